Source: an optimization exercise on an open RTL-to-GDS flow (aim: small area and a short achievable clock period). Production flows keep margins and buffers that such runs may drop. RTL that was checked went through simulation tests only; none was proved equivalent to the original. The runs stand in the order in which they began. Some may have run side by side, so a run need not build on the results above it, and the first need not be the original design. Not every run is shown, and edits may drop behaviour that the tests do not exercise. Only the layout flow was run in runs 2, 4 to 7, 9, 10, 18 and 23; the RTL was not checked for function there.

==> config.mk <==
export PLATFORM = sky130hd
export DESIGN_NAME = ULA_LCD
export DESIGN_NICKNAME = ULA_LCD
export VERILOG_FILES = /design/flow/design.v
export SDC_FILE = /design/flow/constraint.sdc
export NUM_CORES = 4
export LEC_CHECK = 0
export CAP_MARGIN = 20
export CORE_MARGIN = 2
export CORE_UTILIZATION = 40
export SLEW_MARGIN = 20
==> constraint.sdc <==
create_clock -name core_clock -period 120.0 [get_ports {clk}]
set_input_delay 24.0000 -clock core_clock [delete_from_list [all_inputs] [get_ports {clk}]]
set_output_delay 24.0000 -clock core_clock [all_outputs]
set_load 0.01 [all_outputs]
==> design.v <==
module ULA_LCD(clk, rst, rs, rw, en, dados, SOMA, SUBT, MULT, IGUAL, A, B, sinalA, sinalB);
	input [7:0] A;
	input [7:0] B;
	input sinalA;
	input sinalB;
	input SOMA;
	input SUBT;
	input MULT;
	input IGUAL;
	output en;
	output rw;
	output rs;
	output [7:0] dados;
	input clk;
	input rst;
	reg rs;
	reg rw;
	reg en;
	reg [7:0] dados;
	reg [21:0] c45;
	reg [21:0] c5;
	reg [21:0] c25;
	integer c1;
	reg flag45;
	reg flag5;
	reg flag2meio;
	reg [9:0] est2;
	reg flagbt1;
	reg flagbt2;
	reg flagbt3;
	reg flagbt4;
	reg flag_rst;
	reg [31:0] estado;
	reg subest;
	reg [5:0] charPos;
	reg [1:0] operacao;
	reg menos;
	reg [7:0] Alinha;
	reg [7:0] Blinha;
	reg menosA;
	reg menosB;
	reg menosR;
	parameter T45 = 2250, T5 = 250, T25 = 125;
	parameter clear = 1, opSOMA=1, opSUBT=2, opMULT=3, opIGUAL=4, skipLn=192, WAIT=10, WRITE=11, DEFAULT=6;
	reg [21:0] n45, n5, n25;
	reg nf45, nf5, nf25;
	always @(posedge clk) begin
		n45 = c45; n5 = c5; n25 = c25;
		nf45 = flag45; nf5 = flag5; nf25 = flag2meio;
    	if(flag_rst) begin
        	n45 = 0;
        	n25 = 0;
        	n5 = 0;
        	nf5 = 0;
        	nf45 = 0;
        	nf25 = 0;
    	end
    	if(n45 == T45) begin
            	n45 = 0;
            	nf45 = 1;
    	end
    	else if (n45 < T45) begin
        	n45 = n45+1;
    	end
    	if(n5 == T5) begin
        	n5 = 0;
        	nf5 = 1;
    	end
    	else if (n5 < T5) begin
        	n5 = n5 + 1;
    	end
    	if(n25 == T25) begin
			n25 = 0;
			nf25 = 1;
		end
		else if(n25 < T25) begin
			n25 = n25 + 1;
		end
		if(rst) begin
			c45 <= 0; c5 <= 0; c25 <= 0;
			flag45 <= 0; flag5 <= 0; flag2meio <= 0;
		end
		else begin
			c45 <= n45; c5 <= n5; c25 <= n25;
			flag45 <= nf45; flag5 <= nf5; flag2meio <= nf25;
		end
	end
	always @(posedge clk) begin
	if(rst) begin
		rs <= 0;
		rw <= 0;
		en <= 0;
		dados <= 0;
		c1 = 0;
		est2 <= 0;
		flagbt1 = 0;
		flagbt2 = 0;
		flagbt3 = 0;
		flagbt4 = 0;
		flag_rst <= 0;
		estado <= 0;
		subest = 0;
		charPos <= 0;
		operacao = 0;
		menos = 0;
		Alinha = 0;
		Blinha = 0;
		menosA <= 0;
		menosB <= 0;
	end
	else begin
    	case(estado)
			0: begin
				if(flag45) begin
					estado <= 1;
					subest <= 0;
				end
				else begin
					rs <= 0;
					rw <= 0;
					en <= 0;
				end
			end
        	1: begin
   			 if(subest == 0) begin
   				 en <= 0;
   				 subest <= 1;
   				 flag_rst <= 1;
   			 end
   			 else if(subest == 1) begin
   				 if(flag5) begin
   					 c1 = c1+1;
   					 rs <= 0;
   					 rw <= 0;
   					 en <= 1;
   					 dados <= 8'b00111000;
   					 flag_rst <= 1;
   					 subest = 0;
   					 estado <= 20;
   					 est2 <= 1;
   				 end
   				 else begin
   					 en <= 0;
   					 flag_rst <= 0;
   				 end
   				 if(c1 == 4) begin
   					 flag_rst <= 1;
   					 estado <= 20;
   					 subest <= 0;
   					 est2 <= 2;
   				 end
   			 end
        	end
        	20: begin
				en <= 1;
				if(subest == 0) begin
					subest <= 1;
					flag_rst <= 1;
				end
				else if(subest == 1) begin
					if(flag2meio) begin
						estado <= est2;
						subest <= 0;
					end
					else begin
						flag_rst <= 0;
					end
				end
			end
        	2: begin
   			 if(subest == 0) begin
   				 en <= 0;
   				 subest <= 1;
   				 flag_rst <= 1;
   			 end
   			 else if(subest == 1) begin  	
				if(flag5) begin
					 rs <= 0;
					 rw <= 0;
					 en <= 1;
					 dados <= 8'b00001100;
					 flag_rst <= 1;
					 subest <= 0;
					 estado <= 20;
					 est2 <= 3;	
				end
				else flag_rst <= 0; 
   			 end
        	end
        	3: begin
   			 if(subest == 0) begin
   				 en <= 0;
   				 subest <= 1;
   				 flag_rst <= 1;
   			 end
   			 if(subest == 1) begin
   				 if(flag5) begin
   					 dados <= 1;
   					 flag_rst <= 1;
   					 subest <= 0;
   					 estado <= 20;
   					 est2 <= 4;
   				 end
   				 else begin
   					 en <= 0;
   					 flag_rst <= 0;
   				 end
   			 end
        	end
        	4: begin
				 if(subest == 0) begin
					 en <= 0;
					 subest <= 1;
					 flag_rst <= 1;
				 end
				 if(subest == 1) begin
					 if(flag5) begin
						 rs <= 1'b0;
						 rw <= 1'b0;
						 en <= 1'b1;
						 dados <= 8'b0000110;
						 flag_rst <= 1;
						 subest <= 0;
						 estado <= 20;
						 est2 <= 5;
					 end
					 else begin
						 en <= 0;
						 flag_rst <= 0;
					 end
				 end
        	end
        	5: begin
				if(subest == 0) begin
					dados <= 0;
					 en <= 0;
					 subest <= 1;
					 flag_rst <= 1;
				 end
				 if(subest == 1) begin
					 if(flag5) begin
						 subest <= 0;
						 estado <= 6; 
					 end
					 else begin
						 en <= 0;
						 flag_rst <= 0;
					 end
				 end
			end
			6: begin
				en <= 0;
				if(!SOMA & !flagbt1) begin
					flagbt1 = 1;
				end
				else if(SOMA & flagbt1) begin
					subest <= 0;
					estado <= 9;
					charPos <= 20;
					flagbt1 <= 0;
					flag_rst <= 1;
					menosA <= 1;
					menosB <= 1;
					operacao = opSOMA;
				end
				if(!SUBT & !flagbt2) begin
					flagbt2 = 1;
				end
				else if(SUBT & flagbt2) begin
					subest <= 0;
					estado <= 17;
					charPos <= 20;
					flag_rst <= 1;
					flagbt2 <= 0;
					menosA <= 1;
					menosB <= 1;
					operacao = opSUBT;
				end
				if(!MULT & !flagbt3) begin
					flagbt3 = 1;
				end
				else if(MULT & flagbt3) begin
					subest <= 0;
					estado <= 25;
					flagbt3 = 0;
					flag_rst <= 1;
					operacao = opMULT;
					menosA <= 1;
					menosB <= 1;
					charPos <= 20;
				end
				if(!IGUAL & !flagbt4) begin
					flagbt4 = 1;
				end
				else if(IGUAL & flagbt4) begin
					charPos <= 0;
					subest <= 0;
					estado <= 15;
					flagbt4 = 0;
				end
			end
			9: begin
				if(subest == 0) begin
					subest <= 1;
					flag_rst <= 1;
				end
				else if(subest == 1) begin
					if(flag5) begin
						rs <= 0;
						rw <= 0;
						en <= 1;
						dados <= 1;
						subest <= 0;
						flag_rst <= 1;
						estado <= 20;
						est2 <= 10;
					end
					else begin
						flag_rst <= 0;
						en <= 0;
					end
				end
			end
        	10: begin
				en <= 0;
				if(subest == 0) begin
					subest <= 1;
					flag_rst <= 1;
				end
				else if(subest == 1) begin
					if(flag5) begin
						subest <= 0;
						flag_rst <= 1;
						estado <= 11;
					end
					else begin
						flag_rst <= 0;
					end
				end
   			end
   			11: begin
				if (charPos == 20) begin
					rs <= 0;
					rw <= 0;
					en <= 1;
					dados <= 1;
					charPos <= 0;
					estado <= 20;
					est2 <= 10;
					subest <= 0;
				end	
				else if(charPos == 0) begin
					if(sinalA & menosA) begin
						rs <= 1;
						rw <= 0;
						en <= 1;
						dados <= 45;
						estado <= 20;
						est2 <= 10;
						subest <= 0;
						menosA <= 0;
					end
					else begin 
						rs <= 1;
						rw <= 0;
						en <= 1;
						dados <= ((A/100) + 48);
						charPos <= 1;
						estado <= 20;
						est2 <= 10;
						subest <= 0;
					end
				end
				else if(charPos == 1) begin
					rs <= 1;
					rw <= 0;
					en <= 1;
					dados <= (((A/10)%10) + 48);
					charPos <= 2;
					estado <= 20;
					est2 <= 10;
					subest <= 0;
				end
				else if(charPos == 2) begin
					rs <= 1;
					rw <= 0;
					en <= 1;
					dados <= ((A%10) + 48);
					charPos <= 3;
					estado <= 20;
					est2 <= 10;
					subest <= 0;
				end
				else if(charPos == 3) begin
					rs <= 1;
					rw <= 0;
					en <= 1;
					dados <= 32;
					charPos <= 4;
					estado <= 20;
					est2 <= 10;
					subest <= 0;
				end
				else if(charPos == 4) begin
					rs <= 1;
					rw <= 0;
					en <= 1;
					dados <= 43;
					charPos <= 5;
					estado <= 20;
					est2 <= 10;
					subest <= 0;
				end
				else if(charPos == 5) begin
					rs <= 1;
					rw <= 0;
					en <= 1;
					dados <= 32;
					charPos <= 6;
					estado <= 20;
					est2 <= 10;
					subest <= 0;
				end
				else if(charPos == 6) begin
					if(sinalB & menosB) begin
						rs <= 1;
						rw <= 0;
						en <= 1;
						dados <= 45;
						estado <= 20;
						est2 <= 10;
						subest <= 0;
						menosB <= 0;
					end
					else begin
						rs <= 1;
						rw <= 0;
						en <= 1;
						dados <= ((B/100) + 48);
						charPos <= 7;
						estado <= 20;
						est2 <= 10;
						subest <= 0;
					end
				end
				else if(charPos == 7) begin
					rs <= 1;
					rw <= 0;
					en <= 1;
					dados <= ((B/10)%10 + 48);
					charPos <= 8;
					estado <= 20;
					est2 <= 10;
					subest <= 0;
				end
				else if(charPos == 8) begin
					rs <= 1;
					rw <= 0;
					en <= 1;
					dados <= ((B%10) + 48);
					charPos <= 9;
					estado <= 20;
					est2 <= 10;
					subest <= 0;
				end
				else if(charPos == 9) begin
					rs <= 1;
					rw <= 0;
					en <= 1;
					dados <= 32;
					charPos <= 10;
					estado <= 20;
					est2 <= 10;
					subest <= 0;
				end
				else if(charPos == 10) begin
					rs <= 1;
					rw <= 0;
					en <= 1;
					dados <= 32;
					charPos <= 11;
					estado <= 20;
					est2 <= 10;
					subest <= 0;
				end
				else if(charPos == 11) begin
					rs <= 1;
					rw <= 0;
					en <= 1;
					dados <= 32;
					charPos <= 12;
					estado <= 20;
					est2 <= 10;
					subest <= 0;
				end
				else if(charPos == 12) begin
					rs <= 1;
					rw <= 0;
					en <= 1;
					dados <= 32;
					charPos <= 13;
					estado <= 20;
					est2 <= 10;
					subest <= 0;
				end
				else if(charPos == 13) begin
					rs <= 1;
					rw <= 0;
					en <= 1;
					dados <= 32;
					charPos <= 14;
					estado <= 20;
					est2 <= 10;
					subest <= 0;
				end
				else if(charPos == 14) begin
					rs <= 1;
					rw <= 0;
					en <= 1;
					dados <= 32;
					charPos <= 15;
					estado <= 20;
					est2 <= 10;
					subest <= 0;
				end
				else if(charPos == 15) begin
					rs <= 1;
					rw <= 0;
					en <= 1;
					dados <= 32;
					charPos <= 17;
					estado <= 20;
					est2 <= 10;
					subest <= 0;
				end
				else if(charPos == 17) begin
					en <= 0;
					estado <= 20;
					est2 <= 10;
					charPos <= 18;
					subest <= 0;
				end
				else if(charPos == 18) begin
					estado <= 6;
					subest <= 0;
				end
			end
   			15: begin
				Alinha = A;
				Blinha = B;
				if(operacao == opSOMA) begin
					if(sinalA & !sinalB) begin
						operacao = opSUBT;
						if(A > B) begin
							menos = 1;
						end
						else begin
							menos = 0;
							Alinha = B;
							Blinha = A;
						end
					end
					else if(!sinalA & sinalB) begin
						operacao = opSUBT;
						if(B > A) begin
							menos = 1;
							Alinha = B;
							Blinha = A;
						end
						else menos = 0;
					end
					else if(sinalA & sinalB) begin
						if(A>0 & B>0) menos = 1;
						else menos = 0;
					end
					else menos = 0;
				end
				else if(operacao == opSUBT) begin
					if(sinalA & !sinalB) begin
						operacao = opSOMA;
						if(A>0 & B>0) menos = 1;
						else menos = 0;
					end
					else if(!sinalA & sinalB) begin
						operacao = opSOMA;
						menos = 0;
					end
					else if(sinalA & sinalB) begin
						if(A > B) begin
							menos = 1;
						end
						else begin
							menos = 0;
							Alinha = B;
							Blinha = A;
						end
					end
					else begin
						if(B > A) begin
							menos = 1;
							Alinha = B;
							Blinha = A;
						end
						else menos = 0;
					end
				end
				case(operacao) 
					opSOMA: begin
						if(subest == 0) begin
							en <= 0;
							subest <= 1;
							flag_rst <= 1;
						end
						else if(subest == 1) begin
							if(flag5) begin
								rs <= 0;
								rw <= 0;
								en <= 1;
								subest <= 0;
								estado <= 20;
								est2 <= 13;
								dados <= 8'b11000000;
							end
							else begin
								flag_rst <= 0;
								en <= 0;
							end
						end
					end
					opSUBT: begin
						if(subest == 0) begin
							en <= 0;
							subest <= 1;
							flag_rst <= 1;
						end
						else if(subest == 1) begin
							if(flag5) begin
								rs <= 0;
								rw <= 0;
								en <= 1;
								subest <= 0;
								estado <= 20;
								est2 <= 18;
								dados <= 8'b11000000;
							end
							else begin
								flag_rst <= 0;
								en <= 0;
							end
						end
					end
					opMULT: begin
						if(subest == 0) begin
							en <= 0;
							subest <= 1;
							flag_rst <= 1;
						end
						else if(subest == 1) begin
							if(flag5) begin
								rs <= 0;
								rw <= 0;
								en <= 1;
								subest <= 0;
								estado <= 20;
								est2 <= 21;
								dados <= 8'b11000000;
								if(sinalA & !sinalB || !sinalA & sinalB) begin
									if(A>0 & B>0) menos = 1;
									else menos = 0;
								end
								else begin
									menos = 0;
								end
							end
							else begin
								flag_rst <= 0;
								en <= 0;
							end
						end
					end
				endcase		
			end
			13: begin
				if(subest == 0) begin
					en <= 0;
					subest <= 1;
					flag_rst <= 1;
				end
				else if(subest == 1) begin
					if(flag5) begin
						subest <= 0;
						estado <= 14;
					end
					else begin
						flag_rst <= 0;
						en <= 0;
					end
				end
			end
			14: begin
				if(subest == 0) begin
					en <= 0;
					subest <= 1;
					flag_rst <= 1;
				end
				else if(subest == 1) begin
					if(flag5) begin
						if(charPos == 0) begin
							subest <= 0;
							estado <= 20;
							est2 <= 13;
							charPos <= 1;
						end
						else if(charPos == 1) begin
							if(menos) begin
								menos = 0;
								rs <= 1;
								rw <= 0;
								en <= 1;
								dados <= 45;
								estado <= 20;
								est2 <= 13;
								subest <= 0;
							end
							else begin
								rs <= 1;
								rw <= 0;
								en <= 1;
								dados <= ((A+B)/100 + 48);
								subest <= 0;
								charPos <= 2;
								estado <= 20;
								est2 <= 13;
							end
						end
						else if(charPos == 2) begin
							rs <= 1;
							rw <= 0;
							en <= 1;
							dados <= ((((A+B)/10)%10) + 48);
							subest <= 0;
							charPos <= 3;
							estado <= 20;
							est2 <= 13;
						end
						else if(charPos == 3) begin
							rs <= 1;
							rw <= 0;
							en <= 1;
							dados <= (((A+B)%10) + 48);
							subest <= 0;
							charPos <= 4;
							estado <= 20;
							est2 <= 13;
						end
						else if(charPos == 4) begin
							rs <= 1;
							rw <= 0;
							en <= 1;
							dados <= 32;
							subest <= 0;
							charPos <= 5;
							estado <= 20;
							est2 <= 13;
						end
						else if(charPos == 5) begin
							subest <= 0;
							estado <= 20;
							est2 <= 6;
						end
					end
					else begin
						flag_rst <= 0;
						en <= 0;
					end
				end
			end
			16: begin
				en <= 0;
				if(subest == 0) begin
					subest <= 1;
					flag_rst <= 1;
				end
				else if(subest == 1) begin
					if(flag5) begin
						subest <= 0;
						flag_rst <= 1;
						estado <= 17;
					end
					else begin
						flag_rst <= 0;
					end
				end
			end
			17: begin
				if (charPos == 20) begin
					rs <= 0;
					rw <= 0;
					en <= 1;
					dados <= 1;
					charPos <= 0;
					estado <= 20;
					est2 <= 16;
					subest <= 0;
				end	
				else if(charPos == 0) begin
					if(sinalA & menosA) begin
						rs <= 1;
						rw <= 0;
						en <= 1;
						dados <= 45;
						estado <= 20;
						est2 <= 16;
						subest <= 0;
						menosA <= 0;
					end
					else begin 
						rs <= 1;
						rw <= 0;
						en <= 1;
						dados <= ((A/100) + 48);
						charPos <= 1;
						estado <= 20;
						est2 <= 16;
						subest <= 0;
					end
				end
				else if(charPos == 1) begin
					rs <= 1;
					rw <= 0;
					en <= 1;
					dados <= (((A/10)%10) + 48);
					charPos <= 2;
					estado <= 20;
					est2 <= 16;
					subest <= 0;
				end
				else if(charPos == 2) begin
					rs <= 1;
					rw <= 0;
					en <= 1;
					dados <= ((A%10) + 48);
					charPos <= 3;
					estado <= 20;
					est2 <= 16;
					subest <= 0;
				end
				else if(charPos == 3) begin
					rs <= 1;
					rw <= 0;
					en <= 1;
					dados <= 32;
					charPos <= 4;
					estado <= 20;
					est2 <= 16;
					subest <= 0;
				end
				else if(charPos == 4) begin
					rs <= 1;
					rw <= 0;
					en <= 1;
					dados <= 45;
					charPos <= 5;
					estado <= 20;
					est2 <= 16;
					subest <= 0;
				end
				else if(charPos == 5) begin
					rs <= 1;
					rw <= 0;
					en <= 1;
					dados <= 32;
					charPos <= 6;
					estado <= 20;
					est2 <= 16;
					subest <= 0;
				end
				else if(charPos == 6) begin
					if(sinalB & menosB) begin
						rs <= 1;
						rw <= 0;
						en <= 1;
						dados <= 45;
						estado <= 20;
						est2 <= 16;
						subest <= 0;
						menosB <= 0;
					end
					else begin 
						rs <= 1;
						rw <= 0;
						en <= 1;
						dados <= ((B/100) + 48);
						charPos <= 7;
						estado <= 20;
						est2 <= 16;
						subest <= 0;
					end
				end
				else if(charPos == 7) begin
					rs <= 1;
					rw <= 0;
					en <= 1;
					dados <= ((B/10)%10 + 48);
					charPos <= 8;
					estado <= 20;
					est2 <= 16;
					subest <= 0;
				end
				else if(charPos == 8) begin
					rs <= 1;
					rw <= 0;
					en <= 1;
					dados <= ((B%10) + 48);
					charPos <= 9;
					estado <= 20;
					est2 <= 16;
					subest <= 0;
				end
				else if(charPos == 9) begin
					rs <= 1;
					rw <= 0;
					en <= 1;
					dados <= 32;
					charPos <= 10;
					estado <= 20;
					est2 <= 16;
					subest <= 0;
				end
				else if(charPos == 10) begin
					rs <= 1;
					rw <= 0;
					en <= 1;
					dados <= 32;
					charPos <= 11;
					estado <= 20;
					est2 <= 16;
					subest <= 0;
				end
				else if(charPos == 11) begin
					rs <= 1;
					rw <= 0;
					en <= 1;
					dados <= 32;
					charPos <= 12;
					estado <= 20;
					est2 <= 16;
					subest <= 0;
				end
				else if(charPos == 12) begin
					rs <= 1;
					rw <= 0;
					en <= 1;
					dados <= 32;
					charPos <= 13;
					estado <= 20;
					est2 <= 16;
					subest <= 0;
				end
				else if(charPos == 13) begin
					rs <= 1;
					rw <= 0;
					en <= 1;
					dados <= 32;
					charPos <= 14;
					estado <= 20;
					est2 <= 16;
					subest <= 0;
				end
				else if(charPos == 14) begin
					rs <= 1;
					rw <= 0;
					en <= 1;
					dados <= 32;
					charPos <= 15;
					estado <= 20;
					est2 <= 16;
					subest <= 0;
				end
				else if(charPos == 15) begin
					rs <= 1;
					rw <= 0;
					en <= 1;
					dados <= 32;
					charPos <= 16;
					estado <= 20;
					est2 <= 16;
					subest <= 0;
				end
				else if(charPos == 16) begin
					en <= 0;
					estado <= 20;
					est2 <= 16;
					charPos <= 17;
					subest <= 0;
				end
				else if(charPos == 17) begin
					estado <= 6;
					subest <= 0;
				end
			end
			18: begin
				if(subest == 0) begin
					en <= 0;
					subest <= 1;
					flag_rst <= 1;
				end
				else if(subest == 1) begin
					if(flag5) begin
						subest <= 0;
						estado <= 19;
					end
					else begin
						flag_rst <= 0;
						en <= 0;
					end
				end
			end
			19: begin
				if(subest == 0) begin
					en <= 0;
					subest <= 1;
					flag_rst <= 1;
				end
				else if(subest == 1) begin
					if(flag5) begin
						if(charPos == 0) begin
							subest <= 0;
							estado <= 20;
							est2 <= 18;
							charPos <= 1;
						end
						else if(charPos == 1) begin
							if(menos) begin
								menos = 0;
								rs <= 1;
								rw <= 0;
								en <= 1;
								dados <= 45;
								estado <= 20;
								est2 <= 18;
								subest <= 0;
							end
							else begin
								rs <= 1;
								rw <= 0;
								en <= 1;
								dados <= ((Alinha-Blinha)/100 + 48);
								subest <= 0;
								charPos <= 2;
								estado <= 20;
								est2 <= 18;
							end
						end
						else if(charPos == 2) begin
							rs <= 1;
							rw <= 0;
							en <= 1;
							dados <= ((((Alinha-Blinha)/10)%10) + 48);
							subest <= 0;
							charPos <= 3;
							estado <= 20;
							est2 <= 18;
						end
						else if(charPos == 3) begin
							rs <= 1;
							rw <= 0;
							en <= 1;
							dados <= (((Alinha-Blinha)%10) + 48);
							subest <= 0;
							charPos <= 4;
							estado <= 20;
							est2 <= 18;
						end
						else if(charPos == 4) begin
							rs <= 1;
							rw <= 0;
							en <= 1;
							dados <= 32;
							subest <= 0;
							charPos <= 5;
							estado <= 20;
							est2 <= 18;
						end
						else if(charPos == 5) begin
							subest <= 0;
							estado <= 20;
							est2 <= 6;
						end
					end
					else begin
						flag_rst <= 0;
						en <= 0;
					end
				end
			end
			21: begin
				if(subest == 0) begin
					en <= 0;
					subest <= 1;
					flag_rst <= 1;
				end
				else if(subest == 1) begin
					if(flag5) begin
						subest <= 0;
						estado <= 22;
					end
					else begin
						flag_rst <= 0;
						en <= 0;
					end
				end
			end
			22: begin
				if(subest == 0) begin
					en <= 0;
					subest <= 1;
					flag_rst <= 1;
				end
				else if(subest == 1) begin
					if(flag5) begin
						if(charPos == 0) begin
							subest <= 0;
							estado <= 20;
							est2 <= 21;
							charPos <= 1;
						end
						else if(charPos == 1) begin
							if(menos) begin
								menos = 0;
								rs <= 1;
								rw <= 0;
								en <= 1;
								dados <= 45;
								estado <= 20;
								est2 <= 21;
								subest <= 0;
							end
							else begin
								rs <= 1;
								rw <= 0;
								en <= 1;
								dados <= ((A*B)/10000 + 48);
								subest <= 0;
								charPos <= 2;
								estado <= 20;
								est2 <= 21;
							end
						end
						else if(charPos == 2) begin
							rs <= 1;
							rw <= 0;
							en <= 1;
							dados <= ((((A*B)/1000)%10) + 48);
							subest <= 0;
							charPos <= 3;
							estado <= 20;
							est2 <= 21;
						end
						else if(charPos == 3) begin
							rs <= 1;
							rw <= 0;
							en <= 1;
							dados <= (((A*B/100)%10) + 48);
							subest <= 0;
							charPos <= 4;
							estado <= 20;
							est2 <= 21;
						end
						else if(charPos == 4) begin
							rs <= 1;
							rw <= 0;
							en <= 1;
							dados <= (((A*B/10)%10) + 48);
							subest <= 0;
							charPos <= 5;
							estado <= 20;
							est2 <= 21;
						end
						else if(charPos == 5) begin
							rs <= 1;
							rw <= 0;
							en <= 1;
							dados <= ((A*B)%10) + 48;
							subest <= 0;
							charPos <= 6;
							estado <= 20;
							est2 <= 21;
						end
						else if(charPos == 6) begin
							rs <= 1;
							rw <= 0;
							en <= 1;
							dados <= 32;
							subest <= 0;
							charPos <= 7;
							estado <= 20;
							est2 <= 21;
						end
						else if(charPos == 7) begin
							subest <= 0;
							estado <= 20;
							est2 <= 6;
						end
					end
					else begin
						flag_rst <= 0;
						en <= 0;
					end
				end
			end
			24: begin
				en <= 0;
				if(subest == 0) begin
					subest <= 1;
					flag_rst <= 1;
				end
				else if(subest == 1) begin
					if(flag5) begin
						subest <= 0;
						flag_rst <= 1;
						estado <= 25;
					end
					else begin
						flag_rst <= 0;
					end
				end
			end
			25: begin
				if (charPos == 20) begin
					rs <= 0;
					rw <= 0;
					en <= 1;
					dados <= 1;
					charPos <= 0;
					estado <= 20;
					est2 <= 24;
					subest <= 0;
				end	
				else if(charPos == 0) begin
					if(sinalA & menosA) begin
						rs <= 1;
						rw <= 0;
						en <= 1;
						dados <= 45;
						estado <= 20;
						est2 <= 24;
						subest <= 0;
						menosA <= 0;
					end
					else begin 
						rs <= 1;
						rw <= 0;
						en <= 1;
						dados <= ((A/100) + 48);
						charPos <= 1;
						estado <= 20;
						est2 <= 24;
						subest <= 0;
					end
				end
				else if(charPos == 1) begin
					rs <= 1;
					rw <= 0;
					en <= 1;
					dados <= (((A/10)%10) + 48);
					charPos <= 2;
					estado <= 20;
					est2 <= 24;
					subest <= 0;
				end
				else if(charPos == 2) begin
					rs <= 1;
					rw <= 0;
					en <= 1;
					dados <= ((A%10) + 48);
					charPos <= 3;
					estado <= 20;
					est2 <=24;
					subest <= 0;
				end
				else if(charPos == 3) begin
					rs <= 1;
					rw <= 0;
					en <= 1;
					dados <= 32;
					charPos <= 4;
					estado <= 20;
					est2 <= 24;
					subest <= 0;
				end
				else if(charPos == 4) begin
					rs <= 1;
					rw <= 0;
					en <= 1;
					dados <= 42;
					charPos <= 5;
					estado <= 20;
					est2 <= 24;
					subest <= 0;
				end
				else if(charPos == 5) begin
					rs <= 1;
					rw <= 0;
					en <= 1;
					dados <= 32;
					charPos <= 6;
					estado <= 20;
					est2 <= 24;
					subest <= 0;
				end
				else if(charPos == 6) begin
					if(sinalB & menosB) begin
						rs <= 1;
						rw <= 0;
						en <= 1;
						dados <= 45;
						estado <= 20;
						est2 <= 24;
						subest <= 0;
						menosB <= 0;
					end
					else begin 
						rs <= 1;
						rw <= 0;
						en <= 1;
						dados <= ((B/100) + 48);
						charPos <= 7;
						estado <= 20;
						est2 <= 24;
						subest <= 0;
					end
				end
				else if(charPos == 7) begin
					rs <= 1;
					rw <= 0;
					en <= 1;
					dados <= ((B/10)%10 + 48);
					charPos <= 8;
					estado <= 20;
					est2 <= 24;
					subest <= 0;
				end
				else if(charPos == 8) begin
					rs <= 1;
					rw <= 0;
					en <= 1;
					dados <= ((B%10) + 48);
					charPos <= 9;
					estado <= 20;
					est2 <= 24;
					subest <= 0;
				end
				else if(charPos == 9) begin
					rs <= 1;
					rw <= 0;
					en <= 1;
					dados <= 32;
					charPos <= 10;
					estado <= 20;
					est2 <= 24;
					subest <= 0;
				end
				else if(charPos == 10) begin
					rs <= 1;
					rw <= 0;
					en <= 1;
					dados <= 32;
					charPos <= 11;
					estado <= 20;
					est2 <= 24;
					subest <= 0;
				end
				else if(charPos == 11) begin
					rs <= 1;
					rw <= 0;
					en <= 1;
					dados <= 32;
					charPos <= 12;
					estado <= 20;
					est2 <= 24;
					subest <= 0;
				end
				else if(charPos == 12) begin
					rs <= 1;
					rw <= 0;
					en <= 1;
					dados <= 32;
					charPos <= 13;
					estado <= 20;
					est2 <= 24;
					subest <= 0;
				end
				else if(charPos == 13) begin
					rs <= 1;
					rw <= 0;
					en <= 1;
					dados <= 32;
					charPos <= 14;
					estado <= 20;
					est2 <= 24;
					subest <= 0;
				end
				else if(charPos == 14) begin
					rs <= 1;
					rw <= 0;
					en <= 1;
					dados <= 32;
					charPos <= 15;
					estado <= 20;
					est2 <= 24;
					subest <= 0;
				end
				else if(charPos == 15) begin
					rs <= 1;
					rw <= 0;
					en <= 1;
					dados <= 32;
					charPos <= 16;
					estado <= 20;
					est2 <= 24;
					subest <= 0;
				end
				else if(charPos == 16) begin
					en <= 0;
					estado <= 20;
					est2 <= 24;
					charPos <= 17;
					subest <= 0;
				end
				else if(charPos == 17) begin
					estado <= 6;
					subest <= 0;
				end
			end
    	endcase
	end
	end
endmodule
==> run.sh <==
#!/bin/bash
# synth_recipe.tcl (not shown) runs the flow's synth.tcl, then flattens the netlist and writes it again
# the make line also repeats each setting of config.mk as NAME=value (left out here)
make -C /OpenROAD-flow-scripts/flow DESIGN_CONFIG=/design/flow/config.mk WORK_HOME=/design/flow/orfs CLKGATE_MAP_FILE= SYNTH_SCRIPT=/design/flow/synth_recipe.tcl finish
==> impl_metrics.ini, run 1 <==
[status]
status = complete, no violations

[clock_network]
clkTransAtPathRegs_ps = 80
cts_hold_buf = 0
cts_buffer_depth = 2
cts-root-buf = clkbuf_16
cts_setup_buffers = 0
post_cts_resized = 0
cts_sinks = 186
cts_tree = yes
htree_levels = 4
clock_latency_ps = 460
numCtsBuffers = 17

[timing]
post-route-period-util_pct = 34.7
fmax_mhz = 24.0
fin_ws_ps = 78380
rsz0062_at_grt = no
timing.final.crit_period_ps = 41620
max_slew_margin_pct = 22.3
tns_ps = 0
slew_violations = 0
finClkSkew_ps = 14.8
worst_slew_pin_slew_ps = 1160
hold_viol = 0
setup_viol = 0

[placed_design]
gp_congestion = 0.986
dpl.hpwl_um = 72900
dp_slack_ps = 78260
port_buffers = 33

[floorplan]
num_rows = 98
pin_count = 35
fp.dieW_um = 272
die_area_sq_um = 74000
initial_core_util_pct = 40.3
die-height_um = 272
coreArea_sq_um = 71400

[synth]
synth_edf_count = 0
synth-async-reset-ratio_pct = 0
yosys-top-cells-area = dfxtp_1 13%, nor2_1 6.2%, ha_1 6.1%
avgSynthCellArea_sq_um = 6.80
ys_warn_count = 1
yosysTopAreaCell = dfxtp_1
ys_types = 125
synthCells = 4225
synth_flop_cell = dfxtp_1
yosysSeqAreaShare_pct = 13.0
ys_seq_elements = 186
synth_area_sq_um = 28700
post-synth-top-area-fraction_pct = 13.0

[drt]
dr.pass1.iters = 7
top_layer = met4
dr_wl_met3_um = 6360
wl_per_cell_um = 18.9
vias = 31500
ant_nets = 0
drc = 0
wl_met2_um = 43500
dr.first_iter.drc_count = 3260
drt-met1-wl_um = 43200
vias_per_cell = 6.22
wirelength_um = 95500

[grt]
antenna_found_initial = 0
grtUsageTotal_pct = 24.9
grt_max_degree = 91
grt_overflow = 0
first_global_vias = 28400
grt_pass1_wl_um = 154000

[cells_and_area]
drive_above_1_share_pct = 5.32
n_fill_cell = 7573
layout.nets = 4303
syn_to_final_growth_pct = 5.74
finalCoreUtilization_pct = 42.6

[worst_setup_path]
arrival_ps = 42020
path_max_fanout = 20
cp_slowest_cell = clkdlybuf4s50_1
cp_top_family = compound AO/OA/AOI/OAI gates
worst-endpoint-required_ps = 120400
worst_setup_path_start_kind = input port
endpoint_kind = flop
slowest_delay_ps = 1020
cpMostUsedCell = ha_1
critical_path_class = input port to flop
crit_buf_inv = 4

[run]
max_cap_viol_count = 0

[worst_hold_path]
hp-class = flop to flop
-- layer usage --
| layer | GRT usage (%) | up-vias |
|---|---|---|
| li1 | - | 15300 |
| met5 | 0 | - |
| met2 | 40.9 | 1231 |
| met3 | 2.35 | 178 |
| met1 | 34.7 | 14800 |
| met4 | 6.77 | 0 |
-- worst reg2reg max path, stage by stage (launching register included) --
cell and delay, ps:
dfxtp_1 600, nand2_1 140, nor2_1 170, and3_1 300, nand2_1 80, nor2_1 200, and3_1 310, inv_1 60
nor2_1 240, and3_1 290, and2_1 220, nor2b_1 320, and3_1 260, xor2_1 80, nor3_1 150, nor4b_1 490
a31oi_1 330, nand2_1 220, o21a_1 200, nor3b_1 740, a21oi_1 280, and2_1 240
-- worst paths after layout --
| path | start | end | slack, ps | cells after the start |
|---|---|---|---|---|
| max reg2reg | flag5 | est2[5] | 113990 | 21 |
| min reg2reg | c5[13] | c5[13] | 460 | 1 |
| max | A[4] | dados[5] | 78380 | 53 |
| min | c5[13] | c5[13] | 460 | 1 |
-- cell usage after synthesis, types with 20 or more instances --
library cell  count
maj3_1           29
a211oi_1         81
xnor2_1         169
o2111ai_1        29
nor4_1           57
inv_1           173
nand4_1          59
nor2b_1          60
nor3_1          144
dfxtp_1         186
a21oi_1         314
mux2i_1          52
ha_1            141
fa_1             38
o211ai_1         61
a31oi_1          88
clkbuf_1        181
nand2_1         439
or3_1            51
nor2_1          472
o22ai_1          46
a21o_1           44
o21ai_0         274
o21bai_1         20
o21a_1           28
and2_1           94
buf_2            21
a22oi_1          30
xor2_1           89
and3_1           58
or2_2            28
nand2b_1         37
a211o_1          22
nand3_1         147
a221oi_1         29
o31ai_1          26
-- final cells by class --
cell class,count,area (sq um),area share [%]
multi-input combinational,3621,23400,77.1
clock buffer,18,429,1.41
inverter,185,697,2.29
tap,950,1190,3.91
sequential,186,3720,12.2
clock inverter,14,184,0.605
timing repair buffer,89,748,2.46
antenna,1,2.50,0.00823
-- cells by family after synthesis --
kind of cell | Yosys count | synth area share (%)
AO/OA/AOI/OAI | 1335 | 31.1
XOR/XNOR | 262 | 8.09
adder cells (fa/ha/maj) | 210 | 9.87
buffers and inverters | 421 | 5.94
flip-flops | 186 | 13.0
multiplexers | 68 | 2.44
other | 2 | 0.0261
AND/OR/NAND/NOR | 1741 | 29.5
-- cell usage in the layout (no fill, tap or decap), types with 37 or more instances in the layout --
| cell type | instances |
|---|---|
| buf_4 | 57 |
| o211ai_1 | 61 |
| xnor2_1 | 164 |
| nor2_1 | 471 |
| nand3_1 | 147 |
| nor2b_1 | 60 |
| dfxtp_1 | 186 |
| nand2_1 | 439 |
| nor4_1 | 56 |
| and3_1 | 57 |
| xor2_1 | 85 |
| o22ai_1 | 46 |
| a31oi_1 | 87 |
| ha_1 | 141 |
| fa_1 | 38 |
| and2_1 | 94 |
| inv_1 | 173 |
| nand4_1 | 59 |
| or3_1 | 51 |
| a211oi_1 | 81 |
| mux2i_1 | 52 |
| a21oi_1 | 314 |
| a21o_1 | 44 |
| nand2b_1 | 37 |
| o21ai_0 | 274 |
| nor3_1 | 144 |
-- through the flow --
stage,area [sq um],hold WS (ps),std cells
floorplan,28800,429,4228
global route,30400,475,5063
finish,30400,459,5064
detailed placement,29800,444,5031
global placement,29800,442,5031
CTS,30400,465,5063
-- state kept, by name, indices dropped and copies added (netlist names), 2 cells and up --
signal and flops:
c1 32, estado 32, c25 22, c45 22, c5 22, est2 10
Alinha 8, Blinha 8, dados 8, charPos 6, operacao 2
Power of run 1 is left out: the tool's default activity adds up to more than one toggle a clock period on the data nets, which glitch-free logic cannot reach.
==> run 2: changes to the inputs <==
==> design.v (replaced) <==
module ULA_LCD(clk, rst, rs, rw, en, dados, SOMA, SUBT, MULT, IGUAL, A, B, sinalA, sinalB);
	input [7:0] A;
	input [7:0] B;
	input sinalA;
	input sinalB;
	input SOMA;
	input SUBT;
	input MULT;
	input IGUAL;
	output en;
	output rw;
	output rs;
	output [7:0] dados;
	input clk;
	input rst;
	reg rs;
	reg en;
	reg [7:0] dados;
	parameter T45 = 2250, T5 = 250, T25 = 125;
	assign rw = 1'b0;
	reg [11:0] cnt;
	reg flag_rst;
	wire flag45    = (cnt == T45 + 1);
	wire flag5     = (cnt > T5);
	wire flag2meio = (cnt > T25);
	always @(posedge clk) begin
		if (rst)
			cnt <= 0;
		else if (flag_rst)
			cnt <= 1;
		else if (cnt != T45 + 1)
			cnt <= cnt + 1'b1;
	end
	localparam E0 = 4'd0,      
	           E1 = 4'd1,      
	           E2 = 4'd2,      
	           E3 = 4'd3,      
	           E4 = 4'd4,      
	           E5 = 4'd5,      
	           E6 = 4'd6,      
	           E9 = 4'd7,      
	           L1W = 4'd8,     
	           L1 = 4'd9,      
	           E15 = 4'd10,    
	           L2W = 4'd11,    
	           L2 = 4'd12;     
	reg [3:0] estado;    
	reg in20;            
	reg subest;
	reg [4:0] charPos;   
	reg [1:0] operacao;
	reg menos;
	reg menosA;
	reg menosB;
	reg flagbt1, flagbt2, flagbt3, flagbt4;
	reg [7:0] D;         
	wire sL2 = (estado == L2);
	wire opMul = (operacao == 2'd3);
	wire opSub = (operacao == 2'd2);
	wire selB = charPos[3] | (charPos[2] & charPos[1]);    
	wire mulsel = sL2 & opMul;
	wire xa = sL2 ? (operacao == 2'd1) : ~selB;
	wire [7:0] X = mulsel ? B : {7'd0, xa};
	wire [7:0] Y = (sL2 ? (opSub ? D : (operacao == 2'd1) ? B : 8'd0) : (selB ? B : 8'd0));
	reg [15:0] V;
	reg [7:0] s, c, ns, nc, pp;
	reg cy;
	integer r, k;
	always @(*) begin
		pp = A & {8{X[0]}};
		s = pp ^ Y;
		c = pp & Y;
		V[0] = s[0];
		for (r = 1; r < 8; r = r + 1) begin
			pp = A & {8{X[r]}};
			for (k = 0; k < 8; k = k + 1) begin
				ns[k] = pp[k] ^ (k < 7 ? s[k+1] : 1'b0) ^ c[k];
				nc[k] = pp[k] & (k < 7 ? s[k+1] : 1'b0) | c[k] & (pp[k] ^ (k < 7 ? s[k+1] : 1'b0));
			end
			s = ns;
			c = nc;
			V[r] = s[0];
		end
		cy = 1'b0;
		for (k = 0; k < 8; k = k + 1) begin
			V[8+k] = (k < 7 ? s[k+1] : 1'b0) ^ c[k] ^ cy;
			cy = (k < 7 ? s[k+1] : 1'b0) & c[k] | cy & ((k < 7 ? s[k+1] : 1'b0) ^ c[k]);
		end
	end
	function [3:0] add3(input [3:0] x);
		add3 = {x[3] | x[2]&x[0] | x[2]&x[1],
		        x[3]&x[0] | x[2]&~x[1]&~x[0],
		        x[3]&~x[0] | ~x[2]&x[1] | x[1]&x[0],
		        x[3]&~x[0] | ~x[3]&~x[2]&x[0] | x[2]&x[1]&~x[0]};
	endfunction
	reg [19:0] bcd;
	integer i;
	always @(*) begin
		bcd = 0;
		for (i = 15; i >= 0; i = i - 1) begin
			bcd[3:0] = add3(bcd[3:0]);
			bcd[7:4] = add3(bcd[7:4]);
			bcd[11:8] = add3(bcd[11:8]);
			bcd[15:12] = add3(bcd[15:12]);
			bcd = {bcd[18:0], V[i]};
		end
	end
	reg [3:0] dig;
	always @(*) begin
		if (sL2) begin
			case (charPos[2:0])
				3'd1: dig = opMul ? bcd[19:16] : bcd[11:8];
				3'd2: dig = opMul ? bcd[15:12] : bcd[7:4];
				3'd3: dig = opMul ? bcd[11:8] : bcd[3:0];
				3'd4: dig = bcd[7:4];
				default: dig = bcd[3:0];
			endcase
		end
		else begin
			case (charPos[3:0])
				4'd0, 4'd6: dig = bcd[11:8];
				4'd1, 4'd7: dig = bcd[7:4];
				default: dig = bcd[3:0];
			endcase
		end
	end
	wire [7:0] dch = {4'b0011, dig};
	wire [8:0] dif = {1'b0, A} - {1'b0, B};
	wire AgtB = ~dif[8] & (dif[7:0] != 0);
	wire BgtA = dif[8];
	wire [7:0] absd = dif[8] ? (~dif[7:0] + 1'b1) : dif[7:0];
	wire nz = (A != 0) & (B != 0);
	reg [1:0] opn;
	reg menosn;
	reg [2:0] c1n;
	task go20(input [3:0] st);
		begin
			in20 <= 1;
			estado <= st;
			subest <= 0;
		end
	endtask
	always @(posedge clk) begin
	if (rst) begin
		rs <= 0;
		en <= 0;
		dados <= 0;
		flagbt1 <= 0;
		flagbt2 <= 0;
		flagbt3 <= 0;
		flagbt4 <= 0;
		flag_rst <= 0;
		estado <= E0;
		in20 <= 0;
		subest <= 0;
		charPos <= 0;
		operacao <= 0;
		menos <= 0;
		D <= 0;
		menosA <= 0;
		menosB <= 0;
	end
	else if (in20) begin
		en <= 1;
		if (subest == 0) begin
			subest <= 1;
			flag_rst <= 1;
		end
		else if (flag2meio) begin
			in20 <= 0;
			subest <= 0;
		end
		else
			flag_rst <= 0;
	end
	else case (estado)
		E0: begin
			if (flag45) begin
				estado <= E1;
				subest <= 0;
			end
		end
		E6: begin
			en <= 0;
			opn = operacao;
			if (!SOMA & !flagbt1) flagbt1 <= 1;
			else if (SOMA & flagbt1) begin
				subest <= 0;
				estado <= E9;
				charPos <= 31;
				flagbt1 <= 0;
				flag_rst <= 1;
				menosA <= 1;
				menosB <= 1;
				opn = 1;
			end
			if (!SUBT & !flagbt2) flagbt2 <= 1;
			else if (SUBT & flagbt2) begin
				subest <= 0;
				estado <= L1;
				charPos <= 31;
				flag_rst <= 1;
				flagbt2 <= 0;
				menosA <= 1;
				menosB <= 1;
				opn = 2;
			end
			if (!MULT & !flagbt3) flagbt3 <= 1;
			else if (MULT & flagbt3) begin
				subest <= 0;
				estado <= L1;
				flagbt3 <= 0;
				flag_rst <= 1;
				opn = 3;
				menosA <= 1;
				menosB <= 1;
				charPos <= 31;
			end
			if (!IGUAL & !flagbt4) flagbt4 <= 1;
			else if (IGUAL & flagbt4) begin
				charPos <= 0;
				subest <= 0;
				estado <= E15;
				flagbt4 <= 0;
			end
			operacao <= opn;
		end
		L1: begin
			if (charPos == 17) begin
				estado <= E6;
				subest <= 0;
			end
			else if (charPos == 16) begin
				en <= 0;
				go20(L1W);
				charPos <= 17;
			end
			else if (charPos <= 15 || charPos == 31) begin
				rs <= 1;
				en <= 1;
				go20(L1W);
				charPos <= charPos + 1'b1;
				case (charPos)
				31: begin
					rs <= 0;
					dados <= 1;
				end
				0: begin
					if (sinalA & menosA) begin
						dados <= 45;
						menosA <= 0;
						charPos <= 0;
					end
					else dados <= dch;
				end
				1, 2, 7, 8: dados <= dch;
				4: dados <= (operacao == 2'd1) ? 8'd43 : (operacao == 2'd2) ? 8'd45 : 8'd42;
				6: begin
					if (sinalB & menosB) begin
						dados <= 45;
						menosB <= 0;
						charPos <= 6;
					end
					else dados <= dch;
				end
				default: dados <= 32;
				endcase
			end
		end
		default: begin
			opn = operacao;
			menosn = menos;
			if (estado == E15) begin
				if (operacao == 1) begin
					if (sinalA & !sinalB) begin
						opn = 2;
						menosn = AgtB;
					end
					else if (!sinalA & sinalB) begin
						opn = 2;
						menosn = BgtA;
					end
					else if (sinalA & sinalB) menosn = nz;
					else menosn = 0;
				end
				else if (operacao == 2) begin
					if (sinalA & !sinalB) begin
						opn = 1;
						menosn = nz;
					end
					else if (!sinalA & sinalB) begin
						opn = 1;
						menosn = 0;
					end
					else if (sinalA & sinalB) menosn = AgtB;
					else menosn = BgtA;
				end
				D <= absd;
				operacao <= opn;
			end
			if (estado != E15 || opn != 0) begin
				if (subest == 0) begin
					en <= 0;
					subest <= 1;
					flag_rst <= 1;
					if (estado == E5) dados <= 0;
				end
				else if (!flag5) begin
					en <= 0;
					flag_rst <= 0;
				end
				else case (estado)
					E1: begin
						c1n = charPos[2:0] + 1'b1;
						charPos <= c1n;
						rs <= 0;
						en <= 1;
						dados <= 8'h38;
						flag_rst <= 1;
						go20((c1n == 4) ? E2 : E1);
					end
					E2: begin
						rs <= 0;
						en <= 1;
						dados <= 8'h0C;
						flag_rst <= 1;
						go20(E3);
					end
					E3: begin
						dados <= 1;
						flag_rst <= 1;
						go20(E4);
					end
					E4: begin
						rs <= 0;
						en <= 1;
						dados <= 8'h06;
						flag_rst <= 1;
						go20(E5);
					end
					E5: begin
						subest <= 0;
						estado <= E6;
					end
					E9: begin
						rs <= 0;
						en <= 1;
						dados <= 1;
						flag_rst <= 1;
						go20(L1W);
					end
					L1W: begin
						en <= 0;
						subest <= 0;
						flag_rst <= 1;
						estado <= L1;
					end
					E15: begin
						rs <= 0;
						en <= 1;
						dados <= 8'hC0;
						go20(L2W);
						if (opn == 3) menosn = (sinalA ^ sinalB) & nz;
					end
					L2W: begin
						subest <= 0;
						estado <= L2;
					end
					L2: begin
						if (charPos == 0) begin
							go20(L2W);
							charPos <= 1;
						end
						else if (charPos == 1 && menos) begin
							menosn = 0;
							rs <= 1;
							en <= 1;
							dados <= 45;
							go20(L2W);
						end
						else if (opMul ? (charPos == 7) : (charPos == 5)) begin
							go20(E6);
						end
						else if (opMul ? (charPos <= 6) : (charPos <= 4)) begin
							rs <= 1;
							en <= 1;
							dados <= (opMul ? (charPos == 6) : (charPos == 4)) ? 8'd32 : dch;
							charPos <= charPos + 1'b1;
							go20(L2W);
						end
					end
					default: ;
				endcase
			end
			menos <= menosn;
		end
	endcase
	end
endmodule
--- a/config.mk
+++ b/config.mk
@@ -6,4 +6,5 @@
 export NUM_CORES = 4
 export LEC_CHECK = 0
+export ABC_AREA = 1
 export CAP_MARGIN = 20
 export CORE_MARGIN = 2
==> run 2 against run 1 <==
- area after synthesis decreased by 67%
- synthesized cell count decreased by 63%
- still clean on timing, DRC and antenna
- worst hold slack got worse by 19 ps
- global-route usage decreased by 3.7 points
- sequential share of layout area decreased by 2.6 points
- clock skew decreased by 7.8 ps
- count of clock-buffer cells in the layout decreased by 13
- critical path depth increased by 9
- sequential cell count decreased by 136
==> impl_metrics.ini, run 2 <==
[status]
status = complete, no violations

[floorplan]
die-height_um = 158
num_rows = 56
fp.dieW_um = 158
initial_core_util_pct = 40.5
pin_count = 35
die_area_sq_um = 25000
coreArea_sq_um = 23400

[synth]
ys_warn_count = 1
post-synth-top-area-fraction_pct = 14.3
avgSynthCellArea_sq_um = 6.00
synth-async-reset-ratio_pct = 0
synth_area_sq_um = 9490
synth_commonest_cells = 362 x nand2_1, 227 x nor2_1, 217 x inv_1
yosysTopAreaCell = nand2_1
yosysMostFrequentCell = nand2_1
synthCells = 1581
synth_flop_cell = dfxtp_1
yosys-top-cells-area = nand2_1 14%, fa_1 12%, dfxtp_1 11%
ys_types = 56
synth_edf_count = 0
ys_seq_elements = 50
yosysSeqAreaShare_pct = 10.6

[timing]
slew_violations = 0
post-route-period-util_pct = 29.7
tns_ps = 0
max_slew_margin_pct = 43.0
rsz0062_at_grt = no
timing.final.crit_period_ps = 35630
worst_slew_pin_slew_ps = 855
setup_viol = 0
fmax_mhz = 28.1
finClkSkew_ps = 6.92
hold_viol = 0

[worst_setup_path]
worst_setup_path_start_kind = input port
r2r_end = dados[0]
reg2reg_slack_ps = 106290
critical_path_class = input port to flop
path_max_fanout = 8
worst-endpoint-required_ps = 120200
arrival_ps = 35830
endpoint_kind = flop
reg2regPathDepth = 65
crit_path_end = dados[0]
slowest_delay_ps = 600
cpMostUsedCell = nand2_1
cp_slowest_cell = fa_1
startpoint = B[0]

[cells_and_area]
final_cell_mix = 362 x nand2_1, 227 x nor2_1, 217 x inv_1, 143 x nand3_1, 85 x a21oi_1
layout.nets = 1737
syn_to_final_growth_pct = 8.81
final_common_cell = nand2_1
drive_above_1_share_pct = 8.91
n_fill_cell = 2539
finalCoreUtilization_pct = 44.1
n_antenna_cell = 0
largest_register_ffs = 12
top_register = cnt

[grt]
grt_pass1_wl_um = 43900
grtUsageTotal_pct = 21.2
first_global_vias = 9154
grt_max_degree = 26
antenna_found_initial = 0
grt_overflow = 0

[drt]
drc = 0
dr.pass1.iters = 5
vias = 10000
wl_per_cell_um = 13.5
ant_nets = 0
vias_per_cell = 5.21
wirelength_um = 26000
dr.first_iter.drc_count = 737

[clock_network]
cts_buffer_depth = 2
htree_levels = 2
cts_tree = yes
cts_sinks = 50
post_cts_resized = 0
cts_hold_buf = 0
numCtsBuffers = 5
clock_latency_ps = 300
clkTransAtPathRegs_ps = 70
cts-root-buf = clkbuf_16
cts_setup_buffers = 0

[placed_design]
port_buffers = 33
gp_congestion = 0.960
dpl.hpwl_um = 21300

[worst_hold_path]
hp-class = flop to flop

[run]
max_cap_viol_count = 0
run 2: worst min path at each step:
stage | endpoint | cells after the start | startpoint
4_1_cts | cnt[10] | 1 | cnt[10]
3_5_place_dp | cnt[10] | 1 | cnt[10]
3_3_place_gp | cnt[10] | 1 | cnt[10]
5_1_grt | cnt[10] | 1 | cnt[10]
6_report | cnt[10] | 1 | cnt[10]
2_1_floorplan | cnt[10] | 1 | cnt[10]
run 2: cell type report:
type / instances / area (sq um) / share of cell area (%)
inverters: 240 / 901 / 8.73
clock inverters: 3 / 40.0 / 0.388
well taps: 319 / 399 / 3.87
clock buffers: 5 / 125 / 1.21
multi-input cells: 1270 / 7500 / 72.6
flip-flops and latches: 50 / 1000 / 9.70
repair buffers: 37 / 360 / 3.49
run 2: stage by stage:
step                      instance area [sq um]  hold slack [ps]  setup WS, ps  instances
after global placement                    10200              430         84190       1916
final                                     10300              439         84370       1924
after floorplan                            9490              412         85590       1581
after detailed placement                  10200              429         84010       1916
after global routing                      10300              475         83380       1924
after CTS                                 10300              443         84330       1924
run 2: cell families (layout without fill, tap and decap cells):
group                      after synthesis  after routing  synth area share, %
DFF                                     50             50                 10.6
AOI/OAI and AO/OA                      276            276                 17.8
other                                    1              1               0.0395
adders and majority gates              109            109                 18.8
buffers and inverters                  261            285                 10.4
and+or+nand+nor                        873            873                 41.4
xor gates and xnor gates                11             11                 1.02
run 2: critical path: cells and delay by family:
| family | cells | cell delay (ps) |
|---|---|---|
| adders and majority gates | 15 | 6110 |
| and+or+nand+nor | 39 | 4020 |
| AOI/OAI and AO/OA | 3 | 970 |
| buffers and inverters | 5 | 740 |
run 2: metal layers:
| metal | vias to the layer above | part of all wire (%) | track usage, % |
|---|---|---|---|
| met4 | 0 | 0.92 | 2.45 |
| met3 | 26 | 5.6 | 2.55 |
| met1 | 4552 | 51 | 32.3 |
| met2 | 244 | 43 | 32.9 |
| met5 | - | 0 | 0 |
| li1 | 5197 | - | - |
Power of run 2 is not shown: the default activity estimate is doubtful for this run.
==> run 3: changes to the inputs <==
==> design.v (replaced) <==
module ULA_LCD(clk, rst, rs, rw, en, dados, SOMA, SUBT, MULT, IGUAL, A, B, sinalA, sinalB);
	input [7:0] A;
	input [7:0] B;
	input sinalA;
	input sinalB;
	input SOMA;
	input SUBT;
	input MULT;
	input IGUAL;
	output en;
	output rw;
	output rs;
	output [7:0] dados;
	input clk;
	input rst;
	reg rs;
	reg en;
	reg [7:0] dados;
	parameter T45 = 2250, T5 = 250, T25 = 125;
	assign rw = 1'b0;
	localparam E0 = 4'd0,      
	           E1 = 4'd1,      
	           E2 = 4'd2,      
	           E3 = 4'd3,      
	           E4 = 4'd4,      
	           E5 = 4'd5,      
	           E6 = 4'd6,      
	           E9 = 4'd7,      
	           L1W = 4'd8,     
	           L1 = 4'd9,      
	           E15 = 4'd10,    
	           L2W = 4'd11,    
	           L2 = 4'd12;     
	reg [3:0] estado;    
	reg in20;            
	reg subest;
	reg [4:0] charPos;   
	reg flag_rst;
	reg [1:0] operacao;
	reg menos;
	reg menosA;
	reg menosB;
	reg flagbt1, flagbt2, flagbt3, flagbt4;
	reg [7:0] S;         
	reg sgn;             
	wire sE0 = (estado == E0);
	wire sE1 = (estado == E1);
	wire sE2 = (estado == E2);
	wire sE3 = (estado == E3);
	wire sE4 = (estado == E4);
	wire sE5 = (estado == E5);
	wire sE6 = (estado == E6);
	wire sE9 = (estado == E9);
	wire sL1W = (estado == L1W);
	wire sL1 = (estado == L1);
	wire sE15 = (estado == E15);
	wire sL2W = (estado == L2W);
	wire sL2 = (estado == L2);
	reg [7:0] cnt;
	wire flag45    = charPos[3] & (cnt == 8'd203);
	wire flag5     = (cnt > T5) | (sE1 & (charPos == 0));
	wire flag2meio = (cnt > T25);
	always @(posedge clk) begin
		if (rst)
			cnt <= 0;
		else if (flag_rst)
			cnt <= 1;
		else if (cnt != 8'd255 || sE0)
			cnt <= cnt + 1'b1;
	end
	wire opSom = (operacao == 2'd1);
	wire opSub = (operacao == 2'd2);
	wire opMul = (operacao == 2'd3);
	wire selB = charPos[3] | (charPos[2] & charPos[1]);    
	wire mulsel = sL2 & opMul;
	wire xa = sE15 | (sL2 ? opSom : ~selB);
	wire [7:0] X = mulsel ? B : {7'd0, xa};
	wire cin = sE15 | (sL2 & opSub & sgn);
	wire [7:0] Y = sE15 ? ~B :
	               sL2 ? (opSub ? (S ^ {8{sgn}}) : opSom ? B : 8'd0) :
	               (selB ? B : 8'd0);
	reg [15:0] V;
	reg [7:0] s, c, ns, nc, pp;
	reg cy;
	integer r, k;
	always @(*) begin
		pp = A & {8{X[0]}};
		s = pp ^ Y ^ {7'd0, cin};
		c = (pp & Y) | ({7'd0, cin} & (pp ^ Y));
		V[0] = s[0];
		for (r = 1; r < 8; r = r + 1) begin
			pp = A & {8{X[r]}};
			for (k = 0; k < 8; k = k + 1) begin
				ns[k] = pp[k] ^ (k < 7 ? s[k+1] : 1'b0) ^ c[k];
				nc[k] = pp[k] & (k < 7 ? s[k+1] : 1'b0) | c[k] & (pp[k] ^ (k < 7 ? s[k+1] : 1'b0));
			end
			s = ns;
			c = nc;
			V[r] = s[0];
		end
		cy = 1'b0;
		for (k = 0; k < 8; k = k + 1) begin
			V[8+k] = (k < 7 ? s[k+1] : 1'b0) ^ c[k] ^ cy;
			cy = (k < 7 ? s[k+1] : 1'b0) & c[k] | cy & ((k < 7 ? s[k+1] : 1'b0) ^ c[k]);
		end
	end
	function [3:0] add3(input [3:0] x);
		case (x)
			4'd5: add3 = 4'd8;
			4'd6: add3 = 4'd9;
			4'd7: add3 = 4'd10;
			4'd8: add3 = 4'd11;
			4'd9: add3 = 4'd12;
			default: add3 = x;
		endcase
	endfunction
	reg [19:0] bcd;
	integer i;
	always @(*) begin
		bcd = 0;
		for (i = 15; i >= 0; i = i - 1) begin
			bcd[3:0] = add3(bcd[3:0]);
			bcd[7:4] = add3(bcd[7:4]);
			bcd[11:8] = add3(bcd[11:8]);
			bcd[15:12] = add3(bcd[15:12]);
			bcd = {bcd[18:0], V[i]};
		end
	end
	reg [3:0] dig;
	always @(*) begin
		if (sL2) begin
			case (charPos[2:0])
				3'd1: dig = opMul ? bcd[19:16] : bcd[11:8];
				3'd2: dig = opMul ? bcd[15:12] : bcd[7:4];
				3'd3: dig = opMul ? bcd[11:8] : bcd[3:0];
				3'd4: dig = bcd[7:4];
				default: dig = bcd[3:0];
			endcase
		end
		else begin
			case (charPos[3:0])
				4'd0, 4'd6: dig = bcd[11:8];
				4'd1, 4'd7: dig = bcd[7:4];
				default: dig = bcd[3:0];
			endcase
		end
	end
	wire [7:0] dch = {4'b0011, dig};
	wire AgtB = V[8] & (V[7:0] != 0);
	wire BgtA = ~V[8];
	wire nz = (A != 0) & (B != 0);
	reg [1:0] opn;       
	reg menosn;
	always @(*) begin
		opn = operacao;
		menosn = menos;
		if (opSom) begin
			if (sinalA & !sinalB) begin
				opn = 2;
				menosn = AgtB;
			end
			else if (!sinalA & sinalB) begin
				opn = 2;
				menosn = BgtA;
			end
			else if (sinalA & sinalB) menosn = nz;
			else menosn = 0;
		end
		else if (opSub) begin
			if (sinalA & !sinalB) begin
				opn = 1;
				menosn = nz;
			end
			else if (!sinalA & sinalB) begin
				opn = 1;
				menosn = 0;
			end
			else if (sinalA & sinalB) menosn = AgtB;
			else menosn = BgtA;
		end
	end
	wire inW = sE1 | sE2 | sE3 | sE4 | sE5 | sE9 | sL1W | sL2W | sL2 | (sE15 & (operacao != 0));
	wire fire = !in20 & inW & subest & flag5;
	wire relS = sE6 & !in20 & SOMA & flagbt1;
	wire relU = sE6 & !in20 & SUBT & flagbt2;
	wire relM = sE6 & !in20 & MULT & flagbt3;
	wire relI = sE6 & !in20 & IGUAL & flagbt4;
	wire relOp = relS | relU | relM;
	wire l1 = !in20 & sL1;
	wire l1clr = charPos == 31;
	wire l1end = charPos == 17;
	wire l1off = charPos == 16;
	wire l1chr = !charPos[4];                
	wire l1signA = (charPos == 0) & sinalA & menosA;
	wire l1signB = (charPos == 6) & sinalB & menosB;
	wire l1dig = (charPos[3:0] == 0) | (charPos[3:0] == 1) | (charPos[3:0] == 2) |
	             (charPos[3:0] == 6) | (charPos[3:0] == 7) | (charPos[3:0] == 8);
	wire l1op = charPos[3:0] == 4;
	wire l2 = fire & sL2;
	wire l2last = opMul ? (charPos == 7) : (charPos == 5);
	wire l2sp = opMul ? (charPos == 6) : (charPos == 4);
	wire l2minus = (charPos == 1) & menos;
	wire l2skip = (charPos == 0);
	wire wr1 = l1 & (l1clr | l1chr);
	wire wr2 = l2 & !l2skip & !l2last;
	wire wrC = fire & (sE1 | sE2 | sE4 | sE9 | sE15);    
	wire wr = wr1 | wr2 | wrC;
	always @(posedge clk) begin
		if (rst) begin
			estado <= E0;
			in20 <= 0;
			subest <= 0;
			flag_rst <= 0;
			charPos <= 0;
			rs <= 0;
			en <= 0;
			dados <= 0;
			operacao <= 0;
			menos <= 0;
			menosA <= 0;
			menosB <= 0;
			flagbt1 <= 0;
			flagbt2 <= 0;
			flagbt3 <= 0;
			flagbt4 <= 0;
			S <= 0;
			sgn <= 0;
		end
		else begin
			if (in20) subest <= !(subest & flag2meio);
			else subest <= inW & !(subest & flag5);
			if (in20 | inW) begin
				if (!subest) flag_rst <= 1;
				else if (!(in20 ? flag2meio : flag5)) flag_rst <= 0;
				else if (!in20 & (sE1 | sE2 | sE3 | sE4 | sE9 | sL1W)) flag_rst <= 1;
			end
			else if (relOp) flag_rst <= 1;
			en <= in20 | wr;
			if (in20) begin
				if (subest & flag2meio) in20 <= 0;
			end
			else if (sE0) begin
				if (flag45) estado <= E1;
			end
			else if (sE6) begin
				if (relI) estado <= E15;
				else if (relM | relU) estado <= L1;
				else if (relS) estado <= E9;
			end
			else if (l1) begin
				if (l1end) estado <= E6;
				else if (l1off | l1clr | l1chr) in20 <= 1;
				if (l1off | l1clr | l1chr) estado <= L1W;
			end
			else if (fire) begin
				if (!sE5 & !sL1W & !sL2W) in20 <= 1;
				case (estado)
					E1: estado <= (charPos == 3) ? E2 : E1;
					E2: estado <= E3;
					E3: estado <= E4;
					E4: estado <= E5;
					E5: estado <= E6;
					E9: estado <= L1W;
					L1W: estado <= L1;
					E15: estado <= L2W;
					L2W: estado <= L2;
					L2: estado <= l2last ? E6 : L2W;
					default: ;
				endcase
			end
			if (sE0 & !in20) begin
				if (flag45) charPos <= 0;
				else if (cnt == 8'd255) charPos <= charPos + 1'b1;
			end
			else if (sE6 & !in20) begin
				if (relI) charPos <= 0;
				else if (relOp) charPos <= 31;
			end
			else if ((fire & sE1) | (l1 & (l1clr | l1off | (l1chr & !l1signA & !l1signB))) |
			         (l2 & !l2minus & !l2last))
				charPos <= charPos + 1'b1;
			if (wr) rs <= wr1 ? !l1clr : wr2;
			if (wr) begin
				if (wrC) begin
					dados <= sE1 ? 8'h38 : sE2 ? 8'h0C : sE4 ? 8'h06 : sE15 ? 8'hC0 : 8'h01;
				end
				else if (wr1) begin
					if (l1clr) dados <= 8'h01;
					else if (l1signA | l1signB) dados <= 45;
					else if (l1dig) dados <= dch;
					else if (l1op) dados <= opSom ? 8'd43 : opSub ? 8'd45 : 8'd42;
					else dados <= 32;
				end
				else begin
					if (l2minus) dados <= 45;
					else if (l2sp) dados <= 32;
					else dados <= dch;
				end
			end
			else if (fire & sE3) dados <= 8'h01;
			else if (!in20 & sE5 & !subest) dados <= 0;
			if (sE6 & !in20) begin
				if (relM) operacao <= 3;
				else if (relU) operacao <= 2;
				else if (relS) operacao <= 1;
			end
			else if (sE15 & !in20) operacao <= opn;
			if (sE15 & !in20) begin
				if (fire & (opn == 3)) menos <= (sinalA ^ sinalB) & nz;
				else menos <= menosn;
				S <= V[7:0];
				sgn <= ~V[8];
			end
			else if (l2 & l2minus) menos <= 0;
			if (relOp) begin
				menosA <= 1;
				menosB <= 1;
			end
			else if (l1 & l1signA) menosA <= 0;
			else if (l1 & l1signB) menosB <= 0;
			if (sE6 & !in20) begin
				if (!SOMA & !flagbt1) flagbt1 <= 1;
				else if (SOMA & flagbt1) flagbt1 <= 0;
				if (!SUBT & !flagbt2) flagbt2 <= 1;
				else if (SUBT & flagbt2) flagbt2 <= 0;
				if (!MULT & !flagbt3) flagbt3 <= 1;
				else if (MULT & flagbt3) flagbt3 <= 0;
				if (!IGUAL & !flagbt4) flagbt4 <= 1;
				else if (IGUAL & flagbt4) flagbt4 <= 0;
			end
		end
	end
endmodule
==> run 3 against run 2 <==
- cell area down 15%
- setup slack worse by 160 ps
- register-to-register slack better by 170 ps
- worst hold slack better by 30 ps
- sequential cell count down 3
- non-clock buffer count down 2
- highest routed layer unchanged
- count of clock-buffer cells in the layout up 1
- synthesized cell count down 17%
==> impl_metrics.ini, run 3 <==
[drt]
wl_per_cell_um = 12.9
wirelength_um = 20600
dr.first_iter.drc_count = 548
vias = 8300
ant_nets = 0
dr.pass1.iters = 5
vias_per_cell = 5.20
drc = 0

[run]
max_cap_viol_count = 0

[cells_and_area]
n_antenna_cell = 0
final_common_cell = nand2_1
layout.nets = 1449
n_fill_cell = 2082
multi_input_area_sq_um = 6130
fin_cells = 1596
drive_above_1_share_pct = 8.19
syn_to_final_growth_pct = 9.61
final_cell_mix = 316 x nand2_1, 208 x inv_1, 136 x nor2_1, 89 x nand3_1, 76 x a21oi_1
seq_area_sq_um = 941

[worst_setup_path]
cpMostUsedCell = fa_1
slowest_delay_ps = 580
critical_path_class = input port to flop
path_max_fanout = 8
worst-endpoint-required_ps = 120210
arrival_ps = 36010
endpoint_kind = flop
cp_slowest_cell = fa_1
worst_setup_path_start_kind = input port

[clock_network]
cts_setup_buffers = 0
post_cts_resized = 0
cts_sinks = 47
cts_buffer_depth = 2
clkTransAtPathRegs_ps = 70
cts_hold_buf = 0
cts-root-buf = clkbuf_16
htree_levels = 2
clock_latency_ps = 290
numCtsBuffers = 5
cts_tree = yes

[grt]
grt_overflow = 0
antenna_found_initial = 0
first_global_vias = 7601
grtUsageTotal_pct = 19.7
grt_pass1_wl_um = 35600
grt_max_degree = 22

[floorplan]
fp.dieW_um = 146
die-height_um = 146
coreArea_sq_um = 19600
die_area_sq_um = 21200
pin_count = 35
num_rows = 51
initial_core_util_pct = 41.0

[synth]
synth_edf_count = 0
ys_seq_elements = 47
post-synth-top-area-fraction_pct = 14.8
avgSynthCellArea_sq_um = 6.14
yosysSeqAreaShare_pct = 11.7
yosysMostFrequentCell = nand2_1
synth_flop_cell = dfxtp_1
yosys-top-cells-area = nand2_1 15%, fa_1 14%, dfxtp_1 12%
synth_commonest_cells = 316 x nand2_1, 208 x inv_1, 137 x nor2_1
synth-async-reset-ratio_pct = 0
yosysTopAreaCell = nand2_1
synth_area_sq_um = 8030
synthCells = 1309
ys_types = 55
ys_warn_count = 1

[worst_hold_path]
hp-class = flop to flop

[timing]
rsz0062_at_grt = no
finClkSkew_ps = 6.16
fmax_mhz = 27.9
post-route-period-util_pct = 29.8
worst_slew_pin_slew_ps = 850
hold_viol = 0
slew_violations = 0
tns_ps = 0
timing.final.crit_period_ps = 35790
max_slew_margin_pct = 43.2
setup_viol = 0

[placed_design]
port_buffers = 33
gp_congestion = 0.873
dpl.hpwl_um = 17000
post-place-cells = 1588

[status]
status = complete, no violations
## run 3: cell count changes after synthesis, sizes merged, moves of 5 or more
cell / delta
nor2: -91
nand4: +27
o211ai: -6
o31ai: +5
xnor2: +8
nor3: -13
nand3: -69
nand2: -72
a21oi: -9
ha: -14
a211oi: -12
a22oi: +7
o21ai: -19
xor2: -6
## run 3: layer usage
layer	track usage, %	part of all wire (%)	up-vias
li1	-	-	4307
met1	29.1	51	3755
met2	30.4	42	210
met3	2.79	4.9	28
met4	4.61	1.9	0
met5	0	0	-
## run 3: worst paths after layout
kind / start / endpoint / slack, ps / cells past startpoint
worst max-delay path: B[0] / dados[2] / 84210 / 57
worst min-delay path: dados[2] / dados[2] / 470 / 2
worst max register to register: estado[0] / dados[2] / 106460 / 62
worst min register to register: dados[2] / dados[2] / 470 / 2
## run 3: kinds of logic after synthesis
| family | share of synthesized area (%) |
|---|---|
| flops | 11.7 |
| compound gates | 18.8 |
| fa+ha+maj | 20.0 |
| buf+inv | 12.1 |
| xor+xnor | 1.42 |
| simple gates | 36.0 |
| other cells | 0.0467 |
## run 3: cell type report
type | count | area share [%]
Clock inverter | 2 | 0.398
Clock buffer | 6 | 1.58
Multi-Input combinational cell | 1006 | 69.6
Tap cell | 265 | 3.77
Sequential cell | 47 | 10.7
Timing Repair Buffer | 35 | 3.92
Inverter | 235 | 10.0
## run 3: worst max-delay path: cells and delay by family
kind / cells / cell delay [ps]
simple gates: 20 / 1920
buf+inv: 10 / 1070
compound gates: 12 / 2730
fa+ha+maj: 15 / 6270
## run 3: per-stage QoR
stage / utilization, % / setup WS (ps) / cell area, sq um / hold slack (ps)
final: 45.0 / 84210 / 8810 / 469
after floorplan: - / 85390 / 8030 / 455
after CTS: 44.9 / 84210 / 8800 / 466
after global placement: 44.1 / 84030 / 8630 / 453
after detailed placement: 44.1 / 83890 / 8630 / 457
after global routing: 45.0 / 83140 / 8810 / 502
Power of run 3 is not shown: the default activity estimate is doubtful for this run.
==> run 4: changes to the inputs <==
--- a/design.v
+++ b/design.v
@@ -16,5 +16,7 @@
 	reg rs;
 	reg en;
-	reg [7:0] dados;
+	reg [7:0] dados_r;   
+	reg [15:0] Vr;       
+	reg dsel;            
 	parameter T45 = 2250, T5 = 250, T25 = 125;
 	assign rw = 1'b0;
@@ -124,15 +126,16 @@
 			bcd[11:8] = add3(bcd[11:8]);
 			bcd[15:12] = add3(bcd[15:12]);
-			bcd = {bcd[18:0], V[i]};
+			bcd = {bcd[18:0], Vr[i]};
 		end
 	end
+	wire line2 = (estado == L2) | (estado == L2W);
 	reg [3:0] dig;
 	always @(*) begin
-		if (sL2) begin
+		if (line2) begin
 			case (charPos[2:0])
-				3'd1: dig = opMul ? bcd[19:16] : bcd[11:8];
-				3'd2: dig = opMul ? bcd[15:12] : bcd[7:4];
-				3'd3: dig = opMul ? bcd[11:8] : bcd[3:0];
-				3'd4: dig = bcd[7:4];
+				3'd2: dig = opMul ? bcd[19:16] : bcd[11:8];
+				3'd3: dig = opMul ? bcd[15:12] : bcd[7:4];
+				3'd4: dig = opMul ? bcd[11:8] : bcd[3:0];
+				3'd5: dig = bcd[7:4];
 				default: dig = bcd[3:0];
 			endcase
@@ -140,11 +143,11 @@
 		else begin
 			case (charPos[3:0])
-				4'd0, 4'd6: dig = bcd[11:8];
-				4'd1, 4'd7: dig = bcd[7:4];
+				4'd1, 4'd7: dig = bcd[11:8];
+				4'd2, 4'd8: dig = bcd[7:4];
 				default: dig = bcd[3:0];
 			endcase
 		end
 	end
-	wire [7:0] dch = {4'b0011, dig};
+	assign dados = {dados_r[7:4], dsel ? dig : dados_r[3:0]};
 	wire AgtB = V[8] & (V[7:0] != 0);
 	wire BgtA = ~V[8];
@@ -215,5 +218,7 @@
 			rs <= 0;
 			en <= 0;
-			dados <= 0;
+			dados_r <= 0;
+			Vr <= 0;
+			dsel <= 0;
 			operacao <= 0;
 			menos <= 0;
@@ -282,22 +287,36 @@
 			if (wr) rs <= wr1 ? !l1clr : wr2;
 			if (wr) begin
+				dsel <= 0;
 				if (wrC) begin
-					dados <= sE1 ? 8'h38 : sE2 ? 8'h0C : sE4 ? 8'h06 : sE15 ? 8'hC0 : 8'h01;
+					dados_r <= sE1 ? 8'h38 : sE2 ? 8'h0C : sE4 ? 8'h06 : sE15 ? 8'hC0 : 8'h01;
 				end
 				else if (wr1) begin
-					if (l1clr) dados <= 8'h01;
-					else if (l1signA | l1signB) dados <= 45;
-					else if (l1dig) dados <= dch;
-					else if (l1op) dados <= opSom ? 8'd43 : opSub ? 8'd45 : 8'd42;
-					else dados <= 32;
+					if (l1clr) dados_r <= 8'h01;
+					else if (l1signA | l1signB) dados_r <= 45;
+					else if (l1dig) begin
+						dados_r <= 8'h30;
+						dsel <= 1;
+					end
+					else if (l1op) dados_r <= opSom ? 8'd43 : opSub ? 8'd45 : 8'd42;
+					else dados_r <= 32;
 				end
 				else begin
-					if (l2minus) dados <= 45;
-					else if (l2sp) dados <= 32;
-					else dados <= dch;
+					if (l2minus) dados_r <= 45;
+					else if (l2sp) dados_r <= 32;
+					else begin
+						dados_r <= 8'h30;
+						dsel <= 1;
+					end
 				end
 			end
-			else if (fire & sE3) dados <= 8'h01;
-			else if (!in20 & sE5 & !subest) dados <= 0;
+			else if (fire & sE3) begin
+				dados_r <= 8'h01;
+				dsel <= 0;
+			end
+			else if (!in20 & sE5 & !subest) begin
+				dados_r <= 0;
+				dsel <= 0;
+			end
+			if (wr & ((wr1 & !l1clr & !l1signA & !l1signB & l1dig) | (wr2 & !l2minus & !l2sp))) Vr <= V;
 			if (sE6 & !in20) begin
 				if (relM) operacao <= 3;
==> run 4 against run 3 <==
- still clean
- setup slack better by 4500 ps
- critical path depth shrank 32
- clock skew rose by 1.9 ps
- via count rose by 5.5%
- critical endpoint is now Vr[15]
- highest routed layer unchanged
==> impl_metrics.ini, run 4 <==
[cells_and_area]
layout.nets = 1533
drive_above_1_share_pct = 7.05
n_antenna_cell = 0
finalCoreUtilization_pct = 44.8
final_common_cell = nand2_1
largest_register_ffs = 16
syn_to_final_growth_pct = 9.81
top_register = Vr
n_fill_cell = 2258
final_cell_mix = 353 x nand2_1, 215 x inv_1, 137 x nor2_1, 92 x nand3_1, 88 x a21oi_1

[clock_network]
clock_latency_ps = 340
cts_hold_buf = 0
post_cts_resized = 0
htree_levels = 3
cts_setup_buffers = 0
cts_tree = yes
clkTransAtPathRegs_ps = 60
cts-root-buf = clkbuf_16
cts_sinks = 64
cts_buffer_depth = 2
numCtsBuffers = 9

[timing]
tns_ps = 0
rsz0062_at_grt = no
worst_slew_pin_slew_ps = 1050
slew_violations = 0
post-route-period-util_pct = 26.1
fmax_mhz = 31.9
hold_viol = 0
setup_viol = 0
finClkSkew_ps = 8.02
max_slew_margin_pct = 30.2
timing.final.crit_period_ps = 31310

[synth]
ys_seq_elements = 64
yosysTopAreaCell = nand2_1
post-synth-top-area-fraction_pct = 15.5
synth-async-reset-ratio_pct = 0
synth_area_sq_um = 8570
synth_flop_cell = dfxtp_1
yosys-top-cells-area = nand2_1 15%, dfxtp_1 15%, fa_1 13%
synth_edf_count = 0
synthCells = 1394
yosysMostFrequentCell = nand2_1
ys_types = 48
avgSynthCellArea_sq_um = 6.15
ys_warn_count = 1
yosysSeqAreaShare_pct = 15.0
synth_commonest_cells = 353 x nand2_1, 215 x inv_1, 137 x nor2_1

[floorplan]
coreArea_sq_um = 21000
initial_core_util_pct = 40.8
pin_count = 35
die-height_um = 150
num_rows = 53
fp.dieW_um = 150
die_area_sq_um = 22600

[grt]
grt_pass1_wl_um = 37600
grt_max_degree = 36
grt_overflow = 0
first_global_vias = 8130
antenna_found_initial = 0
grtUsageTotal_pct = 20.1

[drt]
dr.pass1.iters = 5
wirelength_um = 21900
wl_per_cell_um = 12.9
vias = 8756
drc = 0
vias_per_cell = 5.17
dr.first_iter.drc_count = 641
ant_nets = 0

[worst_setup_path]
path_max_fanout = 8
worst_setup_path_start_kind = input port
reg2regPathDepth = 31
endpoint_kind = flop
arrival_ps = 31530
critical_path_class = input port to flop
worst-endpoint-required_ps = 120210

[placed_design]
port_buffers = 33
dpl.hpwl_um = 17700
gp_congestion = 0.900

[run]
max_cap_viol_count = 0

[worst_hold_path]
hp-class = flop to flop
hold_depth = 2

[status]
status = complete, no violations
## run 4: layout make-up
cell class,instances,area [sq um],area share (%)
clock buffers,9,225,2.39
clock inverters,7,47.5,0.505
inverters,240,901,9.57
multi-input cells,1063,6260,66.5
flip-flops and latches,64,1280,13.6
well taps,275,344,3.66
repair buffers,36,353,3.75
## run 4: per-stage QoR
stage | area [sq um] | setup WS, ps | std cells | hold WS, ps
2_1_floorplan | 8570 | 89170 | 1394 | 441
3_3_place_gp | 9140 | 88380 | 1678 | 452
3_5_place_dp | 9140 | 88250 | 1678 | 454
4_1_cts | 9410 | 88610 | 1694 | 464
5_1_grt | 9410 | 88280 | 1694 | 483
6_report | 9410 | 88690 | 1694 | 461
## run 4: final timing paths
kind         startpoint      to  slack (ps)
max                B[0]  Vr[15]       88690
min                  rs      rs         460
max reg2reg   estado[0]  Vr[15]      111190
min reg2reg          rs      rs         460
## run 4: critical path, stage by stage
cell and delay (ps):
clkdlybuf4s50_1 490, o21ai_1 520, nor2_1 90, ha_1 300
inv_1 50, fa_1 400, fa_1 510, fa_1 440
fa_1 540, fa_1 440, fa_1 510, inv_1 50
fa_1 460, ha_1 210, inv_1 60, fa_1 150
inv_1 40, fa_1 370, fa_1 380, fa_1 380
fa_1 380, fa_1 380, xor2_1 150, o21ai_0 150
a21oi_1 60
## run 4: kinds of logic (layout without fill, tap and decap cells)
kind of cell | after synthesis | in the layout | share of synthesized area, %
and+or+nand+nor | 689 | 689 | 34.8
AOI/OAI and AO/OA | 273 | 273 | 18.9
buffers and inverters | 267 | 292 | 12.0
adders and majority gates | 95 | 95 | 18.8
DFF | 64 | 64 | 15.0
xor gates and xnor gates | 5 | 5 | 0.511
other | 1 | 1 | 0.0438
## run 4: layer usage
layer / vias to the layer above / routed length [um] / GRT usage, %
li1: 4559 / - / -
met1: 4009 / 11200 / 28.5
met2: 170 / 9690 / 33.1
met3: 18 / 746 / 2.21
met4: 0 / 215 / 4.34
met5: - / 0 / 0
Power of run 4 is not shown: the default activity estimate is doubtful for this run.
==> run 5: changes to the inputs <==
==> flow/run.sh (new file) <==
#!/bin/bash
# Standard ORFS layout, except that after the standard synthesis the
# combinational logic is mapped again by ABC for area (flow/remap.abc);
# the flip-flops of the standard synthesis are kept as they are, with their
# names and cells.
set -euo pipefail
HERE=$(pwd)
R=$HERE/orfs/results/sky130hd/ULA_LCD/base
LIB=$FLOW_HOME/platforms/sky130hd/lib/sky130_fd_sc_hd__tt_025C_1v80.lib

bash standard.sh synth > $HERE/synth_std.log 2>&1

cp $R/1_2_yosys.v $HERE/netlist_std.v
cat > $HERE/remap.ys <<EOY
read_liberty -ignore_miss_func $LIB
read_verilog $HERE/netlist_std.v
hierarchy -top ULA_LCD
setattr -mod -set blackbox 1 sky130_fd_sc_hd__dfxtp_1
flatten
opt -full
techmap
opt -fast
abc -liberty $LIB $(cat $HERE/flow/dontuse.txt) -script $HERE/flow/remap.abc
opt_clean -purge
hilomap -singleton -hicell sky130_fd_sc_hd__conb_1 HI -locell sky130_fd_sc_hd__conb_1 LO
insbuf -buf sky130_fd_sc_hd__buf_4 A X
splitnets
opt_clean -purge
tee -o $HERE/remap_stat.log stat -liberty $LIB
write_verilog -noattr -nohex -nodec $HERE/netlist_remap.v
EOY
yosys -s $HERE/remap.ys > $HERE/remap.log 2>&1

cat > $HERE/remap_equiv.ys <<EOY
read_liberty -ignore_miss_func $LIB
read_verilog $HERE/netlist_std.v
rename ULA_LCD gold
read_verilog $HERE/netlist_remap.v
rename ULA_LCD gate
flatten gold gate
hierarchy -check
setattr -mod -set blackbox 1 sky130_fd_sc_hd__dfxtp_1
opt_clean
equiv_make gold gate eq
hierarchy -top eq
equiv_simple -seq 1
equiv_status -assert
EOY
yosys -s $HERE/remap_equiv.ys > $HERE/remap_equiv.log 2>&1

cp $HERE/netlist_remap.v $R/1_2_yosys.v
touch $R/1_2_yosys.v
bash standard.sh finish > $HERE/finish.log 2>&1
==> flow/dontuse.txt (new file) <==
-dont_use sky130_fd_sc_hd__lpflow_bleeder_1 -dont_use sky130_fd_sc_hd__lpflow_clkbufkapwr_1 -dont_use sky130_fd_sc_hd__lpflow_clkbufkapwr_16 -dont_use sky130_fd_sc_hd__lpflow_clkbufkapwr_2 -dont_use sky130_fd_sc_hd__lpflow_clkbufkapwr_4 -dont_use sky130_fd_sc_hd__lpflow_clkbufkapwr_8 -dont_use sky130_fd_sc_hd__lpflow_clkinvkapwr_1 -dont_use sky130_fd_sc_hd__lpflow_clkinvkapwr_16 -dont_use sky130_fd_sc_hd__lpflow_clkinvkapwr_2 -dont_use sky130_fd_sc_hd__lpflow_clkinvkapwr_4 -dont_use sky130_fd_sc_hd__lpflow_clkinvkapwr_8 -dont_use sky130_fd_sc_hd__lpflow_decapkapwr_12 -dont_use sky130_fd_sc_hd__lpflow_decapkapwr_3 -dont_use sky130_fd_sc_hd__lpflow_decapkapwr_4 -dont_use sky130_fd_sc_hd__lpflow_decapkapwr_6 -dont_use sky130_fd_sc_hd__lpflow_decapkapwr_8 -dont_use sky130_fd_sc_hd__lpflow_inputiso0n_1 -dont_use sky130_fd_sc_hd__lpflow_inputiso0p_1 -dont_use sky130_fd_sc_hd__lpflow_inputiso1n_1 -dont_use sky130_fd_sc_hd__lpflow_inputiso1p_1 -dont_use sky130_fd_sc_hd__lpflow_inputisolatch_1 -dont_use sky130_fd_sc_hd__lpflow_isobufsrc_1 -dont_use sky130_fd_sc_hd__lpflow_isobufsrc_16 -dont_use sky130_fd_sc_hd__lpflow_isobufsrc_2 -dont_use sky130_fd_sc_hd__lpflow_isobufsrc_4 -dont_use sky130_fd_sc_hd__lpflow_isobufsrc_8 -dont_use sky130_fd_sc_hd__lpflow_isobufsrckapwr_16 -dont_use sky130_fd_sc_hd__lpflow_lsbuf_lh_hl_isowell_tap_1 -dont_use sky130_fd_sc_hd__lpflow_lsbuf_lh_hl_isowell_tap_2 -dont_use sky130_fd_sc_hd__lpflow_lsbuf_lh_hl_isowell_tap_4 -dont_use sky130_fd_sc_hd__lpflow_lsbuf_lh_isowell_4 -dont_use sky130_fd_sc_hd__lpflow_lsbuf_lh_isowell_tap_1 -dont_use sky130_fd_sc_hd__lpflow_lsbuf_lh_isowell_tap_2 -dont_use sky130_fd_sc_hd__lpflow_lsbuf_lh_isowell_tap_4 -dont_use sky130_fd_sc_hd__probe_p_8 -dont_use sky130_fd_sc_hd__probec_p_8 
==> flow/remap.abc (new file) <==
strash
dch
amap
topo
==> standard.sh (new file) <==
#!/bin/bash
# synth_recipe.tcl (not shown) runs the flow's synth.tcl, then flattens the netlist and writes it again
# the make line also repeats each setting of config.mk as NAME=value (left out here)
make -C /OpenROAD-flow-scripts/flow DESIGN_CONFIG=/design/flow/config.mk WORK_HOME=/design/flow/orfs CLKGATE_MAP_FILE= SYNTH_SCRIPT=/design/flow/synth_recipe.tcl "${@:-finish}"
removed: run.sh
==> run 5 against run 4 <==
- via count grew 2.9%
- count of clock-buffer cells in the layout is the same
- critical endpoint is now dados[1]
- critical path type is now flop to output pin
- wire length is 1.2% higher
- area after synthesis down 14%
- sequential cell count did not move
- core utilization grew 1.2 points
==> impl_metrics.ini, run 5 <==
[clock_network]
clock_latency_ps = 340
post_cts_resized = 0
cts_hold_buf = 0
cts_tree = yes
cts_setup_buffers = 0
clkTransAtPathRegs_ps = 60
cts-root-buf = clkbuf_16
cts_sinks = 64
numCtsBuffers = 9
cts_buffer_depth = 2
htree_levels = 3

[cells_and_area]
final_cell_mix = 349 x nor2_1, 146 x clkinv_1, 136 x nand2_1, 130 x o21ai_0, 122 x a21oi_1
top_register = Vr
n_fill_cell = 1966
syn_to_final_growth_pct = 12.3
n_antenna_cell = 0
drive_above_1_share_pct = 1.70
layout.nets = 1375
final_common_cell = nor2_1
largest_register_ffs = 16

[status]
status = complete, no violations

[drt]
dr.first_iter.drc_count = 698
drc = 0
ant_nets = 0
dr.pass1.iters = 7
vias_per_cell = 5.68
vias = 9010
wl_per_cell_um = 14.0
wirelength_um = 22100

[floorplan]
die_area_sq_um = 19500
coreArea_sq_um = 18000
fp.dieW_um = 140
num_rows = 49
die-height_um = 140
initial_core_util_pct = 40.9
pin_count = 35

[timing]
timing.final.crit_period_ps = 33060
fmax_mhz = 30.2
post-route-period-util_pct = 27.6
finClkSkew_ps = 10.7
rsz0062_at_grt = no
slew_violations = 0
worst_slew_pin_slew_ps = 972
hold_viol = 0
tns_ps = 0
setup_viol = 0
max_slew_margin_pct = 34.4

[worst_setup_path]
crit_buf_inv = 7
reg2regPathDepth = 46
worst-endpoint-required_ps = 96000
cp_slowest_cell = clkdlybuf4s50_1
cpMostUsedCell = nor2_1
arrival_ps = 9060
cp_top_family = compound AO/OA/AOI/OAI gates
critical_path_class = flop to output pin
r2r_end = Vr[14]
worst_setup_path_start_kind = flop
endpoint_kind = output pin
reg2reg_slack_ps = 111860
slowest_delay_ps = 590
path_max_fanout = 6

[placed_design]
gp_congestion = 0.940
port_buffers = 33
dpl.hpwl_um = 17500

[run]
max_cap_viol_count = 0

[grt]
grt_max_degree = 41
grtUsageTotal_pct = 22.7
grt_overflow = 0
grt_pass1_wl_um = 37700
antenna_found_initial = 0
first_global_vias = 8108

[synth]
avgSynthCellArea_sq_um = 5.65
ys_warn_count = 1
synth_area_sq_um = 7380
synthCells = 1306

[worst_hold_path]
worstHoldEndpoint = cnt[3]
hold_depth = 2
hp-class = flop to flop
hold_start = cnt[3]
run 5: tightest hold or removal path: cells and delay by family, from the launching register on:
| family | cells | cell delay (ps) |
|---|---|---|
| DFF | 1 | 310 |
| AOI/OAI and AO/OA | 1 | 60 |
| buffers and inverters | 1 | 50 |
run 5: worst max path at each step:
stage,end,startpoint,cells after the start
2_1_floorplan,dados[1],Vr[13],41
6_report,dados[1],Vr[13],42
5_1_grt,dados[1],Vr[13],42
4_1_cts,dados[1],Vr[13],42
3_3_place_gp,dados[1],Vr[13],42
3_5_place_dp,dados[1],Vr[13],42
run 5: stage by stage:
step	util (%)	setup slack, ps	cells	hold WS, ps	cell area (sq um)
3_5_place_dp	44.4	87460	1569	461	8000
2_1_floorplan	-	88980	1306	435	7380
6_report	45.9	86940	1585	463	8280
3_3_place_gp	44.4	87820	1569	464	8000
5_1_grt	45.9	85690	1585	495	8280
4_1_cts	45.9	87080	1585	471	8270
run 5: routing by layer:
| metal | vias up | GRT usage [%] | wire length [um] |
|---|---|---|---|
| met3 | 26 | 2.44 | 908 |
| met2 | 230 | 36.9 | 9790 |
| li1 | 4765 | - | - |
| met4 | 0 | 6.53 | 334 |
| met5 | - | 0 | 0 |
| met1 | 3989 | 31.8 | 11100 |
run 5: layout make-up:
class / count / area (sq um) / share of cell area (%)
Multi-Input combinational cell: 1091 / 5520 / 66.6
Sequential cell: 64 / 1280 / 15.5
Inverter: 146 / 548 / 6.62
Timing Repair Buffer: 39 / 375 / 4.53
Tap cell: 229 / 287 / 3.46
Clock buffer: 9 / 225 / 2.72
Clock inverter: 7 / 47.5 / 0.574
Power of run 5 is not shown: the default activity estimate is doubtful for this run.
==> run 6: changes to the inputs <==
--- a/design.v
+++ b/design.v
@@ -16,5 +16,5 @@
 	reg rs;
 	reg en;
-	reg [7:0] dados_r;   
+	reg [6:0] dados_r;   
 	reg [15:0] Vr;       
 	reg dsel;            
@@ -149,5 +149,5 @@
 		end
 	end
-	assign dados = {dados_r[7:4], dsel ? dig : dados_r[3:0]};
+	assign dados = {dados_r[6], dados_r[6:4], dsel ? dig : dados_r[3:0]};
 	wire AgtB = V[8] & (V[7:0] != 0);
 	wire BgtA = ~V[8];
@@ -219,16 +219,10 @@
 			en <= 0;
 			dados_r <= 0;
-			Vr <= 0;
 			dsel <= 0;
 			operacao <= 0;
-			menos <= 0;
-			menosA <= 0;
-			menosB <= 0;
 			flagbt1 <= 0;
 			flagbt2 <= 0;
 			flagbt3 <= 0;
 			flagbt4 <= 0;
-			S <= 0;
-			sgn <= 0;
 		end
 		else begin
@@ -289,21 +283,21 @@
 				dsel <= 0;
 				if (wrC) begin
-					dados_r <= sE1 ? 8'h38 : sE2 ? 8'h0C : sE4 ? 8'h06 : sE15 ? 8'hC0 : 8'h01;
+					dados_r <= sE1 ? 7'h38 : sE2 ? 7'h0C : sE4 ? 7'h06 : sE15 ? 7'h40 : 7'h01;
 				end
 				else if (wr1) begin
-					if (l1clr) dados_r <= 8'h01;
-					else if (l1signA | l1signB) dados_r <= 45;
+					if (l1clr) dados_r <= 7'h01;
+					else if (l1signA | l1signB) dados_r <= 7'd45;
 					else if (l1dig) begin
-						dados_r <= 8'h30;
+						dados_r <= 7'h30;
 						dsel <= 1;
 					end
-					else if (l1op) dados_r <= opSom ? 8'd43 : opSub ? 8'd45 : 8'd42;
-					else dados_r <= 32;
+					else if (l1op) dados_r <= opSom ? 7'd43 : opSub ? 7'd45 : 7'd42;
+					else dados_r <= 7'd32;
 				end
 				else begin
-					if (l2minus) dados_r <= 45;
-					else if (l2sp) dados_r <= 32;
+					if (l2minus) dados_r <= 7'd45;
+					else if (l2sp) dados_r <= 7'd32;
 					else begin
-						dados_r <= 8'h30;
+						dados_r <= 7'h30;
 						dsel <= 1;
 					end
@@ -311,5 +305,5 @@
 			end
 			else if (fire & sE3) begin
-				dados_r <= 8'h01;
+				dados_r <= 7'h01;
 				dsel <= 0;
 			end
@@ -318,5 +312,4 @@
 				dsel <= 0;
 			end
-			if (wr & ((wr1 & !l1clr & !l1signA & !l1signB & l1dig) | (wr2 & !l2minus & !l2sp))) Vr <= V;
 			if (sE6 & !in20) begin
 				if (relM) operacao <= 3;
@@ -325,17 +318,4 @@
 			end
 			else if (sE15 & !in20) operacao <= opn;
-			if (sE15 & !in20) begin
-				if (fire & (opn == 3)) menos <= (sinalA ^ sinalB) & nz;
-				else menos <= menosn;
-				S <= V[7:0];
-				sgn <= ~V[8];
-			end
-			else if (l2 & l2minus) menos <= 0;
-			if (relOp) begin
-				menosA <= 1;
-				menosB <= 1;
-			end
-			else if (l1 & l1signA) menosA <= 0;
-			else if (l1 & l1signB) menosB <= 0;
 			if (sE6 & !in20) begin
 				if (!SOMA & !flagbt1) flagbt1 <= 1;
@@ -350,3 +330,19 @@
 		end
 	end
+	always @(posedge clk) begin
+		if (!dsel | wr) Vr <= V;
+		if (sE15 & !in20) begin
+			if (fire & (opn == 3)) menos <= (sinalA ^ sinalB) & nz;
+			else menos <= menosn;
+			S <= V[7:0];
+			sgn <= ~V[8];
+		end
+		else if (l2 & l2minus) menos <= 0;
+		if (relOp) begin
+			menosA <= 1;
+			menosB <= 1;
+		end
+		else if (l1 & l1signA) menosA <= 0;
+		else if (l1 & l1signB) menosB <= 0;
+	end
 endmodule
--- a/flow/run.sh
+++ b/flow/run.sh
@@ -16,5 +16,5 @@
 read_verilog $HERE/netlist_std.v
 hierarchy -top ULA_LCD
-setattr -mod -set blackbox 1 sky130_fd_sc_hd__dfxtp_1
+setattr -mod -set blackbox 1 sky130_fd_sc_hd__*df*
 flatten
 opt -full
@@ -40,5 +40,5 @@
 flatten gold gate
 hierarchy -check
-setattr -mod -set blackbox 1 sky130_fd_sc_hd__dfxtp_1
+setattr -mod -set blackbox 1 sky130_fd_sc_hd__*df*
 opt_clean
 equiv_make gold gate eq
@@ -51,3 +51,3 @@
 cp $HERE/netlist_remap.v $R/1_2_yosys.v
 touch $R/1_2_yosys.v
-bash standard.sh finish > $HERE/finish.log 2>&1
+bash standard.sh finish SETUP_SLACK_MARGIN=90 > $HERE/finish.log 2>&1
==> flow/remap.abc (replaced) <==
strash
&get -n
&deepsyn -T 30
&put
dch -f
amap
topo
==> run 6 against run 5 <==
- still clean
- cell count down 3.0%
- die area shrank 9.3%
- sequential cell count unchanged
- first-iteration DRC count is 1.4% lower
- via count down 3.4%
- wire length rose by 9.7%
- global-route usage rose by 1.5 points
- sequential share of layout area grew 0.29 points
- non-clock buffer count is 143 higher
- critical path depth rose by 16
- count of clock-buffer cells in the layout stayed put
==> impl_metrics.ini, run 6 <==
[synth]
synthCells = 1124
synth_area_sq_um = 6670
avgSynthCellArea_sq_um = 5.93
ys_warn_count = 1

[timing]
post-route-period-util_pct = 27.5
slew_violations = 0
max_slew_margin_pct = 36.8
fmax_mhz = 30.3
setup_viol = 0
worst_slew_pin_slew_ps = 938
timing.final.crit_period_ps = 33050
finClkSkew_ps = 13.9
tns_ps = 0
rsz0062_at_grt = yes
hold_viol = 0

[clock_network]
cts_hold_buf = 0
cts_buffer_depth = 2
clock_latency_ps = 330
cts_tree = yes
cts_sinks = 64
clkTransAtPathRegs_ps = 60
cts-root-buf = clkbuf_16
htree_levels = 3
numCtsBuffers = 9

[worst_setup_path]
arrival_ps = 9050
critical_path_class = flop to output pin
path_max_fanout = 3
endpoint_kind = output pin
cpMostUsedCell = nor2_4
reg2regPathDepth = 53
r2r-start = estado[2]
reg2reg_slack_ps = 112310
r2r_end = Vr[14]
worst-endpoint-required_ps = 96000
startpoint = Vr[15]
worst_setup_path_start_kind = flop
slowest_delay_ps = 610
cp_slowest_cell = a21oi_1

[floorplan]
pin_count = 35
coreArea_sq_um = 16500
die-height_um = 133
fp.dieW_um = 133
die_area_sq_um = 17700
initial_core_util_pct = 40.5
num_rows = 47

[placed_design]
port_buffers = 33
dpl.hpwl_um = 15300
gp_congestion = 0.935

[drt]
dr.pass1.iters = 5
vias_per_cell = 5.66
ant_nets = 0
vias = 8707
wirelength_um = 24300
drc = 0
wl_per_cell_um = 15.8
dr.first_iter.drc_count = 688

[grt]
grtUsageTotal_pct = 24.2
grt_max_degree = 23
grt_overflow = 0
first_global_vias = 7456
antenna_found_initial = 0
grt_pass1_wl_um = 35700

[status]
status = complete, no violations

[cells_and_area]
final_cell_mix = 228 x nor2_1, 141 x nand2_1, 136 x buf_4, 81 x clkinv_1, 70 x o21ai_0
layout.nets = 1336
n_antenna_cell = 0
final_common_cell = nor2_1
drive_above_1_share_pct = 29.2
syn_to_final_growth_pct = 46.7
top_register = Vr
largest_register_ffs = 16

[worst_hold_path]
hp-class = flop to flop
hold_start = menosA
hold_depth = 2
worstHoldEndpoint = menosA

[run]
max_cap_viol_count = 0
==> run 6: how the worst max path moves through the flow <==
stage	end	slack, ps
4_1_cts	dados[1]	87650
2_1_floorplan	dados[1]	87700
6_report	dados[1]	86950
3_5_place_dp	dados[1]	86080
3_3_place_gp	dados[1]	86330
5_1_grt	dados[1]	86520
==> run 6: repair_timing <==
item                       4_1_cts  5_1_grt
setup endpoints to repair        6        8
pin swaps                       54       94
buffers inserted                84       62
gates resized for setup        107      207
cloned                           0        0
==> run 6: routing by layer <==
| layer | global-route usage (%) | wire, um |
|---|---|---|
| met5 | 0 | 0 |
| met3 | 3.01 | 1370 |
| met4 | 7.33 | 881 |
| met1 | 34.0 | 11000 |
| met2 | 39.2 | 11000 |
==> run 6: critical path, delay by kind of cell (launching register included) <==
kind | cells | cell delay [ps]
buffers and inverters | 19 | 2180
DFF | 1 | 380
and+or+nand+nor | 17 | 1970
AOI/OAI and AO/OA | 22 | 4160
==> run 6: cell type report <==
cell class | instances | area (sq um)
multi-input combinational | 935 | 5680
inverter | 120 | 514
clock inverter | 7 | 45.0
clock buffer | 9 | 225
timing repair buffer | 182 | 1500
sequential | 64 | 1540
fill | 1526 | 6680
tap | 220 | 275
==> run 6: stage by stage <==
step | hold WS, ps | setup WS, ps | instance area [sq um] | utilization, % | std cells
floorplan | 428 | 87700 | 6920 | - | 1124
global placement | 439 | 86330 | 7510 | 45.6 | 1375
detailed placement | 446 | 86080 | 7510 | 45.6 | 1375
CTS | 455 | 87650 | 8720 | 53.0 | 1475
global route | 474 | 86520 | 9780 | 59.4 | 1537
finish | 460 | 86950 | 9780 | 59.4 | 1537
Power of run 6 is not shown: the default activity estimate is doubtful for this run.
==> run 7: changes to the inputs <==
--- a/flow/run.sh
+++ b/flow/run.sh
@@ -51,3 +51,3 @@
 cp $HERE/netlist_remap.v $R/1_2_yosys.v
 touch $R/1_2_yosys.v
-bash standard.sh finish SETUP_SLACK_MARGIN=90 > $HERE/finish.log 2>&1
+bash standard.sh finish SETUP_SLACK_MARGIN=88 > $HERE/finish.log 2>&1
==> run 7 against run 6 <==
- register-to-register slack worse by 340 ps
- cell area decreased by 2.7%
- maximum frequency increased by 0.98%
- wire length shrank 1.2%
- area after synthesis did not move
- setup slack better by 320 ps
- highest routed layer unchanged
- critical path type unchanged
- non-clock buffer count is 13 lower
- cell count fell by 0.85%
- still clean on timing, DRC and antenna
==> impl_metrics.ini, run 7 <==
[worst_setup_path]
path_max_fanout = 4
arrival_ps = 8730
endpoint_kind = output pin
critical_path_class = flop to output pin
slowest_delay_ps = 450
cp_slowest_cell = edfxtp_1
cpMostUsedCell = nor2_4
worst_setup_path_start_kind = flop
worst-endpoint-required_ps = 96000

[timing]
max_slew_margin_pct = 34.4
setup_viol = 0
tns_ps = 0
slew_violations = 0
finClkSkew_ps = 11.0
hold_ws_ps = 453
timing.final.crit_period_ps = 32730
post-route-period-util_pct = 27.3
rsz0062_at_grt = yes
fmax_mhz = 30.6
worst_slew_pin_slew_ps = 973
hold_viol = 0

[floorplan]
fp.dieW_um = 133
initial_core_util_pct = 40.5
die-height_um = 133
num_rows = 47
coreArea_sq_um = 16500
die_area_sq_um = 17700
pin_count = 35

[clock_network]
cts_sinks = 64
clkTransAtPathRegs_ps = 60
cts_buffer_depth = 2
cts_tree = yes
cts-root-buf = clkbuf_16
htree_levels = 3
clock_latency_ps = 340
numCtsBuffers = 9

[cells_and_area]
layout.nets = 1323
drive_above_1_share_pct = 24.2
fin_area_sq_um = 9520
n_fill_cell = 1554
seq_area_sq_um = 1540
final_cell_mix = 237 x nor2_1, 143 x nand2_1, 122 x buf_4, 105 x o21ai_0, 91 x clkinv_1
finalCoreUtilization_pct = 57.8
multi_input_area_sq_um = 5540
syn_to_final_growth_pct = 42.8
n_antenna_cell = 0
top_register = Vr
final_common_cell = nor2_1
largest_register_ffs = 16

[grt]
first_global_vias = 7612
grt_pass1_wl_um = 36100
antenna_found_initial = 0
grtUsageTotal_pct = 24.5
grt_max_degree = 23
grt_overflow = 0

[drt]
wirelength_um = 24000
ant_nets = 0
dr.pass1.iters = 6
drc = 0
wl_met2_um = 10900
dr_wl_met3_um = 1200
wl_per_cell_um = 15.7
dr.first_iter.drc_count = 673
vias_per_cell = 5.63
vias = 8586
top_layer = met4
drt-met1-wl_um = 10900

[synth]
avgSynthCellArea_sq_um = 5.93
ys_warn_count = 1
synth_area_sq_um = 6670
synthCells = 1124

[placed_design]
port_buffers = 33
place_area_sq_um = 7510
gp_congestion = 0.972
dpl.hpwl_um = 15400

[status]
status = complete, no violations

[run]
max_cap_viol_count = 0

[worst_hold_path]
hp-class = flop to flop
run 7: per-layer routing:
layer	vias up	track usage [%]
li1	4351	-
met1	3868	33.1
met2	279	40.8
met3	88	3.08
met4	0	7.74
met5	-	0
run 7: critical path: cells and delay by family (launching register included):
| family | cells | cell delay [ps] |
|---|---|---|
| buffers and inverters | 16 | 1590 |
| DFF | 1 | 450 |
| and+or+nand+nor | 23 | 2680 |
| AOI/OAI and AO/OA | 24 | 3640 |
run 7: worst paths after layout:
| path | start | to | slack [ps] | cells past startpoint |
|---|---|---|---|---|
| setup / recovery | Vr[13] | dados[2] | 87270 | 63 |
| hold / removal | menosA | menosA | 450 | 2 |
| setup reg to reg | estado[2] | Vr[14] | 111970 | 53 |
| hold reg to reg | menosA | menosA | 450 | 2 |
run 7: through the flow:
stage          std cells  setup WS [ps]
6_report            1524          87270
3_3_place_gp        1375          86240
4_1_cts             1488          87700
5_1_grt             1524          86870
2_1_floorplan       1124          87700
3_5_place_dp        1375          86010
run 7: cell type report:
cell class                 instances  share of cell area [%]
clock inverter                     6                   0.421
inverter                         120                    5.22
multi-input combinational        935                    58.2
tap                              220                    2.89
timing repair buffer             169                    14.5
sequential                        64                    16.2
clock buffer                      10                    2.51
run 7: repair_timing:
action,4_1_cts,5_1_grt
setup buffers,97,36
pin swaps,63,77
gates resized for setup,115,99
hold buffers,0,0
hold endpoints to repair,0,0
endpoints found under the setup margin,4,4
cloned,0,0
Power of run 7 is not shown: the default activity estimate is doubtful for this run.
==> run 8: changes to the inputs <==
--- a/design.v
+++ b/design.v
@@ -44,5 +44,4 @@
 	reg menosB;
 	reg flagbt1, flagbt2, flagbt3, flagbt4;
-	reg [7:0] S;         
 	reg sgn;             
 	wire sE0 = (estado == E0);
@@ -80,5 +79,5 @@
 	wire cin = sE15 | (sL2 & opSub & sgn);
 	wire [7:0] Y = sE15 ? ~B :
-	               sL2 ? (opSub ? (S ^ {8{sgn}}) : opSom ? B : 8'd0) :
+	               sL2 ? (opSub ? (Vr[7:0] ^ {8{sgn}}) : opSom ? B : 8'd0) :
 	               (selB ? B : 8'd0);
 	reg [15:0] V;
@@ -331,12 +330,12 @@
 	end
 	always @(posedge clk) begin
-		if (!dsel | wr) Vr <= V;
+		if (wr | (sE15 & !in20)) Vr <= V;
 		if (sE15 & !in20) begin
 			if (fire & (opn == 3)) menos <= (sinalA ^ sinalB) & nz;
 			else menos <= menosn;
-			S <= V[7:0];
 			sgn <= ~V[8];
 		end
-		else if (l2 & l2minus) menos <= 0;
+		else if (wr & sL2 & opSub) sgn <= 0;    
+		if (!(sE15 & !in20) & l2 & l2minus) menos <= 0;
 		if (relOp) begin
 			menosA <= 1;
--- a/flow/run.sh
+++ b/flow/run.sh
@@ -51,3 +51,3 @@
 cp $HERE/netlist_remap.v $R/1_2_yosys.v
 touch $R/1_2_yosys.v
-bash standard.sh finish SETUP_SLACK_MARGIN=88 > $HERE/finish.log 2>&1
+bash standard.sh finish > $HERE/finish.log 2>&1
==> run 8 against run 7 <==
- setup slack got worse by 3400 ps
- non-clock buffer count fell by 133
- global-route usage fell by 1.2 points
- clock skew rose by 0.52 ps
- critical endpoint is now dados[1]
- wire length fell by 21%
- critical path type unchanged
- worst hold slack improved by 7.0 ps
- cell count fell by 14%
- critical path depth fell by 16
- sequential cell count fell by 8
- register-to-register slack improved by 380 ps
==> impl_metrics.ini, run 8 <==
[floorplan]
num_rows = 45
die_area_sq_um = 16700
coreArea_sq_um = 15300
pin_count = 35
initial_core_util_pct = 41.2
fp.dieW_um = 129
die-height_um = 129

[clock_network]
cts_setup_buffers = 0
cts_tree = yes
post_cts_resized = 0
cts_buffer_depth = 2
cts_hold_buf = 0
cts_sinks = 56
htree_levels = 2
clkTransAtPathRegs_ps = 70
cts-root-buf = clkbuf_16
clock_latency_ps = 310
numCtsBuffers = 5

[timing]
timing.final.crit_period_ps = 36150
fmax_mhz = 27.7
post-route-period-util_pct = 30.1
hold_ws_ps = 460
rsz0062_at_grt = no
max_slew_margin_pct = 39.4
tns_ps = 0
worst_slew_pin_slew_ps = 902
setup_viol = 0
slew_violations = 0
finClkSkew_ps = 11.5
hold_viol = 0

[worst_hold_path]
hp-class = flop to flop

[worst_setup_path]
cp_slowest_cell = a311oi_1
critical_path_class = flop to output pin
endpoint_kind = output pin
worst-endpoint-required_ps = 96000
worst_setup_path_start_kind = flop
slowest_delay_ps = 780
arrival_ps = 12150
path_max_fanout = 10

[placed_design]
post-place-cells = 1304
port_buffers = 33
dpl.hpwl_um = 15300
gp_congestion = 0.994

[grt]
antenna_found_initial = 0
grt_use_met3_pct = 3.14
grt_overflow = 0
grtUsageTotal_pct = 23.3
busiest_layer = met1
grt_max_degree = 24
met1_usage_pct = 35.5
met2_usage_pct = 33.8
first_global_vias = 6476
grt_pass1_wl_um = 31800

[cells_and_area]
fin_cells = 1312
syn_to_final_growth_pct = 11.6
layout.nets = 1124
final_common_cell = nor2_1
final_cell_mix = 230 x nor2_1, 155 x o21ai_0, 129 x nand2_1, 120 x clkinv_1, 79 x a21oi_1
n_antenna_cell = 0
top_register = Vr
drive_above_1_share_pct = 0.999
largest_register_ffs = 16

[synth]
synthCells = 1062
ys_warn_count = 1
synth_area_sq_um = 6290
avgSynthCellArea_sq_um = 5.92

[drt]
wirelength_um = 19000
wl_per_cell_um = 14.4
vias = 7556
vias_per_cell = 5.76
dr.first_iter.drc_count = 772
dr.pass1.iters = 8
ant_nets = 0
drc = 0

[status]
status = complete, no violations

[run]
max_cap_viol_count = 0
run 8: cell types whose count changed in the layout (fill, tap and decap cells not counted), sizes merged, moves of 18 or more:
cell | previous run | this run
buf | 140 | 3
nor2 | 280 | 230
o21ai | 129 | 155
nand2 | 153 | 129
a21oi | 102 | 79
inv | 22 | 1
clkinv | 103 | 121
run 8: cell type report:
cell class,count,area (sq um)
repair buffers,36,353
flip-flops and latches,56,1290
well taps,211,264
clock inverters,2,13.8
fillers,1638,8240
multi-input cells,881,4510
clock buffers,6,129
inverters,120,450
run 8: worst paths after layout:
kind / from / to / slack [ps] / cells past startpoint
setup / recovery: Vr[15] / dados[1] / 83850 / 47
hold / removal: flagbt4 / flagbt4 / 460 / 2
setup reg to reg: estado[1] / Vr[14] / 112350 / 42
hold reg to reg: flagbt4 / flagbt4 / 460 / 2
run 8: per-layer routing:
metal | up-vias | part of all wire (%)
met5 | - | 0
met4 | 0 | 2.0
met3 | 30 | 7.6
met2 | 264 | 40
met1 | 3292 | 51
li1 | 3970 | -
run 8: critical path, delay by kind of cell, from the launching register on:
kind,cells,cell delay (ps)
and+or+nand+nor,14,2690
buffers and inverters,9,2020
DFF,1,460
AOI/OAI and AO/OA,24,6670
run 8: stage by stage:
stage / worst slack [ps] / util (%) / cell area, sq um
floorplan: 86770 / - / 6290
global placement: 84970 / 45.0 / 6870
detailed placement: 84480 / 45.0 / 6870
CTS: 84060 / 46.0 / 7010
global route: 82290 / 46.0 / 7010
finish: 83850 / 46.0 / 7010
Power of run 8 is left out: the tool's default activity adds up to more than one toggle a clock period on the data nets, which glitch-free logic cannot reach.
==> run 9: changes to the inputs <==
--- a/design.v
+++ b/design.v
@@ -17,5 +17,5 @@
 	reg en;
 	reg [6:0] dados_r;   
-	reg [15:0] Vr;       
+	reg [16:0] Vr;       
 	reg dsel;            
 	parameter T45 = 2250, T5 = 250, T25 = 125;
@@ -116,9 +116,18 @@
 		endcase
 	endfunction
-	reg [19:0] bcd;
+	reg [19:0] bcdh;
 	integer i;
 	always @(*) begin
-		bcd = 0;
-		for (i = 15; i >= 0; i = i - 1) begin
+		bcdh = 0;
+		for (i = 15; i >= 11; i = i - 1) begin
+			bcdh[3:0] = add3(bcdh[3:0]);
+			bcdh = {bcdh[18:0], V[i]};
+		end
+	end
+	wire [16:0] Vin = {bcdh[5:0], V[10:0]};
+	reg [19:0] bcd;
+	always @(*) begin
+		bcd = {14'd0, Vr[16:11]};
+		for (i = 10; i >= 0; i = i - 1) begin
 			bcd[3:0] = add3(bcd[3:0]);
 			bcd[7:4] = add3(bcd[7:4]);
@@ -330,5 +339,5 @@
 	end
 	always @(posedge clk) begin
-		if (wr | (sE15 & !in20)) Vr <= V;
+		if (wr | (sE15 & !in20)) Vr <= Vin;
 		if (sE15 & !in20) begin
 			if (fire & (opn == 3)) menos <= (sinalA ^ sinalB) & nz;
==> run 9 against run 8 <==
- critical path type unchanged
- sequential cell count is 1 higher
- global-route usage shrank 1.0 points
- synthesized cell count up 10%
- sequential share of layout area fell by 1.2 points
- critical path depth up 5
- setup slack better by 1800 ps
- worst hold slack barely moved
- core utilization grew 0.46 points
- cell count increased by 9.5%
- die area increased by 7.1%
- non-clock buffer count stayed put
- count of clock-buffer cells in the layout increased by 3
- still clean
==> impl_metrics.ini, run 9 <==
[worst_setup_path]
worst-endpoint-required_ps = 96000
worst_setup_path_start_kind = flop
reg2regPathDepth = 50
r2r_end = Vr[14]
path_max_fanout = 6
cp_slowest_cell = clkdlybuf4s50_1
cpMostUsedCell = nor2_1
endpoint_kind = output pin
reg2reg_slack_ps = 111210
r2r-start = estado[1]
arrival_ps = 10380
critical_path_class = flop to output pin
slowest_delay_ps = 570

[drt]
wirelength_um = 19700
vias = 8063
dr.pass1.iters = 7
drc = 0
dr.first_iter.drc_count = 662
top_layer = met4
drt-met1-wl_um = 9670
wl_met2_um = 8550
vias_per_cell = 5.61
wl_per_cell_um = 13.7
dr_wl_met3_um = 1100
ant_nets = 0

[synth]
ys_warn_count = 1
avgSynthCellArea_sq_um = 5.77
synthCells = 1169
synth_area_sq_um = 6750

[floorplan]
die-height_um = 134
fp.dieW_um = 134
die_area_sq_um = 17900
num_rows = 47
coreArea_sq_um = 16500
pin_count = 35
initial_core_util_pct = 40.8

[cells_and_area]
drive_above_1_share_pct = 1.73
largest_register_ffs = 17
n_antenna_cell = 0
syn_to_final_growth_pct = 13.7
layout.nets = 1235
final_cell_mix = 257 x nor2_1, 188 x o21ai_0, 147 x nand2_1, 134 x clkinv_1, 84 x a21oi_1
final_common_cell = nor2_1
top_register = Vr
n_fill_cell = 1744

[grt]
grt_max_degree = 30
antenna_found_initial = 0
grtUsageTotal_pct = 22.2
first_global_vias = 7060
grt_overflow = 0
grt_pass1_wl_um = 33300

[timing]
tns_ps = 0
rsz0062_at_grt = no
fmax_mhz = 29.1
finClkSkew_ps = 11.2
timing.final.crit_period_ps = 34380
slew_violations = 0
max_slew_margin_pct = 44.7
post-route-period-util_pct = 28.7
hold_viol = 0
setup_viol = 0
worst_slew_pin_slew_ps = 826

[clock_network]
clkTransAtPathRegs_ps = 60
post_cts_resized = 0
numCtsBuffers = 9
cts_hold_buf = 0
cts_setup_buffers = 0
clock_latency_ps = 340
cts_buffer_depth = 2
htree_levels = 3
cts_sinks = 57
cts_tree = yes
cts-root-buf = clkbuf_16

[worst_hold_path]
hp-class = flop to flop
hold_start = rs
worstHoldEndpoint = rs
hold_depth = 2

[placed_design]
port_buffers = 33
gp_congestion = 0.957
dpl.hpwl_um = 15800

[run]
max_cap_viol_count = 0

[status]
status = complete, no violations
run 9: how the worst max path moves through the flow:
stage	slack [ps]	to	cells past startpoint	from
after floorplan	87600	dados[3]	51	Vr[14]
after global placement	86410	dados[3]	52	Vr[14]
after detailed placement	86050	dados[3]	52	Vr[14]
after CTS	85650	dados[3]	52	Vr[14]
after global routing	84120	dados[1]	52	Vr[14]
final	85620	dados[3]	52	Vr[14]
run 9: area by class of cell:
cell class	count	area [sq um]	share of cell area [%]
clock buffers	9	225	2.94
flip-flops and latches	57	1320	17.2
repair buffers	36	353	4.60
inverters	134	503	6.56
clock inverters	7	101	1.32
well taps	220	275	3.59
multi-input cells	973	4890	63.8
run 9: worst max-delay path: cells and delay by family, from the launching register on:
family | cells | cell delay [ps]
AOI/OAI and AO/OA | 20 | 4540
DFF | 1 | 320
and+or+nand+nor | 23 | 3430
buffers and inverters | 9 | 1770
run 9: through the flow:
stage / instance area, sq um / utilization [%] / cells / setup slack (ps) / hold WS [ps]
after detailed placement: 7350 / 44.5 / 1420 / 86050 / 455
final: 7670 / 46.4 / 1436 / 85620 / 460
after floorplan: 6750 / - / 1169 / 87600 / 427
after global placement: 7350 / 44.5 / 1420 / 86410 / 445
after CTS: 7670 / 46.4 / 1436 / 85650 / 464
after global routing: 7670 / 46.4 / 1436 / 84120 / 476
run 9: routing by layer:
layer / global-route usage, % / vias up
li1: - / 4289
met1: 31.3 / 3510
met2: 35.8 / 225
met3: 2.87 / 39
met4: 5.91 / 0
met5: 0 / -
Power of run 9 is not shown: the default activity estimate is doubtful for this run.
==> run 10: changes to the inputs <==
==> flow/remap.abc (replaced) <==
strash
&get -n
&deepsyn -T 30
&put
dch -f
map -a
topo
==> run 10 against run 9 <==
- wire length up 2.5%
- cell count rose by 10%
- global-route usage shrank 1.4 points
- area after synthesis increased by 7.5%
- clock skew down 4.0 ps
- largest cell class unchanged
- highest routed layer unchanged
==> impl_metrics.ini, run 10 <==
[floorplan]
fp.dieW_um = 139
coreArea_sq_um = 17900
num_rows = 49
die_area_sq_um = 19200
die-height_um = 139
pin_count = 35
initial_core_util_pct = 40.5

[cells_and_area]
final_cell_mix = 276 x nand2_1, 236 x nor2_1, 211 x clkinv_1, 121 x o21ai_0, 113 x a21oi_1
drive_above_1_share_pct = 3.77
syn_to_final_growth_pct = 12.1
largest_register_ffs = 17
layout.nets = 1370
top_register = Vr
n_antenna_cell = 0
final_common_cell = nand2_1
n_fill_cell = 1951

[synth]
synthCells = 1305
avgSynthCellArea_sq_um = 5.56
synth_area_sq_um = 7250
ys_warn_count = 1

[clock_network]
cts_hold_buf = 0
post_cts_resized = 0
cts_tree = yes
htree_levels = 3
clock_latency_ps = 330
cts_setup_buffers = 0
clkTransAtPathRegs_ps = 50
cts-root-buf = clkbuf_16
cts_sinks = 57
numCtsBuffers = 9
cts_buffer_depth = 2

[worst_setup_path]
worst-endpoint-required_ps = 96000
arrival_ps = 9390
cp_slowest_cell = clkdlybuf4s50_1
endpoint_kind = output pin
cpMostUsedCell = nand2_1
worst_setup_path_start_kind = flop
r2r_end = Vr[12]
reg2reg_slack_ps = 111970
reg2regPathDepth = 45
slowest_delay_ps = 570
path_max_fanout = 4
critical_path_class = flop to output pin

[drt]
ant_nets = 0
wl_per_cell_um = 12.8
drc = 0
vias_per_cell = 5.25
dr.first_iter.drc_count = 460
dr.pass1.iters = 5
wirelength_um = 20200
vias = 8292

[run]
max_cap_viol_count = 0

[status]
status = complete, no violations

[placed_design]
dpl.hpwl_um = 16900
gp_congestion = 0.959
port_buffers = 33

[grt]
grt_overflow = 0
antenna_found_initial = 0
grt_max_degree = 18
first_global_vias = 7256
grt_pass1_wl_um = 34000
grtUsageTotal_pct = 20.8

[worst_hold_path]
hp-class = flop to flop
hold_start = flagbt2
worstHoldEndpoint = flagbt2
hold_depth = 2

[timing]
hold_viol = 0
worst_slew_pin_slew_ps = 804
tns_ps = 0
fmax_mhz = 29.9
post-route-period-util_pct = 27.8
finClkSkew_ps = 7.23
timing.final.crit_period_ps = 33390
rsz0062_at_grt = no
setup_viol = 0
slew_violations = 0
max_slew_margin_pct = 46.1
[run 10: layout make-up]
type	instances	area (sq um)	area share (%)
clock buffers	10	239	2.94
multi-input cells	1032	5100	62.8
inverters	211	792	9.74
well taps	229	287	3.52
repair buffers	35	345	4.25
clock inverters	6	41.3	0.508
flip-flops and latches	57	1320	16.3
[run 10: critical path: cells and delay by family, from the launching register on]
family | cells | cell delay (ps)
xor+xnor | 1 | 200
buf+inv | 13 | 1730
flops | 1 | 420
compound gates | 17 | 2820
simple gates | 34 | 3920
[run 10: worst max path at each step]
stage          startpoint  endpoint  slack, ps  cells past startpoint
3_5_place_dp       Vr[14]  dados[1]      87100                     65
2_1_floorplan      Vr[14]  dados[1]      88490                     64
5_1_grt            Vr[14]  dados[1]      85260                     65
3_3_place_gp       Vr[14]  dados[1]      87510                     65
6_report           Vr[14]  dados[1]      86610                     65
4_1_cts            Vr[14]  dados[1]      86710                     65
[run 10: per-stage QoR]
step           util [%]  std cells  setup WS (ps)  cell area, sq um  hold WS [ps]
6_report           45.4       1580          86610              8130           435
5_1_grt            45.4       1580          85260              8130           464
4_1_cts            45.4       1580          86710              8130           440
3_5_place_dp       43.8       1564          87100              7850           432
3_3_place_gp       43.8       1564          87510              7850           426
2_1_floorplan         -       1305          88490              7250           412
[run 10: routing by layer]
layer | vias up | part of all wire, % | track usage, %
li1 | 4446 | - | -
met1 | 3650 | 51 | 30.2
met2 | 182 | 44 | 33.2
met3 | 14 | 4.4 | 2.35
met4 | 0 | 1.1 | 4.73
met5 | - | 0 | 0
Power of run 10 is not shown: the default activity estimate is doubtful for this run.
==> run 11: changes to the inputs <==
--- a/design.v
+++ b/design.v
@@ -17,5 +17,5 @@
 	reg en;
 	reg [6:0] dados_r;   
-	reg [16:0] Vr;       
+	reg [15:0] Vr;       
 	reg dsel;            
 	parameter T45 = 2250, T5 = 250, T25 = 125;
@@ -116,18 +116,9 @@
 		endcase
 	endfunction
-	reg [19:0] bcdh;
-	integer i;
-	always @(*) begin
-		bcdh = 0;
-		for (i = 15; i >= 11; i = i - 1) begin
-			bcdh[3:0] = add3(bcdh[3:0]);
-			bcdh = {bcdh[18:0], V[i]};
-		end
-	end
-	wire [16:0] Vin = {bcdh[5:0], V[10:0]};
 	reg [19:0] bcd;
+	integer i;
 	always @(*) begin
-		bcd = {14'd0, Vr[16:11]};
-		for (i = 10; i >= 0; i = i - 1) begin
+		bcd = 0;
+		for (i = 15; i >= 0; i = i - 1) begin
 			bcd[3:0] = add3(bcd[3:0]);
 			bcd[7:4] = add3(bcd[7:4]);
@@ -339,5 +330,5 @@
 	end
 	always @(posedge clk) begin
-		if (wr | (sE15 & !in20)) Vr <= Vin;
+		if (wr | (sE15 & !in20)) Vr <= V;
 		if (sE15 & !in20) begin
 			if (fire & (opn == 3)) menos <= (sinalA ^ sinalB) & nz;
==> run 11 against run 10 <==
- still clean on timing, DRC and antenna
- synthesized cell count down 9.0%
- wire length down 3.5%
- setup slack worse by 37 ps
- first-iteration DRC count up 13%
- count of clock-buffer cells in the layout down 5
- sequential cell count down 1
- maximum frequency down 0.11%
- non-clock buffer count down 1
- clock skew up 7.2 ps
==> impl_metrics.ini, run 11 <==
[run]
max_cap_viol_count = 0

[clock_network]
post_cts_resized = 0
cts_tree = yes
cts_hold_buf = 0
clkTransAtPathRegs_ps = 80
cts_setup_buffers = 0
cts_sinks = 56
numCtsBuffers = 5
htree_levels = 2
cts_buffer_depth = 2
cts-root-buf = clkbuf_16
clock_latency_ps = 310

[timing]
max_slew_margin_pct = 43.4
hold_viol = 0
tns_ps = 0
rsz0062_at_grt = no
post-route-period-util_pct = 27.9
slew_violations = 0
setup_viol = 0
finClkSkew_ps = 14.4
worst_slew_pin_slew_ps = 828
timing.final.crit_period_ps = 33430
hold_ws_ps = 463
fmax_mhz = 29.9

[drt]
dr.pass1.iters = 5
dr.first_iter.drc_count = 518
ant_nets = 0
vias_per_cell = 5.30
vias = 7657
drc = 0
wl_per_cell_um = 13.5
wirelength_um = 19500

[synth]
ys_warn_count = 1
synth_area_sq_um = 6840
avgSynthCellArea_sq_um = 5.76
synthCells = 1187

[placed_design]
port_buffers = 33
gp_congestion = 0.944
dpl.hpwl_um = 16200

[floorplan]
num_rows = 47
fp.dieW_um = 135
die-height_um = 135
coreArea_sq_um = 16600
initial_core_util_pct = 41.1
pin_count = 35
die_area_sq_um = 18200

[worst_setup_path]
r2r_end = Vr[14]
reg2reg_slack_ps = 111670
cp_slowest_cell = edfxtp_1
path_max_fanout = 11
critical_path_class = flop to output pin
arrival_ps = 9430
slowest_delay_ps = 550
worst_setup_path_start_kind = flop
r2r-start = estado[3]
endpoint_kind = output pin
reg2regPathDepth = 42
worst-endpoint-required_ps = 96000
cpMostUsedCell = nor2_1

[grt]
grt_pass1_wl_um = 32300
first_global_vias = 6687
antenna_found_initial = 0
grtUsageTotal_pct = 21.6
grt_overflow = 0
grt_max_degree = 21

[cells_and_area]
top_register = Vr
drive_above_1_share_pct = 4.25
final_common_cell = nand2_1
largest_register_ffs = 16
syn_to_final_growth_pct = 10.7
final_cell_mix = 212 x nand2_1, 207 x nor2_1, 202 x clkinv_1, 106 x o21ai_0, 80 x a21oi_1
n_antenna_cell = 0
layout.nets = 1247

[worst_hold_path]
worstHoldEndpoint = flagbt3
hp-class = flop to flop
hold_depth = 2
hold_start = flagbt3

[status]
status = complete, no violations
[run 11: per-stage QoR]
step	setup slack (ps)	std cells	utilization [%]	cell area, sq um
final	86570	1444	45.5	7570
after global routing	85200	1444	45.5	7570
after CTS	86700	1444	45.5	7570
after detailed placement	87070	1436	44.6	7420
after global placement	87220	1436	44.6	7420
after floorplan	89070	1187	-	6840
[run 11: cell type report]
cell class	instances	area (sq um)
clock buffers	5	125
clock inverters	3	28.8
fillers	1853	9070
inverters	202	758
multi-input cells	924	4750
flip-flops and latches	56	1290
well taps	220	275
repair buffers	34	338
[run 11: how the worst max path moves through the flow]
stage | slack (ps) | endpoint | startpoint | cells past startpoint
after detailed placement | 87070 | dados[1] | Vr[15] | 53
after global placement | 87220 | dados[1] | Vr[15] | 51
after floorplan | 89070 | dados[1] | Vr[15] | 52
after CTS | 86700 | dados[1] | Vr[15] | 53
after global routing | 85200 | dados[1] | Vr[15] | 55
final | 86570 | dados[1] | Vr[15] | 53
[run 11: critical path, delay by kind of cell (launching register included)]
kind / cells / cell delay (ps)
buffers and inverters: 9 / 1600
AO/OA/AOI/OAI: 16 / 3220
flip-flops: 1 / 550
AND/OR/NAND/NOR: 27 / 3510
XOR/XNOR: 1 / 260
[run 11: layer usage]
layer	wire (um)	track usage, %
met4	331	5.38
met1	10000	32.5
met3	1010	2.10
met2	8170	33.1
met5	0	0
Power of run 11 is left out: the tool's default activity adds up to more than one toggle a clock period on the data nets, which glitch-free logic cannot reach.
==> run 12: changes to the inputs <==
--- a/flow/run.sh
+++ b/flow/run.sh
@@ -51,3 +51,3 @@
 cp $HERE/netlist_remap.v $R/1_2_yosys.v
 touch $R/1_2_yosys.v
-bash standard.sh finish > $HERE/finish.log 2>&1
+bash standard.sh finish "BUFFER_PORTS_ARGS=-buffer_cell sky130_fd_sc_hd__buf_2" > $HERE/finish.log 2>&1
==> run 12 against run 11 <==
- still clean
- worst hold slack got worse by 7.1 ps
- via count decreased by 0.46%
- die area unchanged
- synthesized cell count unchanged
- global-route usage increased by 0.17 points
- register-to-register slack got worse by 130 ps
- maximum frequency increased by 1.6%
- wire length increased by 0.52%
- cell count unchanged
- area after synthesis unchanged
- non-clock buffer count unchanged
- largest cell class unchanged
==> impl_metrics.ini, run 12 <==
[placed_design]
dpl.hpwl_um = 16400
port_buffers = 33
place_area_sq_um = 7250
dp_slack_ps = 87500
gp_congestion = 0.959

[worst_setup_path]
worst-endpoint-required_ps = 96000
startpoint = Vr[15]
r2r-start = estado[1]
arrival_ps = 8900
path_depth = 55
cp_top_family = simple AND/OR/NAND/NOR gates
slowest_delay_ps = 550
endpoint_kind = output pin
path_max_fanout = 11
reg2regPathDepth = 42
crit_buf_inv = 12
critical_path_class = flop to output pin
worst_setup_path_start_kind = flop
cp_slowest_cell = edfxtp_1
cpMostUsedCell = nor2_1
reg2reg_slack_ps = 111540

[cells_and_area]
final_cell_mix = 212 x nand2_1, 207 x nor2_1, 202 x clkinv_1, 106 x o21ai_0, 80 x a21oi_1
fin_area_sq_um = 7400
seq_area_sq_um = 1290
drive_above_1_share_pct = 6.94
n_fill_cell = 1839
layout.nets = 1247
largest_register_ffs = 16
top_register = Vr
syn_to_final_growth_pct = 8.25
multi_input_area_sq_um = 4750
final_common_cell = nand2_1
n_antenna_cell = 0

[drt]
wl_per_cell_um = 13.6
drc = 0
ant_nets = 0
vias = 7622
dr.pass1.iters = 4
wirelength_um = 19600
vias_per_cell = 5.28
dr.first_iter.drc_count = 526

[floorplan]
die_area_sq_um = 18200
coreArea_sq_um = 16600
fp.dieW_um = 135
initial_core_util_pct = 41.1
die-height_um = 135
num_rows = 47
pin_count = 35

[grt]
antenna_found_initial = 0
grt_max_degree = 21
grt_overflow = 0
grt_pass1_wl_um = 32800
grtUsageTotal_pct = 21.8
first_global_vias = 6817

[clock_network]
cts_tree = yes
cts_setup_buffers = 0
htree_levels = 2
clkTransAtPathRegs_ps = 80
clock_latency_ps = 300
cts_sinks = 56
cts_buffer_depth = 2
cts_hold_buf = 0
cts-root-buf = clkbuf_16
numCtsBuffers = 5
post_cts_resized = 0

[worst_hold_path]
hold_depth = 2
hold_start = dados_r[4]
hp-class = flop to flop

[timing]
tns_ps = 0
fmax_mhz = 30.4
worst_slew_pin_slew_ps = 794
fin_ws_ps = 87100
setup_viol = 0
slew_violations = 0
hold_viol = 0
post-route-period-util_pct = 27.4
rsz0062_at_grt = no
finClkSkew_ps = 10.5
max_slew_margin_pct = 45.7
timing.final.crit_period_ps = 32900

[synth]
synth_area_sq_um = 6840
avgSynthCellArea_sq_um = 5.76
ys_warn_count = 1
synthCells = 1187

[status]
status = complete, no violations

[run]
max_cap_viol_count = 0
==> run 12: changes by cell type in the layout (fill, tap and decap cells not counted) <==
cell / delta
buf_2: +33
clkdlybuf4s50_1: -33
==> run 12: layout make-up <==
type,count,area share (%)
clock buffer,5,1.69
clock inverter,3,0.389
inverter,202,10.2
multi-input combinational,924,64.2
sequential,56,17.4
tap,220,3.72
timing repair buffer,34,2.33
==> run 12: path summary, 6_finish.rpt <==
path	to
max	dados[1]
min	dados_r[4]
max reg2reg	Vr[14]
min reg2reg	dados_r[4]
==> run 12: layer usage <==
| metal | GRT usage [%] | part of all wire (%) | vias to the layer above |
|---|---|---|---|
| li1 | - | - | 4042 |
| met1 | 32.3 | 51 | 3403 |
| met2 | 34.1 | 43 | 154 |
| met3 | 1.65 | 4.1 | 23 |
| met4 | 5.79 | 1.9 | 0 |
| met5 | 0 | 0 | - |
==> run 12: worst min-delay path, delay by kind of cell (launching register included) <==
family | cells | cell delay, ps
flops | 1 | 330
simple gates | 2 | 100
==> run 12: metrics by stage <==
step | utilization, % | instances | hold slack (ps)
detailed placement | 43.6 | 1436 | 441
CTS | 44.5 | 1444 | 459
global placement | 43.6 | 1436 | 440
finish | 44.5 | 1444 | 456
global route | 44.5 | 1444 | 481
floorplan | - | 1187 | 428
Power of run 12 is left out for the same reason.
==> run 13: changes to the inputs <==
==> flow/remap.abc (replaced) <==
strash
&get -n
&deepsyn -T 30
&dch -f
&nf -p -R 1000
&put
topo
==> run 13 against run 12 <==
- core utilization up 0.15 points
- via count is 11% lower
- area after synthesis down 3.7%
- cell count decreased by 15%
- clock skew is 0.55 ps higher
==> impl_metrics.ini, run 13 <==
[timing]
fmax_mhz = 29.9
finClkSkew_ps = 11.1
rsz0062_at_grt = no
timing.final.crit_period_ps = 33440
setup_viol = 0
worst_slew_pin_slew_ps = 898
max_slew_margin_pct = 39.8
post-route-period-util_pct = 27.9
slew_violations = 0
tns_ps = 0
hold_viol = 0
fin_ws_ps = 86560

[clock_network]
clock_latency_ps = 310
cts_buffer_depth = 2
numCtsBuffers = 5
cts_tree = yes
clkTransAtPathRegs_ps = 80
cts_sinks = 56
cts-root-buf = clkbuf_16
htree_levels = 2
post_cts_resized = 0
cts_setup_buffers = 0
cts_hold_buf = 0

[synth]
avgSynthCellArea_sq_um = 6.75
synthCells = 975
ys_warn_count = 1
synth_area_sq_um = 6580

[floorplan]
pin_count = 35
num_rows = 46
die_area_sq_um = 17500
fp.dieW_um = 132
die-height_um = 132
initial_core_util_pct = 41.1
coreArea_sq_um = 16000

[drt]
wl_per_cell_um = 13.8
wirelength_um = 17000
dr.first_iter.drc_count = 433
dr.pass1.iters = 5
drc = 0
ant_nets = 0
vias = 6818
vias_per_cell = 5.55

[worst_setup_path]
cp_slowest_cell = edfxtp_1
arrival_ps = 9440
path_max_fanout = 15
cpMostUsedCell = o21ai_0
critical_path_class = flop to output pin
worst-endpoint-required_ps = 96000
worst_setup_path_start_kind = flop
crit_path_end = dados[1]
reg2reg_slack_ps = 112710
endpoint_kind = output pin
slowest_delay_ps = 640
r2r_end = Vr[14]
startpoint = Vr[15]
r2r-start = estado[1]
reg2regPathDepth = 33

[cells_and_area]
n_fill_cell = 1694
top_register = Vr
final_common_cell = nand2_1
layout.nets = 1035
drive_above_1_share_pct = 4.15
syn_to_final_growth_pct = 8.49
largest_register_ffs = 16
n_antenna_cell = 0
final_cell_mix = 173 x nand2_1, 100 x nor2_1, 92 x a21oi_1, 74 x xnor2_1, 69 x o21ai_0

[placed_design]
dp_slack_ps = 86930
gp_congestion = 0.907
port_buffers = 33
dpl.hpwl_um = 13600

[grt]
grt_overflow = 0
grt_max_degree = 25
first_global_vias = 5959
grtUsageTotal_pct = 19.3
antenna_found_initial = 0
grt_pass1_wl_um = 28700

[run]
max_cap_viol_count = 0

[worst_hold_path]
hp-class = flop to flop

[status]
status = complete, no violations
run 13: how the worst min path moves through the flow:
| stage | from | endpoint | slack [ps] | cells after the start |
|---|---|---|---|---|
| after floorplan | menosB | menosB | 420 | 2 |
| after global placement | flagbt4 | flagbt4 | 440 | 2 |
| after detailed placement | menosA | menosA | 440 | 2 |
| after CTS | menosA | menosA | 450 | 2 |
| after global routing | menosB | menosB | 480 | 2 |
| final | menosA | menosA | 450 | 2 |
run 13: routing by layer:
| layer | share of wire [%] | track usage, % |
|---|---|---|
| met5 | 0 | 0 |
| met4 | 0.79 | 3.29 |
| met3 | 4.3 | 2.15 |
| met2 | 43 | 30.2 |
| met1 | 52 | 28.9 |
run 13: final cells by class:
class                   count  area (sq um)  area share [%]
multi-input cells         888          5160            72.2
inverters                  26          97.6            1.37
clock buffers               5           125            1.75
repair buffers             34           173            2.42
clock inverters             3          28.8           0.403
flip-flops and latches     56          1290            18.1
well taps                 216           270            3.78
run 13: per-stage QoR:
stage          instance area, sq um  std cells  hold slack [ps]  util, %
2_1_floorplan                  6580        975              423        -
3_3_place_gp                   6990       1220              436     43.7
3_5_place_dp                   6990       1220              439     43.7
4_1_cts                        7140       1228              452     44.6
5_1_grt                        7140       1228              484     44.6
6_report                       7140       1228              446     44.6
run 13: critical path, delay by kind of cell (launching register included):
family                 cells  cell delay, ps
XOR/XNOR                   3             850
AND/OR/NAND/NOR           14            2470
AO/OA/AOI/OAI             20            4680
buffers and inverters      4             470
flip-flops                 1             640
Power of run 13 is not shown: the default activity estimate is doubtful for this run.
==> run 14: changes to the inputs <==
--- a/config.mk
+++ b/config.mk
@@ -9,4 +9,6 @@
 export CAP_MARGIN = 20
 export CORE_MARGIN = 2
-export CORE_UTILIZATION = 40
+export CORE_UTILIZATION = 60
+export CTS_BUF_LIST = sky130_fd_sc_hd__clkbuf_8
+export CTS_CLUSTER_SIZE = 30
 export SLEW_MARGIN = 20
==> run 14 against run 13 <==
- cell count shrank 6.2%
- area after synthesis stayed put
- maximum frequency is 0.30% higher
- largest cell class unchanged
- worst hold slack improved by 2.9 ps
- sequential cell count unchanged
- count of clock-buffer cells in the layout unchanged
- first-iteration DRC count up 49%
- still clean on timing, DRC and antenna
- sequential share of layout area is 0.36 points higher
- clock skew is 1.2 ps lower
- via count about the same
- synthesized cell count is the same
==> impl_metrics.ini, run 14 <==
[worst_setup_path]
cp_top_family = compound AO/OA/AOI/OAI gates
arrival_ps = 9340
worst-endpoint-required_ps = 96000
slowest_delay_ps = 650
r2r-start = estado[1]
cpMostUsedCell = o21ai_0
path_max_fanout = 15
worst_setup_path_start_kind = flop
reg2regPathDepth = 30
r2r_end = Vr[14]
critical_path_class = flop to output pin
crit_buf_inv = 4
endpoint_kind = output pin
cp_slowest_cell = edfxtp_1
reg2reg_slack_ps = 112580

[placed_design]
post-place-cells = 1144
dpl.hpwl_um = 13100
port_buffers = 33
gp_congestion = 0.941

[clock_network]
cts_hold_buf = 0
cts-root-buf = clkbuf_8
clock_latency_ps = 330
htree_levels = 2
cts_buffer_depth = 2
cts_sinks = 56
clkTransAtPathRegs_ps = 100
cts_setup_buffers = 0
cts_tree = yes
post_cts_resized = 0
numCtsBuffers = 5

[timing]
setup_viol = 0
timing.final.crit_period_ps = 33340
post-route-period-util_pct = 27.8
tns_ps = 0
slew_violations = 0
rsz0062_at_grt = no
fmax_mhz = 30.0
worst_slew_pin_slew_ps = 886
hold_viol = 0
finClkSkew_ps = 9.92
max_slew_margin_pct = 40.7

[grt]
antenna_found_initial = 0
grtUsageTotal_pct = 28.0
grt_overflow = 0
grt_max_degree = 25
grt_pass1_wl_um = 26900
first_global_vias = 5650

[drt]
dr.pass1.iters = 5
ant_nets = 0
vias = 6816
vias_per_cell = 5.92
dr.first_iter.drc_count = 644
wirelength_um = 16400
wl_per_cell_um = 14.3
drc = 0

[cells_and_area]
fin_cells = 1152
seq_area_sq_um = 1290
final_cell_mix = 173 x nand2_1, 100 x nor2_1, 92 x a21oi_1, 74 x xnor2_1, 69 x o21ai_0
multi_input_area_sq_um = 5160
syn_to_final_growth_pct = 6.40
finalCoreUtilization_pct = 64.9
n_antenna_cell = 0
final_common_cell = nand2_1
n_fill_cell = 1048
drive_above_1_share_pct = 4.05
top_register = Vr
layout.nets = 1035
largest_register_ffs = 16

[worst_hold_path]
hp-class = flop to flop
hold_start = menosB
worstHoldEndpoint = menosB
hold_depth = 2

[run]
max_cap_viol_count = 0

[floorplan]
coreArea_sq_um = 10800
fp.dieW_um = 109
pin_count = 35
die-height_um = 109
die_area_sq_um = 11800
num_rows = 38
initial_core_util_pct = 61.0

[synth]
synth_area_sq_um = 6580
ys_warn_count = 1
synthCells = 975
avgSynthCellArea_sq_um = 6.75

[status]
status = complete, no violations
## run 14: worst max-delay path by stage
stage	to	cells past startpoint	slack (ps)	startpoint
floorplan	dados[2]	39	88410	Vr[15]
CTS	dados[1]	41	86690	Vr[15]
global route	dados[1]	41	85370	Vr[15]
finish	dados[1]	41	86660	Vr[15]
global placement	dados[1]	39	87390	Vr[15]
detailed placement	dados[1]	40	87100	Vr[15]
## run 14: layer usage
metal | up-vias | wire length (um) | GRT usage [%]
met4 | 0 | 172 | 5.68
met3 | 17 | 1070 | 4.24
met1 | 3070 | 8270 | 42.3
li1 | 3537 | - | -
met5 | - | 0 | 0
met2 | 192 | 6930 | 42.1
## run 14: metrics by stage
step,worst slack [ps],area [sq um],hold WS (ps)
after global routing,85370,7010,487
after floorplan,88410,6580,423
final,86660,7010,449
after CTS,86690,7010,454
after detailed placement,87100,6890,438
after global placement,87390,6890,434
## run 14: layout make-up
class / count / share of cell area, %
multi-input combinational: 888 / 73.6
clock inverter: 3 / 0.607
tap: 140 / 2.50
inverter: 26 / 1.39
timing repair buffer: 34 / 2.46
sequential: 56 / 18.4
clock buffer: 5 / 0.982
## run 14: worst min-delay path: stages, from the launching register on
cell and delay, ps:
dfxtp_1 320, nand2_1 50, nand2_1 40
Power of run 14 is not shown: the default activity estimate is doubtful for this run.
==> run 15: changes to the inputs <==
--- a/flow/run.sh
+++ b/flow/run.sh
@@ -51,3 +51,3 @@
 cp $HERE/netlist_remap.v $R/1_2_yosys.v
 touch $R/1_2_yosys.v
-bash standard.sh finish "BUFFER_PORTS_ARGS=-buffer_cell sky130_fd_sc_hd__buf_2" > $HERE/finish.log 2>&1
+bash standard.sh finish SETUP_SLACK_MARGIN=87.7 "BUFFER_PORTS_ARGS=-buffer_cell sky130_fd_sc_hd__buf_2" > $HERE/finish.log 2>&1
==> run 15 against run 14 <==
- still clean on timing, DRC and antenna
- wire length increased by 4.2%
- global-route usage increased by 0.34 points
- register-to-register slack about the same
- critical path depth fell by 1
- cell count up 1.3%
- clock skew about the same
- sequential share of layout area down 0.83 points
- cell area is 4.7% higher
- count of clock-buffer cells in the layout did not move
- non-clock buffer count increased by 15
- setup slack improved by 1500 ps
- largest cell class unchanged
==> impl_metrics.ini, run 15 <==
[cells_and_area]
fin_cells = 1167
top_register = Vr
drive_above_1_share_pct = 9.64
n_antenna_cell = 0
largest_register_ffs = 16
syn_to_final_growth_pct = 11.4
final_cell_mix = 169 x nand2_1, 96 x nor2_1, 87 x a21oi_1, 70 x xnor2_1, 59 x o21ai_0
final_common_cell = nand2_1
layout.nets = 1050

[clock_network]
clkTransAtPathRegs_ps = 100
cts_buffer_depth = 2
numCtsBuffers = 5
htree_levels = 2
cts_sinks = 56
cts_tree = yes
cts-root-buf = clkbuf_8
clock_latency_ps = 330

[floorplan]
die_area_sq_um = 11800
num_rows = 38
initial_core_util_pct = 61.0
die-height_um = 109
coreArea_sq_um = 10800
fp.dieW_um = 109
pin_count = 35

[worst_setup_path]
endpoint_kind = output pin
r2r-start = estado[1]
arrival_ps = 7830
critical_path_class = flop to output pin
path_max_fanout = 14
slowest_delay_ps = 430
worst_setup_path_start_kind = flop
startpoint = Vr[15]
worst-endpoint-required_ps = 96000
cp_slowest_cell = or3_1

[timing]
hold_viol = 0
max_slew_margin_pct = 40.8
timing.final.crit_period_ps = 31830
fin_ws_ps = 88170
tns_ps = 0
slew_violations = 0
setup_viol = 0
rsz0062_at_grt = yes
post-route-period-util_pct = 26.5
worst_slew_pin_slew_ps = 885
fmax_mhz = 31.4
finClkSkew_ps = 10.1

[drt]
dr.first_iter.drc_count = 598
wirelength_um = 17100
dr.pass1.iters = 7
drc = 0
wl_per_cell_um = 14.7
ant_nets = 0
vias = 7011
vias_per_cell = 6.01

[synth]
avgSynthCellArea_sq_um = 6.75
synthCells = 975
ys_warn_count = 1
synth_area_sq_um = 6580

[run]
max_cap_viol_count = 0

[grt]
met1_usage_pct = 42.7
grt_max_degree = 25
grt_overflow = 0
grtUsageTotal_pct = 28.4
busiest_layer = met1
met2_usage_pct = 42.5
antenna_found_initial = 0
grt_pass1_wl_um = 27200
first_global_vias = 5688
grt_use_met3_pct = 4.48

[placed_design]
dp_slack_ps = 87100
dpl.hpwl_um = 13100
gp_congestion = 0.941
port_buffers = 33
post-place-cells = 1144

[worst_hold_path]
hp-class = flop to flop
hold_start = menosA

[status]
status = complete, no violations
-- run 15: cell types whose count changed in the layout (fill, tap and decap cells not counted), sizes merged --
cell    previous run  this run
inv                2         3
clkinv            26        25
buf               34        49
-- run 15: routing by layer --
| layer | up-vias | wire length (um) | part of all wire, % |
|---|---|---|---|
| met2 | 216 | 7390 | 43 |
| met4 | 0 | 176 | 1.0 |
| met1 | 3212 | 8390 | 49 |
| li1 | 3568 | - | - |
| met5 | - | 0 | 0 |
| met3 | 15 | 1180 | 6.9 |
-- run 15: repair_timing --
item	in CTS	in global routing
setup buffers	4	11
pin swaps	0	11
resized for setup	11	48
hold buffers	0	0
cloned	0	0
setup endpoints to repair	4	4
-- run 15: worst max-delay path: cells and delay by family, from the launching register on --
family                 cells  cell delay, ps
AO/OA/AOI/OAI             18            3270
AND/OR/NAND/NOR           16            2610
XOR/XNOR                   3             740
buffers and inverters      3             440
flip-flops                 1             420
-- run 15: worst paths after layout --
path / endpoint / slack (ps) / cells past startpoint
worst max-delay path: dados[2] / 88170 / 40
worst min-delay path: menosA / 450 / 2
worst max register to register: Vr[14] / 112570 / 30
worst min register to register: menosA / 450 / 2
-- run 15: final cells by class --
| cell class | instances | area [sq um] |
|---|---|---|
| inverters | 26 | 97.6 |
| fillers | 994 | 3460 |
| repair buffers | 49 | 285 |
| well taps | 140 | 175 |
| clock inverters | 3 | 42.5 |
| flip-flops and latches | 56 | 1290 |
| clock buffers | 5 | 68.8 |
| multi-input cells | 888 | 5380 |
-- run 15: metrics by stage --
step	instance area, sq um	util [%]	hold WS, ps
floorplan	6580	-	423
global placement	6890	63.9	434
detailed placement	6890	63.9	438
CTS	7080	65.6	454
global route	7340	68.0	487
finish	7340	68.0	450
Power of run 15 is not shown: the default activity estimate is doubtful for this run.
==> run 16: changes to the inputs <==
--- a/flow/run.sh
+++ b/flow/run.sh
@@ -51,3 +51,3 @@
 cp $HERE/netlist_remap.v $R/1_2_yosys.v
 touch $R/1_2_yosys.v
-bash standard.sh finish SETUP_SLACK_MARGIN=87.7 "BUFFER_PORTS_ARGS=-buffer_cell sky130_fd_sc_hd__buf_2" > $HERE/finish.log 2>&1
+bash standard.sh finish SETUP_SLACK_MARGIN=88.2 "BUFFER_PORTS_ARGS=-buffer_cell sky130_fd_sc_hd__buf_2" > $HERE/finish.log 2>&1
==> run 16 against run 15 <==
- wire length up 9.4%
- global-route usage up 0.52 points
- sequential share of layout area down 0.76 points
- critical path depth down 1
- highest routed layer unchanged
- register-to-register slack about the same
- area after synthesis unchanged
- via count up 4.8%
- core utilization up 3.1 points
- still clean
==> impl_metrics.ini, run 16 <==
[timing]
max_slew_margin_pct = 40.1
slew_violations = 0
post-route-period-util_pct = 26.6
fmax_mhz = 31.4
worst_slew_pin_slew_ps = 895
setup_viol = 0
tns_ps = 0
timing.final.crit_period_ps = 31880
finClkSkew_ps = 11.4
hold_viol = 0
hold_ws_ps = 448
rsz0062_at_grt = yes

[worst_setup_path]
cp_top_family = compound AO/OA/AOI/OAI gates
critical_path_class = flop to output pin
cp_slowest_cell = edfxtp_1
worst_setup_path_start_kind = flop
slowest_delay_ps = 490
arrival_ps = 7880
crit_buf_inv = 3
path_max_fanout = 8
reg2reg_slack_ps = 112570
endpoint_kind = output pin
worst-endpoint-required_ps = 96000

[grt]
grtUsageTotal_pct = 28.9
first_global_vias = 5849
antenna_found_initial = 0
grt_overflow = 0
grt_max_degree = 25
grt_pass1_wl_um = 27700

[floorplan]
die_area_sq_um = 11800
coreArea_sq_um = 10800
pin_count = 35
fp.dieW_um = 109
die-height_um = 109
initial_core_util_pct = 61.0
num_rows = 38

[placed_design]
dpl.hpwl_um = 13100
port_buffers = 33
place_area_sq_um = 6890
post-place-cells = 1144
gp_congestion = 0.941

[drt]
ant_nets = 0
vias_per_cell = 6.19
drc = 0
wl_per_cell_um = 15.8
dr.first_iter.drc_count = 758
wirelength_um = 18700
vias = 7349
dr.pass1.iters = 6

[clock_network]
cts_hold_buf = 0
numCtsBuffers = 5
cts_buffer_depth = 2
clock_latency_ps = 330
cts-root-buf = clkbuf_8
clkTransAtPathRegs_ps = 100
htree_levels = 2
cts_sinks = 56
cts_tree = yes

[cells_and_area]
largest_register_ffs = 16
layout.nets = 1070
fin_area_sq_um = 7670
syn_to_final_growth_pct = 16.5
n_antenna_cell = 0
final_common_cell = nand2_1
fin_cells = 1187
drive_above_1_share_pct = 13.2
top_register = Vr
final_cell_mix = 168 x nand2_1, 95 x nor2_1, 85 x a21oi_1, 69 x xnor2_1, 55 x o21ai_0

[synth]
synthCells = 975
avgSynthCellArea_sq_um = 6.75
ys_warn_count = 1
synth_area_sq_um = 6580

[status]
status = complete, no violations

[worst_hold_path]
hp-class = flop to flop

[run]
max_cap_viol_count = 0
==> run 16: changes by cell type in the layout (fill, tap and decap cells not counted), sizes merged <==
cell	change
buf	+20
clkinv	-1
inv	+1
==> run 16: stage by stage <==
step	utilization, %	setup WS, ps
after CTS	67.3	88210
after detailed placement	63.9	87100
after floorplan	-	88410
after global routing	71.0	87810
after global placement	63.9	87390
final	71.0	88120
==> run 16: cell type report <==
type	count	area, sq um
Clock buffer	5	68.8
Tap cell	140	175
Sequential cell	56	1290
Timing Repair Buffer	69	439
Fill cell	936	3130
Multi-Input combinational cell	888	5550
Clock inverter	3	42.5
Inverter	26	97.6
==> run 16: timing repair <==
item	4_1_cts	5_1_grt
gates cloned	0	0
pin swaps	5	20
setup buffers	14	21
gates resized for setup	32	66
setup endpoints to repair	4	4
==> run 16: worst reg2reg max path, delay by kind of cell, from the launching register on <==
family | cells | cell delay (ps)
compound gates | 10 | 2220
simple gates | 14 | 2520
xor+xnor | 7 | 1480
fa+ha+maj | 1 | 370
flops | 1 | 590
==> run 16: layer usage <==
layer	vias to the layer above	track usage (%)	routed length [um]
met3	42	4.36	1360
met1	3370	43.0	8770
met4	0	6.41	309
met5	-	0	0
li1	3610	-	-
met2	327	44.0	8300
==> run 16: worst paths after layout <==
check / startpoint / endpoint / depth (start not counted)
worst max-delay path: Vr[12] / dados[2] / 39
worst max register to register: estado[1] / Vr[14] / 32
worst min-delay path: menosB / menosB / 2
worst min register to register: menosB / menosB / 2
Power of run 16 is not shown: the default activity estimate is doubtful for this run.
==> run 17: changes to the inputs <==
--- a/flow/run.sh
+++ b/flow/run.sh
@@ -51,3 +51,3 @@
 cp $HERE/netlist_remap.v $R/1_2_yosys.v
 touch $R/1_2_yosys.v
-bash standard.sh finish SETUP_SLACK_MARGIN=88.2 "BUFFER_PORTS_ARGS=-buffer_cell sky130_fd_sc_hd__buf_2" > $HERE/finish.log 2>&1
+bash standard.sh finish SETUP_SLACK_MARGIN=87.2 "BUFFER_PORTS_ARGS=-buffer_cell sky130_fd_sc_hd__buf_2" > $HERE/finish.log 2>&1
==> run 17 against run 16 <==
- still clean on timing, DRC and antenna
- non-clock buffer count down 23
- worst hold slack better by 1.1 ps
- cell area down 6.0%
- first-iteration DRC count down 12%
- clock skew down 1.7 ps
- critical path depth unchanged
- cell count down 1.9%
- count of clock-buffer cells in the layout unchanged
==> impl_metrics.ini, run 17 <==
[status]
status = complete, no violations

[worst_setup_path]
critical_path_class = flop to output pin
endpoint_kind = output pin
arrival_ps = 8110
worst-endpoint-required_ps = 96000
slowest_delay_ps = 500
path_max_fanout = 8
worst_setup_path_start_kind = flop
cpMostUsedCell = o21ai_0
cp_slowest_cell = edfxtp_1

[cells_and_area]
final_cell_mix = 173 x nand2_1, 98 x nor2_1, 89 x a21oi_1, 71 x xnor2_1, 64 x o21ai_0
n_fill_cell = 1017
syn_to_final_growth_pct = 9.45
n_antenna_cell = 0
layout.nets = 1047
drive_above_1_share_pct = 7.03
largest_register_ffs = 16
top_register = Vr
final_common_cell = nand2_1

[drt]
ant_nets = 0
drc = 0
wirelength_um = 16900
vias = 6888
dr.pass1.iters = 5
dr.first_iter.drc_count = 669
vias_per_cell = 5.92
wl_per_cell_um = 14.5

[floorplan]
coreArea_sq_um = 10800
pin_count = 35
initial_core_util_pct = 61.0
num_rows = 38
fp.dieW_um = 109
die_area_sq_um = 11800
die-height_um = 109

[clock_network]
htree_levels = 2
cts_buffer_depth = 2
cts_tree = yes
clkTransAtPathRegs_ps = 100
cts_sinks = 56
clock_latency_ps = 330
numCtsBuffers = 5
cts-root-buf = clkbuf_8

[synth]
synthCells = 975
ys_warn_count = 1
synth_area_sq_um = 6580
avgSynthCellArea_sq_um = 6.75

[placed_design]
dp_slack_ps = 87100
port_buffers = 33
dpl.hpwl_um = 13100
gp_congestion = 0.941

[grt]
first_global_vias = 5675
grt_max_degree = 25
grtUsageTotal_pct = 28.2
grt_pass1_wl_um = 27000
antenna_found_initial = 0
grt_overflow = 0

[timing]
tns_ps = 0
fin_ws_ps = 87890
post-route-period-util_pct = 26.8
hold_viol = 0
worst_slew_pin_slew_ps = 856
finClkSkew_ps = 9.74
rsz0062_at_grt = yes
fmax_mhz = 31.1
timing.final.crit_period_ps = 32110
setup_viol = 0
slew_violations = 0
max_slew_margin_pct = 42.7

[run]
max_cap_viol_count = 0

[worst_hold_path]
hp-class = flop to flop
-- run 17: per-layer routing --
metal  GRT usage, %  share of wire, %  vias up
met2           42.2                43      176
met4           5.77              0.94        0
met5              0                 0        -
li1               -                 -     3560
met3           4.36               5.7       15
met1           42.6                50     3137
-- run 17: per-stage QoR --
stage                     hold slack, ps  std cells  area (sq um)  utilization [%]
after floorplan                      423        975          6580                -
after global placement               434       1144          6890             63.9
after detailed placement             438       1144          6890             63.9
after CTS                            454       1155          7040             65.2
after global routing                 487       1164          7210             66.8
final                                449       1164          7210             66.8
-- run 17: layout make-up --
type                       instances  area (sq um)  share of cell area, %
multi-input combinational        888          5270                   73.1
sequential                        56          1290                   17.9
timing repair buffer              46           263                   3.65
tap                              140           175                   2.43
inverter                          26          97.6                   1.35
clock buffer                       5          68.8                  0.955
clock inverter                     3          42.5                  0.590
-- run 17: worst paths after layout --
| path | start | to | slack (ps) | cells after the start |
|---|---|---|---|---|
| worst max-delay path | Vr[13] | dados[1] | 87890 | 39 |
| worst min-delay path | menosB | menosB | 450 | 2 |
| worst max register to register | estado[1] | Vr[14] | 112560 | 30 |
| worst min register to register | menosB | menosB | 450 | 2 |
-- run 17: what timing repair did --
action / in CTS / in global routing
endpoints found under the setup margin: 4 / 4
resized for setup: 3 / 23
pin swaps: 0 / 3
buffers inserted: 3 / 9
hold buffers: 0 / 0
-- run 17: worst max-delay path: cells and delay by family (launching register included) --
kind | cells | cell delay, ps
compound gates | 19 | 3620
simple gates | 14 | 2540
xor+xnor | 4 | 940
flops | 1 | 500
buf+inv | 2 | 180
Power of run 17 is not shown: the default activity estimate is doubtful for this run.
==> run 18: changes to the inputs <==
--- a/design.v
+++ b/design.v
@@ -14,9 +14,9 @@
 	input clk;
 	input rst;
-	reg rs;
 	reg en;
 	reg [6:0] dados_r;   
 	reg [15:0] Vr;       
 	reg dsel;            
+	assign rs = dsel | (dados_r[5] & ~dados_r[4]);
 	parameter T45 = 2250, T5 = 250, T25 = 125;
 	assign rw = 1'b0;
@@ -215,5 +215,4 @@
 			flag_rst <= 0;
 			charPos <= 0;
-			rs <= 0;
 			en <= 0;
 			dados_r <= 0;
@@ -278,5 +277,4 @@
 			         (l2 & !l2minus & !l2last))
 				charPos <= charPos + 1'b1;
-			if (wr) rs <= wr1 ? !l1clr : wr2;
 			if (wr) begin
 				dsel <= 0;
==> run 18 against run 17 <==
- core utilization increased by 6.5 points
- cell count rose by 3.1%
- die area up 1.6%
- synthesized cell count up 0.21%
- first-iteration DRC count rose by 16%
- clock skew decreased by 1.7 ps
- setup slack worse by 1200 ps
- critical path depth up 17
- wire length increased by 18%
- area after synthesis up 1.6%
- non-clock buffer count grew 34
- critical endpoint is now dados[2]
==> impl_metrics.ini, run 18 <==
[worst_setup_path]
cp_slowest_cell = edfxtp_1
worst_setup_path_start_kind = flop
critical_path_class = flop to output pin
arrival_ps = 9340
crit_buf_inv = 5
slowest_delay_ps = 480
cpMostUsedCell = nor2_2
endpoint_kind = output pin
cp_top_family = simple AND/OR/NAND/NOR gates
worst-endpoint-required_ps = 96000
path_max_fanout = 5

[cells_and_area]
final_common_cell = nand2_1
finalCoreUtilization_pct = 73.2
largest_register_ffs = 16
drive_above_1_share_pct = 16.3
syn_to_final_growth_pct = 18.6
final_cell_mix = 135 x nand2_1, 126 x nor2_1, 68 x a21oi_1, 68 x xnor2_1, 60 x xor2_1
n_antenna_cell = 0
layout.nets = 1083
top_register = Vr

[timing]
setup_viol = 0
worst_slew_pin_slew_ps = 996
max_slew_margin_pct = 33.6
fmax_mhz = 30.0
tns_ps = 0
timing.final.crit_period_ps = 33340
rsz0062_at_grt = yes
slew_violations = 0
post-route-period-util_pct = 27.8
finClkSkew_ps = 8.07
hold_viol = 0

[drt]
top_layer = met4
drc = 0
dr.pass1.iters = 5
dr_wl_met3_um = 1640
wl_met2_um = 9010
drt-met1-wl_um = 8750
wirelength_um = 19800
wl_per_cell_um = 16.5
vias = 7421
dr.first_iter.drc_count = 779
ant_nets = 0
vias_per_cell = 6.18

[synth]
ys_warn_count = 1
synth_area_sq_um = 6690
avgSynthCellArea_sq_um = 6.85
synthCells = 977

[grt]
antenna_found_initial = 0
grt_overflow = 0
grt_pass1_wl_um = 28400
grt_max_degree = 31
first_global_vias = 6089
grtUsageTotal_pct = 29.4

[clock_network]
numCtsBuffers = 5
cts_buffer_depth = 2
cts_sinks = 55
htree_levels = 2
cts_tree = yes
clock_latency_ps = 330
clkTransAtPathRegs_ps = 110
cts-root-buf = clkbuf_8

[status]
status = complete, no violations

[placed_design]
gp_congestion = 0.944
port_buffers = 33
dpl.hpwl_um = 13500

[floorplan]
coreArea_sq_um = 10800
die-height_um = 110
die_area_sq_um = 12000
fp.dieW_um = 110
num_rows = 38
initial_core_util_pct = 61.7
pin_count = 35

[run]
max_cap_viol_count = 0

[worst_hold_path]
hp-class = flop to flop
[run 18: tightest hold or removal path, delay by kind of cell, from the launching register on]
kind | cells | cell delay, ps
AOI/OAI and AO/OA | 1 | 60
buffers and inverters | 1 | 40
DFF | 1 | 320
[run 18: timing repair]
item / 4_1_cts / 5_1_grt
hold buffers: 0 / 0
gates resized for setup: 34 / 86
cloned: 0 / 0
setup buffers: 19 / 27
setup endpoints to repair: 4 / 4
pin swaps: 17 / 55
[run 18: routing by layer]
layer  GRT usage [%]  up-vias
met2            46.1      317
met4            5.24        0
li1                -     3637
met1            42.4     3420
met5               0        -
met3            5.69       47
[run 18: path summary, 6_finish.rpt]
kind,from,end,slack (ps),cells past startpoint
max,Vr[13],dados[2],86660,56
min,menos,menos,470,2
max reg2reg,estado[3],Vr[14],111700,30
min reg2reg,menos,menos,470,2
[run 18: cell type report]
class	instances	area [sq um]
Clock buffer	5	68.8
Clock inverter	3	42.5
Fill cell	903	2900
Inverter	30	113
Multi-Input combinational cell	887	5730
Sequential cell	55	1270
Tap cell	140	175
Timing Repair Buffer	80	542
[run 18: per-stage QoR]
stage          area [sq um]  setup slack (ps)  cells  hold WS, ps
4_1_cts                7390             87220   1173          466
6_report               7940             86660   1200          465
3_3_place_gp           7010             86220   1146          444
3_5_place_dp           7010             85930   1146          451
2_1_floorplan          6700             87240    977          426
5_1_grt                7940             86290   1200          487
Power of run 18 is not shown: the default activity estimate is doubtful for this run.
==> run 19: changes to the inputs <==
--- a/design.v
+++ b/design.v
@@ -14,9 +14,9 @@
 	input clk;
 	input rst;
+	reg rs;
 	reg en;
 	reg [6:0] dados_r;   
 	reg [15:0] Vr;       
 	reg dsel;            
-	assign rs = dsel | (dados_r[5] & ~dados_r[4]);
 	parameter T45 = 2250, T5 = 250, T25 = 125;
 	assign rw = 1'b0;
@@ -215,4 +215,5 @@
 			flag_rst <= 0;
 			charPos <= 0;
+			rs <= 0;
 			en <= 0;
 			dados_r <= 0;
@@ -277,4 +278,5 @@
 			         (l2 & !l2minus & !l2last))
 				charPos <= charPos + 1'b1;
+			if (wr) rs <= wr1 ? !l1clr : wr2;
 			if (wr) begin
 				dsel <= 0;
==> flow/remap.abc (replaced) <==
strash
&get -n
&deepsyn -T 30
&dch -f
&nf -p -R 50
&put
topo
==> run 19 against run 18 <==
- via count shrank 3.1%
- maximum frequency grew 3.3%
- cell area shrank 9.0%
- critical path depth shrank 19
- worst hold slack lost 17 ps
- global-route usage shrank 0.33 points
- first-iteration DRC count shrank 1.9%
- count of clock-buffer cells in the layout is the same
- register-to-register slack gained 950 ps
- synthesized cell count shrank 0.72%
- wire length shrank 11%
==> impl_metrics.ini, run 19 <==
[status]
status = complete, no violations

[drt]
ant_nets = 0
vias_per_cell = 6.17
drc = 0
wl_per_cell_um = 15.1
vias = 7191
dr.pass1.iters = 5
dr.first_iter.drc_count = 764
wirelength_um = 17600

[worst_setup_path]
startpoint = Vr[15]
crit_buf_inv = 1
cp_top_family = compound AO/OA/AOI/OAI gates
slowest_delay_ps = 550
cpMostUsedCell = nand2_1
worst_setup_path_start_kind = flop
cp_slowest_cell = edfxtp_1
worst-endpoint-required_ps = 96000
critical_path_class = flop to output pin
path_max_fanout = 9
r2r-start = estado[1]
endpoint_kind = output pin
arrival_ps = 8290

[floorplan]
coreArea_sq_um = 10800
initial_core_util_pct = 61.1
die-height_um = 109
die_area_sq_um = 11900
num_rows = 38
pin_count = 35
fp.dieW_um = 109

[run]
max_cap_viol_count = 0

[placed_design]
port_buffers = 33
gp_congestion = 0.990
place_area_sq_um = 6910
dp_slack_ps = 87520
dpl.hpwl_um = 13800

[cells_and_area]
drive_above_1_share_pct = 7.41
multi_input_area_sq_um = 5280
layout.nets = 1048
n_fill_cell = 982
fin_area_sq_um = 7230
top_register = Vr
syn_to_final_growth_pct = 9.52
largest_register_ffs = 16
final_common_cell = nand2_1
n_antenna_cell = 0
final_cell_mix = 171 x nand2_1, 96 x nor2_1, 91 x a21oi_1, 71 x xnor2_1, 61 x o21ai_0
seq_area_sq_um = 1290

[timing]
post-route-period-util_pct = 26.9
timing.final.crit_period_ps = 32290
fin_ws_ps = 87710
fmax_mhz = 31.0
max_slew_margin_pct = 41.5
finClkSkew_ps = 12.9
tns_ps = 0
slew_violations = 0
hold_viol = 0
rsz0062_at_grt = no
worst_slew_pin_slew_ps = 873
setup_viol = 0

[clock_network]
cts_buffer_depth = 2
cts_hold_buf = 0
cts_tree = yes
htree_levels = 2
cts-root-buf = clkbuf_8
cts_sinks = 56
numCtsBuffers = 5
clock_latency_ps = 320
clkTransAtPathRegs_ps = 110

[grt]
grt_overflow = 0
grt_pass1_wl_um = 28500
antenna_found_initial = 0
first_global_vias = 6219
grt_max_degree = 25
grtUsageTotal_pct = 29.1

[synth]
avgSynthCellArea_sq_um = 6.80
synthCells = 970
ys_warn_count = 1
synth_area_sq_um = 6600

[worst_hold_path]
hp-class = flop to flop
hold_start = menosB
-- run 19: worst reg2reg max path, delay by kind of cell (launching register included) --
| family | cells | cell delay, ps |
|---|---|---|
| AO/OA/AOI/OAI | 10 | 2210 |
| XOR/XNOR | 7 | 1450 |
| adder cells (fa/ha/maj) | 1 | 370 |
| AND/OR/NAND/NOR | 14 | 2510 |
| flip-flops | 1 | 560 |
-- run 19: final timing paths --
check	end	slack [ps]	cells after the start
max	dados[1]	87710	37
min	menosB	450	2
max reg2reg	Vr[14]	112650	32
min reg2reg	menosB	450	2
-- run 19: area by class of cell --
class	count	share of cell area, %
multi-input combinational	888	73.1
sequential	56	17.9
timing repair buffer	52	4.26
tap	140	2.42
inverter	21	1.09
clock buffer	5	0.952
clock inverter	3	0.312
-- run 19: timing repair --
item                                   CTS  global route
setup endpoints to repair                1             4
buffers inserted                         0            18
pin swaps                                0             2
endpoints found under the hold margin    0             0
gates resized for setup                  1            19
-- run 19: per-stage QoR --
step / hold slack (ps) / std cells / utilization, %
after floorplan: 423 / 970 / -
after global placement: 434 / 1139 / 64.0
after detailed placement: 435 / 1139 / 64.0
after CTS: 452 / 1147 / 64.9
after global routing: 483 / 1165 / 66.9
final: 448 / 1165 / 66.9
-- run 19: layer usage --
layer / track usage [%] / vias up / part of all wire (%)
li1: - / 3577 / -
met1: 42.1 / 3342 / 47
met2: 46.0 / 253 / 44
met3: 4.54 / 19 / 7.1
met4: 5.31 / 0 / 1.3
met5: 0 / - / 0
Power of run 19 is not shown: the default activity estimate is doubtful for this run.
==> run 20: changes to the inputs <==
--- a/flow/run.sh
+++ b/flow/run.sh
@@ -51,3 +51,3 @@
 cp $HERE/netlist_remap.v $R/1_2_yosys.v
 touch $R/1_2_yosys.v
-bash standard.sh finish SETUP_SLACK_MARGIN=87.2 "BUFFER_PORTS_ARGS=-buffer_cell sky130_fd_sc_hd__buf_2" > $HERE/finish.log 2>&1
+bash standard.sh finish SETUP_SLACK_MARGIN=87.6 "BUFFER_PORTS_ARGS=-buffer_cell sky130_fd_sc_hd__buf_2" > $HERE/finish.log 2>&1
==> run 20 against run 19 <==
- still clean
- critical path depth rose by 1
- wire length barely moved
- worst hold slack barely moved
- sequential share of layout area fell by 0.12 points
- cell area rose by 0.69%
- area after synthesis did not move
- setup slack improved by 390 ps
- maximum frequency rose by 1.2%
- critical path type unchanged
- highest routed layer unchanged
==> impl_metrics.ini, run 20 <==
[timing]
post-route-period-util_pct = 26.6
worst_slew_pin_slew_ps = 873
timing.final.crit_period_ps = 31900
tns_ps = 0
fmax_mhz = 31.3
hold_ws_ps = 448
max_slew_margin_pct = 41.5
slew_violations = 0
setup_viol = 0
hold_viol = 0
rsz0062_at_grt = yes
finClkSkew_ps = 12.5

[cells_and_area]
fin_cells = 1164
largest_register_ffs = 16
final_cell_mix = 170 x nand2_1, 96 x nor2_1, 90 x a21oi_1, 71 x xnor2_1, 59 x o21ai_0
drive_above_1_share_pct = 8.30
top_register = Vr
syn_to_final_growth_pct = 10.3
layout.nets = 1047
n_antenna_cell = 0
n_fill_cell = 980
final_common_cell = nand2_1

[floorplan]
coreArea_sq_um = 10800
die_area_sq_um = 11900
initial_core_util_pct = 61.1
num_rows = 38
fp.dieW_um = 109
die-height_um = 109
pin_count = 35

[worst_setup_path]
reg2reg_slack_ps = 112680
worst-endpoint-required_ps = 96000
slowest_delay_ps = 460
crit_buf_inv = 2
worst_setup_path_start_kind = flop
path_max_fanout = 7
critical_path_class = flop to output pin
arrival_ps = 7900
r2r_end = Vr[14]
cpMostUsedCell = nand2_1
cp_top_family = compound AO/OA/AOI/OAI gates
cp_slowest_cell = edfxtp_1
reg2regPathDepth = 32
r2r-start = estado[1]
endpoint_kind = output pin

[worst_hold_path]
hold_start = menosB
worstHoldEndpoint = menosB
hold_depth = 2
hp-class = flop to flop

[drt]
ant_nets = 0
vias_per_cell = 6.22
vias = 7241
drc = 0
dr.first_iter.drc_count = 679
wl_per_cell_um = 15.1
wirelength_um = 17600
dr.pass1.iters = 5

[grt]
antenna_found_initial = 0
grt_pass1_wl_um = 28800
grt_max_degree = 25
grt_overflow = 0
first_global_vias = 6294
grtUsageTotal_pct = 29.4

[clock_network]
cts_buffer_depth = 2
cts-root-buf = clkbuf_8
cts_tree = yes
clkTransAtPathRegs_ps = 110
cts_sinks = 56
htree_levels = 2
clock_latency_ps = 320
numCtsBuffers = 5

[placed_design]
gp_congestion = 0.990
dpl.hpwl_um = 13800
post-place-cells = 1139
port_buffers = 33

[synth]
synth_area_sq_um = 6600
ys_warn_count = 1
synthCells = 970
avgSynthCellArea_sq_um = 6.80

[run]
max_cap_viol_count = 0

[status]
status = complete, no violations
-- run 20: cell types whose count changed in the layout (fill, tap and decap cells not counted), sizes merged --
| cell | change |
|---|---|
| buf | -1 |
-- run 20: worst max path at each step --
stage,slack (ps),depth (start not counted),endpoint,start
3_3_place_gp,87960,36,dados[1],Vr[15]
2_1_floorplan,88880,33,dados[3],Vr[15]
6_report,88100,38,dados[1],Vr[14]
3_5_place_dp,87520,36,dados[1],Vr[15]
5_1_grt,87400,39,dados[1],Vr[14]
4_1_cts,87610,37,dados[1],Vr[13]
-- run 20: repair_timing --
action / CTS / global route
hold buffers: 0 / 0
setup endpoints to repair: 4 / 4
pin swaps: 1 / 7
gates resized for setup: 3 / 32
setup buffers: 6 / 11
-- run 20: area by class of cell --
class	count	area [sq um]	area share (%)
clock inverters	3	22.5	0.310
well taps	140	175	2.41
multi-input cells	888	5340	73.4
clock buffers	5	68.8	0.946
repair buffers	51	300	4.13
inverters	21	78.8	1.08
flip-flops and latches	56	1290	17.7
-- run 20: per-layer routing --
metal  wire, um  track usage (%)
met1       8220             41.9
met4        227             5.40
met3       1300             4.66
met5          0                0
met2       7880             47.1
-- run 20: metrics by stage --
stage	utilization (%)	setup WS, ps	instance area (sq um)
after global routing	67.4	87400	7280
final	67.4	88100	7280
after global placement	64.0	87960	6910
after detailed placement	64.0	87520	6910
after floorplan	-	88880	6600
after CTS	65.4	87610	7060
-- run 20: worst reg2reg max path, delay by kind of cell, from the launching register on --
family / cells / cell delay [ps]
simple gates: 14 / 2490
flops: 1 / 560
compound gates: 10 / 2210
xor+xnor: 7 / 1450
fa+ha+maj: 1 / 370
Power of run 20 is not shown: the default activity estimate is doubtful for this run.
==> run 21: changes to the inputs <==
--- a/flow/run.sh
+++ b/flow/run.sh
@@ -51,3 +51,3 @@
 cp $HERE/netlist_remap.v $R/1_2_yosys.v
 touch $R/1_2_yosys.v
-bash standard.sh finish SETUP_SLACK_MARGIN=87.6 "BUFFER_PORTS_ARGS=-buffer_cell sky130_fd_sc_hd__buf_2" > $HERE/finish.log 2>&1
+bash standard.sh finish SETUP_SLACK_MARGIN=87.2 "BUFFER_PORTS_ARGS=-buffer_cell sky130_fd_sc_hd__buf_2" > $HERE/finish.log 2>&1
==> flow/remap.abc (replaced) <==
strash
&get -n
&deepsyn -T 30
&dch -f
&nf -p -R 1000
&put
topo
--- a/config.mk
+++ b/config.mk
@@ -9,5 +9,5 @@
 export CAP_MARGIN = 20
 export CORE_MARGIN = 2
-export CORE_UTILIZATION = 60
+export CORE_UTILIZATION = 70
 export CTS_BUF_LIST = sky130_fd_sc_hd__clkbuf_8
 export CTS_CLUSTER_SIZE = 30
==> run 21 against run 20 <==
- via count increased by 3.0%
- area after synthesis decreased by 0.21%
- global-route usage increased by 5.6 points
==> impl_metrics.ini, run 21 <==
[status]
status = complete, no violations

[timing]
finClkSkew_ps = 21.5
rsz0062_at_grt = no
hold_viol = 0
setup_viol = 0
timing.final.crit_period_ps = 32440
post-route-period-util_pct = 27.0
max_slew_margin_pct = 45.6
fmax_mhz = 30.8
worst_slew_pin_slew_ps = 812
slew_violations = 0
tns_ps = 0

[run]
max_cap_viol_count = 0

[clock_network]
htree_levels = 2
cts_buffer_depth = 2
cts_sinks = 56
clock_latency_ps = 320
cts_tree = yes
clkTransAtPathRegs_ps = 110
cts-root-buf = clkbuf_8
numCtsBuffers = 5

[grt]
grt_overflow = 0
met2_usage_pct = 59.1
first_global_vias = 6621
met1_usage_pct = 46.3
grt_max_degree = 25
busiest_layer = met2
grt_use_met3_pct = 5.48
grt_pass1_wl_um = 29600
antenna_found_initial = 0
grtUsageTotal_pct = 34.9

[drt]
dr.first_iter.drc_count = 586
drc = 0
wirelength_um = 19000
vias = 7461
wl_per_cell_um = 16.7
ant_nets = 0
dr.pass1.iters = 6
vias_per_cell = 6.56

[cells_and_area]
syn_to_final_growth_pct = 8.99
top_register = Vr
layout.nets = 1049
final_common_cell = nand2_1
fin_area_sq_um = 7180
final_cell_mix = 172 x nand2_1, 98 x nor2_1, 90 x a21oi_1, 71 x xnor2_1, 60 x o21ai_0
fin_cells = 1137
drive_above_1_share_pct = 7.50
finalCoreUtilization_pct = 78.0
largest_register_ffs = 16
n_antenna_cell = 0

[floorplan]
pin_count = 35
coreArea_sq_um = 9200
die-height_um = 101
die_area_sq_um = 10200
initial_core_util_pct = 71.6
num_rows = 35
fp.dieW_um = 101

[placed_design]
place_area_sq_um = 6860
dpl.hpwl_um = 14100
port_buffers = 33
post-place-cells = 1115
gp_congestion = 0.979

[worst_setup_path]
critical_path_class = flop to output pin
worst_setup_path_start_kind = flop
slowest_delay_ps = 410
path_max_fanout = 14
worst-endpoint-required_ps = 96000
arrival_ps = 8440
endpoint_kind = output pin
cp_slowest_cell = edfxtp_1
cpMostUsedCell = nand2_1

[worst_hold_path]
hp-class = flop to flop

[synth]
ys_warn_count = 1
synthCells = 975
avgSynthCellArea_sq_um = 6.75
synth_area_sq_um = 6580
## run 21: stage by stage
| step | hold slack (ps) | setup slack [ps] |
|---|---|---|
| floorplan | 423 | 88410 |
| global route | 482 | 87020 |
| finish | 469 | 87560 |
| CTS | 464 | 87210 |
| global placement | 431 | 87550 |
| detailed placement | 446 | 86730 |
## run 21: worst paths after layout
path / start / end / slack [ps] / cells after the start
worst min register to register: menosA / menosA / 470 / 2
worst min-delay path: menosA / menosA / 470 / 2
worst max-delay path: Vr[15] / dados[1] / 87560 / 39
worst max register to register: estado[1] / Vr[14] / 112210 / 34
## run 21: layout make-up
class                   instances  area (sq um)
inverters                      26          97.6
well taps                     111           139
flip-flops and latches         56          1290
clock buffers                   5          68.8
repair buffers                 48           278
multi-input cells             888          5280
fillers                       701          2020
clock inverters                 3          25.0
## run 21: repair_timing
action,CTS,global route
gates resized for setup,9,23
pin swaps,0,6
buffers inserted,3,11
setup endpoints to repair,4,4
hold buffers,0,0
## run 21: critical path: cells and delay by family (launching register included)
kind	cells	cell delay (ps)
and+or+nand+nor	18	2900
xor gates and xnor gates	6	1610
buffers and inverters	3	590
DFF	1	410
AOI/OAI and AO/OA	12	2600
## run 21: per-layer routing
layer	share of wire, %	routed length (um)
met2	47	8920
met5	0	0
met3	8.7	1650
met4	2.5	467
met1	42	7970
Power of run 21 is not shown: the default activity estimate is doubtful for this run.
==> run 22: changes to the inputs <==
--- a/config.mk
+++ b/config.mk
@@ -9,6 +9,7 @@
 export CAP_MARGIN = 20
 export CORE_MARGIN = 2
-export CORE_UTILIZATION = 70
+export CORE_UTILIZATION = 60
 export CTS_BUF_LIST = sky130_fd_sc_hd__clkbuf_8
 export CTS_CLUSTER_SIZE = 30
+export PLACE_DENSITY = 0.8
 export SLEW_MARGIN = 20
==> run 22 against run 21 <==
- clock skew fell by 2.5 ps
- still clean
- maximum frequency up 0.86%
- register-to-register slack gained 350 ps
- core utilization fell by 12 points
- synthesized cell count unchanged
- area after synthesis stayed put
- sequential share of layout area barely moved
- cell count grew 2.1%
==> impl_metrics.ini, run 22 <==
[grt]
antenna_found_initial = 0
grt_pass1_wl_um = 26500
grt_max_degree = 25
first_global_vias = 5761
grtUsageTotal_pct = 27.2
grt_overflow = 0

[worst_setup_path]
r2r-start = estado[1]
reg2regPathDepth = 30
path_depth = 41
slowest_delay_ps = 440
worst_setup_path_start_kind = flop
path_max_fanout = 14
startpoint = Vr[15]
cp_slowest_cell = or3_1
r2r_end = Vr[14]
crit_buf_inv = 3
crit_path_end = dados[2]
endpoint_kind = output pin
cp_top_family = compound AO/OA/AOI/OAI gates
worst-endpoint-required_ps = 96000
arrival_ps = 8170
critical_path_class = flop to output pin
cpMostUsedCell = nand2_1
reg2reg_slack_ps = 112560

[timing]
fmax_mhz = 31.1
tns_ps = 0
hold_viol = 0
worst_slew_pin_slew_ps = 920
finClkSkew_ps = 19.0
timing.final.crit_period_ps = 32170
max_slew_margin_pct = 38.2
post-route-period-util_pct = 26.8
setup_viol = 0
slew_violations = 0
rsz0062_at_grt = no
fin_ws_ps = 87830

[drt]
ant_nets = 0
dr.pass1.iters = 5
wirelength_um = 16300
drc = 0
vias_per_cell = 5.99
wl_per_cell_um = 14.1
dr.first_iter.drc_count = 573
vias = 6953

[clock_network]
cts_hold_buf = 0
clkTransAtPathRegs_ps = 110
htree_levels = 2
cts_tree = yes
numCtsBuffers = 5
cts_buffer_depth = 2
cts_sinks = 56
cts-root-buf = clkbuf_8
clock_latency_ps = 320

[floorplan]
coreArea_sq_um = 10800
die_area_sq_um = 11800
pin_count = 35
initial_core_util_pct = 61.0
fp.dieW_um = 109
num_rows = 38
die-height_um = 109

[cells_and_area]
final_common_cell = nand2_1
n_fill_cell = 1000
top_register = Vr
layout.nets = 1044
syn_to_final_growth_pct = 9.03
multi_input_area_sq_um = 5290
n_antenna_cell = 0
largest_register_ffs = 16
final_cell_mix = 172 x nand2_1, 99 x nor2_1, 89 x a21oi_1, 71 x xnor2_1, 62 x o21ai_0
seq_area_sq_um = 1290
drive_above_1_share_pct = 6.95

[status]
status = complete, no violations

[placed_design]
gp_congestion = 0.953
dpl.hpwl_um = 12600
dp_slack_ps = 87170
port_buffers = 33

[run]
max_cap_viol_count = 0

[synth]
avgSynthCellArea_sq_um = 6.75
synthCells = 975
ys_warn_count = 1
synth_area_sq_um = 6580

[worst_hold_path]
hp-class = flop to flop
hold_start = menosB
## run 22: what timing repair did
action | CTS | global route
buffers inserted | 3 | 7
setup endpoints to repair | 4 | 4
resized for setup | 3 | 28
pin swaps | 0 | 4
## run 22: worst min-delay path by stage
stage / end / slack (ps) / cells past startpoint
CTS: menosB / 460 / 2
detailed placement: menosB / 440 / 2
global placement: flagbt1 / 430 / 2
finish: menosB / 460 / 2
global route: menosB / 480 / 2
floorplan: menosB / 420 / 2
## run 22: through the flow
step,utilization (%),instance area (sq um),std cells,hold WS [ps]
after floorplan,-,6580,975,423
after global placement,63.8,6890,1143,434
after detailed placement,63.8,6890,1143,443
after CTS,64.9,7010,1154,458
after global routing,66.5,7180,1161,485
final,66.5,7180,1161,455
## run 22: final cells by class
cell class	count	share of cell area (%)
repair buffers	43	3.35
well taps	140	2.44
inverters	26	1.36
clock buffers	5	0.959
flip-flops and latches	56	18.0
clock inverters	3	0.244
multi-input cells	888	73.7
## run 22: worst register-to-register path: cells and delay by family, from the launching register on
family / cells / cell delay (ps)
compound gates: 8 / 2180
flops: 1 / 580
fa+ha+maj: 1 / 390
xor+xnor: 8 / 1740
simple gates: 13 / 2290
## run 22: per-layer routing
metal / share of wire [%] / global-route usage, %
met5: 0 / 0
met4: 1.4 / 5.95
met3: 6.1 / 2.93
met2: 43 / 41.1
met1: 49 / 41.6
Power of run 22 is not shown: the default activity estimate is doubtful for this run.
==> run 23: changes to the inputs <==
--- a/design.v
+++ b/design.v
@@ -14,9 +14,9 @@
 	input clk;
 	input rst;
-	reg rs;
 	reg en;
 	reg [6:0] dados_r;   
 	reg [15:0] Vr;       
-	reg dsel;            
+	wire dsel = (dados_r == 7'h30);
+	assign rs = dados_r[5] & (~dados_r[4] | (dados_r[3:0] == 4'd0));
 	parameter T45 = 2250, T5 = 250, T25 = 125;
 	assign rw = 1'b0;
@@ -215,8 +215,6 @@
 			flag_rst <= 0;
 			charPos <= 0;
-			rs <= 0;
 			en <= 0;
 			dados_r <= 0;
-			dsel <= 0;
 			operacao <= 0;
 			flagbt1 <= 0;
@@ -278,7 +276,5 @@
 			         (l2 & !l2minus & !l2last))
 				charPos <= charPos + 1'b1;
-			if (wr) rs <= wr1 ? !l1clr : wr2;
 			if (wr) begin
-				dsel <= 0;
 				if (wrC) begin
 					dados_r <= sE1 ? 7'h38 : sE2 ? 7'h0C : sE4 ? 7'h06 : sE15 ? 7'h40 : 7'h01;
@@ -289,5 +285,4 @@
 					else if (l1dig) begin
 						dados_r <= 7'h30;
-						dsel <= 1;
 					end
 					else if (l1op) dados_r <= opSom ? 7'd43 : opSub ? 7'd45 : 7'd42;
@@ -299,5 +294,4 @@
 					else begin
 						dados_r <= 7'h30;
-						dsel <= 1;
 					end
 				end
@@ -305,9 +299,7 @@
 			else if (fire & sE3) begin
 				dados_r <= 7'h01;
-				dsel <= 0;
 			end
 			else if (!in20 & sE5 & !subest) begin
 				dados_r <= 0;
-				dsel <= 0;
 			end
 			if (sE6 & !in20) begin
==> run 23 against run 22 <==
- still clean on timing, DRC and antenna
- cell area is 1.6% higher
- count of clock-buffer cells in the layout stayed put
- area after synthesis is 3.1% higher
- worst hold slack better by 14 ps
- global-route usage is 1.6 points higher
- maximum frequency is 0.12% higher
- setup slack better by 40 ps
- critical path depth is 6 lower
- largest cell class unchanged
- highest routed layer unchanged
==> impl_metrics.ini, run 23 <==
[clock_network]
cts_sinks = 54
cts_buffer_depth = 2
clkTransAtPathRegs_ps = 110
cts-root-buf = clkbuf_8
cts_tree = yes
clock_latency_ps = 320
cts_hold_buf = 0
htree_levels = 2
numCtsBuffers = 5

[synth]
synthCells = 991
ys_warn_count = 1
synth_area_sq_um = 6790
avgSynthCellArea_sq_um = 6.85

[worst_setup_path]
cpMostUsedCell = nor2_1
path_depth = 35
reg2regPathDepth = 33
path_max_fanout = 9
critical_path_class = flop to output pin
r2r_end = Vr[14]
worst_setup_path_start_kind = flop
worst-endpoint-required_ps = 96000
arrival_ps = 8130
reg2reg_slack_ps = 111990
crit_path_end = dados[2]
slowest_delay_ps = 500
cp_top_family = compound AO/OA/AOI/OAI gates
endpoint_kind = output pin
startpoint = Vr[12]
r2r-start = estado[2]
crit_buf_inv = 1
cp_slowest_cell = edfxtp_1

[status]
status = complete, no violations

[cells_and_area]
multi_input_area_sq_um = 5460
n_fill_cell = 1027
drive_above_1_share_pct = 5.52
final_cell_mix = 172 x nand2_1, 90 x nor2_1, 78 x o21ai_0, 58 x a21oi_1, 56 x xnor2_1
fin_cells = 1172
largest_register_ffs = 16
final_common_cell = nand2_1
finalCoreUtilization_pct = 66.7
n_antenna_cell = 0
syn_to_final_growth_pct = 7.47
layout.nets = 1055
seq_area_sq_um = 1250
top_register = Vr

[timing]
hold_ws_ps = 469
fmax_mhz = 31.1
setup_viol = 0
tns_ps = 0
rsz0062_at_grt = no
worst_slew_pin_slew_ps = 862
hold_viol = 0
max_slew_margin_pct = 41.7
slew_violations = 0
finClkSkew_ps = 13.5
post-route-period-util_pct = 26.8
timing.final.crit_period_ps = 32130

[floorplan]
initial_core_util_pct = 62.0
num_rows = 38
die_area_sq_um = 12200
fp.dieW_um = 110
pin_count = 35
die-height_um = 110
coreArea_sq_um = 10900

[placed_design]
post-place-cells = 1160
port_buffers = 33
gp_congestion = 1.01
dpl.hpwl_um = 13700

[drt]
dr.pass1.iters = 5
drc = 0
dr.first_iter.drc_count = 640
vias = 7340
wl_per_cell_um = 15.2
wirelength_um = 17800
vias_per_cell = 6.26
ant_nets = 0

[grt]
grt_pass1_wl_um = 28300
grt_max_degree = 20
grtUsageTotal_pct = 28.8
antenna_found_initial = 0
first_global_vias = 6212
grt_overflow = 0

[run]
max_cap_viol_count = 0

[worst_hold_path]
hp-class = flop to flop
run 23: changes by cell type in the layout (fill, tap and decap cells not counted), moves of 9 or more:
cell	previous run	this run
nor2_1	99	90
o22ai_1	4	14
o21ai_0	62	78
xor2_1	30	48
a21oi_1	89	58
xnor2_1	71	56
run 23: worst register-to-register path: cells and delay by family, from the launching register on:
family / cells / cell delay, ps
XOR/XNOR: 9 / 2370
adder cells (fa/ha/maj): 1 / 360
buffers and inverters: 2 / 160
multiplexers: 1 / 350
AND/OR/NAND/NOR: 11 / 2320
flip-flops: 1 / 610
AO/OA/AOI/OAI: 9 / 1580
run 23: final cells by class:
cell class | instances | area share (%)
clock buffer | 5 | 0.944
clock inverter | 3 | 0.360
inverter | 29 | 1.49
multi-input combinational | 903 | 74.9
sequential | 54 | 17.2
tap | 140 | 2.40
timing repair buffer | 38 | 2.78
run 23: repair_timing:
| action | CTS | global route |
|---|---|---|
| endpoints found under the setup margin | 0 | 4 |
| buffers inserted | 0 | 4 |
| gates resized for setup | 0 | 15 |
run 23: how the worst min path moves through the flow:
stage	startpoint	endpoint	slack, ps	cells after the start
final	flagbt4	flagbt4	470	2
after global routing	menosA	menosA	490	1
after CTS	flagbt3	flagbt3	470	2
after detailed placement	flagbt3	flagbt3	440	2
after global placement	flagbt3	flagbt3	440	2
after floorplan	flagbt3	flagbt3	420	2
run 23: per-layer routing:
metal	GRT usage (%)	vias up	wire length, um
met5	0	-	0
li1	-	3671	-
met2	46.5	241	7950
met4	6.43	0	284
met3	3.00	32	1030
met1	41.4	3396	8530
run 23: per-stage QoR:
step	setup slack [ps]	area (sq um)
6_report	87870	7290
5_1_grt	87110	7290
4_1_cts	87300	7190
3_5_place_dp	87690	7100
3_3_place_gp	87780	7100
2_1_floorplan	89170	6790
Power of run 23 is not shown: the default activity estimate is doubtful for this run.

==> what the ideal ports hide <==
Ports are ideal in the flow. The routed layouts listed here were re-timed in OpenROAD. Step 1, drivers: a clkbuf_16 drives clk and a buf_2 each remaining input, both assumed. Step 2, shift: input delay + t, output delay - t, t = (earliest + latest rising clock arrival at the registers) / 2. This alone moves slack from input paths to output paths. Three values: ideal, step 1, step 2; two values: the first two.
run	t (ns)	setup WS [ns]	hold WS [ns]	clock arrival spread, ns	cell pins on the clock port's net
run 1	0.512	78.381 / 78.410 / 77.898	0.459 / 0.459 / 0.459	0.014 / 0.015	1
run 2	0.341	84.367 / 84.383 / 84.043	0.439 / 0.439 / 0.439	0.007 / 0.007	1
run 3	0.332	84.209 / 84.230 / 83.898	0.469 / 0.469 / 0.469	0.006 / 0.006	1
run 4	0.381	88.686 / 88.703 / 88.323	0.461 / 0.461 / 0.461	0.008 / 0.009	1
run 5	0.371	86.936 / 86.898 / 87.269	0.463 / 0.463 / 0.463	0.010 / 0.011	1
run 6	0.368	86.947 / 86.905 / 87.273	0.460 / 0.460 / 0.460	0.014 / 0.014	1
run 7	0.369	87.270 / 87.230 / 87.599	0.453 / 0.453 / 0.453	0.011 / 0.011	1
run 8	0.345	83.852 / 83.810 / 84.155	0.460 / 0.460 / 0.460	0.012 / 0.012	1
run 9	0.368	85.617 / 85.578 / 85.946	0.460 / 0.460 / 0.460	0.011 / 0.011	1
run 10	0.372	86.610 / 86.568 / 86.941	0.435 / 0.435 / 0.435	0.008 / 0.007	1
run 11	0.344	86.573 / 86.534 / 86.878	0.463 / 0.463 / 0.463	0.015 / 0.015	1
run 12	0.339	87.103 / 87.060 / 87.399	0.456 / 0.456 / 0.456	0.011 / 0.010	1
run 13	0.340	86.557 / 86.520 / 86.860	0.446 / 0.446 / 0.446	0.012 / 0.012	1
run 14	0.360	86.656 / 86.620 / 86.980	0.449 / 0.449 / 0.449	0.010 / 0.010	1
run 15	0.360	88.172 / 88.136 / 88.496	0.450 / 0.450 / 0.450	0.010 / 0.011	1
run 16	0.359	88.116 / 88.080 / 88.439	0.448 / 0.448 / 0.448	0.012 / 0.012	1
run 17	0.359	87.886 / 87.850 / 88.209	0.449 / 0.449 / 0.449	0.010 / 0.010	1
run 18	0.360	86.659 / 86.624 / 86.984	0.465 / 0.465 / 0.465	0.008 / 0.008	1
run 19	0.341	87.710 / 87.678 / 88.019	0.448 / 0.448 / 0.448	0.013 / 0.013	1
run 20	0.343	88.096 / 88.064 / 88.407	0.448 / 0.448 / 0.448	0.012 / 0.012	1
run 21	0.349	87.558 / 87.522 / 87.871	0.469 / 0.469 / 0.469	0.022 / 0.022	1
run 22	0.347	87.835 / 87.800 / 88.147	0.455 / 0.455 / 0.455	0.019 / 0.019	1
run 23	0.351	87.875 / 87.841 / 88.192	0.469 / 0.469 / 0.469	0.013 / 0.013	1
After both steps every run listed still meets setup and hold. The setup slack of run 1, which loses most, moves by +0.029 ns with the drivers and by -0.483 ns with both steps.
